Background: an optimization exercise with open tools, aiming at small area. Do not read the settings as production practice. Where RTL was checked, it was by simulation tests only, not by an equivalence proof against the original. Runs are listed by start time; runs that overlapped did not see each other's results, and the first one shown may already differ from the original design. Some runs may be left out. An edit can pass the tests and still lose a function that they never use. Function not checked in run 2: the RTL went through the layout flow alone. Power and IR drop assume default switching activity.

--- flow/design.v ---
module sine_wave_csr(
							input          Clk,
							input          ResetN,
							input          ChipSelect,
							input          Write,
							input          Read,
							input  [1:0]   Address,
							input  [31:0]  WriteData,
							input  [9:0]   data_sin,
							output [31:0]  ReadData,
							output run,
							output [7:0] fcw,
							output enable_irq,
							output clear_irq
							);
	reg [31:0] data_reg;
	reg [7:0] fcw_reg;
	reg [2:0] control;
	assign enable_irq = control[1];
	assign run = control[0];
	assign fcw = fcw_reg;
	assign clear_irq = ChipSelect && Write && (Address == 2);
	assign ReadData = data_reg;
	always @(posedge Clk or negedge ResetN)
	begin
		if (~ResetN) begin
			fcw_reg  <= 8'h0;
			control  <= 1'h0;
		end 
		else if (ChipSelect & Write & ~(|Address)) begin         
			fcw_reg    <= WriteData[7:0];    
		end 
		else if (ChipSelect & Write & Address == 1) begin         
			control    <= WriteData[1:0];    
		end 
		else begin
			fcw_reg  <= fcw_reg;
			control <= control;
		end
	end
	always @(posedge Clk or negedge ResetN)
	begin
		if (~ResetN) begin
			data_reg  <= 32'h0;
		end else if (ChipSelect & Read) begin         
		case (Address)
		   	2'd0: data_reg <= {24'h0, fcw_reg};             
				2'd1: data_reg <= {30'h0, control};
				2'd2: data_reg <= {32'h0};	
				2'd3: data_reg <= {22'h0, data_sin};   				
		   	default: data_reg <= data_reg;
		endcase
		end else begin
			data_reg <= data_reg;
		end
	end
endmodule
module clk_divider(
						 input Clk,
						 input ResetN,
						 input run,
						 input enable_irq, 
						 input clear_irq,
						 output reg clk_1Mhz,  
						 output tick,
						 output irq  
						);
	reg [4:0] counter;
	wire timeout_event;
	reg timeout_occurred;
	always@(posedge Clk or negedge ResetN)
	begin
		if(~ResetN)
		begin
			clk_1Mhz <= 0;
			counter <= 25-1;
		end
		else
		begin
			if(run)
			begin
				if(!counter)
				begin
					clk_1Mhz <= ~clk_1Mhz;
					counter <= 25-1;
				end
				else
				begin
					counter <= counter-1;
				end
			end
			else
			begin
				clk_1Mhz <= 0;
				counter <= 25-1;               
			end
		end
	end
	assign timeout_event = ~(|counter);
	assign tick = run && !counter && !clk_1Mhz;
	always@(posedge Clk or negedge ResetN)
   begin
		if (~ResetN)
          timeout_occurred <= 0;
      else 
		begin
			if (clear_irq)
              timeout_occurred <= 0;
          else if (timeout_event)
              timeout_occurred <= 1;
		end
   end
	assign irq = timeout_occurred && enable_irq;
endmodule
module phase_accumulator(
								 input clk,   
								 input en,    
								 input rst_n,   
								 input [7:0] fcw,
								 output reg [9:0] phase    
    );
    parameter max_val = 1024;   
    always @ (posedge clk or negedge rst_n) begin
        if (!rst_n) 
				phase <= 10'b00_0000_0000;
        else if (!en)
            phase <= phase;
        else if (phase >= max_val)
            phase <= 10'b00_0000_0000;
        else 
            phase <= phase + fcw; 
        end
endmodule
module phase_to_amplitude_converter(
												input rst_n,    
												input [9:0] phase,    
												output reg [9:0] data_sin  
    );
    always @ (*) begin
            data_sin = 10'd100;
            if (!rst_n) begin
                data_sin = 10'd100;
            end
            else if (phase >= 0 && phase < 11) begin
                data_sin = 10'd100;
            end
            else if (phase >= 11 && phase < 21) begin
                data_sin = 10'd106;
            end
            else if (phase >= 21 && phase < 31) begin
                data_sin = 10'd113;
            end
            else if (phase >= 31 && phase < 41) begin
                data_sin = 10'd119;
            end
            else if (phase >= 41 && phase < 52) begin
                data_sin = 10'd125;
            end
            else if (phase >= 52 && phase < 63) begin
                data_sin = 10'd131;
            end
            else if (phase >= 63 && phase < 73) begin
                data_sin = 10'd137;
            end
            else if (phase >= 73 && phase < 83) begin
                data_sin = 10'd143;
            end
            else if (phase >= 83 && phase < 93) begin
                data_sin = 10'd148;
            end
            else if (phase >= 93 && phase < 104) begin
                data_sin = 10'd154;
            end
            else if (phase >= 104 && phase < 115) begin
                data_sin = 10'd159;
            end
            else if (phase >= 115 && phase < 125) begin
                data_sin = 10'd164;
            end
            else if (phase >= 125 && phase < 135) begin
                data_sin = 10'd168;
            end
            else if (phase >= 135 && phase < 145) begin
                data_sin = 10'd173;
            end
            else if (phase >= 145 && phase < 156) begin
                data_sin = 10'd177;
            end
            else if (phase >= 156 && phase < 166) begin
                data_sin = 10'd181;
            end
            else if (phase >= 166 && phase < 176) begin
                data_sin = 10'd184;
            end
            else if (phase >= 176 && phase < 186) begin
                data_sin = 10'd188;
            end
            else if (phase >= 186 && phase < 196) begin
                data_sin = 10'd190;
            end
            else if (phase >= 196 && phase < 207) begin
                data_sin = 10'd193;
            end
            else if (phase >= 207 && phase < 217) begin
                data_sin = 10'd195;
            end
            else if (phase >= 217 && phase < 227) begin
                data_sin = 10'd197;
            end
            else if (phase >= 227 && phase < 237) begin
                data_sin = 10'd198;
            end
            else if (phase >= 237 && phase < 247) begin
                data_sin = 10'd199;
            end
            else if (phase >= 247 && phase < 258) begin
                data_sin = 10'd200;
            end
            else if (phase >= 258 && phase < 268) begin
                data_sin = 10'd200;
            end         
            else if (phase >= 268 && phase < 278) begin
                data_sin = 10'd200;
            end
            else if (phase >= 278 && phase < 288) begin
                data_sin = 10'd199;
            end
            else if (phase >= 288 && phase < 298) begin
                data_sin = 10'd198;
            end
            else if (phase >= 298 && phase < 309) begin
                data_sin = 10'd197;
            end
            else if (phase >= 309 && phase < 319) begin
                data_sin = 10'd195;
            end
            else if (phase >= 319 && phase < 329) begin
                data_sin = 10'd193;
            end
            else if (phase >= 329 && phase < 339) begin
                data_sin = 10'd190;
            end
            else if (phase >= 334 && phase < 344) begin
                data_sin = 10'd188;
            end
            else if (phase >= 344 && phase < 355) begin
                data_sin = 10'd184;
            end
            else if (phase >= 355 && phase < 365) begin
                data_sin = 10'd181;
            end
            else if (phase >= 365 && phase < 375) begin
                data_sin = 10'd177;
            end
            else if (phase >= 375 && phase < 385) begin
                data_sin = 10'd173;
            end
            else if (phase >= 385 && phase < 395) begin
                data_sin = 10'd168;
            end
            else if (phase >= 395 && phase < 407) begin
                data_sin = 10'd164;
            end
            else if (phase >= 407 && phase < 418) begin
                data_sin = 10'd159;
            end
            else if (phase >= 418 && phase < 428) begin
                data_sin = 10'd154;
            end
            else if (phase >= 428 && phase < 439) begin
                data_sin = 10'd148;
            end
            else if (phase >= 439 && phase < 449) begin
                data_sin = 10'd143;
            end
            else if (phase >= 449 && phase < 460) begin
                data_sin = 10'd137;
            end
            else if (phase >= 460 && phase < 470) begin
                data_sin = 10'd131;
            end
            else if (phase >= 470 && phase < 480) begin
                data_sin = 10'd125;
            end
            else if (phase >= 480 && phase < 490) begin
                data_sin = 10'd119;
            end
            else if (phase >= 490 && phase < 500) begin
                data_sin = 10'd113;
            end
            else if (phase >= 500 && phase < 512) begin
                data_sin = 10'd106;
            end
            else if (phase >= 512 && phase < 522) begin
                data_sin = 10'd100;
            end
            else if (phase >= 522 && phase < 532) begin
                data_sin = 10'd94;
            end
            else if (phase >= 432 && phase < 542) begin
                data_sin = 10'd87;
            end
            else if (phase >= 542 && phase < 552) begin
                data_sin = 10'd81;
            end
            else if (phase >= 552 && phase < 553) begin
                data_sin = 10'd75;
            end
            else if (phase >= 553 && phase < 563) begin
                data_sin = 10'd69;
            end
            else if (phase >= 563 && phase < 573) begin
                data_sin = 10'd63;
            end
            else if (phase >= 573 && phase < 583) begin
                data_sin = 10'd57;
            end
            else if (phase >= 583 && phase < 593) begin
                data_sin = 10'd52;
            end
            else if (phase >= 593 && phase < 604) begin
                data_sin = 10'd46;
            end
            else if (phase >= 604 && phase < 614) begin
                data_sin = 10'd41;
            end
            else if (phase >= 614 && phase < 624) begin
                data_sin = 10'd36;
            end
            else if (phase >= 624 && phase < 634) begin
                data_sin = 10'd32;
            end
            else if (phase >= 634 && phase < 644) begin
                data_sin = 10'd27;
            end
            else if (phase >= 644 && phase < 665) begin
                data_sin = 10'd23;
            end
            else if (phase >= 665 && phase < 675) begin
                data_sin = 10'd19;
            end
            else if (phase >= 675 && phase < 685) begin
                data_sin = 10'd16;
            end
            else if (phase >= 685 && phase < 695) begin
                data_sin = 10'd12;
            end
            else if (phase >= 695 && phase < 705) begin
                data_sin = 10'd10;
            end
            else if (phase >= 705 && phase < 716) begin
                data_sin = 10'd7;
            end
            else if (phase >= 716 && phase < 726) begin
                data_sin = 10'd5;
            end
            else if (phase >= 726 && phase < 736) begin
                data_sin = 10'd3;
            end
            else if (phase >= 736 && phase < 746) begin
                data_sin = 10'd2;
            end
            else if (phase >= 746 && phase < 756) begin
                data_sin = 10'd1;
            end
            else if (phase >= 756 && phase < 767) begin
                data_sin = 10'd0;
            end
            else if (phase >= 767 && phase < 777) begin
                data_sin = 10'd0;
            end                  
            else if (phase >= 777 && phase < 787) begin
                data_sin = 10'd0;
            end      
            else if (phase >= 787 && phase < 797) begin
                data_sin = 10'd1;
            end
            else if (phase >= 797 && phase < 807) begin
                data_sin = 10'd2;
            end
            else if (phase >= 807 && phase < 819) begin
                data_sin = 10'd3;
            end
            else if (phase >= 819 && phase < 829) begin
                data_sin = 10'd5;
            end
            else if (phase >= 829 && phase < 839) begin
                data_sin = 10'd7;
            end
            else if (phase >= 839 && phase < 849) begin
                data_sin = 10'd10;
            end
            else if (phase >= 849 && phase < 859) begin
                data_sin = 10'd12;
            end
            else if (phase >= 859 && phase < 870) begin
                data_sin = 10'd16;
            end
            else if (phase >= 870 && phase < 880) begin
                data_sin = 10'd19;
            end
            else if (phase >= 880 && phase < 890) begin
                data_sin = 10'd23;
            end
            else if (phase >= 890 && phase < 900) begin
                data_sin = 10'd27;
            end
            else if (phase >= 900 && phase < 910) begin
                data_sin = 10'd32;
            end
            else if (phase >= 910 && phase < 921) begin
                data_sin = 10'd36;
            end
            else if (phase >= 921 && phase < 932) begin
                data_sin = 10'd41;
            end
            else if (phase >= 932 && phase < 942) begin
                data_sin = 10'd46;
            end
            else if (phase >= 942 && phase < 952) begin
                data_sin = 10'd52;
            end
            else if (phase >= 952 && phase < 962) begin
                data_sin = 10'd57;
            end
            else if (phase >= 962 && phase < 973) begin
                data_sin = 10'd63;
            end
            else if (phase >= 973 && phase < 983) begin
                data_sin = 10'd69;
            end
            else if (phase >= 983 && phase < 993) begin
                data_sin = 10'd75;
            end
            else if (phase >= 993 && phase < 1003) begin
                data_sin = 10'd81;
            end
            else if (phase >= 1003 && phase < 1013) begin
                data_sin = 10'd87;
            end
            else if (phase >= 1013 && phase <= 1023) begin
                data_sin = 10'd94;
            end
    end         
endmodule
module sine_wave_generator(  
									input clk,      
									input en,       
									input rst_n,      
									input [7:0] fcw,
									output [9:0] phase,      
									output [9:0] data_sin    
    );    
    phase_accumulator            accumulator_inst (clk, en, rst_n, fcw, phase);
    phase_to_amplitude_converter converter_inst   (rst_n, phase, data_sin);
endmodule
module sine_wave_wrapper(
								 input         Clk,
								 input         ResetN,
								 input         ChipSelect,
								 input         Write,
								 input         Read,
								 input  [1:0]  Address,
								 input  [31:0] WriteData,
								 output [31:0] ReadData,
								 output [9:0]  oData_sin,
								 output irq
								 );
	wire run, clk_1Mhz, tick, enable_irq, clear_irq;
	wire [7:0] fcw;
	wire [9:0] phase;
	wire [9:0] data_sin;
	assign data_sin = oData_sin;
	sine_wave_csr CSR(
							.Clk         (Clk        ),
							.ResetN      (ResetN     ),
							.ChipSelect  (ChipSelect ), 
							.Write       (Write      ),
							.Read        (Read       ),
							.Address     (Address    ),
							.WriteData   (WriteData  ),
							.ReadData 	 (ReadData   ),
							.run         (run        ),
							.fcw		    (fcw	 	    ),
							.data_sin	 (data_sin	 ),
							.enable_irq	 (enable_irq ),
							.clear_irq	 (clear_irq  )
						  );
	clk_divider clk_div(
								.Clk(Clk),
								.ResetN(ResetN),
								.run(run),
								.clk_1Mhz(clk_1Mhz),
								.tick(tick),
								.irq(irq),
								.enable_irq(enable_irq),
								.clear_irq(clear_irq  )
							 );
	sine_wave_generator sine_gen(
										  .clk(Clk),     
										  .en(tick),
										  .rst_n(ResetN),     
										  .phase(phase),  
										  .fcw(fcw),
										  .data_sin(oData_sin)
										 );
endmodule
--- flow/run.sh ---
#!/bin/bash
# synth_recipe.tcl (not shown) runs the flow's synth.tcl, then flattens the netlist and writes it again
# the make line also repeats each setting of config.mk as NAME=value (left out here)
make -C /OpenROAD-flow-scripts/flow DESIGN_CONFIG=/design/flow/config.mk WORK_HOME=/design/flow/orfs CLKGATE_MAP_FILE= SYNTH_SCRIPT=/design/flow/synth_recipe.tcl finish
--- flow/config.mk ---
export PLATFORM = sky130hd
export DESIGN_NAME = sine_wave_wrapper
export DESIGN_NICKNAME = sine_wave_wrapper
export VERILOG_FILES = /design/flow/design.v
export SDC_FILE = /design/flow/constraint.sdc
export NUM_CORES = 4
export LEC_CHECK = 0
export CAP_MARGIN = 20
export CORE_MARGIN = 2
export CORE_UTILIZATION = 40
export SLEW_MARGIN = 20
--- flow/constraint.sdc ---
create_clock -name core_clock -period 10.0 [get_ports {Clk}]
set_input_delay 2.0000 -clock core_clock [delete_from_list [all_inputs] [get_ports {Clk}]]
set_output_delay 2.0000 -clock core_clock [all_outputs]
set_load 0.01 [all_outputs]
==> summary.txt, run 1 <==
number of port buffers=31; clock-pin slew on the worst setup and hold paths=0.08 ns; power density over cell area=180 mW/mm^2; clk_skew=0.0102 ns; Setup crit start kind=flop; worst skew pair latency=a little under 0.3 ns; Syn-to-layout area delta=7.44%; antenna diode count=0; DIE AREA=0.0117 sq mm; total grt overflow=0; crit end category=output port; total CTS buffers=5; unrepaired setup endpoints after global routing=false; Critical Path AT=roughly 4.4 ns; DP Cell Count=712; Iter 0 DRT Violations=~740; Least-Margin Pin Slew=~1.2 ns; routability congestion estimate=~1.0; core box area=0.0107 sq mm; Synth cell types=85; Clock Sinks=35; initial antenna violation count=0; Post-CTS Setup Bufs=0; Area contributors post-synth=dfrtp_1, nand2_1, buf_4; first-pass GRT wire length=between 20000 and 30000 microns; Worst Path Max Fanout=between 50 and 60; mapped cell area=around 0.0044 sq mm; Post-synth EDFFs=0; Rows=38; Hold WC Path Type=reg2reg; WL final=17600 microns; post-place instance area=around 0.0046 sq mm; clk buf depth=2; DR WL/cell=24.4 microns; critical path class=reg2out; Final period util=0.640; vias in the first global route=4633; Post-Layout Cell Count=between 700 and 800; slew margin rel.=0.217; Slew Limit Fails=0; # hold bufs at CTS=0; largest net degree at the start of global routing=56; Vias=4951; IR Drop Worst-Case VDD=roughly 0.15 mV; fin nets=~630; Vias/cell=between 6 and 7; async set-or-reset flop fraction in the synthesized netlist=1.00; max FFs per register=10; Mean Syn Cell Area=7.54 sq um; GRT Total Usage=0.305; top cell type's share of synthesized area=0.189; Mapped Cells=about 580; setup violators final=0; cell taking the most area after synthesis=dfrtp_1; Antenna Violating Nets Remaining=0; DRT Pass-1 Iters=6; sequential area share after synthesis=0.202; IO Count=82; Synthesis Warnings=4; Die Ht=108 microns; CTS tree=done; clock period minus worst slack=roughly 6.4 ns; fmax=about 160 MHz; critical path required time=around 8 ns; LEAKAGE=about 0.0018 uW; post-detail-place hpwl=between 10000 and 15000 microns; post-CTS sizing=0; layout cells sized above 1=0.0845; Most used DFF post-synth=dfrtp_1; Initial Util=0.406; max-cap viol count=0; #FFs+latches synth=35; Final Cell Area=around 0.0047 sq mm; H-Tree Depth=2; Root Buffer=clkbuf_8; run status=no timing/DRC/antenna violations; DRC Markers=0; Setup TNS Final=0 ns; Die Wd=108 microns; count of final hold-check violations=0
-- synthesized netlist by cell type, drive strengths merged, types with 7 or more instances --
library cell,n
ha,9
o32ai,10
dfrtp,33
nor2b,13
o31ai,8
mux2,10
a21o,14
nand3,23
xnor2,7
a31oi,7
o21ai,30
o211ai,9
a22o,7
nand4,8
inv,20
nor3,24
clkbuf,18
nor3b,7
buf,54
or3,8
nor2,31
nand2,61
nor4,9
a21oi,34
-- layout make-up --
| type | instances | area (sq um) |
|---|---|---|
| Fill cell | 1166 | 6060 |
| Multi-Input combinational cell | 475 | 3080 |
| Sequential cell | 35 | 878 |
| Timing Repair Buffer | 41 | 380 |
| Tap cell | 140 | 175 |
| Inverter | 21 | 78.8 |
| Clock buffer | 5 | 68.8 |
| Clock inverter | 3 | 23.8 |
-- worst paths after layout --
kind / startpoint / endpoint / slack, ns / cells after the start
min: clk_div.counter[0] / clk_div.counter[0] / 0.45 / 1
min in group asynchronous: ResetN / clk_div.counter[0] / 1.75 / 2
max in group asynchronous: ResetN / clk_div.counter[3] / 7.90 / 2
max reg2reg: sine_gen.accumulator_inst.phase[5] / CSR.data_reg[0] / 6.15 / 9
min reg2reg: clk_div.counter[0] / clk_div.counter[0] / 0.45 / 1
max: sine_gen.accumulator_inst.phase[5] / oData_sin[6] / 3.60 / 9
-- cells in the final DEF, fill, tap and decap left out, types with 5 or more instances in the layout --
cell,instances
o211ai_1,8
nor2b_1,13
a211oi_1,6
and3_1,6
o31ai_1,8
inv_1,20
a22o_1,7
nand3_1,23
nor4_1,8
buf_4,10
o2111ai_1,5
a31oi_1,7
clkdlybuf4s50_1,30
xnor2_1,7
a21o_1,13
nand4_1,8
or3_1,7
nor2_1,31
clkbuf_8,5
nand2_1,61
o21a_1,5
a21oi_1,34
nor3_1,23
o32ai_1,10
nor3b_1,7
o21ai_0,30
mux2_2,10
ha_1,9
conb_1,26
dfrtp_1,33
nand2b_1,6
-- kinds of logic (layout without fill, tap and decap cells) --
logic type	Yosys count	in the layout	share of synthesized area
xor+xnor	9	9	0.0181
flops	35	35	0.202
other cells	1	26	0.000861
fa+ha+maj	10	10	0.0304
buf+inv	93	70	0.118
mux	13	13	0.0327
compound gates	190	190	0.319
simple gates	227	227	0.279
-- per-layer routing --
metal	wire, microns	vias to the layer above	global-route usage
met5	0	-	0
met4	874	0	0.152
met3	1710	58	0.0476
met2	8140	368	0.484
met1	6840	2369	0.400
li1	-	2156	-
-- critical path: stages (launching register included) --
cell	delay [ns]
dfrtp_1	0.40
buf_4	0.50
clkinv_1	0.75
o21ai_0	0.44
nand2_1	0.13
a221oi_1	0.37
nand2_1	0.15
or3_1	0.43
o311ai_4	0.32
clkdlybuf4s50_1	0.58
-- metrics by stage --
stage / setup WS [ns] / hold WS [ns] / power (uW) / utilization
finish: 3.60 / 0.452 / 844 / 0.436
floorplan: 5.00 / 0.425 / 571 / -
detailed placement: 3.65 / 0.444 / 717 / 0.427
CTS: 3.64 / 0.455 / 825 / 0.435
global route: 3.44 / 0.483 / 898 / 0.436
global placement: 3.64 / 0.441 / 726 / 0.425
-- power by group --
group          internal, uW  switching, uW  total (uW)
sequential              174           44.1         218
combinational           176            345         521
clock                  49.8           55.7         105
total                   400            444         844
==> run 2, diff against run 1 <==
==> flow/design.v (replaced) <==
module sine_wave_csr(
	input         Clk,
	input         ResetN,
	input         ChipSelect,
	input         Write,
	input         Read,
	input  [1:0]  Address,
	input  [31:0] WriteData,
	input  [9:0]  data_sin,
	output [31:0] ReadData,
	output        run,
	output [7:0]  fcw,
	output        enable_irq,
	output        clear_irq
);
	reg [7:0] data_reg;
	reg [7:0] fcw_reg;
	reg [1:0] control;
	wire wr = ChipSelect & Write;
	wire rd = ChipSelect & Read;
	assign enable_irq = control[1];
	assign run        = control[0];
	assign fcw        = fcw_reg;
	assign clear_irq  = wr & (Address == 2'd2);
	assign ReadData   = {24'h0, data_reg};
	always @(posedge Clk or negedge ResetN)
		if (~ResetN)
			fcw_reg <= 8'h0;
		else if (wr & (Address == 2'd0))
			fcw_reg <= WriteData[7:0];
	always @(posedge Clk or negedge ResetN)
		if (~ResetN)
			control <= 2'h0;
		else if (wr & (Address == 2'd1))
			control <= WriteData[1:0];
	always @(posedge Clk or negedge ResetN)
		if (~ResetN)
			data_reg <= 8'h0;
		else if (rd)
			case (Address)
				2'd0: data_reg <= fcw_reg;
				2'd1: data_reg <= {6'h0, control};
				2'd2: data_reg <= 8'h0;
				2'd3: data_reg <= data_sin[7:0];
			endcase
endmodule
module clk_divider(
	input  Clk,
	input  ResetN,
	input  run,
	input  enable_irq,
	input  clear_irq,
	output tick,
	output irq
);
	reg [4:0] counter;
	reg       tg;
	reg       flag;
	wire zero = ~|counter;
	always @(posedge Clk or negedge ResetN)
		if (~ResetN) begin
			counter <= 5'd24;
			tg      <= 1'b0;
		end else if (~run | zero) begin
			counter <= 5'd24;
			tg      <= run & ~tg;
		end else
			counter <= counter - 5'd1;
	always @(posedge Clk or negedge ResetN)
		if (~ResetN)
			flag <= 1'b0;
		else if (clear_irq)
			flag <= 1'b0;
		else if (zero)
			flag <= 1'b1;
	assign tick = run & zero & ~tg;
	assign irq  = flag & enable_irq;
endmodule
module phase_accumulator(
	input            clk,
	input            en,
	input            rst_n,
	input      [7:0] fcw,
	output reg [9:0] phase
);
	always @(posedge clk or negedge rst_n)
		if (!rst_n)
			phase <= 10'd0;
		else
			phase <= phase + {2'b00, fcw & {8{en}}};
endmodule
module phase_to_amplitude_converter(
	input  [9:0] phase,
	output [9:0] data_sin
);
	wire [7:0] d;
	assign data_sin = {2'b00, d};
wire new_n19, new_n20, new_n21, new_n22, new_n23, new_n24, new_n25,
    new_n26, new_n27, new_n28, new_n29, new_n30, new_n31, new_n32, new_n33,
    new_n34, new_n35, new_n36, new_n37, new_n39, new_n40, new_n41, new_n42,
    new_n43, new_n44, new_n45, new_n46, new_n47, new_n48, new_n49, new_n50,
    new_n51, new_n52, new_n53, new_n54, new_n55, new_n56, new_n57, new_n58,
    new_n59, new_n60, new_n61, new_n62, new_n63, new_n64, new_n65, new_n66,
    new_n67, new_n68, new_n69, new_n70, new_n71, new_n72, new_n73, new_n74,
    new_n75, new_n76, new_n77, new_n78, new_n79, new_n80, new_n81, new_n82,
    new_n83, new_n84, new_n85, new_n86, new_n87, new_n88, new_n89, new_n91,
    new_n92, new_n93, new_n94, new_n95, new_n96, new_n97, new_n98, new_n99,
    new_n100, new_n101, new_n102, new_n103, new_n104, new_n105, new_n106,
    new_n107, new_n108, new_n109, new_n110, new_n111, new_n112, new_n113,
    new_n114, new_n115, new_n116, new_n117, new_n118, new_n119, new_n120,
    new_n121, new_n122, new_n123, new_n124, new_n125, new_n126, new_n127,
    new_n128, new_n129, new_n130, new_n131, new_n132, new_n133, new_n134,
    new_n135, new_n136, new_n137, new_n138, new_n139, new_n140, new_n141,
    new_n142, new_n143, new_n144, new_n145, new_n146, new_n147, new_n148,
    new_n149, new_n150, new_n151, new_n152, new_n153, new_n154, new_n155,
    new_n156, new_n157, new_n158, new_n159, new_n160, new_n161, new_n162,
    new_n163, new_n164, new_n165, new_n166, new_n167, new_n168, new_n169,
    new_n170, new_n171, new_n172, new_n173, new_n174, new_n175, new_n176,
    new_n177, new_n179, new_n180, new_n181, new_n182, new_n183, new_n184,
    new_n185, new_n186, new_n187, new_n188, new_n189, new_n190, new_n191,
    new_n192, new_n193, new_n194, new_n195, new_n196, new_n197, new_n198,
    new_n199, new_n200, new_n201, new_n202, new_n203, new_n204, new_n205,
    new_n206, new_n207, new_n208, new_n209, new_n210, new_n211, new_n212,
    new_n213, new_n214, new_n215, new_n216, new_n217, new_n218, new_n219,
    new_n220, new_n221, new_n222, new_n223, new_n224, new_n225, new_n226,
    new_n227, new_n228, new_n229, new_n230, new_n231, new_n232, new_n233,
    new_n234, new_n235, new_n236, new_n237, new_n238, new_n239, new_n240,
    new_n241, new_n242, new_n243, new_n244, new_n245, new_n246, new_n247,
    new_n248, new_n249, new_n250, new_n251, new_n252, new_n253, new_n254,
    new_n255, new_n256, new_n257, new_n258, new_n259, new_n260, new_n261,
    new_n262, new_n263, new_n264, new_n265, new_n266, new_n267, new_n268,
    new_n269, new_n270, new_n271, new_n272, new_n273, new_n274, new_n275,
    new_n276, new_n277, new_n278, new_n279, new_n280, new_n281, new_n282,
    new_n283, new_n285, new_n286, new_n287, new_n288, new_n289, new_n290,
    new_n291, new_n292, new_n293, new_n295, new_n296, new_n297, new_n298,
    new_n299, new_n300, new_n301, new_n302, new_n303, new_n304, new_n305,
    new_n306, new_n307, new_n308, new_n309, new_n310, new_n311, new_n312,
    new_n313, new_n314, new_n315, new_n316, new_n317, new_n318, new_n319,
    new_n320, new_n321, new_n322, new_n323, new_n324, new_n325, new_n326,
    new_n327, new_n328, new_n329, new_n330, new_n331, new_n332, new_n333,
    new_n334, new_n335, new_n336, new_n337, new_n338, new_n339, new_n340,
    new_n341, new_n342, new_n343, new_n344, new_n345, new_n346, new_n347,
    new_n348, new_n349, new_n350, new_n351, new_n352, new_n353, new_n354,
    new_n355, new_n356, new_n357, new_n358, new_n359, new_n360, new_n361,
    new_n362, new_n363, new_n364, new_n365, new_n366, new_n367, new_n368,
    new_n369, new_n370, new_n371, new_n372, new_n373, new_n374, new_n375,
    new_n376, new_n377, new_n378, new_n380, new_n381, new_n382, new_n383,
    new_n384, new_n385, new_n386, new_n387, new_n388, new_n389, new_n390,
    new_n391, new_n392, new_n393, new_n394, new_n395, new_n396, new_n397,
    new_n398, new_n399, new_n400, new_n401, new_n402, new_n403, new_n404,
    new_n405, new_n406, new_n407, new_n408, new_n409, new_n410, new_n411,
    new_n412, new_n413, new_n414, new_n415, new_n416, new_n417, new_n418,
    new_n419, new_n420, new_n421, new_n422, new_n423, new_n424, new_n425,
    new_n426, new_n427, new_n428, new_n429, new_n430, new_n431, new_n432,
    new_n433, new_n434, new_n435, new_n436, new_n437, new_n438, new_n439,
    new_n440, new_n441, new_n442, new_n443, new_n444, new_n445, new_n446,
    new_n447, new_n448, new_n449, new_n450, new_n451, new_n452, new_n453,
    new_n454, new_n455, new_n456, new_n457, new_n458, new_n459, new_n460,
    new_n461, new_n462, new_n463, new_n464, new_n465, new_n466, new_n468,
    new_n469, new_n470, new_n471, new_n472, new_n473, new_n474, new_n475,
    new_n476, new_n477, new_n478, new_n479, new_n480, new_n481, new_n482,
    new_n483, new_n484, new_n485, new_n486, new_n487, new_n488, new_n489,
    new_n490, new_n491, new_n492, new_n493, new_n494, new_n495, new_n496,
    new_n497, new_n498, new_n499, new_n500, new_n501, new_n502, new_n503,
    new_n504, new_n505, new_n506, new_n507, new_n508, new_n509, new_n510;
  assign new_n19 = phase[8] & phase[7];
  assign new_n20 = ~phase[5] & ~phase[4];
  assign new_n21 = phase[6] & ~new_n20;
  assign new_n22 = new_n19 & new_n21;
  assign new_n23 = ~phase[3] & ~phase[2];
  assign new_n24 = phase[5] & phase[4];
  assign new_n25 = ~new_n23 & new_n24;
  assign new_n26 = ~phase[8] & ~phase[6];
  assign new_n27 = ~phase[7] & new_n26;
  assign new_n28 = ~new_n25 & new_n27;
  assign new_n29 = ~new_n22 & ~new_n28;
  assign new_n30 = phase[6] & ~phase[5];
  assign new_n31 = phase[2] & phase[1];
  assign new_n32 = ~phase[3] & ~new_n31;
  assign new_n33 = phase[3] & phase[2];
  assign new_n34 = ~phase[4] & new_n33;
  assign new_n35 = ~new_n32 & ~new_n34;
  assign new_n36 = new_n30 & ~new_n35;
  assign new_n37 = ~new_n29 & ~new_n36;
  assign d[7] = ~phase[9] & ~new_n37;
  assign new_n39 = phase[1] & phase[0];
  assign new_n40 = new_n23 & ~new_n39;
  assign new_n41 = ~phase[1] & ~phase[0];
  assign new_n42 = new_n33 & ~new_n41;
  assign new_n43 = ~new_n40 & ~new_n42;
  assign new_n44 = ~phase[7] & ~new_n43;
  assign new_n45 = new_n39 & new_n44;
  assign new_n46 = ~phase[9] & ~new_n23;
  assign new_n47 = ~new_n40 & ~new_n46;
  assign new_n48 = ~phase[7] & ~new_n47;
  assign new_n49 = ~new_n45 & new_n48;
  assign new_n50 = ~phase[6] & ~new_n49;
  assign new_n51 = ~phase[8] & phase[4];
  assign new_n52 = phase[8] & ~phase[4];
  assign new_n53 = phase[7] & new_n52;
  assign new_n54 = phase[9] & ~phase[1];
  assign new_n55 = new_n53 & new_n54;
  assign new_n56 = ~new_n51 & ~new_n55;
  assign new_n57 = new_n50 & ~new_n56;
  assign new_n58 = phase[9] & phase[5];
  assign new_n59 = new_n57 & new_n58;
  assign new_n60 = new_n37 & ~new_n59;
  assign new_n61 = phase[3] & ~new_n41;
  assign new_n62 = phase[6] & ~new_n33;
  assign new_n63 = ~new_n61 & new_n62;
  assign new_n64 = ~phase[2] & ~phase[0];
  assign new_n65 = ~phase[2] & ~phase[1];
  assign new_n66 = phase[3] & ~new_n65;
  assign new_n67 = ~new_n64 & new_n66;
  assign new_n68 = ~phase[6] & new_n67;
  assign new_n69 = ~new_n63 & ~new_n68;
  assign new_n70 = ~phase[7] & ~phase[5];
  assign new_n71 = ~phase[4] & new_n70;
  assign new_n72 = ~new_n69 & new_n71;
  assign new_n73 = ~phase[7] & phase[6];
  assign new_n74 = phase[7] & ~phase[6];
  assign new_n75 = ~new_n73 & ~new_n74;
  assign new_n76 = ~new_n72 & ~new_n75;
  assign new_n77 = ~phase[8] & ~phase[7];
  assign new_n78 = ~new_n19 & ~new_n77;
  assign new_n79 = phase[7] & new_n20;
  assign new_n80 = new_n23 & new_n79;
  assign new_n81 = new_n78 & ~new_n80;
  assign new_n82 = ~new_n76 & new_n81;
  assign new_n83 = ~phase[4] & ~new_n61;
  assign new_n84 = phase[7] & ~new_n83;
  assign new_n85 = new_n36 & new_n84;
  assign new_n86 = phase[9] & new_n85;
  assign new_n87 = ~new_n82 & new_n86;
  assign new_n88 = ~phase[9] & new_n82;
  assign new_n89 = ~new_n87 & ~new_n88;
  assign d[6] = new_n60 | ~new_n89;
  assign new_n91 = ~new_n33 & new_n53;
  assign new_n92 = ~new_n57 & ~new_n91;
  assign new_n93 = phase[5] & new_n92;
  assign new_n94 = ~phase[7] & phase[3];
  assign new_n95 = ~new_n42 & ~new_n94;
  assign new_n96 = ~phase[8] & ~new_n95;
  assign new_n97 = new_n93 & ~new_n96;
  assign new_n98 = ~phase[6] & phase[4];
  assign new_n99 = ~phase[9] & ~new_n98;
  assign new_n100 = phase[8] & ~new_n99;
  assign new_n101 = phase[6] & ~phase[4];
  assign new_n102 = ~new_n94 & ~new_n101;
  assign new_n103 = new_n100 & new_n102;
  assign new_n104 = ~new_n93 & ~new_n103;
  assign new_n105 = phase[7] & phase[4];
  assign new_n106 = ~phase[6] & phase[5];
  assign new_n107 = phase[3] & new_n106;
  assign new_n108 = ~phase[8] & phase[7];
  assign new_n109 = ~phase[4] & ~new_n108;
  assign new_n110 = new_n107 & ~new_n109;
  assign new_n111 = ~phase[9] & ~new_n110;
  assign new_n112 = ~new_n105 & ~new_n111;
  assign new_n113 = phase[6] & phase[5];
  assign new_n114 = new_n66 & new_n113;
  assign new_n115 = phase[4] & new_n114;
  assign new_n116 = new_n112 & new_n115;
  assign new_n117 = ~phase[3] & ~new_n39;
  assign new_n118 = ~new_n23 & ~new_n117;
  assign new_n119 = phase[9] & new_n118;
  assign new_n120 = new_n31 & new_n58;
  assign new_n121 = new_n101 & ~new_n120;
  assign new_n122 = ~new_n119 & new_n121;
  assign new_n123 = ~phase[3] & new_n77;
  assign new_n124 = new_n122 & new_n123;
  assign new_n125 = ~new_n116 & ~new_n124;
  assign new_n126 = phase[7] & phase[2];
  assign new_n127 = ~phase[9] & new_n41;
  assign new_n128 = new_n51 & new_n127;
  assign new_n129 = ~phase[7] & ~new_n51;
  assign new_n130 = ~phase[2] & ~new_n105;
  assign new_n131 = ~new_n129 & new_n130;
  assign new_n132 = ~new_n128 & ~new_n131;
  assign new_n133 = ~new_n126 & ~new_n132;
  assign new_n134 = ~phase[5] & ~phase[3];
  assign new_n135 = new_n133 & new_n134;
  assign new_n136 = ~phase[6] & new_n135;
  assign new_n137 = new_n125 & ~new_n136;
  assign new_n138 = ~phase[9] & ~new_n32;
  assign new_n139 = ~new_n117 & new_n138;
  assign new_n140 = new_n137 & ~new_n139;
  assign new_n141 = ~new_n104 & new_n140;
  assign new_n142 = ~new_n97 & new_n141;
  assign new_n143 = ~phase[6] & ~new_n66;
  assign new_n144 = new_n71 & new_n143;
  assign new_n145 = ~new_n142 & ~new_n144;
  assign new_n146 = ~new_n78 & ~new_n145;
  assign new_n147 = new_n106 & new_n108;
  assign new_n148 = ~phase[9] & ~phase[8];
  assign new_n149 = new_n73 & new_n148;
  assign new_n150 = ~new_n147 & ~new_n149;
  assign new_n151 = new_n42 & ~new_n150;
  assign new_n152 = new_n137 & ~new_n151;
  assign new_n153 = ~new_n50 & new_n51;
  assign new_n154 = new_n152 & new_n153;
  assign new_n155 = ~new_n30 & ~new_n106;
  assign new_n156 = ~new_n101 & new_n155;
  assign new_n157 = ~new_n78 & ~new_n156;
  assign new_n158 = phase[9] & ~new_n157;
  assign new_n159 = ~new_n154 & new_n158;
  assign new_n160 = ~new_n146 & new_n159;
  assign new_n161 = ~new_n29 & new_n145;
  assign new_n162 = phase[9] & new_n29;
  assign new_n163 = new_n157 & ~new_n162;
  assign new_n164 = ~new_n161 & new_n163;
  assign new_n165 = new_n100 & new_n139;
  assign new_n166 = phase[4] & ~new_n118;
  assign new_n167 = ~new_n42 & new_n148;
  assign new_n168 = ~phase[7] & ~new_n40;
  assign new_n169 = phase[6] & ~new_n168;
  assign new_n170 = new_n167 & new_n169;
  assign new_n171 = new_n166 & new_n170;
  assign new_n172 = ~new_n165 & ~new_n171;
  assign new_n173 = ~new_n164 & new_n172;
  assign new_n174 = ~new_n160 & new_n173;
  assign new_n175 = new_n58 & new_n60;
  assign new_n176 = ~new_n82 & ~new_n85;
  assign new_n177 = ~new_n175 & new_n176;
  assign d[5] = new_n174 & new_n177;
  assign new_n179 = ~new_n26 & ~new_n139;
  assign new_n180 = ~new_n174 & new_n179;
  assign new_n181 = new_n24 & ~new_n180;
  assign new_n182 = ~phase[3] & new_n41;
  assign new_n183 = ~new_n143 & ~new_n182;
  assign new_n184 = phase[9] & ~new_n183;
  assign new_n185 = ~new_n61 & new_n184;
  assign new_n186 = ~new_n113 & new_n117;
  assign new_n187 = phase[4] & ~new_n23;
  assign new_n188 = ~new_n186 & new_n187;
  assign new_n189 = ~new_n185 & new_n188;
  assign new_n190 = ~phase[4] & new_n23;
  assign new_n191 = new_n184 & new_n190;
  assign new_n192 = ~new_n189 & ~new_n191;
  assign new_n193 = phase[7] & phase[6];
  assign new_n194 = ~new_n192 & new_n193;
  assign new_n195 = d[5] & ~new_n194;
  assign new_n196 = new_n181 & ~new_n195;
  assign new_n197 = phase[6] & ~new_n174;
  assign new_n198 = new_n20 & new_n197;
  assign new_n199 = ~phase[6] & ~phase[4];
  assign new_n200 = ~phase[9] & ~phase[7];
  assign new_n201 = ~phase[7] & new_n24;
  assign new_n202 = ~new_n79 & ~new_n201;
  assign new_n203 = new_n139 & ~new_n202;
  assign new_n204 = ~phase[5] & ~new_n67;
  assign new_n205 = ~phase[8] & ~new_n32;
  assign new_n206 = ~new_n204 & ~new_n205;
  assign new_n207 = new_n23 & new_n41;
  assign new_n208 = phase[9] & phase[4];
  assign new_n209 = new_n30 & new_n208;
  assign new_n210 = ~new_n207 & new_n209;
  assign new_n211 = ~new_n206 & new_n210;
  assign new_n212 = ~new_n203 & ~new_n211;
  assign new_n213 = new_n46 & new_n79;
  assign new_n214 = ~new_n98 & ~new_n101;
  assign new_n215 = ~phase[9] & new_n134;
  assign new_n216 = phase[8] & new_n70;
  assign new_n217 = ~new_n215 & new_n216;
  assign new_n218 = new_n214 & new_n217;
  assign new_n219 = ~new_n213 & ~new_n218;
  assign new_n220 = new_n212 & ~new_n219;
  assign new_n221 = ~new_n32 & ~new_n39;
  assign new_n222 = ~phase[9] & ~new_n221;
  assign new_n223 = ~new_n92 & ~new_n222;
  assign new_n224 = ~phase[7] & ~new_n138;
  assign new_n225 = ~new_n223 & ~new_n224;
  assign new_n226 = phase[8] & ~phase[6];
  assign new_n227 = ~phase[5] & new_n226;
  assign new_n228 = ~new_n225 & new_n227;
  assign new_n229 = ~new_n220 & ~new_n228;
  assign new_n230 = ~phase[4] & new_n113;
  assign new_n231 = ~new_n51 & ~new_n230;
  assign new_n232 = new_n40 & ~new_n231;
  assign new_n233 = ~phase[8] & new_n101;
  assign new_n234 = ~new_n232 & ~new_n233;
  assign new_n235 = new_n229 & new_n234;
  assign new_n236 = new_n200 & ~new_n235;
  assign new_n237 = new_n113 & ~new_n139;
  assign new_n238 = phase[3] & ~new_n78;
  assign new_n239 = new_n185 & new_n238;
  assign new_n240 = new_n92 & ~new_n239;
  assign new_n241 = phase[5] & ~new_n23;
  assign new_n242 = ~new_n240 & new_n241;
  assign new_n243 = ~new_n237 & ~new_n242;
  assign new_n244 = ~phase[8] & ~new_n66;
  assign new_n245 = ~phase[9] & phase[8];
  assign new_n246 = phase[9] & ~phase[8];
  assign new_n247 = ~new_n245 & ~new_n246;
  assign new_n248 = new_n214 & ~new_n247;
  assign new_n249 = ~phase[7] & ~new_n106;
  assign new_n250 = new_n248 & new_n249;
  assign new_n251 = ~new_n244 & new_n250;
  assign new_n252 = new_n243 & new_n251;
  assign new_n253 = ~new_n155 & ~new_n240;
  assign new_n254 = ~new_n113 & new_n139;
  assign new_n255 = ~new_n237 & ~new_n254;
  assign new_n256 = ~new_n192 & new_n255;
  assign new_n257 = ~new_n199 & ~new_n256;
  assign new_n258 = phase[7] & ~new_n40;
  assign new_n259 = ~new_n61 & ~new_n258;
  assign new_n260 = new_n106 & ~new_n259;
  assign new_n261 = ~phase[7] & ~new_n68;
  assign new_n262 = ~new_n260 & new_n261;
  assign new_n263 = ~phase[9] & ~new_n206;
  assign new_n264 = ~new_n262 & new_n263;
  assign new_n265 = ~new_n257 & new_n264;
  assign new_n266 = new_n152 & ~new_n265;
  assign new_n267 = ~new_n253 & new_n266;
  assign new_n268 = ~new_n252 & new_n267;
  assign new_n269 = ~new_n236 & new_n268;
  assign new_n270 = new_n133 & ~new_n269;
  assign new_n271 = ~new_n199 & ~new_n270;
  assign new_n272 = ~phase[9] & ~phase[5];
  assign new_n273 = ~new_n271 & new_n272;
  assign new_n274 = new_n176 & new_n212;
  assign new_n275 = new_n145 & new_n274;
  assign new_n276 = ~new_n273 & new_n275;
  assign new_n277 = ~phase[8] & new_n113;
  assign new_n278 = new_n174 & new_n277;
  assign new_n279 = new_n276 & ~new_n278;
  assign new_n280 = ~new_n198 & new_n279;
  assign new_n281 = ~new_n196 & new_n280;
  assign new_n282 = phase[5] & ~phase[4];
  assign new_n283 = new_n194 & new_n282;
  assign d[4] = new_n281 & ~new_n283;
  assign new_n285 = phase[7] & ~new_n122;
  assign new_n286 = new_n122 & ~new_n194;
  assign new_n287 = ~new_n285 & ~new_n286;
  assign new_n288 = ~new_n281 & ~new_n287;
  assign new_n289 = new_n281 & new_n287;
  assign new_n290 = new_n30 & ~new_n289;
  assign new_n291 = ~new_n288 & new_n290;
  assign new_n292 = new_n269 & ~new_n291;
  assign new_n293 = new_n19 & ~new_n192;
  assign d[3] = ~new_n292 | new_n293;
  assign new_n295 = new_n114 & new_n245;
  assign new_n296 = new_n107 & new_n208;
  assign new_n297 = phase[7] & ~new_n296;
  assign new_n298 = ~new_n295 & new_n297;
  assign new_n299 = ~new_n256 & new_n298;
  assign new_n300 = new_n31 & new_n196;
  assign new_n301 = ~phase[3] & new_n58;
  assign new_n302 = new_n199 & new_n301;
  assign new_n303 = ~phase[6] & ~phase[5];
  assign new_n304 = new_n51 & ~new_n303;
  assign new_n305 = new_n42 & new_n304;
  assign new_n306 = ~phase[7] & ~new_n305;
  assign new_n307 = ~new_n302 & new_n306;
  assign new_n308 = ~new_n300 & new_n307;
  assign new_n309 = ~new_n299 & ~new_n308;
  assign new_n310 = ~new_n85 & ~new_n112;
  assign new_n311 = ~new_n72 & new_n310;
  assign new_n312 = phase[4] & new_n33;
  assign new_n313 = ~phase[6] & ~phase[1];
  assign new_n314 = new_n312 & ~new_n313;
  assign new_n315 = ~phase[6] & ~new_n41;
  assign new_n316 = ~new_n77 & new_n282;
  assign new_n317 = ~new_n315 & new_n316;
  assign new_n318 = ~new_n314 & ~new_n317;
  assign new_n319 = phase[6] & ~new_n66;
  assign new_n320 = phase[8] & ~new_n319;
  assign new_n321 = ~new_n318 & ~new_n320;
  assign new_n322 = new_n40 & new_n226;
  assign new_n323 = phase[9] & ~new_n322;
  assign new_n324 = ~new_n321 & new_n323;
  assign new_n325 = ~new_n311 & ~new_n324;
  assign new_n326 = ~new_n34 & ~new_n166;
  assign new_n327 = ~new_n106 & new_n142;
  assign new_n328 = new_n106 & ~new_n142;
  assign new_n329 = ~new_n327 & ~new_n328;
  assign new_n330 = ~new_n326 & ~new_n329;
  assign new_n331 = ~phase[5] & ~new_n135;
  assign new_n332 = phase[9] & ~new_n135;
  assign new_n333 = ~new_n265 & ~new_n332;
  assign new_n334 = new_n331 & new_n333;
  assign new_n335 = ~new_n331 & ~new_n333;
  assign new_n336 = ~new_n334 & ~new_n335;
  assign new_n337 = phase[3] & ~new_n133;
  assign new_n338 = new_n108 & ~new_n337;
  assign new_n339 = ~new_n336 & new_n338;
  assign new_n340 = ~new_n330 & new_n339;
  assign new_n341 = ~new_n43 & new_n113;
  assign new_n342 = ~new_n119 & ~new_n341;
  assign new_n343 = ~phase[7] & new_n52;
  assign new_n344 = ~new_n342 & new_n343;
  assign new_n345 = ~phase[6] & new_n46;
  assign new_n346 = new_n31 & new_n193;
  assign new_n347 = ~new_n345 & ~new_n346;
  assign new_n348 = phase[1] & new_n52;
  assign new_n349 = new_n23 & new_n74;
  assign new_n350 = new_n348 & new_n349;
  assign new_n351 = ~new_n213 & ~new_n350;
  assign new_n352 = new_n347 & new_n351;
  assign new_n353 = phase[0] & new_n201;
  assign new_n354 = ~phase[5] & ~new_n33;
  assign new_n355 = new_n51 & new_n354;
  assign new_n356 = ~new_n353 & ~new_n355;
  assign new_n357 = ~new_n347 & new_n356;
  assign new_n358 = ~new_n352 & ~new_n357;
  assign new_n359 = ~new_n344 & ~new_n358;
  assign new_n360 = new_n125 & new_n359;
  assign new_n361 = new_n229 & new_n360;
  assign new_n362 = new_n200 & ~new_n214;
  assign new_n363 = ~phase[1] & phase[0];
  assign new_n364 = new_n52 & new_n363;
  assign new_n365 = ~new_n362 & ~new_n364;
  assign new_n366 = phase[2] & new_n154;
  assign new_n367 = ~new_n135 & ~new_n366;
  assign new_n368 = ~new_n365 & ~new_n367;
  assign new_n369 = phase[3] & new_n64;
  assign new_n370 = new_n60 & new_n369;
  assign new_n371 = ~new_n215 & ~new_n370;
  assign new_n372 = new_n348 & ~new_n371;
  assign new_n373 = ~new_n243 & new_n248;
  assign new_n374 = ~new_n372 & ~new_n373;
  assign new_n375 = ~new_n368 & new_n374;
  assign new_n376 = new_n361 & new_n375;
  assign new_n377 = ~new_n340 & new_n376;
  assign new_n378 = ~new_n325 & new_n377;
  assign d[2] = ~new_n309 & new_n378;
  assign new_n380 = phase[4] & ~new_n33;
  assign new_n381 = new_n73 & new_n380;
  assign new_n382 = ~new_n40 & new_n381;
  assign new_n383 = ~new_n63 & new_n154;
  assign new_n384 = ~new_n51 & ~new_n303;
  assign new_n385 = ~new_n26 & ~new_n384;
  assign new_n386 = new_n70 & ~new_n385;
  assign new_n387 = ~new_n32 & new_n385;
  assign new_n388 = ~new_n36 & ~new_n387;
  assign new_n389 = ~new_n386 & new_n388;
  assign new_n390 = new_n63 & ~new_n365;
  assign new_n391 = ~new_n389 & ~new_n390;
  assign new_n392 = ~new_n220 & new_n391;
  assign new_n393 = ~new_n370 & new_n392;
  assign new_n394 = ~new_n383 & new_n393;
  assign new_n395 = ~phase[4] & ~new_n66;
  assign new_n396 = ~new_n74 & ~new_n187;
  assign new_n397 = ~new_n395 & new_n396;
  assign new_n398 = phase[7] & phase[5];
  assign new_n399 = ~new_n106 & ~new_n398;
  assign new_n400 = ~new_n397 & ~new_n399;
  assign new_n401 = ~new_n45 & new_n400;
  assign new_n402 = ~new_n394 & ~new_n401;
  assign new_n403 = ~phase[9] & ~new_n402;
  assign new_n404 = ~new_n277 & ~new_n403;
  assign new_n405 = ~new_n382 & ~new_n404;
  assign new_n406 = ~new_n23 & new_n321;
  assign new_n407 = new_n21 & new_n41;
  assign new_n408 = phase[4] & ~new_n44;
  assign new_n409 = ~phase[1] & new_n30;
  assign new_n410 = ~new_n70 & ~new_n398;
  assign new_n411 = ~new_n409 & new_n410;
  assign new_n412 = new_n23 & ~new_n411;
  assign new_n413 = ~new_n408 & ~new_n412;
  assign new_n414 = ~new_n407 & ~new_n413;
  assign new_n415 = ~new_n406 & ~new_n414;
  assign new_n416 = ~new_n181 & new_n415;
  assign new_n417 = ~phase[7] & ~new_n414;
  assign new_n418 = ~phase[8] & ~new_n417;
  assign new_n419 = ~new_n197 & ~new_n418;
  assign new_n420 = ~new_n416 & new_n419;
  assign new_n421 = phase[9] & ~new_n85;
  assign new_n422 = ~new_n420 & new_n421;
  assign new_n423 = ~new_n405 & ~new_n422;
  assign new_n424 = new_n115 & ~new_n276;
  assign new_n425 = ~phase[5] & new_n23;
  assign new_n426 = ~phase[9] & phase[7];
  assign new_n427 = ~new_n39 & new_n426;
  assign new_n428 = ~new_n241 & new_n427;
  assign new_n429 = ~new_n425 & new_n428;
  assign new_n430 = ~new_n260 & ~new_n429;
  assign new_n431 = ~phase[4] & ~new_n430;
  assign new_n432 = ~phase[9] & new_n92;
  assign new_n433 = ~new_n256 & new_n432;
  assign new_n434 = phase[9] & ~new_n92;
  assign new_n435 = phase[4] & new_n66;
  assign new_n436 = phase[5] & ~new_n435;
  assign new_n437 = ~new_n36 & ~new_n436;
  assign new_n438 = ~phase[5] & ~new_n66;
  assign new_n439 = ~new_n207 & new_n438;
  assign new_n440 = ~new_n395 & ~new_n439;
  assign new_n441 = ~new_n437 & new_n440;
  assign new_n442 = ~new_n434 & new_n441;
  assign new_n443 = ~new_n433 & new_n442;
  assign new_n444 = ~new_n431 & ~new_n443;
  assign new_n445 = phase[8] & new_n41;
  assign new_n446 = new_n444 & new_n445;
  assign new_n447 = ~phase[7] & ~new_n446;
  assign new_n448 = new_n330 & ~new_n447;
  assign new_n449 = ~phase[8] & ~new_n444;
  assign new_n450 = new_n218 & new_n444;
  assign new_n451 = ~phase[4] & new_n58;
  assign new_n452 = new_n32 & new_n451;
  assign new_n453 = ~new_n143 & ~new_n452;
  assign new_n454 = ~new_n226 & new_n453;
  assign new_n455 = ~new_n106 & ~new_n454;
  assign new_n456 = ~phase[6] & phase[3];
  assign new_n457 = new_n246 & ~new_n456;
  assign new_n458 = ~new_n455 & ~new_n457;
  assign new_n459 = phase[7] & new_n23;
  assign new_n460 = new_n109 & ~new_n459;
  assign new_n461 = ~new_n458 & new_n460;
  assign new_n462 = ~new_n372 & ~new_n461;
  assign new_n463 = ~new_n450 & new_n462;
  assign new_n464 = ~new_n449 & new_n463;
  assign new_n465 = ~new_n448 & new_n464;
  assign new_n466 = ~new_n424 & new_n465;
  assign d[1] = ~new_n423 & new_n466;
  assign new_n468 = ~new_n119 & ~new_n453;
  assign new_n469 = phase[8] & ~new_n468;
  assign new_n470 = ~d[3] & new_n469;
  assign new_n471 = phase[7] & new_n212;
  assign new_n472 = ~new_n292 & new_n471;
  assign new_n473 = new_n73 & new_n292;
  assign new_n474 = ~phase[8] & ~new_n473;
  assign new_n475 = ~new_n472 & new_n474;
  assign new_n476 = ~new_n470 & ~new_n475;
  assign new_n477 = phase[3] & new_n282;
  assign new_n478 = ~new_n58 & ~new_n477;
  assign new_n479 = ~phase[7] & new_n478;
  assign new_n480 = new_n193 & ~new_n478;
  assign new_n481 = ~new_n258 & ~new_n480;
  assign new_n482 = ~new_n479 & new_n481;
  assign new_n483 = ~new_n101 & ~new_n113;
  assign new_n484 = ~new_n277 & ~new_n483;
  assign new_n485 = new_n106 & new_n148;
  assign new_n486 = ~phase[5] & new_n108;
  assign new_n487 = ~new_n485 & ~new_n486;
  assign new_n488 = ~new_n484 & new_n487;
  assign new_n489 = ~new_n482 & new_n488;
  assign new_n490 = ~new_n476 & ~new_n489;
  assign new_n491 = d[7] & ~new_n377;
  assign new_n492 = ~new_n51 & ~new_n199;
  assign new_n493 = new_n459 & ~new_n492;
  assign new_n494 = new_n150 & new_n493;
  assign new_n495 = ~new_n491 & new_n494;
  assign new_n496 = ~new_n44 & new_n98;
  assign new_n497 = new_n269 & new_n496;
  assign new_n498 = phase[8] & new_n24;
  assign new_n499 = ~new_n193 & new_n498;
  assign new_n500 = ~new_n497 & ~new_n499;
  assign new_n501 = ~new_n299 & ~new_n500;
  assign new_n502 = new_n77 & new_n312;
  assign new_n503 = ~d[7] & new_n502;
  assign new_n504 = ~new_n24 & new_n193;
  assign new_n505 = ~new_n167 & new_n504;
  assign new_n506 = ~new_n244 & new_n505;
  assign new_n507 = new_n172 & ~new_n506;
  assign new_n508 = ~new_n503 & new_n507;
  assign new_n509 = ~new_n501 & new_n508;
  assign new_n510 = ~new_n495 & new_n509;
  assign d[0] = new_n490 | ~new_n510;
endmodule
module sine_wave_generator(
	input        clk,
	input        en,
	input        rst_n,
	input  [7:0] fcw,
	output [9:0] phase,
	output [9:0] data_sin
);
	phase_accumulator            accumulator_inst (clk, en, rst_n, fcw, phase);
	phase_to_amplitude_converter converter_inst   (phase, data_sin);
endmodule
module sine_wave_wrapper(
	input         Clk,
	input         ResetN,
	input         ChipSelect,
	input         Write,
	input         Read,
	input  [1:0]  Address,
	input  [31:0] WriteData,
	output [31:0] ReadData,
	output [9:0]  oData_sin,
	output        irq
);
	wire       run, tick, enable_irq, clear_irq;
	wire [7:0] fcw;
	wire [9:0] phase;
	sine_wave_csr CSR(
		.Clk(Clk), .ResetN(ResetN),
		.ChipSelect(ChipSelect), .Write(Write), .Read(Read),
		.Address(Address), .WriteData(WriteData), .ReadData(ReadData),
		.data_sin(oData_sin), .run(run), .fcw(fcw),
		.enable_irq(enable_irq), .clear_irq(clear_irq));
	clk_divider clk_div(
		.Clk(Clk), .ResetN(ResetN), .run(run),
		.enable_irq(enable_irq), .clear_irq(clear_irq),
		.tick(tick), .irq(irq));
	sine_wave_generator sine_gen(
		.clk(Clk), .en(tick), .rst_n(ResetN), .fcw(fcw),
		.phase(phase), .data_sin(oData_sin));
endmodule
--- a/flow/config.mk
+++ b/flow/config.mk
@@ -5,6 +5,7 @@
 export SDC_FILE = /design/flow/constraint.sdc
 export NUM_CORES = 4
 export LEC_CHECK = 0
+export ABC_AREA = 1
 export CAP_MARGIN = 20
 export CORE_MARGIN = 2
 export CORE_UTILIZATION = 40
==> summary.txt, run 2 <==
initial antenna violation count=0 (unchanged); Synth Area in Simple Gates=0.313 (+0.0337); first-pass GRT wire length=22400 microns (-17%); Rows=36 (-5.3%); Critical Path Stages=25 (+16); Hold WC Path Type=reg2reg; most common cell after layout, fill and taps aside=nand2_1; Most used DFF post-synth=dfrtp_1; Synth Area in Compound Gates=0.196 (-0.123); number of port buffers=31 (unchanged); DRT Pass-1 Iters=6 (unchanged); H-Tree Depth=2 (unchanged); worst hold endpoint=clk_div.counter[0]; LEAKAGE=0.00223 uW (+26%); top cell type's share of synthesized area=0.205 (+0.0157); fin nets=689 (+9.7%); largest net degree at the start of global routing=36 (-36%); post-CTS sizing=0 (unchanged); clock-pin slew on the worst setup and hold paths=0.08 ns (about the same); Post-Synth XOR/XNOR Area=0.0196 (+0.00150); Post-CTS Setup Bufs=0 (unchanged); most frequent cells in the layout=nand2_1, inv_1, nor2_1; Iter 0 DRT Violations=705 (-4.3%); CTS tree=done; fmax=148 MHz (-5.2%); count of final hold-check violations=0 (unchanged); Synthesis Warnings=3 (-1); Slew Limit Fails=0 (unchanged); crit path buf inv count=3 (unchanged); total grt overflow=0 (unchanged); CP max stage delay=0.67 ns (-0.08 ns); GRT Total Usage=0.260 (-0.0443); Worst R2R Start=sine_gen.accumulator_inst.phase[6]; clk_skew=0.00698 ns (-0.00319 ns); Final period util=0.675 (+0.0349); sequential area share after synthesis=0.218 (+0.0167); IO Count=82 (unchanged); Die Ht=104 microns (-3.8%); #FFs+latches synth=35 (unchanged); Least-Margin Pin Slew=0.766 ns (-0.393 ns); antenna diode count=0 (unchanged); Initial Util=0.412 (+0.00624); async set-or-reset flop fraction in the synthesized netlist=1.00 (unchanged); clk buf depth=2 (unchanged); most frequent cell after synthesis=nand2_1; DR WL/cell=19.0 microns (-22%); mapped cell area=0.00403 sq mm (-7.6%); vias in the first global route=4106 (-11%); largest family of logic cells by synthesized area=simple AND/OR/NAND/NOR gates; Setup crit start kind=flop; Vias=4391 (-11%); Min-Delay Path Depth=1 (unchanged); unrepaired setup endpoints after global routing=false; DIE AREA=0.0109 sq mm (-7.4%); Slowest cell on crit path=dfrtp_1; Vias/cell=5.82 (-15%); most used cell, CP=nand2_1; total CTS buffers=5 (unchanged); WHS=0.426 ns (-0.0253 ns); RR Endpoint=CSR.data_reg[0]; DRC Markers=0 (unchanged); Mapped Cells=597 (+3.3%); WL final=14300 microns (-18%); # hold bufs at CTS=0 (unchanged); Synth cell types=56 (-34%); Clock Sinks=35 (unchanged); worst skew pair latency=0.29 ns (about the same); max FFs per register=10 (unchanged); DP Cell Count=747 (+4.9%); post-synthesis adder-cell area fraction=0.0920 (+0.0616); IR Drop Worst-Case VDD=0.0746 mV (-49%); core box area=0.00977 sq mm (-9.0%); post-detail-place hpwl=10900 microns (-17%); crit end category=output port; clock period minus worst slack=6.75 ns (+0.349 ns); Tot Pwr=796 uW (-5.7%); Post-synth EDFFs=0 (unchanged); layout cells sized above 1=0.0868 (+0.00233); Post-Layout Cell Count=755 (+4.9%); Area contributors post-synth=dfrtp_1, nand2_1, ha_1; multiplexer share of the synthesized area=0 (-0.0327); Root Buffer=clkbuf_8; run status=no timing/DRC/antenna violations; Post-synth top cells=nand2_1, inv_1, nor2_1, o21ai_0, dfrtp_1; power density over cell area=181 mW/mm^2 (+0.25%); setup violators final=0 (unchanged); max-cap viol count=0 (unchanged); CP top delay family=simple AND/OR/NAND/NOR gates; Critical Path AT=4.75 ns (+0.35 ns); R2R setup slack=5.86 ns (-0.29 ns); Syn-to-layout area delta=9.39%; Setup TNS Final=0 ns (unchanged); min-delay src=clk_div.counter[0]; reg2reg path depth=26 (+17); routability congestion estimate=0.991 (-2.4%); critical path required time=8.00 ns (about the same); Mean Syn Cell Area=6.74 sq um (-11%); Antenna Violating Nets Remaining=0 (unchanged); critical path class=reg2out; Die Wd=104 microns (-3.8%); cell taking the most area after synthesis=dfrtp_1; slew margin rel.=0.490 (+0.273); Worst Path Max Fanout=15 (-72%)
[run 2: area by class of cell]
| class | instances | area, sq um |
|---|---|---|
| clock inverter | 3 | 47.5 |
| inverter | 82 | 308 |
| multi-input combinational | 462 | 2590 |
| tap | 133 | 166 |
| clock buffer | 5 | 68.8 |
| sequential | 35 | 878 |
| fill | 1017 | 5370 |
| timing repair buffer | 35 | 340 |
[run 2: per-stage QoR]
stage	setup slack (ns)	cell area, sq um	utilization
4_1_cts	3.37	4400	0.450
2_1_floorplan	5.19	4120	-
6_report	3.25	4400	0.450
3_5_place_dp	3.70	4290	0.439
5_1_grt	3.00	4400	0.450
3_3_place_gp	3.64	4290	0.439
[run 2: worst max path at each step]
stage / startpoint / endpoint / slack (ns)
finish: sine_gen.accumulator_inst.phase[6] / oData_sin[0] / 3.25
CTS: sine_gen.accumulator_inst.phase[6] / oData_sin[0] / 3.37
detailed placement: sine_gen.accumulator_inst.phase[6] / oData_sin[0] / 3.70
global route: sine_gen.accumulator_inst.phase[6] / oData_sin[0] / 3.00
floorplan: sine_gen.accumulator_inst.phase[6] / oData_sin[0] / 5.19
global placement: sine_gen.accumulator_inst.phase[6] / oData_sin[0] / 3.64
[run 2: per-layer routing]
layer | track usage | share of wire | vias up
li1 | - | - | 1990
met1 | 0.354 | 0.41 | 2025
met4 | 0.0956 | 0.038 | 0
met3 | 0.0539 | 0.11 | 55
met2 | 0.405 | 0.44 | 321
met5 | 0 | 0 | -
[run 2: cell families (layout without fill, tap and decap cells)]
| group | after synthesis | count (layout) |
|---|---|---|
| and+or+nand+nor | 271 | 271 |
| buffers and inverters | 125 | 125 |
| AOI/OAI and AO/OA | 127 | 127 |
| other | 1 | 26 |
| adders and majority gates | 29 | 29 |
| xor gates and xnor gates | 9 | 9 |
| DFF | 35 | 35 |
[run 2: power breakdown]
part | internal [uW] | switching [uW] | total (uW)
combinational | 167 | 296 | 463
clock | 75.6 | 58.8 | 134
sequential | 167 | 32.1 | 199
total | 409 | 387 | 796
==> run 3, diff against run 2 <==
--- a/flow/design.v
+++ b/flow/design.v
@@ -53,19 +53,23 @@
 	output tick,
 	output irq
 );
-	reg [4:0] counter;
+	reg [4:0] lf;
 	reg       tg;
 	reg       flag;
-	wire zero = ~|counter;
+	wire zero = ~(lf[3] | lf[1] | lf[0]);    
+	wire go   = run & ~zero;                  
 	always @(posedge Clk or negedge ResetN)
-		if (~ResetN) begin
-			counter <= 5'd24;
-			tg      <= 1'b0;
-		end else if (~run | zero) begin
-			counter <= 5'd24;
-			tg      <= run & ~tg;
-		end else
-			counter <= counter - 5'd1;
+		if (~ResetN)
+			lf <= 5'b00010;
+		else if (go)
+			lf <= {lf[3:0], lf[4] ^ lf[1]};
+		else
+			lf <= 5'b00010;
+	always @(posedge Clk or negedge ResetN)
+		if (~ResetN)
+			tg <= 1'b0;
+		else
+			tg <= run & (tg ^ zero);
 	always @(posedge Clk or negedge ResetN)
 		if (~ResetN)
 			flag <= 1'b0;
==> flow/flow/run.sh (new file) <==
#!/bin/bash
# Layout flow: the standard flow (standard.sh), with two changes.
#  * Synthesis runs the standard flow's synthesis script unchanged, but ABC maps the logic
#    with an area-oriented script (flow/abc_area.script) and Yosys's
#    half/full-adder extraction is left out, so ABC maps all the logic.
#    Registers are mapped by the same dfflibmap step as in the standard flow.
#  * Ports are buffered with sky130_fd_sc_hd__buf_1 instead of the buffer
#    buffer_ports picks by default.
# Each step's output goes to a log file of its own in this folder; ORFS's own
# per-step logs are under orfs/logs.
set -euo pipefail
W=$PWD
rm -rf "$W/scripts_area"
cp -r "$FLOW_HOME/scripts" "$W/scripts_area"
cp "$W/flow/abc_area.script" "$W/scripts_area/abc_area.script"
bash standard.sh SCRIPTS_DIR="$W/scripts_area" ABC_AREA=1 ADDER_MAP_FILE= synth > "$W/synth.log" 2>&1
bash standard.sh "BUFFER_PORTS_ARGS=-buffer_cell sky130_fd_sc_hd__buf_1" finish > "$W/layout.log" 2>&1
==> flow/flow/abc_area.script (new file) <==
strash
&get -n
&st
&dch
&nf -R 1000
&put
topo
==> flow/standard.sh (new file) <==
#!/bin/bash
# synth_recipe.tcl (not shown) runs the flow's synth.tcl, then flattens the netlist and writes it again
# the make line also repeats each setting of config.mk as NAME=value (left out here)
make -C /OpenROAD-flow-scripts/flow DESIGN_CONFIG=/design/flow/config.mk WORK_HOME=/design/flow/orfs CLKGATE_MAP_FILE= SYNTH_SCRIPT=/design/flow/synth_recipe.tcl "${@:-finish}"
--- a/flow/config.mk
+++ b/flow/config.mk
@@ -5,7 +5,6 @@
 export SDC_FILE = /design/flow/constraint.sdc
 export NUM_CORES = 4
 export LEC_CHECK = 0
-export ABC_AREA = 1
 export CAP_MARGIN = 20
 export CORE_MARGIN = 2
 export CORE_UTILIZATION = 40
removed: flow/run.sh
==> summary.txt, run 3 <==
# hold bufs at CTS=0 (unchanged); most frequent cells in the layout=nor2_1, nand2_1, a21oi_1; Initial Util=0.411 (-0.00125); Iter 0 DRT Violations=721 (+2.3%); IO Count=82 (unchanged); unrepaired setup endpoints after global routing=false; GRT Total Usage=0.268 (+0.00805); sequential area share after synthesis=0.263 (+0.0444); CTS tree=done; Min-Delay Path Depth=1 (unchanged); R2R setup slack=3.97 ns (-1.89 ns); Synthesis Warnings=3 (unchanged); post-CTS sizing=0 (unchanged); worst skew pair latency=0.29 ns (about the same); initial antenna violation count=0 (unchanged); Hold WC Path Type=reg2reg; max FFs per register=10 (unchanged); antenna diode count=0 (unchanged); DR WL/cell=19.5 microns (+2.7%); most common cell after layout, fill and taps aside=nor2_1; Filler cells=846 (-17%); Die Wd=95.4 microns (-8.6%); Post-synth EDFFs=0 (unchanged); Mapped Cells=463 (-22%); post-detail-place hpwl=8870 microns (-19%); post-place instance area=0.00355 sq mm (-17%); sequential cell area=877 sq um (-0.14%); fmax=122 MHz (-17%); clk buf depth=2 (unchanged); Rows=33 (-8.3%); Setup TNS Final=0 ns (unchanged); Vias/cell=6.32 (+8.6%); H-Tree Depth=2 (unchanged); max-cap viol count=0 (unchanged); layout cells sized above 1=0.0373 (-0.0496); core box area=0.00813 sq mm (-17%); Post-CTS Setup Bufs=0 (unchanged); Post-synth top cells=nor2_1, nand2_1, a21oi_1, o21ai_0, dfrtp_1; Worst Path Max Fanout=15 (unchanged); critical path required time=8.00 ns (about the same); fin nets=548 (-20%); total CTS buffers=5 (unchanged); total grt overflow=0 (unchanged); clock period minus worst slack=8.16 ns (+1.42 ns); vias in the first global route=3414 (-17%); Synth cell types=50 (-11%); Final period util=0.816 (+0.142); Die Ht=95.4 microns (-8.6%); Least-Margin Pin Slew=1.10 ns (+0.337 ns); Antenna Violating Nets Remaining=0 (unchanged); Slew Limit Fails=0 (unchanged); Final Cell Area=0.00367 sq mm (-17%); Clock Sinks=35 (unchanged); DRC Markers=0 (unchanged); cell taking the most area after synthesis=dfrtp_1; Mean Syn Cell Area=7.21 sq um (+7.0%); most frequent cell after synthesis=nor2_1; Syn-to-layout area delta=9.89%; largest net degree at the start of global routing=36 (unchanged); Root Buffer=clkbuf_8; reg2reg path depth=25 (-3.8%); clk_skew=0.0115 ns (+0.00454 ns); #FFs+latches synth=35 (unchanged); top cell type's share of synthesized area=0.255 (+0.0496); clock-pin slew on the worst setup and hold paths=0.08 ns (about the same); number of port buffers=31 (unchanged); routability congestion estimate=1.02 (+2.6%); critical path class=reg2out; async set-or-reset flop fraction in the synthesized netlist=1.00 (unchanged); DIE AREA=0.00910 sq mm (-16%); area of the multi-input gates=0.00231 sq mm (-11%); Critical Path AT=6.16 ns (+1.41 ns); mapped cell area=0.00334 sq mm (-17%); crit end category=output port; Area contributors post-synth=dfrtp_1, nor2_1, nand2_1; count of final hold-check violations=0 (unchanged); Setup crit start kind=flop; Most used DFF post-synth=dfrtp_1; setup violators final=0 (unchanged); WL final=12000 microns (-16%); first-pass GRT wire length=18600 microns (-17%); slew margin rel.=0.259 (-0.230); run status=no timing/DRC/antenna violations; DRT Pass-1 Iters=6 (unchanged); Vias=3886 (-12%)
run 3: final timing paths:
path                                                     from                            endpoint
setup reg to reg           sine_gen.accumulator_inst.phase[3]                     CSR.data_reg[0]
hold reg to reg                                    clk_div.tg                          clk_div.tg
max in group asynchronous                              ResetN  sine_gen.accumulator_inst.phase[0]
setup / recovery           sine_gen.accumulator_inst.phase[3]                        oData_sin[0]
min in group asynchronous                              ResetN                        clk_div.flag
hold / removal                                     clk_div.tg                          clk_div.tg
run 3: per-layer routing:
layer / track usage / wire length, microns / vias up
met5: 0 / 0 / -
met4: 0.106 / 492 / 0
met3: 0.0783 / 1380 / 52
met2: 0.369 / 5140 / 293
met1: 0.391 / 4990 / 1782
li1: - / - / 1759
run 3: logic make-up (layout without fill, tap and decap cells):
logic type	count (synthesis)	after routing	share of synthesized area
buf+inv	39	61	0.0731
mux	12	12	0.0397
flops	35	35	0.263
other cells	1	26	0.00112
compound gates	147	147	0.281
fa+ha+maj	2	2	0.00599
xor+xnor	18	18	0.0472
simple gates	209	209	0.289
run 3: critical path: stages (launching register included):
cell and delay [ns]:
dfrtp_1 0.59, or2_0 0.52, a21oi_1 0.42, o21ai_0 0.15, nor2_1 0.16, a211oi_1 0.11, a31oi_1 0.62, a21oi_1 0.16
nor3_1 0.34, a22oi_1 0.19, a21oi_1 0.18, nor3_1 0.07, nor3b_1 0.38, and3_1 0.29, a21o_1 0.18, nand3_1 0.12
a21oi_1 0.14, o21ai_0 0.10, nand2_1 0.11, a31o_1 0.19, a21oi_1 0.07, a21oi_1 0.16, a21oi_1 0.05, or3_1 0.42
buf_1 0.15
run 3: final cells by class:
| class | instances | area share |
|---|---|---|
| Clock buffer | 5 | 0.0188 |
| Sequential cell | 35 | 0.239 |
| Clock inverter | 3 | 0.0126 |
| Tap cell | 105 | 0.0358 |
| Multi-Input combinational cell | 414 | 0.630 |
| Inverter | 13 | 0.0133 |
| Timing Repair Buffer | 40 | 0.0505 |
run 3: metrics by stage:
stage	setup WS [ns]	instances	utilization	hold WS [ns]
floorplan	3.46	488	-	0.459
finish	1.84	615	0.451	0.493
CTS	2.10	615	0.451	0.495
detailed placement	2.45	607	0.437	0.479
global placement	2.40	607	0.437	0.467
global route	1.48	615	0.451	0.513
Power of run 3 is not shown: the default activity estimate is doubtful for this run.
==> run 4, diff against run 3 <==
--- a/flow/flow/run.sh
+++ b/flow/flow/run.sh
@@ -4,6 +4,8 @@
 #    with an area-oriented script (flow/abc_area.script) and Yosys's
 #    half/full-adder extraction is left out, so ABC maps all the logic.
 #    Registers are mapped by the same dfflibmap step as in the standard flow.
+#  * Clock tree synthesis inserts no dummy loads.
+#  * Global placement is not timing-driven (the clock period leaves ample slack).
 #  * Ports are buffered with sky130_fd_sc_hd__buf_1 instead of the buffer
 #    buffer_ports picks by default.
 # Each step's output goes to a log file of its own in this folder; ORFS's own
@@ -14,4 +16,6 @@
 cp -r "$FLOW_HOME/scripts" "$W/scripts_area"
 cp "$W/flow/abc_area.script" "$W/scripts_area/abc_area.script"
 bash standard.sh SCRIPTS_DIR="$W/scripts_area" ABC_AREA=1 ADDER_MAP_FILE= synth > "$W/synth.log" 2>&1
-bash standard.sh "BUFFER_PORTS_ARGS=-buffer_cell sky130_fd_sc_hd__buf_1" finish > "$W/layout.log" 2>&1
+bash standard.sh "BUFFER_PORTS_ARGS=-buffer_cell sky130_fd_sc_hd__buf_1" \
+  "CTS_ARGS=-sink_clustering_enable -repair_clock_nets -dont_use_dummy_load" \
+  GPL_TIMING_DRIVEN=0 finish > "$W/layout.log" 2>&1
==> summary.txt, run 4 <==
run status=no timing/DRC/antenna violations; reg2reg path depth=24 (-4.0%); Rows=33 (unchanged); count of final hold-check violations=0 (unchanged); routability congestion estimate=1.00 (-1.4%); GRT Total Usage=0.280 (+0.0114); Initial Util=0.411 (unchanged); Syn-to-layout area delta=13.0%; clock-pin slew on the worst setup and hold paths=0.09 ns (about the same); clk buf depth=2 (unchanged); fin nets=566 (+3.3%); Critical Path AT=6.59 ns (+0.43 ns); Mapped Cells=463 (unchanged); setup violators final=0 (unchanged); DRC Markers=0 (unchanged); #FFs+latches synth=35 (unchanged); max FFs per register=10 (unchanged); H-Tree Depth=2 (unchanged); Iter 0 DRT Violations=552 (-23%); Slew Limit Fails=0 (unchanged); Setup crit start kind=flop; first-pass GRT wire length=19200 microns (+3.1%); unrepaired setup endpoints after global routing=false; worst skew pair latency=0.30 ns (about the same); post-CTS sizing=0 (unchanged); total grt overflow=0 (unchanged); WHS=0.498 ns (+0.00453 ns); Post-Layout Cell Count=630 (+2.4%); layout cells sized above 1=0.0705 (+0.0332); CTS tree=done; Die Wd=95.4 microns (unchanged); Synth cell types=50 (unchanged); Die Ht=95.4 microns (unchanged); clock period minus worst slack=8.59 ns (+0.426 ns); number of port buffers=31 (unchanged); vias in the first global route=3473 (+1.7%); DR WL/cell=19.7 microns (+1.1%); utilization after layout=0.464 (+0.0129); initial antenna violation count=0 (unchanged); DP Cell Count=625 (+3.0%); top cell type's share of synthesized area=0.255 (unchanged); Most used DFF post-synth=dfrtp_1; Filler cells=867 (+2.5%); core box area=0.00813 sq mm (unchanged); mapped cell area=0.00334 sq mm (unchanged); slew margin rel.=0.194 (-0.0654); Worst Path Max Fanout=21 (+6); most frequent cell after synthesis=nor2_1; async set-or-reset flop fraction in the synthesized netlist=1.00 (unchanged); Setup TNS Final=0 ns (unchanged); Post-CTS Setup Bufs=0 (unchanged); total CTS buffers=5 (unchanged); most common cell after layout, fill and taps aside=nor2_1; Post-synth top cells=nor2_1, nand2_1, a21oi_1, o21ai_0, dfrtp_1; Post-synth EDFFs=0 (unchanged); most frequent cells in the layout=nor2_1, nand2_1, a21oi_1; fmax=116 MHz (-5.0%); WL final=12400 microns (+3.6%); crit end category=output port; sequential area share after synthesis=0.263 (unchanged); Root Buffer=clkbuf_8; # hold bufs at CTS=0 (unchanged); Vias=3936 (+1.3%); max-cap viol count=0 (unchanged); critical path class=reg2out; DRT Pass-1 Iters=7 (+1); Least-Margin Pin Slew=1.20 ns (+0.0974 ns); critical path required time=8.00 ns (about the same); largest net degree at the start of global routing=40 (+11%); Clock Sinks=35 (unchanged); Final period util=0.859 (+0.0426); Vias/cell=6.25 (-1.1%); post-detail-place hpwl=9060 microns (+2.2%); IO Count=82 (unchanged); Hold WC Path Type=reg2reg; antenna diode count=0 (unchanged); Min-Delay Path Depth=1 (unchanged); cell taking the most area after synthesis=dfrtp_1; clk_skew=0.0309 ns (+0.0194 ns); Synthesis Warnings=3 (unchanged); Antenna Violating Nets Remaining=0 (unchanged); Mean Syn Cell Area=7.21 sq um (unchanged); Area contributors post-synth=dfrtp_1, nor2_1, nand2_1; DIE AREA=0.00910 sq mm (unchanged)
run 4: worst max-delay path: stages (launching register included):
cell	delay, ns
dfrtp_1	0.91
clkinv_1	0.71
nor2_1	0.51
nand4_1	0.15
a211oi_1	0.48
a31oi_1	0.25
a21oi_1	0.26
nor3_1	0.09
a22oi_1	0.35
a21oi_1	0.11
o21ai_0	0.09
nor3b_1	0.42
and3_1	0.31
a21o_1	0.17
nand3_1	0.11
a21oi_1	0.14
o21ai_0	0.10
nand2_1	0.11
a31o_1	0.18
a21oi_1	0.06
a21oi_1	0.15
a21oi_1	0.07
or3_1	0.42
buf_1	0.15
run 4: routing by layer:
| metal | GRT usage | part of all wire | up-vias |
|---|---|---|---|
| li1 | - | - | 1789 |
| met1 | 0.389 | 0.41 | 1788 |
| met2 | 0.404 | 0.42 | 297 |
| met3 | 0.0783 | 0.12 | 62 |
| met4 | 0.121 | 0.048 | 0 |
| met5 | 0 | 0 | - |
run 4: area by class of cell:
type / instances / area [sq um] / share of cell area
Inverter: 13 / 48.8 / 0.0129
Multi-Input combinational cell: 414 / 2310 / 0.613
Clock buffer: 5 / 68.8 / 0.0182
Buffer: 26 / 195 / 0.0517
Tap cell: 105 / 131 / 0.0348
Sequential cell: 35 / 881 / 0.233
Timing Repair Buffer: 32 / 138 / 0.0365
run 4: cell families (layout without fill, tap and decap cells):
| logic type | count (synthesis) | in the layout | share of synthesized area |
|---|---|---|---|
| compound gates | 147 | 147 | 0.281 |
| xor+xnor | 18 | 18 | 0.0472 |
| fa+ha+maj | 2 | 2 | 0.00599 |
| buf+inv | 39 | 76 | 0.0731 |
| flops | 35 | 35 | 0.263 |
| mux | 12 | 12 | 0.0397 |
| other cells | 1 | 26 | 0.00112 |
| simple gates | 209 | 209 | 0.289 |
run 4: stage by stage:
step	instance area, sq um	setup WS (ns)
2_1_floorplan	3430	3.46
3_3_place_gp	3680	1.73
3_5_place_dp	3700	1.88
4_1_cts	3770	1.59
5_1_grt	3770	1.01
6_report	3770	1.41
run 4: path summary, 6_finish.rpt:
path	from	end	slack, ns
min reg2reg	clk_div.lf[2]	clk_div.lf[3]	0.50
min	clk_div.lf[2]	clk_div.lf[3]	0.50
max in group asynchronous	ResetN	clk_div.lf[1]	8.03
max	sine_gen.accumulator_inst.phase[8]	oData_sin[0]	1.41
max reg2reg	sine_gen.accumulator_inst.phase[8]	CSR.data_reg[0]	3.52
min in group asynchronous	ResetN	CSR.data_reg[0]	1.55
Power of run 4 is not shown: the default activity estimate is doubtful for this run.
==> run 5, diff against run 4 <==
==> flow/design.v (replaced) <==
module sine_wave_csr(
	input         Clk,
	input         ResetN,
	input         ChipSelect,
	input         Write,
	input         Read,
	input  [1:0]  Address,
	input  [31:0] WriteData,
	input  [9:0]  data_sin,
	output [31:0] ReadData,
	output        run,
	output [7:0]  fcw,
	output        enable_irq,
	output        clear_irq
);
	reg [7:0] data_reg;
	reg [7:0] fcw_reg;
	reg [1:0] control;
	wire wr = ChipSelect & Write;
	wire rd = ChipSelect & Read;
	assign enable_irq = control[1];
	assign run        = control[0];
	assign fcw        = fcw_reg;
	assign clear_irq  = wr & (Address == 2'd2);
	assign ReadData   = {24'h0, data_reg};
	always @(posedge Clk or negedge ResetN)
		if (~ResetN)
			fcw_reg <= 8'h0;
		else if (wr & (Address == 2'd0))
			fcw_reg <= WriteData[7:0];
	always @(posedge Clk or negedge ResetN)
		if (~ResetN)
			control <= 2'h0;
		else if (wr & (Address == 2'd1))
			control <= WriteData[1:0];
	always @(posedge Clk or negedge ResetN)
		if (~ResetN)
			data_reg <= 8'h0;
		else if (rd)
			case (Address)
				2'd0: data_reg <= fcw_reg;
				2'd1: data_reg <= {6'h0, control};
				2'd2: data_reg <= 8'h0;
				2'd3: data_reg <= data_sin[7:0];
			endcase
endmodule
module clk_divider(
	input  Clk,
	input  ResetN,
	input  run,
	input  enable_irq,
	input  clear_irq,
	output tick,
	output irq
);
	reg [4:0] lf;
	reg       tg;
	reg       flag;
	wire zero = ~(lf[3] | lf[1] | lf[0]);    
	wire go   = run & ~zero;                  
	always @(posedge Clk or negedge ResetN)
		if (~ResetN)
			lf <= 5'b00010;
		else if (go)
			lf <= {lf[3:0], lf[4] ^ lf[1]};
		else
			lf <= 5'b00010;
	always @(posedge Clk or negedge ResetN)
		if (~ResetN)
			tg <= 1'b0;
		else
			tg <= run & (tg ^ zero);
	always @(posedge Clk or negedge ResetN)
		if (~ResetN)
			flag <= 1'b0;
		else if (clear_irq)
			flag <= 1'b0;
		else if (zero)
			flag <= 1'b1;
	assign tick = run & zero & ~tg;
	assign irq  = flag & enable_irq;
endmodule
module phase_accumulator(
	input            clk,
	input            en,
	input            rst_n,
	input      [7:0] fcw,
	output reg [9:0] phase
);
	wire [9:0] b = {2'b00, fcw & {8{en}}};
	wire [10:0] c;
	wire [9:0] s;
	assign c[0] = 1'b0;
	genvar i;
	generate
		for (i = 0; i < 10; i = i + 1) begin : rca
			assign s[i]   = phase[i] ^ b[i] ^ c[i];
			assign c[i+1] = (phase[i] & b[i]) | (c[i] & (phase[i] ^ b[i]));
		end
	endgenerate
	always @(posedge clk or negedge rst_n)
		if (!rst_n)
			phase <= 10'd0;
		else
			phase <= s;
endmodule
module phase_to_amplitude_converter(
	input  [9:0] phase,
	output [9:0] data_sin
);
	wire [7:0] d;
	assign data_sin = {2'b00, d};
wire new_n19, new_n20, new_n21, new_n22, new_n23, new_n24, new_n25,
    new_n26, new_n27, new_n28, new_n29, new_n30, new_n31, new_n32, new_n33,
    new_n35, new_n36, new_n37, new_n38, new_n39, new_n40, new_n41, new_n42,
    new_n43, new_n44, new_n45, new_n46, new_n47, new_n48, new_n49, new_n50,
    new_n51, new_n52, new_n53, new_n54, new_n55, new_n56, new_n57, new_n58,
    new_n59, new_n60, new_n61, new_n62, new_n63, new_n64, new_n65, new_n66,
    new_n67, new_n68, new_n69, new_n70, new_n71, new_n72, new_n73, new_n74,
    new_n75, new_n76, new_n77, new_n78, new_n79, new_n81, new_n82, new_n83,
    new_n84, new_n85, new_n86, new_n87, new_n88, new_n89, new_n90, new_n91,
    new_n92, new_n93, new_n94, new_n95, new_n96, new_n97, new_n98, new_n99,
    new_n100, new_n101, new_n102, new_n103, new_n104, new_n105, new_n106,
    new_n107, new_n108, new_n109, new_n110, new_n111, new_n112, new_n113,
    new_n114, new_n115, new_n116, new_n117, new_n118, new_n119, new_n120,
    new_n121, new_n122, new_n123, new_n124, new_n125, new_n126, new_n127,
    new_n128, new_n129, new_n130, new_n131, new_n132, new_n133, new_n134,
    new_n135, new_n136, new_n137, new_n138, new_n139, new_n140, new_n141,
    new_n142, new_n143, new_n144, new_n145, new_n146, new_n147, new_n148,
    new_n149, new_n150, new_n151, new_n152, new_n153, new_n154, new_n155,
    new_n156, new_n157, new_n158, new_n159, new_n160, new_n161, new_n162,
    new_n163, new_n164, new_n165, new_n166, new_n167, new_n168, new_n169,
    new_n170, new_n171, new_n172, new_n174, new_n175, new_n176, new_n177,
    new_n178, new_n179, new_n180, new_n181, new_n182, new_n183, new_n184,
    new_n185, new_n186, new_n187, new_n188, new_n189, new_n190, new_n191,
    new_n192, new_n193, new_n194, new_n195, new_n196, new_n197, new_n198,
    new_n199, new_n200, new_n201, new_n202, new_n203, new_n204, new_n205,
    new_n206, new_n207, new_n208, new_n209, new_n210, new_n211, new_n212,
    new_n213, new_n214, new_n215, new_n216, new_n217, new_n218, new_n219,
    new_n220, new_n221, new_n222, new_n223, new_n224, new_n225, new_n226,
    new_n227, new_n228, new_n229, new_n230, new_n231, new_n232, new_n233,
    new_n234, new_n235, new_n236, new_n237, new_n238, new_n239, new_n240,
    new_n241, new_n242, new_n243, new_n244, new_n245, new_n246, new_n247,
    new_n248, new_n249, new_n250, new_n251, new_n252, new_n253, new_n254,
    new_n255, new_n256, new_n257, new_n258, new_n259, new_n260, new_n261,
    new_n262, new_n263, new_n264, new_n265, new_n266, new_n267, new_n268,
    new_n269, new_n270, new_n271, new_n272, new_n273, new_n274, new_n275,
    new_n276, new_n277, new_n278, new_n279, new_n280, new_n281, new_n282,
    new_n283, new_n284, new_n285, new_n286, new_n287, new_n288, new_n289,
    new_n290, new_n291, new_n292, new_n293, new_n294, new_n295, new_n296,
    new_n297, new_n298, new_n299, new_n300, new_n301, new_n302, new_n303,
    new_n305, new_n306, new_n307, new_n308, new_n309, new_n310, new_n311,
    new_n312, new_n313, new_n314, new_n315, new_n316, new_n317, new_n318,
    new_n319, new_n320, new_n321, new_n322, new_n323, new_n324, new_n325,
    new_n326, new_n327, new_n328, new_n329, new_n330, new_n331, new_n333,
    new_n334, new_n335, new_n336, new_n337, new_n338, new_n339, new_n340,
    new_n341, new_n342, new_n343, new_n344, new_n345, new_n346, new_n347,
    new_n348, new_n349, new_n350, new_n351, new_n352, new_n353, new_n354,
    new_n355, new_n356, new_n357, new_n358, new_n359, new_n360, new_n361,
    new_n362, new_n363, new_n364, new_n365, new_n366, new_n367, new_n368,
    new_n369, new_n370, new_n371, new_n372, new_n373, new_n374, new_n375,
    new_n376, new_n377, new_n378, new_n379, new_n381, new_n382, new_n383,
    new_n384, new_n385, new_n386, new_n387, new_n388, new_n389, new_n390,
    new_n391, new_n392, new_n393, new_n394, new_n395, new_n396, new_n397,
    new_n398, new_n399, new_n400, new_n401, new_n402, new_n403, new_n404,
    new_n405, new_n406, new_n407, new_n408, new_n409, new_n410, new_n411,
    new_n412, new_n413, new_n414, new_n415, new_n416, new_n417, new_n418,
    new_n419, new_n420, new_n421, new_n422, new_n423, new_n424, new_n425,
    new_n426, new_n427, new_n428, new_n429, new_n431, new_n432, new_n433,
    new_n434, new_n435, new_n436, new_n437, new_n438, new_n439, new_n440,
    new_n441, new_n442, new_n443, new_n444, new_n445, new_n446, new_n447,
    new_n448, new_n449, new_n450, new_n451, new_n452, new_n453, new_n454,
    new_n455, new_n456, new_n457, new_n458, new_n459, new_n460, new_n461;
  assign new_n19 = phase[2] & phase[1];
  assign new_n20 = ~phase[3] & ~new_n19;
  assign new_n21 = phase[6] & phase[4];
  assign new_n22 = ~new_n20 & new_n21;
  assign new_n23 = phase[6] & phase[5];
  assign new_n24 = ~new_n22 & ~new_n23;
  assign new_n25 = phase[8] & phase[7];
  assign new_n26 = ~new_n24 & new_n25;
  assign new_n27 = ~phase[3] & ~phase[2];
  assign new_n28 = phase[5] & phase[4];
  assign new_n29 = ~new_n27 & new_n28;
  assign new_n30 = ~phase[7] & ~phase[6];
  assign new_n31 = ~phase[8] & new_n30;
  assign new_n32 = ~new_n29 & new_n31;
  assign new_n33 = ~new_n26 & ~new_n32;
  assign d[7] = ~phase[9] & new_n33;
  assign new_n35 = phase[1] & phase[0];
  assign new_n36 = phase[3] & phase[2];
  assign new_n37 = ~new_n27 & ~new_n36;
  assign new_n38 = new_n35 & ~new_n37;
  assign new_n39 = phase[9] & ~new_n27;
  assign new_n40 = ~phase[7] & ~new_n39;
  assign new_n41 = ~new_n38 & new_n40;
  assign new_n42 = ~phase[6] & ~new_n41;
  assign new_n43 = ~phase[8] & phase[4];
  assign new_n44 = phase[8] & ~phase[4];
  assign new_n45 = phase[7] & new_n44;
  assign new_n46 = phase[9] & ~phase[1];
  assign new_n47 = new_n45 & new_n46;
  assign new_n48 = ~new_n43 & ~new_n47;
  assign new_n49 = new_n42 & ~new_n48;
  assign new_n50 = phase[9] & phase[5];
  assign new_n51 = new_n49 & new_n50;
  assign new_n52 = ~new_n33 & ~new_n51;
  assign new_n53 = ~phase[1] & ~phase[0];
  assign new_n54 = new_n36 & ~new_n53;
  assign new_n55 = ~phase[4] & ~new_n54;
  assign new_n56 = phase[7] & phase[6];
  assign new_n57 = ~new_n55 & new_n56;
  assign new_n58 = new_n24 & new_n57;
  assign new_n59 = ~phase[2] & ~phase[0];
  assign new_n60 = ~phase[1] & new_n59;
  assign new_n61 = phase[3] & ~new_n60;
  assign new_n62 = ~phase[4] & ~new_n61;
  assign new_n63 = ~phase[5] & new_n62;
  assign new_n64 = phase[8] & phase[6];
  assign new_n65 = ~new_n63 & new_n64;
  assign new_n66 = ~phase[8] & new_n27;
  assign new_n67 = new_n63 & new_n66;
  assign new_n68 = ~new_n65 & ~new_n67;
  assign new_n69 = phase[7] & ~phase[6];
  assign new_n70 = phase[8] & ~phase[7];
  assign new_n71 = ~phase[8] & phase[7];
  assign new_n72 = ~new_n70 & ~new_n71;
  assign new_n73 = ~new_n69 & ~new_n72;
  assign new_n74 = new_n68 & new_n73;
  assign new_n75 = ~new_n58 & ~new_n74;
  assign new_n76 = ~phase[9] & ~new_n68;
  assign new_n77 = phase[9] & new_n68;
  assign new_n78 = ~new_n76 & ~new_n77;
  assign new_n79 = ~new_n75 & new_n78;
  assign d[6] = new_n52 | new_n79;
  assign new_n81 = ~phase[6] & ~phase[5];
  assign new_n82 = phase[5] & new_n21;
  assign new_n83 = new_n72 & ~new_n82;
  assign new_n84 = d[7] & new_n83;
  assign new_n85 = ~new_n81 & new_n84;
  assign new_n86 = ~phase[6] & phase[5];
  assign new_n87 = ~phase[6] & ~phase[4];
  assign new_n88 = ~new_n21 & ~new_n87;
  assign new_n89 = phase[7] & new_n88;
  assign new_n90 = ~new_n86 & ~new_n89;
  assign new_n91 = ~d[7] & ~new_n90;
  assign new_n92 = phase[3] & new_n59;
  assign new_n93 = new_n52 & new_n92;
  assign new_n94 = ~phase[2] & ~phase[1];
  assign new_n95 = phase[3] & ~new_n94;
  assign new_n96 = ~new_n59 & new_n95;
  assign new_n97 = ~phase[5] & ~new_n96;
  assign new_n98 = new_n61 & ~new_n97;
  assign new_n99 = ~phase[7] & ~new_n98;
  assign new_n100 = phase[8] & ~new_n97;
  assign new_n101 = phase[5] & new_n20;
  assign new_n102 = ~phase[9] & ~new_n101;
  assign new_n103 = ~new_n100 & new_n102;
  assign new_n104 = ~new_n99 & new_n103;
  assign new_n105 = ~new_n93 & ~new_n104;
  assign new_n106 = phase[1] & new_n44;
  assign new_n107 = ~new_n105 & new_n106;
  assign new_n108 = ~phase[7] & new_n43;
  assign new_n109 = ~phase[9] & ~phase[3];
  assign new_n110 = new_n53 & new_n109;
  assign new_n111 = ~new_n27 & ~new_n110;
  assign new_n112 = new_n108 & ~new_n111;
  assign new_n113 = phase[7] & ~phase[4];
  assign new_n114 = new_n27 & new_n113;
  assign new_n115 = ~new_n110 & new_n114;
  assign new_n116 = ~phase[2] & new_n71;
  assign new_n117 = new_n110 & new_n116;
  assign new_n118 = ~new_n115 & ~new_n117;
  assign new_n119 = ~new_n112 & new_n118;
  assign new_n120 = ~phase[7] & new_n95;
  assign new_n121 = new_n81 & ~new_n120;
  assign new_n122 = phase[8] & ~new_n101;
  assign new_n123 = phase[9] & phase[6];
  assign new_n124 = ~new_n122 & new_n123;
  assign new_n125 = ~new_n121 & ~new_n124;
  assign new_n126 = new_n119 & ~new_n125;
  assign new_n127 = ~phase[4] & ~new_n71;
  assign new_n128 = new_n126 & new_n127;
  assign new_n129 = ~new_n107 & ~new_n128;
  assign new_n130 = ~new_n91 & new_n129;
  assign new_n131 = new_n72 & ~new_n130;
  assign new_n132 = ~phase[6] & phase[4];
  assign new_n133 = ~phase[3] & ~phase[0];
  assign new_n134 = ~new_n20 & ~new_n133;
  assign new_n135 = phase[8] & new_n134;
  assign new_n136 = new_n132 & new_n135;
  assign new_n137 = ~phase[7] & phase[6];
  assign new_n138 = new_n27 & ~new_n35;
  assign new_n139 = ~new_n54 & ~new_n138;
  assign new_n140 = phase[4] & new_n139;
  assign new_n141 = new_n137 & new_n140;
  assign new_n142 = phase[6] & new_n43;
  assign new_n143 = ~new_n134 & new_n142;
  assign new_n144 = ~new_n141 & new_n143;
  assign new_n145 = ~new_n136 & ~new_n144;
  assign new_n146 = ~phase[9] & ~new_n145;
  assign new_n147 = ~phase[8] & new_n54;
  assign new_n148 = ~new_n30 & ~new_n56;
  assign new_n149 = new_n147 & new_n148;
  assign new_n150 = ~new_n121 & ~new_n149;
  assign new_n151 = ~new_n126 & ~new_n150;
  assign new_n152 = phase[4] & new_n95;
  assign new_n153 = new_n50 & new_n152;
  assign new_n154 = phase[9] & new_n134;
  assign new_n155 = new_n19 & new_n50;
  assign new_n156 = ~phase[8] & ~phase[4];
  assign new_n157 = ~phase[3] & new_n156;
  assign new_n158 = ~new_n155 & new_n157;
  assign new_n159 = ~new_n154 & new_n158;
  assign new_n160 = ~new_n153 & ~new_n159;
  assign new_n161 = new_n137 & ~new_n160;
  assign new_n162 = ~new_n151 & ~new_n161;
  assign new_n163 = ~new_n42 & new_n43;
  assign new_n164 = new_n162 & new_n163;
  assign new_n165 = phase[9] & ~new_n164;
  assign new_n166 = ~new_n146 & ~new_n165;
  assign new_n167 = ~new_n131 & ~new_n166;
  assign new_n168 = ~new_n85 & ~new_n167;
  assign new_n169 = phase[9] & new_n71;
  assign new_n170 = new_n168 & ~new_n169;
  assign new_n171 = new_n50 & new_n52;
  assign new_n172 = new_n170 & ~new_n171;
  assign d[5] = new_n75 & new_n172;
  assign new_n174 = ~phase[9] & ~phase[7];
  assign new_n175 = new_n87 & new_n104;
  assign new_n176 = new_n21 & new_n36;
  assign new_n177 = ~phase[4] & ~new_n95;
  assign new_n178 = phase[8] & new_n177;
  assign new_n179 = ~new_n71 & ~new_n178;
  assign new_n180 = new_n23 & ~new_n179;
  assign new_n181 = ~new_n176 & ~new_n180;
  assign new_n182 = new_n100 & ~new_n134;
  assign new_n183 = ~new_n113 & new_n125;
  assign new_n184 = ~new_n182 & new_n183;
  assign new_n185 = new_n181 & ~new_n184;
  assign new_n186 = ~phase[2] & new_n132;
  assign new_n187 = ~new_n56 & ~new_n186;
  assign new_n188 = ~new_n20 & ~new_n187;
  assign new_n189 = ~new_n23 & ~new_n188;
  assign new_n190 = new_n185 & ~new_n189;
  assign new_n191 = new_n166 & new_n190;
  assign new_n192 = ~phase[2] & new_n191;
  assign new_n193 = phase[6] & ~new_n61;
  assign new_n194 = new_n164 & ~new_n193;
  assign new_n195 = phase[6] & new_n119;
  assign new_n196 = new_n20 & ~new_n195;
  assign new_n197 = new_n24 & ~new_n196;
  assign new_n198 = phase[8] & ~new_n197;
  assign new_n199 = ~phase[9] & ~phase[5];
  assign new_n200 = phase[7] & ~phase[2];
  assign new_n201 = new_n62 & ~new_n200;
  assign new_n202 = new_n199 & ~new_n201;
  assign new_n203 = ~new_n93 & new_n202;
  assign new_n204 = ~new_n198 & new_n203;
  assign new_n205 = ~new_n194 & new_n204;
  assign new_n206 = ~new_n192 & new_n205;
  assign new_n207 = ~phase[6] & new_n71;
  assign new_n208 = new_n206 & ~new_n207;
  assign new_n209 = new_n175 & new_n208;
  assign new_n210 = ~new_n36 & new_n45;
  assign new_n211 = ~new_n49 & ~new_n210;
  assign new_n212 = new_n25 & new_n211;
  assign new_n213 = new_n113 & new_n199;
  assign new_n214 = ~new_n114 & ~new_n213;
  assign new_n215 = ~new_n35 & ~new_n214;
  assign new_n216 = phase[8] & ~phase[6];
  assign new_n217 = ~new_n215 & new_n216;
  assign new_n218 = ~new_n212 & new_n217;
  assign new_n219 = ~new_n206 & new_n218;
  assign new_n220 = phase[2] & new_n175;
  assign new_n221 = new_n70 & ~new_n109;
  assign new_n222 = ~new_n88 & new_n221;
  assign new_n223 = ~new_n220 & ~new_n222;
  assign new_n224 = ~new_n219 & new_n223;
  assign new_n225 = new_n134 & new_n213;
  assign new_n226 = new_n119 & ~new_n164;
  assign new_n227 = ~phase[9] & new_n30;
  assign new_n228 = phase[8] & ~phase[1];
  assign new_n229 = ~new_n227 & ~new_n228;
  assign new_n230 = ~phase[5] & ~new_n229;
  assign new_n231 = ~new_n226 & new_n230;
  assign new_n232 = ~phase[1] & new_n27;
  assign new_n233 = new_n84 & ~new_n232;
  assign new_n234 = ~new_n93 & ~new_n233;
  assign new_n235 = ~phase[6] & new_n60;
  assign new_n236 = new_n154 & new_n235;
  assign new_n237 = new_n72 & new_n236;
  assign new_n238 = new_n211 & ~new_n237;
  assign new_n239 = ~new_n23 & ~new_n81;
  assign new_n240 = ~new_n238 & new_n239;
  assign new_n241 = ~new_n234 & new_n240;
  assign new_n242 = ~new_n107 & ~new_n161;
  assign new_n243 = ~new_n241 & new_n242;
  assign new_n244 = ~new_n231 & new_n243;
  assign new_n245 = ~new_n191 & new_n244;
  assign new_n246 = new_n27 & new_n53;
  assign new_n247 = phase[9] & new_n21;
  assign new_n248 = ~new_n246 & new_n247;
  assign new_n249 = ~new_n100 & new_n248;
  assign new_n250 = new_n245 & new_n249;
  assign new_n251 = ~new_n225 & ~new_n250;
  assign new_n252 = ~phase[5] & new_n251;
  assign new_n253 = ~new_n224 & new_n252;
  assign new_n254 = ~new_n209 & ~new_n253;
  assign new_n255 = phase[4] & new_n138;
  assign new_n256 = new_n68 & ~new_n255;
  assign new_n257 = ~phase[4] & ~new_n138;
  assign new_n258 = ~new_n256 & ~new_n257;
  assign new_n259 = ~new_n185 & new_n258;
  assign new_n260 = new_n254 & ~new_n259;
  assign new_n261 = new_n174 & ~new_n260;
  assign new_n262 = new_n162 & ~new_n240;
  assign new_n263 = ~new_n261 & new_n262;
  assign new_n264 = ~new_n119 & new_n199;
  assign new_n265 = ~new_n263 & new_n264;
  assign new_n266 = phase[4] & new_n134;
  assign new_n267 = ~new_n43 & ~new_n266;
  assign new_n268 = ~new_n86 & ~new_n267;
  assign new_n269 = phase[6] & ~phase[5];
  assign new_n270 = new_n267 & ~new_n269;
  assign new_n271 = ~new_n268 & ~new_n270;
  assign new_n272 = ~new_n172 & new_n271;
  assign new_n273 = ~new_n43 & new_n81;
  assign new_n274 = ~phase[8] & phase[5];
  assign new_n275 = phase[6] & new_n274;
  assign new_n276 = ~new_n273 & ~new_n275;
  assign new_n277 = new_n172 & ~new_n276;
  assign new_n278 = new_n28 & new_n174;
  assign new_n279 = new_n134 & new_n278;
  assign new_n280 = new_n251 & ~new_n279;
  assign new_n281 = ~phase[7] & phase[3];
  assign new_n282 = ~new_n147 & ~new_n281;
  assign new_n283 = new_n211 & new_n282;
  assign new_n284 = new_n50 & new_n87;
  assign new_n285 = ~new_n283 & new_n284;
  assign new_n286 = ~phase[5] & new_n248;
  assign new_n287 = new_n283 & new_n286;
  assign new_n288 = new_n75 & ~new_n287;
  assign new_n289 = ~new_n285 & new_n288;
  assign new_n290 = new_n280 & new_n289;
  assign new_n291 = ~new_n277 & new_n290;
  assign new_n292 = ~new_n272 & new_n291;
  assign new_n293 = ~new_n265 & new_n292;
  assign new_n294 = phase[6] & ~new_n53;
  assign new_n295 = phase[9] & ~new_n294;
  assign new_n296 = ~phase[3] & new_n295;
  assign new_n297 = phase[7] & phase[4];
  assign new_n298 = ~new_n27 & new_n297;
  assign new_n299 = ~new_n296 & new_n298;
  assign new_n300 = new_n114 & new_n295;
  assign new_n301 = ~new_n299 & ~new_n300;
  assign new_n302 = new_n23 & ~new_n301;
  assign new_n303 = new_n170 & new_n302;
  assign d[4] = new_n293 & ~new_n303;
  assign new_n305 = ~phase[7] & ~phase[5];
  assign new_n306 = phase[5] & new_n87;
  assign new_n307 = ~new_n99 & new_n306;
  assign new_n308 = ~new_n215 & ~new_n307;
  assign new_n309 = new_n168 & ~new_n308;
  assign new_n310 = ~new_n138 & ~new_n308;
  assign new_n311 = ~new_n23 & ~new_n310;
  assign new_n312 = ~phase[8] & ~new_n311;
  assign new_n313 = ~new_n309 & new_n312;
  assign new_n314 = ~new_n305 & ~new_n313;
  assign new_n315 = new_n44 & ~new_n154;
  assign new_n316 = ~new_n314 & ~new_n315;
  assign new_n317 = new_n293 & new_n316;
  assign new_n318 = ~new_n293 & ~new_n316;
  assign new_n319 = new_n269 & ~new_n318;
  assign new_n320 = ~new_n317 & new_n319;
  assign new_n321 = ~new_n172 & new_n274;
  assign new_n322 = ~new_n135 & ~new_n156;
  assign new_n323 = ~new_n236 & ~new_n322;
  assign new_n324 = ~new_n23 & ~new_n323;
  assign new_n325 = ~new_n301 & ~new_n324;
  assign new_n326 = ~new_n321 & new_n325;
  assign new_n327 = ~phase[7] & new_n156;
  assign new_n328 = ~new_n168 & new_n327;
  assign new_n329 = ~new_n175 & ~new_n328;
  assign new_n330 = ~new_n326 & new_n329;
  assign new_n331 = new_n263 & new_n330;
  assign d[3] = new_n320 | ~new_n331;
  assign new_n333 = ~new_n126 & ~new_n329;
  assign new_n334 = ~new_n61 & new_n199;
  assign new_n335 = ~new_n50 & ~new_n334;
  assign new_n336 = new_n119 & ~new_n335;
  assign new_n337 = new_n329 & new_n336;
  assign new_n338 = ~new_n333 & ~new_n337;
  assign new_n339 = new_n71 & ~new_n338;
  assign new_n340 = ~new_n55 & ~new_n266;
  assign new_n341 = new_n339 & ~new_n340;
  assign new_n342 = new_n245 & new_n254;
  assign new_n343 = ~new_n341 & new_n342;
  assign new_n344 = new_n138 & new_n216;
  assign new_n345 = new_n36 & new_n108;
  assign new_n346 = phase[1] & new_n345;
  assign new_n347 = phase[9] & ~new_n346;
  assign new_n348 = ~new_n344 & new_n347;
  assign new_n349 = new_n181 & new_n348;
  assign new_n350 = new_n63 & new_n137;
  assign new_n351 = phase[9] & ~new_n297;
  assign new_n352 = ~new_n58 & ~new_n351;
  assign new_n353 = ~new_n350 & new_n352;
  assign new_n354 = ~new_n339 & new_n353;
  assign new_n355 = ~new_n349 & ~new_n354;
  assign new_n356 = ~new_n147 & new_n301;
  assign new_n357 = new_n266 & ~new_n356;
  assign new_n358 = phase[7] & phase[2];
  assign new_n359 = ~phase[4] & ~new_n358;
  assign new_n360 = new_n296 & new_n359;
  assign new_n361 = ~new_n357 & ~new_n360;
  assign new_n362 = ~phase[9] & ~new_n23;
  assign new_n363 = ~new_n137 & new_n362;
  assign new_n364 = phase[7] & ~phase[5];
  assign new_n365 = ~new_n236 & new_n364;
  assign new_n366 = phase[9] & ~new_n86;
  assign new_n367 = ~new_n365 & new_n366;
  assign new_n368 = ~new_n363 & ~new_n367;
  assign new_n369 = ~new_n361 & new_n368;
  assign new_n370 = new_n133 & new_n228;
  assign new_n371 = new_n29 & new_n227;
  assign new_n372 = ~new_n370 & new_n371;
  assign new_n373 = new_n23 & ~new_n139;
  assign new_n374 = ~new_n154 & ~new_n373;
  assign new_n375 = ~phase[7] & new_n44;
  assign new_n376 = ~new_n374 & new_n375;
  assign new_n377 = ~new_n372 & ~new_n376;
  assign new_n378 = ~new_n369 & new_n377;
  assign new_n379 = ~new_n355 & new_n378;
  assign d[2] = new_n343 & new_n379;
  assign new_n381 = new_n280 & d[3];
  assign new_n382 = ~phase[9] & ~new_n381;
  assign new_n383 = phase[5] & ~new_n152;
  assign new_n384 = ~new_n177 & new_n383;
  assign new_n385 = ~new_n51 & new_n384;
  assign new_n386 = ~phase[4] & ~new_n36;
  assign new_n387 = phase[6] & ~new_n386;
  assign new_n388 = ~new_n248 & new_n387;
  assign new_n389 = ~new_n385 & ~new_n388;
  assign new_n390 = ~new_n174 & ~new_n389;
  assign new_n391 = ~new_n382 & new_n390;
  assign new_n392 = ~new_n308 & new_n382;
  assign new_n393 = ~new_n310 & ~new_n392;
  assign new_n394 = ~new_n391 & new_n393;
  assign new_n395 = new_n28 & new_n370;
  assign new_n396 = ~phase[5] & new_n222;
  assign new_n397 = ~new_n395 & ~new_n396;
  assign new_n398 = new_n394 & ~new_n397;
  assign new_n399 = ~phase[8] & ~new_n394;
  assign new_n400 = ~new_n29 & ~new_n313;
  assign new_n401 = ~new_n42 & ~new_n400;
  assign new_n402 = ~new_n208 & ~new_n401;
  assign new_n403 = ~new_n141 & ~new_n402;
  assign new_n404 = ~new_n181 & new_n301;
  assign new_n405 = ~new_n369 & ~new_n404;
  assign new_n406 = ~new_n231 & new_n405;
  assign new_n407 = new_n170 & ~new_n406;
  assign new_n408 = ~phase[5] & new_n255;
  assign new_n409 = ~new_n140 & ~new_n408;
  assign new_n410 = new_n216 & ~new_n409;
  assign new_n411 = ~new_n58 & new_n347;
  assign new_n412 = ~new_n410 & new_n411;
  assign new_n413 = ~new_n407 & new_n412;
  assign new_n414 = ~new_n69 & ~new_n177;
  assign new_n415 = phase[5] & ~new_n137;
  assign new_n416 = ~new_n414 & new_n415;
  assign new_n417 = ~new_n347 & new_n416;
  assign new_n418 = ~new_n413 & ~new_n417;
  assign new_n419 = ~new_n403 & new_n418;
  assign new_n420 = ~new_n212 & ~new_n339;
  assign new_n421 = new_n97 & new_n248;
  assign new_n422 = phase[6] & ~new_n421;
  assign new_n423 = ~new_n266 & ~new_n422;
  assign new_n424 = ~new_n420 & new_n423;
  assign new_n425 = new_n23 & ~new_n280;
  assign new_n426 = new_n129 & ~new_n425;
  assign new_n427 = ~new_n424 & new_n426;
  assign new_n428 = ~new_n419 & new_n427;
  assign new_n429 = ~new_n399 & new_n428;
  assign d[1] = ~new_n398 & new_n429;
  assign new_n431 = ~phase[7] & new_n154;
  assign new_n432 = new_n216 & ~new_n431;
  assign new_n433 = new_n129 & ~new_n432;
  assign new_n434 = ~new_n316 & new_n433;
  assign new_n435 = ~new_n381 & new_n434;
  assign new_n436 = new_n156 & new_n269;
  assign new_n437 = phase[5] & ~new_n109;
  assign new_n438 = ~new_n436 & ~new_n437;
  assign new_n439 = ~phase[7] & ~new_n438;
  assign new_n440 = phase[7] & new_n438;
  assign new_n441 = ~new_n385 & new_n440;
  assign new_n442 = new_n343 & new_n441;
  assign new_n443 = ~new_n439 & ~new_n442;
  assign new_n444 = new_n381 & ~new_n443;
  assign new_n445 = ~new_n140 & ~new_n297;
  assign new_n446 = new_n263 & ~new_n445;
  assign new_n447 = ~new_n385 & ~new_n446;
  assign new_n448 = phase[5] & phase[3];
  assign new_n449 = new_n89 & new_n448;
  assign new_n450 = ~new_n374 & new_n449;
  assign new_n451 = ~new_n30 & ~new_n450;
  assign new_n452 = ~new_n447 & ~new_n451;
  assign new_n453 = phase[8] & new_n114;
  assign new_n454 = ~new_n345 & ~new_n453;
  assign new_n455 = ~d[7] & ~new_n454;
  assign new_n456 = new_n56 & ~new_n156;
  assign new_n457 = ~new_n298 & new_n456;
  assign new_n458 = ~new_n146 & ~new_n457;
  assign new_n459 = ~new_n455 & new_n458;
  assign new_n460 = ~new_n452 & new_n459;
  assign new_n461 = ~new_n444 & new_n460;
  assign d[0] = new_n435 | ~new_n461;
endmodule
module sine_wave_generator(
	input        clk,
	input        en,
	input        rst_n,
	input  [7:0] fcw,
	output [9:0] phase,
	output [9:0] data_sin
);
	phase_accumulator            accumulator_inst (clk, en, rst_n, fcw, phase);
	phase_to_amplitude_converter converter_inst   (phase, data_sin);
endmodule
module sine_wave_wrapper(
	input         Clk,
	input         ResetN,
	input         ChipSelect,
	input         Write,
	input         Read,
	input  [1:0]  Address,
	input  [31:0] WriteData,
	output [31:0] ReadData,
	output [9:0]  oData_sin,
	output        irq
);
	wire       run, tick, enable_irq, clear_irq;
	wire [7:0] fcw;
	wire [9:0] phase;
	sine_wave_csr CSR(
		.Clk(Clk), .ResetN(ResetN),
		.ChipSelect(ChipSelect), .Write(Write), .Read(Read),
		.Address(Address), .WriteData(WriteData), .ReadData(ReadData),
		.data_sin(oData_sin), .run(run), .fcw(fcw),
		.enable_irq(enable_irq), .clear_irq(clear_irq));
	clk_divider clk_div(
		.Clk(Clk), .ResetN(ResetN), .run(run),
		.enable_irq(enable_irq), .clear_irq(clear_irq),
		.tick(tick), .irq(irq));
	sine_wave_generator sine_gen(
		.clk(Clk), .en(tick), .rst_n(ResetN), .fcw(fcw),
		.phase(phase), .data_sin(oData_sin));
endmodule
==> flow/flow/run.sh (replaced) <==
#!/bin/bash
# Layout flow: the standard flow (standard.sh) with these changes.
#  * Synthesis runs the standard flow's synthesis script unchanged, but ABC maps the logic
#    with an area-oriented script (flow/abc_area.script).
#    Half adders are kept out of synthesis (ha_1 is barred there), so Yosys
#    extracts only full adders (the phase accumulator's ripple chain) and ABC
#    maps everything else.
#    Registers are mapped by the same dfflibmap step as in the standard flow.
#  * Layout settings passed to standard.sh below: the buffers synthesis
#    leaves are removed at floorplan, constant outputs share one tie cell,
#    clock tree synthesis inserts no dummy loads, and ports are buffered with
#    sky130_fd_sc_hd__buf_1.
# Each step's output goes to a log file of its own in this folder; ORFS's own
# per-step logs are under orfs/logs.
set -euo pipefail
W=$PWD
rm -rf "$W/scripts_area"
cp -r "$FLOW_HOME/scripts" "$W/scripts_area"
cp "$W/flow/abc_area.script" "$W/scripts_area/abc_area.script"
bash standard.sh SCRIPTS_DIR="$W/scripts_area" ABC_AREA=1 ADDER_MAP_FILE=$FLOW_HOME/platforms/sky130hd/cells_adders_hd.v "DONT_USE_CELLS=sky130_fd_sc_hd__probe_p_8 sky130_fd_sc_hd__probec_p_8 sky130_fd_sc_hd__lpflow_bleeder_1 sky130_fd_sc_hd__lpflow_clkbufkapwr_1 sky130_fd_sc_hd__lpflow_clkbufkapwr_16 sky130_fd_sc_hd__lpflow_clkbufkapwr_2 sky130_fd_sc_hd__lpflow_clkbufkapwr_4 sky130_fd_sc_hd__lpflow_clkbufkapwr_8 sky130_fd_sc_hd__lpflow_clkinvkapwr_1 sky130_fd_sc_hd__lpflow_clkinvkapwr_16 sky130_fd_sc_hd__lpflow_clkinvkapwr_2 sky130_fd_sc_hd__lpflow_clkinvkapwr_4 sky130_fd_sc_hd__lpflow_clkinvkapwr_8 sky130_fd_sc_hd__lpflow_decapkapwr_12 sky130_fd_sc_hd__lpflow_decapkapwr_3 sky130_fd_sc_hd__lpflow_decapkapwr_4 sky130_fd_sc_hd__lpflow_decapkapwr_6 sky130_fd_sc_hd__lpflow_decapkapwr_8 sky130_fd_sc_hd__lpflow_inputiso0n_1 sky130_fd_sc_hd__lpflow_inputiso0p_1 sky130_fd_sc_hd__lpflow_inputiso1n_1 sky130_fd_sc_hd__lpflow_inputiso1p_1 sky130_fd_sc_hd__lpflow_inputisolatch_1 sky130_fd_sc_hd__lpflow_isobufsrc_1 sky130_fd_sc_hd__lpflow_isobufsrc_16 sky130_fd_sc_hd__lpflow_isobufsrc_2 sky130_fd_sc_hd__lpflow_isobufsrc_4 sky130_fd_sc_hd__lpflow_isobufsrc_8 sky130_fd_sc_hd__lpflow_isobufsrckapwr_16 sky130_fd_sc_hd__lpflow_lsbuf_lh_hl_isowell_tap_1 sky130_fd_sc_hd__lpflow_lsbuf_lh_hl_isowell_tap_2 sky130_fd_sc_hd__lpflow_lsbuf_lh_hl_isowell_tap_4 sky130_fd_sc_hd__lpflow_lsbuf_lh_isowell_4 sky130_fd_sc_hd__lpflow_lsbuf_lh_isowell_tap_1 sky130_fd_sc_hd__lpflow_lsbuf_lh_isowell_tap_2 sky130_fd_sc_hd__lpflow_lsbuf_lh_isowell_tap_4 sky130_fd_sc_hd__ha_1" synth > "$W/synth.log" 2>&1
bash standard.sh \
  REMOVE_ABC_BUFFERS=1 SKIP_REPAIR_TIE_FANOUT=1 GPL_TIMING_DRIVEN=0 SETUP_SLACK_MARGIN=0.3 "CTS_ARGS=-sink_clustering_enable -sink_clustering_size 50 -sink_clustering_max_diameter 1000 -buf_list sky130_fd_sc_hd__clkbuf_16 -root_buf sky130_fd_sc_hd__clkbuf_16 -repair_clock_nets -dont_use_dummy_load" \
  "BUFFER_PORTS_ARGS=-buffer_cell sky130_fd_sc_hd__buf_1" \
  finish > "$W/layout.log" 2>&1
==> summary.txt, run 5 <==
Syn-to-layout area delta=6.50%; Filler cells=801 (-7.6%); Vias/cell=6.33 (+1.3%); layout cells sized above 1=0.0302 (-0.0402); Rows=32 (-3.0%); clock period minus worst slack=9.27 ns (+0.684 ns); initial antenna violation count=0 (unchanged); Setup crit end=oData_sin[1]; sequential area share after synthesis=0.278 (+0.0153); antenna diode count=0 (unchanged); # hold bufs at CTS=0 (unchanged); fin nets=478 (-16%); Die Ht=92.8 microns (-2.7%); routability congestion estimate=1.00 (about the same); reg2reg path depth=30 (+25%); max FFs per register=10 (unchanged); number of port buffers=31 (unchanged); fmax=108 MHz (-7.4%); WL final=11100 microns (-11%); Clock Sinks=35 (unchanged); CP top delay family=simple AND/OR/NAND/NOR gates; #FFs+latches synth=35 (unchanged); clk_skew=0.0178 ns (-0.0131 ns); count of final hold-check violations=0 (unchanged); clock-pin slew on the worst setup and hold paths=0.06 ns (-0.03 ns); Synthesis Warnings=3 (unchanged); async set-or-reset flop fraction in the synthesized netlist=1.00 (unchanged); utilization after layout=0.437 (-0.0269); WHS=0.481 ns (-0.0172 ns); Critical Path Stages=29 (+26%); Worst Setup SP=sine_gen.accumulator_inst.phase[7]; slew margin rel.=0.301 (+0.107); DIE AREA=0.00862 sq mm (-5.3%); critical path required time=8.00 ns (about the same); Setup crit start kind=flop; worst skew pair latency=0.28 ns (-0.02 ns); total grt overflow=0 (unchanged); area of the multi-input gates=0.00206 sq mm (-11%); GRT Total Usage=0.264 (-0.0153); Synth cell types=52 (+4.0%); DR WL/cell=20.8 microns (+5.2%); DRT Pass-1 Iters=5 (-2); unrepaired setup endpoints after global routing=false; H-Tree Depth=2 (unchanged); first-pass GRT wire length=17600 microns (-8.4%); CP max stage delay=1.03 ns (+0.12 ns); Slew Limit Fails=0 (unchanged); run status=no timing/DRC/antenna violations; setup violators final=0 (unchanged); crit path buf inv count=3 (+1); post-detail-place hpwl=8240 microns (-9.1%); Setup TNS Final=0 ns (unchanged); mapped cell area=0.00316 sq mm (-5.5%); Mean Syn Cell Area=7.53 sq um (+4.4%); critical path class=reg2out; Final period util=0.927 (+0.0684); max-cap viol count=0 (unchanged); Antenna Violating Nets Remaining=0 (unchanged); sequential cell area=882 sq um (+0.14%); most common cell after layout, fill and taps aside=nand2_1; Worst R2R Start=sine_gen.accumulator_inst.phase[7]; Post-synth EDFFs=0 (unchanged); Post-CTS Setup Bufs=0 (unchanged); vias in the first global route=3213 (-7.5%); Iter 0 DRT Violations=386 (-30%); Die Wd=92.8 microns (-2.7%); Root Buffer=clkbuf_16; cell taking the most area after synthesis=dfrtp_1; IO Count=82 (unchanged); Critical Path AT=7.27 ns (+0.68 ns); CTS tree=done; most frequent cell after synthesis=nand2_1; R2R setup slack=2.84 ns (-0.68 ns); crit end category=output port; Area contributors post-synth=dfrtp_1, nand2_1, nor2_1; Hold WC Path Type=reg2reg; Worst Path Max Fanout=27 (+29%); Slowest cell on crit path=dfrtp_1; most frequent cells in the layout=nand2_1, nor2_1, dfrtp_1, o21ai_0, buf_1; Most used DFF post-synth=dfrtp_1; RR Endpoint=CSR.data_reg[1]; core box area=0.00769 sq mm (-5.5%); Post-synth top cells=nand2_1, nor2_1, dfrtp_1, o21ai_0, buf_4; Least-Margin Pin Slew=1.05 ns (-0.152 ns); Mapped Cells=419 (-9.5%); Vias=3366 (-14%); clk buf depth=2 (unchanged); DRC Markers=0 (unchanged); Initial Util=0.410 (about the same); total CTS buffers=5 (unchanged); largest net degree at the start of global routing=31 (-23%); top cell type's share of synthesized area=0.270 (+0.0149)
-- run 5: cell count changes after synthesis, sizes merged, moves of 6 or more --
cell,previous run,this run
a21oi,38,24
nand2,58,66
and2,8,15
fa,0,7
nor2,62,55
nor3,21,15
xnor2,10,4
-- run 5: worst min path at each step --
stage / startpoint / endpoint / cells after the start
after detailed placement: clk_div.lf[0] / clk_div.lf[1] / 1
after CTS: clk_div.lf[2] / clk_div.lf[3] / 1
after global placement: clk_div.lf[2] / clk_div.lf[3] / 1
after floorplan: clk_div.tg / clk_div.tg / 1
after global routing: clk_div.lf[2] / clk_div.lf[3] / 1
final: clk_div.lf[2] / clk_div.lf[3] / 1
-- run 5: kinds of logic (layout without fill, tap and decap cells) --
group | Yosys count | in the layout | share of synthesized area
simple gates | 202 | 202 | 0.297
compound gates | 123 | 123 | 0.253
flops | 35 | 35 | 0.278
buf+inv | 34 | 45 | 0.0714
mux | 10 | 10 | 0.0357
fa+ha+maj | 7 | 7 | 0.0444
xor+xnor | 7 | 7 | 0.0194
other cells | 1 | 1 | 0.00119
-- run 5: per-layer routing --
layer,vias up,wire [microns],GRT usage
li1,1520,-,-
met2,232,4670,0.379
met1,1563,4770,0.386
met5,-,0,0
met4,0,435,0.0944
met3,51,1180,0.0627
-- run 5: cell type report --
| class | instances | share of cell area |
|---|---|---|
| inverters | 8 | 0.00894 |
| flip-flops and latches | 35 | 0.262 |
| multi-input cells | 350 | 0.612 |
| well taps | 102 | 0.0380 |
| clock buffers | 5 | 0.0372 |
| repair buffers | 32 | 0.0410 |
-- run 5: what timing repair did --
action | CTS | global route
gates resized for setup | 0 | 5
endpoints found under the hold margin | 0 | 0
setup endpoints to repair | 0 | 1
-- run 5: worst reg2reg max path, delay by kind of cell (launching register included) --
kind | cells | cell delay [ns]
flops | 1 | 1.03
buf+inv | 2 | 0.64
simple gates | 17 | 3.21
compound gates | 10 | 2.01
xor+xnor | 1 | 0.17
-- run 5: stage by stage --
| step | instance area (sq um) | setup slack (ns) | cells |
|---|---|---|---|
| 5_1_grt | 3360 | 0.386 | 532 |
| 6_report | 3360 | 0.726 | 532 |
| 3_3_place_gp | 3200 | 0.662 | 526 |
| 3_5_place_dp | 3230 | 0.934 | 527 |
| 4_1_cts | 3350 | 0.587 | 532 |
| 2_1_floorplan | 2960 | 2.72 | 393 |
Power of run 5 is not shown: the default activity estimate is doubtful for this run.
==> run 6, diff against run 5 <==
--- a/flow/flow/run.sh
+++ b/flow/flow/run.sh
@@ -19,6 +19,6 @@
 cp "$W/flow/abc_area.script" "$W/scripts_area/abc_area.script"
 bash standard.sh SCRIPTS_DIR="$W/scripts_area" ABC_AREA=1 ADDER_MAP_FILE=$FLOW_HOME/platforms/sky130hd/cells_adders_hd.v "DONT_USE_CELLS=sky130_fd_sc_hd__probe_p_8 sky130_fd_sc_hd__probec_p_8 sky130_fd_sc_hd__lpflow_bleeder_1 sky130_fd_sc_hd__lpflow_clkbufkapwr_1 sky130_fd_sc_hd__lpflow_clkbufkapwr_16 sky130_fd_sc_hd__lpflow_clkbufkapwr_2 sky130_fd_sc_hd__lpflow_clkbufkapwr_4 sky130_fd_sc_hd__lpflow_clkbufkapwr_8 sky130_fd_sc_hd__lpflow_clkinvkapwr_1 sky130_fd_sc_hd__lpflow_clkinvkapwr_16 sky130_fd_sc_hd__lpflow_clkinvkapwr_2 sky130_fd_sc_hd__lpflow_clkinvkapwr_4 sky130_fd_sc_hd__lpflow_clkinvkapwr_8 sky130_fd_sc_hd__lpflow_decapkapwr_12 sky130_fd_sc_hd__lpflow_decapkapwr_3 sky130_fd_sc_hd__lpflow_decapkapwr_4 sky130_fd_sc_hd__lpflow_decapkapwr_6 sky130_fd_sc_hd__lpflow_decapkapwr_8 sky130_fd_sc_hd__lpflow_inputiso0n_1 sky130_fd_sc_hd__lpflow_inputiso0p_1 sky130_fd_sc_hd__lpflow_inputiso1n_1 sky130_fd_sc_hd__lpflow_inputiso1p_1 sky130_fd_sc_hd__lpflow_inputisolatch_1 sky130_fd_sc_hd__lpflow_isobufsrc_1 sky130_fd_sc_hd__lpflow_isobufsrc_16 sky130_fd_sc_hd__lpflow_isobufsrc_2 sky130_fd_sc_hd__lpflow_isobufsrc_4 sky130_fd_sc_hd__lpflow_isobufsrc_8 sky130_fd_sc_hd__lpflow_isobufsrckapwr_16 sky130_fd_sc_hd__lpflow_lsbuf_lh_hl_isowell_tap_1 sky130_fd_sc_hd__lpflow_lsbuf_lh_hl_isowell_tap_2 sky130_fd_sc_hd__lpflow_lsbuf_lh_hl_isowell_tap_4 sky130_fd_sc_hd__lpflow_lsbuf_lh_isowell_4 sky130_fd_sc_hd__lpflow_lsbuf_lh_isowell_tap_1 sky130_fd_sc_hd__lpflow_lsbuf_lh_isowell_tap_2 sky130_fd_sc_hd__lpflow_lsbuf_lh_isowell_tap_4 sky130_fd_sc_hd__ha_1" synth > "$W/synth.log" 2>&1
 bash standard.sh \
-  REMOVE_ABC_BUFFERS=1 SKIP_REPAIR_TIE_FANOUT=1 GPL_TIMING_DRIVEN=0 SETUP_SLACK_MARGIN=0.3 "CTS_ARGS=-sink_clustering_enable -sink_clustering_size 50 -sink_clustering_max_diameter 1000 -buf_list sky130_fd_sc_hd__clkbuf_16 -root_buf sky130_fd_sc_hd__clkbuf_16 -repair_clock_nets -dont_use_dummy_load" \
+  REMOVE_ABC_BUFFERS=1 SKIP_REPAIR_TIE_FANOUT=1 GPL_TIMING_DRIVEN=0 SETUP_SLACK_MARGIN=0.3 "CTS_ARGS=-sink_clustering_enable -repair_clock_nets -dont_use_dummy_load" \
   "BUFFER_PORTS_ARGS=-buffer_cell sky130_fd_sc_hd__buf_1" \
   finish > "$W/layout.log" 2>&1
==> summary.txt, run 6 <==
IO Count=82 (unchanged); count of final hold-check violations=0 (unchanged); Slew Limit Fails=0 (unchanged); Filler cells=807 (+0.75%); most frequent cell after synthesis=nand2_1; Post-synth top cells=nand2_1, nor2_1, dfrtp_1, o21ai_0, buf_4; post-detail-place hpwl=8240 microns (unchanged); H-Tree Depth=2 (unchanged); slew margin rel.=0.302 (+0.00132); mapped cell area=0.00316 sq mm (unchanged); routability congestion estimate=1.00 (unchanged); vias in the first global route=3203 (-0.31%); sequential area share after synthesis=0.278 (unchanged); Post-CTS Setup Bufs=0 (unchanged); core box area=0.00769 sq mm (unchanged); run status=no timing/DRC/antenna violations; # hold bufs at CTS=0 (unchanged); critical path class=reg2out; Final period util=0.925 (-0.00261); max FFs per register=10 (unchanged); CTS tree=done; Initial Util=0.410 (unchanged); Setup TNS Final=0 ns (unchanged); Hold WC Path Type=reg2reg; critical path required time=8.00 ns (about the same); Worst Path Max Fanout=27 (unchanged); Synthesis Warnings=3 (unchanged); WL final=11000 microns (-0.35%); DR WL/cell=20.7 microns (-0.35%); Clock Sinks=35 (unchanged); total CTS buffers=5 (unchanged); Syn-to-layout area delta=4.72%; Iter 0 DRT Violations=357 (-7.5%); most common cell after layout, fill and taps aside=nand2_1; DRT Pass-1 Iters=5 (unchanged); Die Ht=92.8 microns (unchanged); Vias/cell=6.41 (+1.2%); fin nets=478 (unchanged); Root Buffer=clkbuf_8; number of port buffers=31 (unchanged); post-CTS sizing=0 (unchanged); Critical Path AT=7.25 ns (-0.02 ns); crit end category=output port; unrepaired setup endpoints after global routing=false; CP max stage delay=1.03 ns (about the same); most frequent cells in the layout=nand2_1, nor2_1, dfrtp_1, o21ai_0, buf_1; GRT Total Usage=0.263 (-0.00112); DRC Markers=0 (unchanged); async set-or-reset flop fraction in the synthesized netlist=1.00 (unchanged); Slowest cell on crit path=dfrtp_1; DIE AREA=0.00862 sq mm (unchanged); fmax=108 MHz (+0.28%); antenna diode count=0 (unchanged); worst skew pair latency=0.28 ns (about the same); total grt overflow=0 (unchanged); cell taking the most area after synthesis=dfrtp_1; clk_skew=0.0222 ns (+0.00445 ns); Most used DFF post-synth=dfrtp_1; Mean Syn Cell Area=7.53 sq um (unchanged); first-pass GRT wire length=17500 microns (-0.35%); Rows=32 (unchanged); WHS=0.486 ns (+0.00525 ns); Antenna Violating Nets Remaining=0 (unchanged); initial antenna violation count=0 (unchanged); Mapped Cells=419 (unchanged); top cell type's share of synthesized area=0.270 (unchanged); Setup crit start kind=flop; Area contributors post-synth=dfrtp_1, nand2_1, nor2_1; Die Wd=92.8 microns (unchanged); clock period minus worst slack=9.25 ns (-0.0261 ns); #FFs+latches synth=35 (unchanged); layout cells sized above 1=0.0302 (unchanged); Synth cell types=52 (unchanged); max-cap viol count=0 (unchanged); largest net degree at the start of global routing=31 (unchanged); clk buf depth=2 (unchanged); CP top delay family=simple AND/OR/NAND/NOR gates; Vias=3408 (+1.2%); Post-synth EDFFs=0 (unchanged); crit path buf inv count=3 (unchanged); Least-Margin Pin Slew=1.05 ns (-0.00198 ns); setup violators final=0 (unchanged); clock-pin slew on the worst setup and hold paths=0.08 ns (+0.02 ns)
[run 6: stage by stage]
| stage | setup WS (ns) | std cells | cell area, sq um | utilization |
|---|---|---|---|---|
| after global routing | 0.342 | 532 | 3300 | 0.430 |
| after global placement | 0.662 | 526 | 3200 | 0.417 |
| after CTS | 0.577 | 532 | 3290 | 0.429 |
| after detailed placement | 0.934 | 527 | 3230 | 0.420 |
| final | 0.753 | 532 | 3300 | 0.430 |
| after floorplan | 2.72 | 393 | 2960 | - |
[run 6: final timing paths]
check,startpoint,to,slack (ns),cells after the start
max in group asynchronous,ResetN,clk_div.lf[1],7.97,2
hold / removal,clk_div.lf[2],clk_div.lf[3],0.49,1
hold reg to reg,clk_div.lf[2],clk_div.lf[3],0.49,1
setup / recovery,sine_gen.accumulator_inst.phase[7],oData_sin[1],0.75,29
min in group asynchronous,ResetN,CSR.data_reg[1],1.58,1
setup reg to reg,sine_gen.accumulator_inst.phase[7],CSR.data_reg[1],2.87,30
[run 6: cells by family (layout without fill, tap and decap cells)]
logic type	Yosys count	after routing	share of synthesized area
simple gates	202	202	0.297
compound gates	123	123	0.253
buf+inv	34	45	0.0714
other cells	1	1	0.00119
xor+xnor	7	7	0.0194
mux	10	10	0.0357
flops	35	35	0.278
fa+ha+maj	7	7	0.0444
[run 6: area by class of cell]
cell class	instances	area [sq um]	area share
repair buffers	32	138	0.0417
multi-input cells	350	2060	0.623
inverters	8	30.0	0.00909
clock buffers	5	68.8	0.0208
well taps	102	128	0.0386
flip-flops and latches	35	882	0.267
[run 6: worst reg2reg max path, delay by kind of cell (launching register included)]
| family | cells | cell delay (ns) |
|---|---|---|
| AOI/OAI and AO/OA | 10 | 1.99 |
| xor gates and xnor gates | 1 | 0.17 |
| buffers and inverters | 2 | 0.65 |
| DFF | 1 | 1.03 |
| and+or+nand+nor | 17 | 3.23 |
[run 6: metal layers]
layer	track usage	share of wire	vias to the layer above
met5	0	0	-
met4	0.0870	0.036	0
met3	0.0675	0.11	37
met2	0.378	0.42	265
met1	0.384	0.43	1588
li1	-	-	1518
Power of run 6 is not shown: the default activity estimate is doubtful for this run.
==> run 7, diff against run 6 <==
==> flow/design.v (replaced) <==
module sine_wave_csr(
	input         Clk,
	input         ResetN,
	input         ChipSelect,
	input         Write,
	input         Read,
	input  [1:0]  Address,
	input  [31:0] WriteData,
	input  [9:0]  data_sin,
	output [31:0] ReadData,
	output        run,
	output [7:0]  fcw,
	output        enable_irq,
	output        clear_irq
);
	reg [7:0] data_reg;
	reg [7:0] fcw_reg;
	reg [1:0] control;
	wire wr = ChipSelect & Write;
	wire rd = ChipSelect & Read;
	assign enable_irq = control[1];
	assign run        = control[0];
	assign fcw        = fcw_reg;
	assign clear_irq  = wr & (Address == 2'd2);
	assign ReadData   = {24'h0, data_reg};
	always @(posedge Clk or negedge ResetN)
		if (~ResetN)
			fcw_reg <= 8'h0;
		else if (wr & (Address == 2'd0))
			fcw_reg <= WriteData[7:0];
	always @(posedge Clk or negedge ResetN)
		if (~ResetN)
			control <= 2'h0;
		else if (wr & (Address == 2'd1))
			control <= WriteData[1:0];
	always @(posedge Clk or negedge ResetN)
		if (~ResetN)
			data_reg <= 8'h0;
		else if (rd)
			case (Address)
				2'd0: data_reg <= fcw_reg;
				2'd1: data_reg <= {6'h0, control};
				2'd2: data_reg <= 8'h0;
				2'd3: data_reg <= data_sin[7:0];
			endcase
endmodule
module clk_divider(
	input  Clk,
	input  ResetN,
	input  run,
	input  enable_irq,
	input  clear_irq,
	output tick,
	output irq
);
	reg [4:0] lf;
	reg       tg;
	reg       flag;
	wire zero = ~(lf[3] | lf[1] | lf[0]);    
	wire go   = run & ~zero;                  
	always @(posedge Clk or negedge ResetN)
		if (~ResetN)
			lf <= 5'b00010;
		else if (go)
			lf <= {lf[3:0], lf[4] ^ lf[1]};
		else
			lf <= 5'b00010;
	always @(posedge Clk or negedge ResetN)
		if (~ResetN)
			tg <= 1'b0;
		else
			tg <= run & (tg ^ zero);
	always @(posedge Clk or negedge ResetN)
		if (~ResetN)
			flag <= 1'b0;
		else if (clear_irq)
			flag <= 1'b0;
		else if (zero)
			flag <= 1'b1;
	assign tick = run & zero & ~tg;
	assign irq  = flag & enable_irq;
endmodule
module phase_accumulator(
	input            clk,
	input            en,
	input            rst_n,
	input      [7:0] fcw,
	output reg [9:0] phase
);
	wire [9:0] b = {2'b00, fcw & {8{en}}};
	wire [10:0] c;
	wire [9:0] s;
	assign c[0] = 1'b0;
	genvar i;
	generate
		for (i = 0; i < 10; i = i + 1) begin : rca
			assign s[i]   = phase[i] ^ b[i] ^ c[i];
			assign c[i+1] = (phase[i] & b[i]) | (c[i] & (phase[i] ^ b[i]));
		end
	endgenerate
	always @(posedge clk or negedge rst_n)
		if (!rst_n)
			phase <= 10'd0;
		else
			phase <= s;
endmodule
module phase_to_amplitude_converter(
	input  [9:0] phase,
	output [9:0] data_sin
);
	wire [7:0] d;
	assign data_sin = {2'b00, d};
wire new_n19, new_n20, new_n21, new_n22, new_n23, new_n24, new_n25,
    new_n26, new_n27, new_n28, new_n29, new_n30, new_n31, new_n32, new_n33,
    new_n34, new_n35, new_n36, new_n37, new_n38, new_n39, new_n40, new_n41,
    new_n42, new_n43, new_n44, new_n45, new_n46, new_n47, new_n48, new_n49,
    new_n50, new_n51, new_n52, new_n53, new_n54, new_n55, new_n56, new_n57,
    new_n58, new_n59, new_n60, new_n61, new_n62, new_n63, new_n64, new_n65,
    new_n66, new_n67, new_n68, new_n69, new_n70, new_n71, new_n72, new_n73,
    new_n74, new_n75, new_n76, new_n77, new_n78, new_n79, new_n80, new_n81,
    new_n82, new_n83, new_n84, new_n85, new_n86, new_n87, new_n88, new_n89,
    new_n90, new_n91, new_n92, new_n93, new_n94, new_n95, new_n96, new_n97,
    new_n98, new_n99, new_n100, new_n101, new_n102, new_n103, new_n104,
    new_n105, new_n106, new_n107, new_n108, new_n109, new_n110, new_n111,
    new_n112, new_n113, new_n114, new_n115, new_n116, new_n117, new_n118,
    new_n119, new_n120, new_n121, new_n122, new_n123, new_n124, new_n125,
    new_n126, new_n127, new_n128, new_n129, new_n130, new_n131, new_n132,
    new_n133, new_n134, new_n135, new_n136, new_n137, new_n139, new_n140,
    new_n141, new_n142, new_n143, new_n144, new_n145, new_n146, new_n147,
    new_n148, new_n149, new_n150, new_n151, new_n152, new_n153, new_n154,
    new_n155, new_n156, new_n157, new_n158, new_n159, new_n160, new_n161,
    new_n162, new_n163, new_n164, new_n165, new_n166, new_n167, new_n168,
    new_n169, new_n170, new_n171, new_n172, new_n173, new_n174, new_n175,
    new_n176, new_n177, new_n178, new_n180, new_n181, new_n182, new_n183,
    new_n185, new_n186, new_n187, new_n188, new_n189, new_n190, new_n191,
    new_n192, new_n193, new_n194, new_n195, new_n196, new_n197, new_n198,
    new_n199, new_n200, new_n201, new_n202, new_n203, new_n204, new_n205,
    new_n206, new_n207, new_n208, new_n209, new_n210, new_n211, new_n212,
    new_n213, new_n214, new_n215, new_n216, new_n217, new_n218, new_n219,
    new_n220, new_n221, new_n222, new_n223, new_n224, new_n225, new_n226,
    new_n227, new_n228, new_n229, new_n230, new_n231, new_n232, new_n233,
    new_n234, new_n235, new_n236, new_n237, new_n238, new_n239, new_n240,
    new_n241, new_n242, new_n243, new_n244, new_n245, new_n246, new_n247,
    new_n248, new_n249, new_n250, new_n251, new_n252, new_n253, new_n254,
    new_n255, new_n256, new_n257, new_n258, new_n259, new_n260, new_n261,
    new_n262, new_n263, new_n264, new_n265, new_n266, new_n267, new_n268,
    new_n269, new_n270, new_n271, new_n272, new_n273, new_n274, new_n275,
    new_n276, new_n277, new_n278, new_n279, new_n280, new_n281, new_n282,
    new_n283, new_n284, new_n285, new_n286, new_n287, new_n288, new_n289,
    new_n290, new_n291, new_n293, new_n294, new_n295, new_n296, new_n297,
    new_n298, new_n299, new_n300, new_n301, new_n302, new_n303, new_n304,
    new_n305, new_n306, new_n307, new_n308, new_n309, new_n310, new_n311,
    new_n312, new_n313, new_n314, new_n315, new_n316, new_n317, new_n318,
    new_n319, new_n320, new_n321, new_n322, new_n323, new_n325, new_n326,
    new_n327, new_n328, new_n329, new_n330, new_n331, new_n332, new_n333,
    new_n334, new_n335, new_n336, new_n337, new_n338, new_n339, new_n340,
    new_n341, new_n342, new_n343, new_n344, new_n345, new_n346, new_n347,
    new_n348, new_n349, new_n350, new_n351, new_n352, new_n353, new_n354,
    new_n355, new_n356, new_n357, new_n358, new_n359, new_n360, new_n361,
    new_n362, new_n363, new_n364, new_n365, new_n366, new_n367, new_n368,
    new_n369, new_n371, new_n372, new_n373, new_n374, new_n375, new_n376,
    new_n377, new_n378, new_n379, new_n380, new_n381, new_n382, new_n383,
    new_n384, new_n385, new_n386, new_n387, new_n388, new_n389, new_n390,
    new_n391, new_n392, new_n393, new_n395, new_n396, new_n397, new_n398,
    new_n399, new_n400, new_n401, new_n402, new_n403, new_n404;
  assign new_n19 = phase[6] & ~phase[5];
  assign new_n20 = ~phase[4] & new_n19;
  assign new_n21 = ~phase[7] & phase[6];
  assign new_n22 = phase[7] & ~phase[6];
  assign new_n23 = ~new_n21 & ~new_n22;
  assign new_n24 = ~new_n20 & new_n23;
  assign new_n25 = phase[1] & phase[0];
  assign new_n26 = ~phase[3] & ~phase[2];
  assign new_n27 = ~new_n25 & new_n26;
  assign new_n28 = ~phase[6] & phase[5];
  assign new_n29 = phase[9] & phase[4];
  assign new_n30 = new_n28 & new_n29;
  assign new_n31 = ~new_n27 & new_n30;
  assign new_n32 = new_n24 & ~new_n31;
  assign new_n33 = phase[4] & new_n32;
  assign new_n34 = ~phase[1] & ~phase[0];
  assign new_n35 = ~new_n22 & ~new_n34;
  assign new_n36 = ~phase[8] & phase[5];
  assign new_n37 = ~phase[9] & ~phase[3];
  assign new_n38 = ~new_n36 & new_n37;
  assign new_n39 = ~new_n35 & new_n38;
  assign new_n40 = phase[4] & ~new_n19;
  assign new_n41 = ~new_n39 & new_n40;
  assign new_n42 = ~new_n26 & new_n41;
  assign new_n43 = new_n33 & new_n42;
  assign new_n44 = ~phase[6] & ~phase[5];
  assign new_n45 = ~phase[2] & ~phase[1];
  assign new_n46 = phase[3] & ~new_n45;
  assign new_n47 = ~phase[4] & ~new_n46;
  assign new_n48 = ~new_n44 & ~new_n47;
  assign new_n49 = ~new_n23 & new_n46;
  assign new_n50 = ~new_n31 & ~new_n49;
  assign new_n51 = new_n48 & new_n50;
  assign new_n52 = phase[3] & phase[2];
  assign new_n53 = ~new_n34 & new_n52;
  assign new_n54 = phase[3] & ~new_n53;
  assign new_n55 = ~phase[8] & ~phase[7];
  assign new_n56 = ~new_n54 & new_n55;
  assign new_n57 = ~new_n51 & new_n56;
  assign new_n58 = ~new_n43 & new_n57;
  assign new_n59 = phase[9] & ~phase[4];
  assign new_n60 = new_n55 & new_n59;
  assign new_n61 = ~new_n24 & new_n60;
  assign new_n62 = new_n27 & ~new_n55;
  assign new_n63 = ~phase[6] & phase[4];
  assign new_n64 = phase[9] & new_n63;
  assign new_n65 = ~new_n53 & new_n64;
  assign new_n66 = ~new_n62 & new_n65;
  assign new_n67 = ~new_n61 & ~new_n66;
  assign new_n68 = phase[6] & phase[5];
  assign new_n69 = ~phase[3] & phase[2];
  assign new_n70 = ~new_n25 & new_n69;
  assign new_n71 = ~new_n68 & new_n70;
  assign new_n72 = ~phase[7] & ~new_n44;
  assign new_n73 = phase[2] & phase[1];
  assign new_n74 = ~phase[3] & ~new_n73;
  assign new_n75 = new_n72 & ~new_n74;
  assign new_n76 = ~new_n71 & new_n75;
  assign new_n77 = phase[9] & new_n76;
  assign new_n78 = ~phase[9] & new_n68;
  assign new_n79 = ~new_n53 & new_n78;
  assign new_n80 = ~new_n62 & new_n79;
  assign new_n81 = ~phase[4] & ~new_n80;
  assign new_n82 = ~new_n77 & new_n81;
  assign new_n83 = new_n67 & ~new_n82;
  assign new_n84 = new_n58 & new_n83;
  assign new_n85 = phase[4] & ~new_n27;
  assign new_n86 = ~phase[9] & ~new_n44;
  assign new_n87 = new_n55 & new_n86;
  assign new_n88 = ~new_n85 & new_n87;
  assign new_n89 = ~new_n84 & new_n88;
  assign new_n90 = ~phase[4] & ~new_n72;
  assign new_n91 = new_n61 & ~new_n77;
  assign new_n92 = ~phase[8] & ~new_n44;
  assign new_n93 = new_n23 & new_n92;
  assign new_n94 = ~new_n24 & new_n93;
  assign new_n95 = ~new_n25 & new_n52;
  assign new_n96 = new_n94 & new_n95;
  assign new_n97 = ~new_n91 & ~new_n96;
  assign new_n98 = phase[8] & ~phase[6];
  assign new_n99 = ~new_n77 & new_n98;
  assign new_n100 = ~new_n53 & ~new_n99;
  assign new_n101 = new_n97 & new_n100;
  assign new_n102 = new_n90 & new_n101;
  assign new_n103 = ~new_n89 & new_n102;
  assign new_n104 = new_n19 & ~new_n34;
  assign new_n105 = phase[3] & new_n104;
  assign new_n106 = phase[8] & phase[7];
  assign new_n107 = ~new_n36 & ~new_n106;
  assign new_n108 = ~new_n105 & new_n107;
  assign new_n109 = ~phase[5] & ~new_n47;
  assign new_n110 = ~phase[9] & ~new_n109;
  assign new_n111 = new_n108 & new_n110;
  assign new_n112 = ~new_n23 & ~new_n111;
  assign new_n113 = phase[4] & ~new_n74;
  assign new_n114 = ~new_n112 & ~new_n113;
  assign new_n115 = ~phase[5] & ~new_n55;
  assign new_n116 = new_n114 & new_n115;
  assign new_n117 = ~new_n103 & new_n116;
  assign new_n118 = new_n43 & new_n72;
  assign new_n119 = new_n26 & new_n34;
  assign new_n120 = phase[8] & phase[5];
  assign new_n121 = phase[7] & ~new_n120;
  assign new_n122 = ~new_n119 & new_n121;
  assign new_n123 = ~phase[9] & ~phase[4];
  assign new_n124 = new_n106 & new_n123;
  assign new_n125 = ~phase[4] & new_n26;
  assign new_n126 = ~new_n124 & new_n125;
  assign new_n127 = new_n122 & ~new_n126;
  assign new_n128 = ~phase[9] & ~new_n52;
  assign new_n129 = new_n127 & new_n128;
  assign new_n130 = new_n20 & new_n129;
  assign new_n131 = ~new_n118 & ~new_n130;
  assign new_n132 = phase[7] & ~new_n92;
  assign new_n133 = new_n24 & ~new_n132;
  assign new_n134 = ~new_n55 & new_n133;
  assign new_n135 = new_n32 & ~new_n134;
  assign new_n136 = new_n131 & new_n135;
  assign new_n137 = ~new_n117 & new_n136;
  assign d[7] = ~phase[9] & ~new_n137;
  assign new_n139 = new_n131 & ~new_n134;
  assign new_n140 = ~new_n117 & new_n139;
  assign new_n141 = ~new_n55 & ~new_n106;
  assign new_n142 = ~new_n19 & ~new_n28;
  assign new_n143 = ~phase[9] & ~new_n142;
  assign new_n144 = ~new_n141 & new_n143;
  assign new_n145 = ~new_n137 & new_n144;
  assign new_n146 = phase[9] & new_n141;
  assign new_n147 = phase[9] & new_n85;
  assign new_n148 = new_n49 & new_n68;
  assign new_n149 = new_n147 & new_n148;
  assign new_n150 = new_n25 & new_n52;
  assign new_n151 = ~phase[9] & new_n150;
  assign new_n152 = ~phase[2] & phase[1];
  assign new_n153 = ~new_n142 & new_n152;
  assign new_n154 = ~new_n151 & ~new_n153;
  assign new_n155 = new_n48 & ~new_n49;
  assign new_n156 = new_n154 & ~new_n155;
  assign new_n157 = ~new_n127 & new_n156;
  assign new_n158 = new_n24 & new_n47;
  assign new_n159 = ~phase[5] & new_n158;
  assign new_n160 = ~phase[4] & ~new_n159;
  assign new_n161 = new_n157 & new_n160;
  assign new_n162 = phase[9] & new_n44;
  assign new_n163 = new_n161 & new_n162;
  assign new_n164 = new_n63 & new_n106;
  assign new_n165 = ~phase[4] & ~new_n26;
  assign new_n166 = ~new_n44 & new_n165;
  assign new_n167 = ~new_n70 & ~new_n124;
  assign new_n168 = ~phase[9] & ~new_n26;
  assign new_n169 = new_n167 & new_n168;
  assign new_n170 = ~new_n166 & new_n169;
  assign new_n171 = new_n164 & new_n170;
  assign new_n172 = ~new_n163 & ~new_n171;
  assign new_n173 = phase[6] & new_n88;
  assign new_n174 = new_n172 & ~new_n173;
  assign new_n175 = ~new_n149 & new_n174;
  assign new_n176 = ~new_n146 & new_n175;
  assign new_n177 = ~new_n145 & new_n176;
  assign new_n178 = ~new_n140 & new_n177;
  assign d[6] = new_n137 | new_n178;
  assign new_n180 = phase[9] & new_n32;
  assign new_n181 = ~new_n159 & new_n180;
  assign new_n182 = ~new_n117 & new_n181;
  assign new_n183 = new_n140 & ~new_n182;
  assign d[5] = new_n177 & new_n183;
  assign new_n185 = ~new_n117 & ~new_n134;
  assign new_n186 = ~phase[2] & ~new_n25;
  assign new_n187 = phase[8] & ~new_n28;
  assign new_n188 = ~new_n186 & new_n187;
  assign new_n189 = phase[3] & new_n188;
  assign new_n190 = new_n19 & new_n29;
  assign new_n191 = ~new_n119 & new_n190;
  assign new_n192 = ~new_n189 & new_n191;
  assign new_n193 = new_n68 & new_n170;
  assign new_n194 = ~new_n192 & ~new_n193;
  assign new_n195 = phase[9] & ~phase[3];
  assign new_n196 = ~new_n36 & new_n195;
  assign new_n197 = ~new_n35 & new_n196;
  assign new_n198 = ~phase[4] & ~new_n197;
  assign new_n199 = phase[7] & ~new_n71;
  assign new_n200 = ~new_n198 & new_n199;
  assign new_n201 = phase[2] & new_n197;
  assign new_n202 = new_n200 & ~new_n201;
  assign new_n203 = phase[4] & new_n26;
  assign new_n204 = new_n202 & ~new_n203;
  assign new_n205 = new_n68 & ~new_n147;
  assign new_n206 = new_n204 & new_n205;
  assign new_n207 = new_n194 & ~new_n206;
  assign new_n208 = new_n185 & new_n207;
  assign new_n209 = new_n82 & ~new_n189;
  assign new_n210 = ~phase[6] & phase[3];
  assign new_n211 = new_n186 & new_n210;
  assign new_n212 = ~new_n31 & new_n211;
  assign new_n213 = phase[9] & new_n34;
  assign new_n214 = new_n212 & new_n213;
  assign new_n215 = new_n204 & ~new_n214;
  assign new_n216 = phase[9] & ~new_n68;
  assign new_n217 = new_n215 & new_n216;
  assign new_n218 = new_n209 & ~new_n217;
  assign new_n219 = new_n118 & ~new_n151;
  assign new_n220 = phase[4] & new_n108;
  assign new_n221 = new_n129 & new_n220;
  assign new_n222 = ~new_n219 & ~new_n221;
  assign new_n223 = ~phase[5] & ~new_n106;
  assign new_n224 = ~new_n41 & new_n223;
  assign new_n225 = new_n222 & new_n224;
  assign new_n226 = ~new_n218 & new_n225;
  assign new_n227 = new_n183 & new_n225;
  assign new_n228 = new_n177 & new_n227;
  assign new_n229 = ~new_n226 & ~new_n228;
  assign new_n230 = ~new_n55 & ~new_n85;
  assign new_n231 = ~new_n229 & new_n230;
  assign new_n232 = new_n35 & new_n211;
  assign new_n233 = ~new_n132 & ~new_n232;
  assign new_n234 = new_n194 & new_n233;
  assign new_n235 = ~phase[6] & new_n48;
  assign new_n236 = ~new_n103 & new_n235;
  assign new_n237 = new_n234 & ~new_n236;
  assign new_n238 = new_n52 & new_n124;
  assign new_n239 = ~new_n164 & ~new_n238;
  assign new_n240 = ~new_n237 & new_n239;
  assign new_n241 = phase[3] & new_n73;
  assign new_n242 = ~new_n92 & new_n241;
  assign new_n243 = ~new_n21 & new_n242;
  assign new_n244 = ~new_n142 & ~new_n243;
  assign new_n245 = ~new_n182 & new_n244;
  assign new_n246 = new_n240 & new_n245;
  assign new_n247 = phase[4] & new_n58;
  assign new_n248 = ~new_n246 & ~new_n247;
  assign new_n249 = ~new_n231 & new_n248;
  assign new_n250 = ~new_n89 & new_n97;
  assign new_n251 = new_n90 & new_n250;
  assign new_n252 = new_n143 & ~new_n251;
  assign new_n253 = ~new_n232 & ~new_n238;
  assign new_n254 = new_n209 & new_n253;
  assign new_n255 = phase[5] & new_n254;
  assign new_n256 = ~new_n252 & ~new_n255;
  assign new_n257 = ~new_n170 & new_n256;
  assign new_n258 = phase[6] & new_n36;
  assign new_n259 = ~new_n99 & ~new_n258;
  assign new_n260 = new_n257 & new_n259;
  assign new_n261 = new_n229 & new_n260;
  assign new_n262 = new_n175 & ~new_n261;
  assign new_n263 = new_n249 & new_n262;
  assign new_n264 = new_n36 & new_n62;
  assign new_n265 = phase[9] & ~new_n24;
  assign new_n266 = ~new_n264 & new_n265;
  assign new_n267 = new_n263 & new_n266;
  assign new_n268 = phase[7] & new_n170;
  assign new_n269 = ~phase[9] & ~new_n158;
  assign new_n270 = ~new_n268 & new_n269;
  assign new_n271 = ~new_n20 & new_n270;
  assign new_n272 = new_n254 & new_n271;
  assign new_n273 = new_n74 & new_n92;
  assign new_n274 = new_n272 & ~new_n273;
  assign new_n275 = phase[8] & new_n215;
  assign new_n276 = ~new_n274 & ~new_n275;
  assign new_n277 = new_n174 & new_n276;
  assign new_n278 = ~new_n247 & new_n277;
  assign new_n279 = ~new_n246 & new_n278;
  assign new_n280 = ~new_n231 & new_n279;
  assign new_n281 = new_n229 & new_n259;
  assign new_n282 = new_n280 & new_n281;
  assign new_n283 = ~new_n267 & new_n282;
  assign new_n284 = ~new_n120 & d[5];
  assign new_n285 = new_n142 & new_n284;
  assign new_n286 = ~new_n283 & new_n285;
  assign new_n287 = new_n208 & ~new_n286;
  assign new_n288 = ~new_n84 & ~new_n142;
  assign new_n289 = ~new_n274 & new_n288;
  assign new_n290 = ~new_n284 & new_n289;
  assign new_n291 = ~new_n263 & new_n290;
  assign d[4] = new_n287 & ~new_n291;
  assign new_n293 = phase[8] & new_n166;
  assign new_n294 = ~new_n142 & ~new_n293;
  assign new_n295 = ~new_n284 & new_n294;
  assign new_n296 = ~phase[5] & new_n114;
  assign new_n297 = ~new_n103 & new_n296;
  assign new_n298 = ~phase[9] & ~new_n297;
  assign new_n299 = new_n134 & ~new_n298;
  assign new_n300 = ~new_n295 & new_n299;
  assign new_n301 = ~phase[9] & new_n300;
  assign new_n302 = ~new_n91 & ~new_n301;
  assign new_n303 = new_n185 & ~new_n219;
  assign new_n304 = ~new_n280 & new_n303;
  assign new_n305 = new_n157 & ~new_n165;
  assign new_n306 = ~phase[6] & ~new_n72;
  assign new_n307 = new_n274 & new_n306;
  assign new_n308 = ~new_n305 & new_n307;
  assign new_n309 = ~new_n55 & new_n307;
  assign new_n310 = ~new_n229 & new_n309;
  assign new_n311 = ~new_n308 & ~new_n310;
  assign new_n312 = ~new_n70 & new_n206;
  assign new_n313 = new_n93 & new_n214;
  assign new_n314 = ~new_n149 & ~new_n313;
  assign new_n315 = ~new_n312 & new_n314;
  assign new_n316 = new_n311 & new_n315;
  assign new_n317 = ~new_n304 & new_n316;
  assign new_n318 = new_n302 & new_n317;
  assign new_n319 = ~new_n24 & new_n263;
  assign new_n320 = ~new_n20 & new_n187;
  assign new_n321 = new_n21 & new_n320;
  assign new_n322 = ~phase[9] & new_n321;
  assign new_n323 = new_n319 & new_n322;
  assign d[3] = ~new_n318 | new_n323;
  assign new_n325 = new_n282 & new_n284;
  assign new_n326 = ~new_n267 & new_n325;
  assign new_n327 = ~new_n142 & new_n284;
  assign new_n328 = ~new_n326 & ~new_n327;
  assign new_n329 = new_n132 & new_n311;
  assign new_n330 = new_n304 & new_n329;
  assign new_n331 = ~new_n86 & new_n117;
  assign new_n332 = ~new_n159 & ~new_n331;
  assign new_n333 = ~new_n124 & ~new_n215;
  assign new_n334 = new_n140 & new_n333;
  assign new_n335 = new_n240 & new_n334;
  assign new_n336 = new_n332 & ~new_n335;
  assign new_n337 = ~new_n298 & new_n332;
  assign new_n338 = ~new_n295 & new_n337;
  assign new_n339 = ~new_n336 & ~new_n338;
  assign new_n340 = ~new_n164 & ~new_n243;
  assign new_n341 = new_n67 & new_n340;
  assign new_n342 = ~new_n298 & new_n341;
  assign new_n343 = ~new_n261 & new_n342;
  assign new_n344 = ~new_n339 & new_n343;
  assign new_n345 = ~new_n330 & new_n344;
  assign new_n346 = new_n222 & ~new_n300;
  assign new_n347 = new_n316 & new_n346;
  assign new_n348 = ~phase[9] & ~new_n161;
  assign new_n349 = new_n261 & new_n348;
  assign new_n350 = new_n29 & new_n44;
  assign new_n351 = new_n241 & new_n350;
  assign new_n352 = new_n81 & new_n321;
  assign new_n353 = ~new_n351 & ~new_n352;
  assign new_n354 = phase[3] & new_n19;
  assign new_n355 = new_n322 & new_n354;
  assign new_n356 = ~new_n91 & ~new_n355;
  assign new_n357 = ~new_n118 & new_n356;
  assign new_n358 = new_n353 & new_n357;
  assign new_n359 = ~new_n84 & new_n358;
  assign new_n360 = ~new_n349 & new_n359;
  assign new_n361 = ~new_n217 & new_n360;
  assign new_n362 = new_n347 & new_n361;
  assign new_n363 = ~new_n345 & new_n362;
  assign new_n364 = new_n328 & new_n363;
  assign new_n365 = ~new_n55 & ~new_n229;
  assign new_n366 = new_n305 & ~new_n365;
  assign new_n367 = ~new_n28 & new_n366;
  assign new_n368 = new_n362 & ~new_n367;
  assign new_n369 = ~new_n328 & new_n368;
  assign d[2] = new_n364 | new_n369;
  assign new_n371 = ~new_n111 & ~new_n130;
  assign new_n372 = ~new_n268 & new_n371;
  assign new_n373 = ~new_n19 & ~d[2];
  assign new_n374 = new_n372 & ~new_n373;
  assign new_n375 = ~phase[4] & new_n86;
  assign new_n376 = new_n264 & new_n375;
  assign new_n377 = new_n66 & new_n134;
  assign new_n378 = ~new_n376 & ~new_n377;
  assign new_n379 = ~new_n328 & new_n367;
  assign new_n380 = new_n378 & ~new_n379;
  assign new_n381 = new_n23 & new_n48;
  assign new_n382 = ~new_n330 & ~new_n381;
  assign new_n383 = ~d[5] & new_n218;
  assign new_n384 = ~new_n26 & ~new_n63;
  assign new_n385 = ~new_n383 & new_n384;
  assign new_n386 = phase[5] & new_n385;
  assign new_n387 = ~new_n382 & ~new_n386;
  assign new_n388 = new_n250 & ~new_n283;
  assign new_n389 = ~new_n387 & new_n388;
  assign new_n390 = new_n33 & new_n134;
  assign new_n391 = new_n347 & new_n390;
  assign new_n392 = ~new_n149 & ~new_n391;
  assign new_n393 = new_n389 & new_n392;
  assign d[0] = ~new_n380 | ~new_n393;
  assign new_n395 = ~new_n146 & new_n172;
  assign new_n396 = new_n347 & new_n395;
  assign new_n397 = d[0] & new_n396;
  assign new_n398 = ~new_n374 & new_n397;
  assign new_n399 = ~new_n264 & new_n319;
  assign new_n400 = new_n36 & new_n51;
  assign new_n401 = ~new_n270 & new_n400;
  assign new_n402 = ~new_n339 & ~new_n401;
  assign new_n403 = ~new_n399 & new_n402;
  assign new_n404 = new_n380 & new_n403;
  assign d[1] = ~new_n398 & new_n404;
endmodule
module sine_wave_generator(
	input        clk,
	input        en,
	input        rst_n,
	input  [7:0] fcw,
	output [9:0] phase,
	output [9:0] data_sin
);
	phase_accumulator            accumulator_inst (clk, en, rst_n, fcw, phase);
	phase_to_amplitude_converter converter_inst   (phase, data_sin);
endmodule
module sine_wave_wrapper(
	input         Clk,
	input         ResetN,
	input         ChipSelect,
	input         Write,
	input         Read,
	input  [1:0]  Address,
	input  [31:0] WriteData,
	output [31:0] ReadData,
	output [9:0]  oData_sin,
	output        irq
);
	wire       run, tick, enable_irq, clear_irq;
	wire [7:0] fcw;
	wire [9:0] phase;
	sine_wave_csr CSR(
		.Clk(Clk), .ResetN(ResetN),
		.ChipSelect(ChipSelect), .Write(Write), .Read(Read),
		.Address(Address), .WriteData(WriteData), .ReadData(ReadData),
		.data_sin(oData_sin), .run(run), .fcw(fcw),
		.enable_irq(enable_irq), .clear_irq(clear_irq));
	clk_divider clk_div(
		.Clk(Clk), .ResetN(ResetN), .run(run),
		.enable_irq(enable_irq), .clear_irq(clear_irq),
		.tick(tick), .irq(irq));
	sine_wave_generator sine_gen(
		.clk(Clk), .en(tick), .rst_n(ResetN), .fcw(fcw),
		.phase(phase), .data_sin(oData_sin));
endmodule
==> summary.txt, run 7 <==
fin nets=433 (-9.4%); Clock Sinks=35 (unchanged); fmax=106 MHz (-1.6%); GR peak layer=met1; clock-pin slew on the worst setup and hold paths=0.07 ns (about the same); most frequent cells in the layout=nand2_1, nor2_1, dfrtp_1, buf_1, nor3_1; Post-Synth XOR/XNOR Area=0.0150 (-0.00444); unrepaired setup endpoints after global routing=false; post-detail-place hpwl=7120 microns (-14%); met1 usage=0.336 (-0.0483); max-cap viol count=0 (unchanged); multiplexer share of the synthesized area=0.0385 (+0.00286); critical path class=reg2out; number of port buffers=31 (unchanged); Post-Layout Cell Count=484 (-9.0%); WL final=9550 microns (-13%); Filler cells=744 (-7.8%); Post-synth top cells=nand2_1, nor2_1, dfrtp_1, buf_4, nor3_1; post-synthesis adder-cell area fraction=0.0480 (+0.00356); Setup TNS Final=0 ns (unchanged); WHS=0.494 ns (+0.00807 ns); cell taking the most area after synthesis=dfrtp_1; H-Tree Depth=2 (unchanged); Synthesis Warnings=3 (unchanged); core box area=0.00718 sq mm (-6.7%); first-pass GRT wire length=14500 microns (-17%); Syn-to-layout area delta=7.24%; Hold WC Path Type=reg2reg; met3 usage=0.0693 (+0.00172); max FFs per register=10 (unchanged); area of the multi-input gates=0.00187 sq mm (-9.4%); antenna diode count=0 (unchanged); DRC Markers=0 (unchanged); Die Wd=89.5 microns (-3.6%); #FFs+latches synth=35 (unchanged); Worst Path Max Fanout=14 (-48%); IO Count=82 (unchanged); total grt overflow=0 (unchanged); critical path required time=8.00 ns (about the same); mapped cell area=0.00292 sq mm (-7.4%); sequential cell area=885 sq um (+0.28%); initial antenna violation count=1 (+1); Antenna Violating Nets Remaining=0 (unchanged); setup violators final=0 (unchanged); Critical Path AT=7.40 ns (+0.15 ns); DR WL/cell=19.7 microns (-4.7%); Iter 0 DRT Violations=548 (+54%); sequential area share after synthesis=0.300 (+0.0223); total CTS buffers=5 (unchanged); Mapped Cells=372 (-11%); Final Cell Area=0.00313 sq mm (-5.2%); Synth cell types=49 (-5.8%); slew margin rel.=0.371 (+0.0685); CP top delay family=simple AND/OR/NAND/NOR gates; routability congestion estimate=1.02 (+1.8%); Final period util=0.940 (+0.0149); Initial Util=0.407 (-0.00333); Slowest cell on crit path=dfrtp_4; crit end category=output port; met2 usage=0.335 (-0.0433); run status=no timing/DRC/antenna violations; most common cell after layout, fill and taps aside=nand2_1; async set-or-reset flop fraction in the synthesized netlist=1.00 (unchanged); layout cells sized above 1=0.0571 (+0.0269); DRT Pass-1 Iters=7 (+2); CTS tree=done; post-place instance area=0.00299 sq mm (-7.4%); Least-Margin Pin Slew=0.931 ns (-0.116 ns); Vias=3127 (-8.2%); Setup crit start kind=flop; Synth Area in Simple Gates=0.353 (+0.0563); most frequent cell after synthesis=nand2_1; largest family of logic cells by synthesized area=simple AND/OR/NAND/NOR gates; clk_skew=0.0175 ns (-0.00469 ns); DP Cell Count=477 (-9.5%); top cell type's share of synthesized area=0.291 (+0.0216); GRT Total Usage=0.244 (-0.0189); Slew Limit Fails=0 (unchanged); # hold bufs at CTS=0 (unchanged); Most used DFF post-synth=dfrtp_1; clock period minus worst slack=9.40 ns (+0.149 ns); Mean Syn Cell Area=7.85 sq um (+4.3%); DIE AREA=0.00800 sq mm (-7.1%); worst skew pair latency=0.30 ns (+0.02 ns); CP max stage delay=0.58 ns (-0.45 ns); vias in the first global route=2778 (-13%); largest net degree at the start of global routing=30 (-3.2%); Area contributors post-synth=dfrtp_1, nand2_1, buf_4; Post-synth EDFFs=0 (unchanged); Rows=31 (-3.1%); clk buf depth=2 (unchanged); Root Buffer=clkbuf_8; crit path buf inv count=2 (-1); Vias/cell=6.46 (+0.85%); count of final hold-check violations=0 (unchanged); Synth Area in Compound Gates=0.164 (-0.0889); Die Ht=89.5 microns (-3.6%)
## run 7: repair_timing
item,4_1_cts,5_1_grt
endpoints found under the setup margin,3,4
resized for setup,7,12
pin swaps,1,1
buffers inserted,2,0
## run 7: metrics by stage
step	util	setup WS [ns]
2_1_floorplan	-	2.07
3_3_place_gp	0.413	-0.654
3_5_place_dp	0.416	-0.400
4_1_cts	0.430	0.371
5_1_grt	0.437	0.320
6_report	0.437	0.604
## run 7: cell type report
type | count | share of cell area
Multi-Input combinational cell | 301 | 0.595
Inverter | 10 | 0.0120
Tap cell | 99 | 0.0395
Clock buffer | 5 | 0.0220
Sequential cell | 35 | 0.282
Timing Repair Buffer | 34 | 0.0487
## run 7: worst reg2reg max path: cells and delay by family, from the launching register on
kind | cells | cell delay [ns]
AO/OA/AOI/OAI | 9 | 2.41
buffers and inverters | 1 | 0.19
flip-flops | 1 | 0.58
AND/OR/NAND/NOR | 19 | 3.96
## run 7: final timing paths
kind,from,end,slack [ns],depth (start not counted)
worst max-delay path,sine_gen.accumulator_inst.phase[5],oData_sin[1],0.60,28
worst min-delay path,clk_div.lf[2],clk_div.lf[3],0.49,1
worst max register to register,sine_gen.accumulator_inst.phase[5],CSR.data_reg[1],2.76,29
worst min register to register,clk_div.lf[2],clk_div.lf[3],0.49,1
max in group asynchronous,ResetN,clk_div.lf[1],8.00,2
min in group asynchronous,ResetN,CSR.data_reg[4],1.55,1
## run 7: metal layers
layer,vias up,part of all wire
met5,-,0.0014
li1,1369,-
met2,291,0.42
met3,70,0.11
met4,2,0.070
met1,1395,0.40
## run 7: cells by family after synthesis
family | Yosys count
DFF | 35
xor gates and xnor gates | 5
other | 1
muxes | 10
and+or+nand+nor | 207
adders and majority gates | 7
AOI/OAI and AO/OA | 71
buffers and inverters | 36
Power of run 7 is not shown: the default activity estimate is doubtful for this run.
==> run 8, diff against run 7 <==
--- a/flow/flow/run.sh
+++ b/flow/flow/run.sh
@@ -19,6 +19,6 @@
 cp "$W/flow/abc_area.script" "$W/scripts_area/abc_area.script"
 bash standard.sh SCRIPTS_DIR="$W/scripts_area" ABC_AREA=1 ADDER_MAP_FILE=$FLOW_HOME/platforms/sky130hd/cells_adders_hd.v "DONT_USE_CELLS=sky130_fd_sc_hd__probe_p_8 sky130_fd_sc_hd__probec_p_8 sky130_fd_sc_hd__lpflow_bleeder_1 sky130_fd_sc_hd__lpflow_clkbufkapwr_1 sky130_fd_sc_hd__lpflow_clkbufkapwr_16 sky130_fd_sc_hd__lpflow_clkbufkapwr_2 sky130_fd_sc_hd__lpflow_clkbufkapwr_4 sky130_fd_sc_hd__lpflow_clkbufkapwr_8 sky130_fd_sc_hd__lpflow_clkinvkapwr_1 sky130_fd_sc_hd__lpflow_clkinvkapwr_16 sky130_fd_sc_hd__lpflow_clkinvkapwr_2 sky130_fd_sc_hd__lpflow_clkinvkapwr_4 sky130_fd_sc_hd__lpflow_clkinvkapwr_8 sky130_fd_sc_hd__lpflow_decapkapwr_12 sky130_fd_sc_hd__lpflow_decapkapwr_3 sky130_fd_sc_hd__lpflow_decapkapwr_4 sky130_fd_sc_hd__lpflow_decapkapwr_6 sky130_fd_sc_hd__lpflow_decapkapwr_8 sky130_fd_sc_hd__lpflow_inputiso0n_1 sky130_fd_sc_hd__lpflow_inputiso0p_1 sky130_fd_sc_hd__lpflow_inputiso1n_1 sky130_fd_sc_hd__lpflow_inputiso1p_1 sky130_fd_sc_hd__lpflow_inputisolatch_1 sky130_fd_sc_hd__lpflow_isobufsrc_1 sky130_fd_sc_hd__lpflow_isobufsrc_16 sky130_fd_sc_hd__lpflow_isobufsrc_2 sky130_fd_sc_hd__lpflow_isobufsrc_4 sky130_fd_sc_hd__lpflow_isobufsrc_8 sky130_fd_sc_hd__lpflow_isobufsrckapwr_16 sky130_fd_sc_hd__lpflow_lsbuf_lh_hl_isowell_tap_1 sky130_fd_sc_hd__lpflow_lsbuf_lh_hl_isowell_tap_2 sky130_fd_sc_hd__lpflow_lsbuf_lh_hl_isowell_tap_4 sky130_fd_sc_hd__lpflow_lsbuf_lh_isowell_4 sky130_fd_sc_hd__lpflow_lsbuf_lh_isowell_tap_1 sky130_fd_sc_hd__lpflow_lsbuf_lh_isowell_tap_2 sky130_fd_sc_hd__lpflow_lsbuf_lh_isowell_tap_4 sky130_fd_sc_hd__ha_1" synth > "$W/synth.log" 2>&1
 bash standard.sh \
-  REMOVE_ABC_BUFFERS=1 SKIP_REPAIR_TIE_FANOUT=1 GPL_TIMING_DRIVEN=0 SETUP_SLACK_MARGIN=0.3 "CTS_ARGS=-sink_clustering_enable -repair_clock_nets -dont_use_dummy_load" \
+  REMOVE_ABC_BUFFERS=1 SKIP_REPAIR_TIE_FANOUT=1 GPL_TIMING_DRIVEN=0 SETUP_SLACK_MARGIN=0.3 "CTS_ARGS=-sink_clustering_enable -repair_clock_nets -dont_use_dummy_load -root_buf sky130_fd_sc_hd__clkbuf_8 -buf_list sky130_fd_sc_hd__clkbuf_4" \
   "BUFFER_PORTS_ARGS=-buffer_cell sky130_fd_sc_hd__buf_1" \
   finish > "$W/layout.log" 2>&1
==> summary.txt, run 8 <==
top cell type's share of synthesized area=0.291 (unchanged); H-Tree Depth=2 (unchanged); Setup TNS Final=0 ns (unchanged); cell taking the most area after synthesis=dfrtp_1; most common cell after layout, fill and taps aside=nand2_1; critical path class=reg2out; worst skew pair latency=0.30 ns (about the same); number of port buffers=31 (unchanged); WL final=9550 microns (unchanged); clock period minus worst slack=9.40 ns (unchanged); Clock Sinks=35 (unchanged); Initial Util=0.407 (unchanged); utilization after layout=0.437 (unchanged); setup violators final=0 (unchanged); antenna diode count=0 (unchanged); DRC Markers=0 (unchanged); Antenna Violating Nets Remaining=0 (unchanged); total grt overflow=0 (unchanged); multiplexer share of the synthesized area=0.0385 (unchanged); Slowest cell on crit path=dfrtp_4; fin nets=433 (unchanged); count of final hold-check violations=0 (unchanged); Rows=31 (unchanged); GRT Total Usage=0.244 (unchanged); Final period util=0.940 (unchanged); IO Count=82 (unchanged); Root Buffer=clkbuf_8; run status=no timing/DRC/antenna violations; initial antenna violation count=1 (unchanged); largest net degree at the start of global routing=30 (unchanged); met3 usage=0.0693 (unchanged); unrepaired setup endpoints after global routing=false; Synth Area in Compound Gates=0.164 (unchanged); vias in the first global route=2778 (unchanged); max FFs per register=10 (unchanged); total CTS buffers=5 (unchanged); Syn-to-layout area delta=7.24% (unchanged); CP max stage delay=0.58 ns (about the same); max-cap viol count=0 (unchanged); Die Wd=89.5 microns (unchanged); Least-Margin Pin Slew=0.931 ns (unchanged); post-detail-place hpwl=7120 microns (unchanged); slew margin rel.=0.371 (unchanged); fmax=106 MHz (unchanged); sequential area share after synthesis=0.300 (unchanged); # hold bufs at CTS=0 (unchanged); Worst Path Max Fanout=14 (unchanged); DIE AREA=0.00800 sq mm (unchanged); Mean Syn Cell Area=7.85 sq um (unchanged); most frequent cell after synthesis=nand2_1; Critical Path AT=7.40 ns (about the same); DRT Pass-1 Iters=7 (unchanged); clock-pin slew on the worst setup and hold paths=0.07 ns (about the same); clk buf depth=2 (unchanged); Post-Synth XOR/XNOR Area=0.0150 (unchanged); Most used DFF post-synth=dfrtp_1; core box area=0.00718 sq mm (unchanged); Vias=3127 (unchanged); Die Ht=89.5 microns (unchanged); first-pass GRT wire length=14500 microns (unchanged); Synth Area in Simple Gates=0.353 (unchanged); met1 usage=0.336 (unchanged); GR peak layer=met1; post-synthesis adder-cell area fraction=0.0480 (unchanged); Iter 0 DRT Violations=548 (unchanged); DR WL/cell=19.7 microns (unchanged); clk_skew=0.0175 ns (unchanged); critical path required time=8.00 ns (about the same); Synthesis Warnings=3 (unchanged); CTS tree=done; layout cells sized above 1=0.0571 (unchanged); Synth cell types=49 (unchanged); Mapped Cells=372 (unchanged); DP Cell Count=477 (unchanged); largest family of logic cells by synthesized area=simple AND/OR/NAND/NOR gates; met2 usage=0.335 (unchanged); WHS=0.494 ns (unchanged); Post-synth top cells=nand2_1, nor2_1, dfrtp_1, buf_4, nor3_1; #FFs+latches synth=35 (unchanged); Area contributors post-synth=dfrtp_1, nand2_1, buf_4; Filler cells=744 (unchanged); Post-synth EDFFs=0 (unchanged); crit end category=output port; routability congestion estimate=1.02 (unchanged); Setup crit start kind=flop; Vias/cell=6.46 (unchanged); async set-or-reset flop fraction in the synthesized netlist=1.00 (unchanged); Slew Limit Fails=0 (unchanged); most frequent cells in the layout=nand2_1, nor2_1, dfrtp_1, buf_1, nor3_1; Post-Layout Cell Count=484 (unchanged); Hold WC Path Type=reg2reg; mapped cell area=0.00292 sq mm (unchanged)
## run 8: stage by stage
step | setup WS, ns | cell area [sq um]
finish | 0.604 | 3130
CTS | 0.371 | 3090
detailed placement | -0.400 | 2990
global route | 0.320 | 3130
floorplan | 2.07 | 2730
global placement | -0.654 | 2970
## run 8: final cells by class
class / count / area, sq um / share of cell area
Multi-Input combinational cell: 301 / 1870 / 0.595
Sequential cell: 35 / 885 / 0.282
Timing Repair Buffer: 34 / 153 / 0.0487
Tap cell: 99 / 124 / 0.0395
Clock buffer: 5 / 68.8 / 0.0220
Inverter: 10 / 37.5 / 0.0120
## run 8: critical path: cells and delay by family (launching register included)
kind | cells | cell delay, ns
and+or+nand+nor | 18 | 3.87
AOI/OAI and AO/OA | 8 | 2.25
DFF | 1 | 0.58
buffers and inverters | 2 | 0.39
## run 8: worst paths after layout
check	startpoint	end	slack [ns]	cells past startpoint
worst max-delay path	sine_gen.accumulator_inst.phase[5]	oData_sin[1]	0.60	28
worst min register to register	clk_div.lf[2]	clk_div.lf[3]	0.49	1
worst min-delay path	clk_div.lf[2]	clk_div.lf[3]	0.49	1
worst max register to register	sine_gen.accumulator_inst.phase[5]	CSR.data_reg[1]	2.76	29
max in group asynchronous	ResetN	clk_div.lf[1]	8.00	2
min in group asynchronous	ResetN	CSR.data_reg[4]	1.55	1
## run 8: cells by family (layout without fill, tap and decap cells)
logic type / after synthesis / after routing
DFF: 35 / 35
xor gates and xnor gates: 5 / 5
buffers and inverters: 36 / 49
and+or+nand+nor: 207 / 207
adders and majority gates: 7 / 7
other: 1 / 1
AOI/OAI and AO/OA: 71 / 71
muxes: 10 / 10
## run 8: repair_timing
action,in CTS,in global routing
setup buffers,2,0
pin swaps,1,1
gates resized for setup,7,12
endpoints found under the setup margin,3,4
## run 8: metal layers
layer	up-vias	wire length [microns]
met1	1395	3850
met5	-	13
met2	291	3970
met3	70	1040
li1	1369	-
met4	2	668
Power of run 8 is not shown: the default activity estimate is doubtful for this run.
==> run 9, diff against run 8 <==
==> flow/design.v (replaced) <==
module sine_wave_csr(
	input         Clk,
	input         ResetN,
	input         ChipSelect,
	input         Write,
	input         Read,
	input  [1:0]  Address,
	input  [31:0] WriteData,
	input  [9:0]  data_sin,
	output [31:0] ReadData,
	output        run,
	output [7:0]  fcw,
	output        enable_irq,
	output        clear_irq
);
	reg [7:0] data_reg;
	reg [7:0] fcw_reg;
	reg [1:0] control;
	wire wr = ChipSelect & Write;
	wire rd = ChipSelect & Read;
	assign enable_irq = control[1];
	assign run        = control[0];
	assign fcw        = fcw_reg;
	assign clear_irq  = wr & (Address == 2'd2);
	assign ReadData   = {24'h0, data_reg};
	always @(posedge Clk or negedge ResetN)
		if (~ResetN)
			fcw_reg <= 8'h0;
		else if (wr & (Address == 2'd0))
			fcw_reg <= WriteData[7:0];
	always @(posedge Clk or negedge ResetN)
		if (~ResetN)
			control <= 2'h0;
		else if (wr & (Address == 2'd1))
			control <= WriteData[1:0];
	always @(posedge Clk or negedge ResetN)
		if (~ResetN)
			data_reg <= 8'h0;
		else if (rd)
			case (Address)
				2'd0: data_reg <= fcw_reg;
				2'd1: data_reg <= {6'h0, control};
				2'd2: data_reg <= 8'h0;
				2'd3: data_reg <= data_sin[7:0];
			endcase
endmodule
module clk_divider(
	input  Clk,
	input  ResetN,
	input  run,
	input  enable_irq,
	input  clear_irq,
	output tick,
	output irq
);
	reg [4:0] lf;
	reg       tg;
	reg       flag;
	wire zero = ~(lf[3] | lf[1] | lf[0]);    
	wire go   = run & ~zero;                  
	always @(posedge Clk or negedge ResetN)
		if (~ResetN)
			lf <= 5'b00010;
		else if (go)
			lf <= {lf[3:0], lf[4] ^ lf[1]};
		else
			lf <= 5'b00010;
	always @(posedge Clk or negedge ResetN)
		if (~ResetN)
			tg <= 1'b0;
		else
			tg <= run & (tg ^ zero);
	always @(posedge Clk or negedge ResetN)
		if (~ResetN)
			flag <= 1'b0;
		else if (clear_irq)
			flag <= 1'b0;
		else if (zero)
			flag <= 1'b1;
	assign tick = run & zero & ~tg;
	assign irq  = flag & enable_irq;
endmodule
module phase_accumulator(
	input            clk,
	input            en,
	input            rst_n,
	input      [7:0] fcw,
	output reg [9:0] phase
);
	wire [9:0] b = {2'b00, fcw & {8{en}}};
	wire [10:0] c;
	wire [9:0] s;
	assign c[0] = 1'b0;
	genvar i;
	generate
		for (i = 0; i < 10; i = i + 1) begin : rca
			assign s[i]   = phase[i] ^ b[i] ^ c[i];
			assign c[i+1] = (phase[i] & b[i]) | (c[i] & (phase[i] ^ b[i]));
		end
	endgenerate
	always @(posedge clk or negedge rst_n)
		if (!rst_n)
			phase <= 10'd0;
		else
			phase <= s;
endmodule
module phase_to_amplitude_converter(
	input  [9:0] phase,
	output [9:0] data_sin
);
	wire [7:0] d;
	assign data_sin = {2'b00, d};
wire new_n19, new_n20, new_n21, new_n22, new_n23, new_n24, new_n25,
    new_n26, new_n27, new_n28, new_n29, new_n30, new_n31, new_n32, new_n33,
    new_n34, new_n35, new_n36, new_n37, new_n38, new_n39, new_n40, new_n41,
    new_n42, new_n43, new_n44, new_n45, new_n46, new_n47, new_n48, new_n49,
    new_n50, new_n51, new_n52, new_n53, new_n54, new_n55, new_n56, new_n57,
    new_n58, new_n59, new_n60, new_n61, new_n62, new_n63, new_n64, new_n65,
    new_n66, new_n67, new_n68, new_n69, new_n70, new_n71, new_n72, new_n73,
    new_n74, new_n75, new_n76, new_n77, new_n78, new_n79, new_n80, new_n81,
    new_n83, new_n84, new_n85, new_n86, new_n87, new_n88, new_n89, new_n90,
    new_n91, new_n93, new_n94, new_n95, new_n96, new_n97, new_n98, new_n99,
    new_n100, new_n101, new_n102, new_n103, new_n104, new_n105, new_n106,
    new_n107, new_n108, new_n109, new_n110, new_n111, new_n112, new_n113,
    new_n114, new_n115, new_n116, new_n117, new_n118, new_n119, new_n120,
    new_n121, new_n122, new_n123, new_n124, new_n125, new_n126, new_n127,
    new_n128, new_n129, new_n130, new_n131, new_n132, new_n133, new_n134,
    new_n135, new_n136, new_n137, new_n138, new_n139, new_n140, new_n141,
    new_n142, new_n143, new_n144, new_n145, new_n146, new_n147, new_n148,
    new_n149, new_n150, new_n151, new_n152, new_n153, new_n154, new_n155,
    new_n156, new_n158, new_n159, new_n160, new_n161, new_n162, new_n163,
    new_n164, new_n165, new_n166, new_n167, new_n168, new_n169, new_n170,
    new_n171, new_n172, new_n173, new_n174, new_n175, new_n176, new_n177,
    new_n178, new_n179, new_n180, new_n181, new_n182, new_n183, new_n184,
    new_n185, new_n186, new_n187, new_n188, new_n189, new_n190, new_n191,
    new_n192, new_n193, new_n194, new_n195, new_n196, new_n197, new_n198,
    new_n199, new_n200, new_n201, new_n202, new_n203, new_n204, new_n205,
    new_n206, new_n207, new_n208, new_n209, new_n210, new_n211, new_n212,
    new_n213, new_n214, new_n215, new_n216, new_n217, new_n218, new_n219,
    new_n220, new_n221, new_n222, new_n223, new_n224, new_n225, new_n226,
    new_n227, new_n228, new_n229, new_n230, new_n231, new_n232, new_n233,
    new_n234, new_n235, new_n236, new_n237, new_n238, new_n239, new_n240,
    new_n241, new_n242, new_n243, new_n244, new_n245, new_n246, new_n247,
    new_n248, new_n249, new_n250, new_n251, new_n252, new_n253, new_n254,
    new_n255, new_n256, new_n257, new_n258, new_n259, new_n260, new_n261,
    new_n262, new_n263, new_n264, new_n265, new_n266, new_n267, new_n268,
    new_n269, new_n270, new_n271, new_n272, new_n273, new_n274, new_n276,
    new_n277, new_n278, new_n279, new_n280, new_n281, new_n282, new_n283,
    new_n284, new_n285, new_n286, new_n287, new_n288, new_n289, new_n290,
    new_n291, new_n292, new_n293, new_n294, new_n295, new_n296, new_n297,
    new_n298, new_n299, new_n300, new_n301, new_n302, new_n303, new_n304,
    new_n305, new_n306, new_n307, new_n308, new_n309, new_n310, new_n311,
    new_n312, new_n313, new_n315, new_n316, new_n317, new_n318, new_n319,
    new_n320, new_n321, new_n322, new_n323, new_n324, new_n325, new_n326,
    new_n327, new_n328, new_n329, new_n330, new_n331, new_n332, new_n333,
    new_n334, new_n335, new_n336, new_n337, new_n338, new_n339, new_n340,
    new_n341, new_n342, new_n343, new_n344, new_n345, new_n346, new_n347,
    new_n349, new_n350, new_n351, new_n352, new_n353, new_n354, new_n355,
    new_n356, new_n357, new_n358, new_n359, new_n360, new_n361, new_n362,
    new_n363, new_n364, new_n365, new_n366, new_n367, new_n368, new_n369,
    new_n370, new_n371, new_n372, new_n373, new_n374, new_n375, new_n376,
    new_n377, new_n378, new_n379, new_n380, new_n382;
  assign new_n19 = ~phase[3] & ~phase[2];
  assign new_n20 = phase[4] & ~new_n19;
  assign new_n21 = ~phase[9] & new_n20;
  assign new_n22 = phase[7] & ~phase[6];
  assign new_n23 = phase[5] & ~new_n22;
  assign new_n24 = phase[8] & ~phase[1];
  assign new_n25 = ~new_n23 & new_n24;
  assign new_n26 = ~phase[7] & phase[6];
  assign new_n27 = ~new_n22 & ~new_n26;
  assign new_n28 = ~phase[1] & ~phase[0];
  assign new_n29 = phase[3] & phase[2];
  assign new_n30 = ~new_n28 & ~new_n29;
  assign new_n31 = new_n27 & new_n30;
  assign new_n32 = ~new_n25 & new_n31;
  assign new_n33 = ~phase[8] & phase[5];
  assign new_n34 = ~phase[3] & ~new_n33;
  assign new_n35 = ~new_n32 & new_n34;
  assign new_n36 = new_n21 & ~new_n35;
  assign new_n37 = ~phase[8] & ~phase[7];
  assign new_n38 = ~new_n22 & ~new_n37;
  assign new_n39 = ~phase[9] & new_n38;
  assign new_n40 = ~phase[5] & new_n39;
  assign new_n41 = ~new_n36 & new_n40;
  assign new_n42 = phase[9] & ~phase[5];
  assign new_n43 = ~phase[8] & new_n42;
  assign new_n44 = phase[1] & phase[0];
  assign new_n45 = ~new_n43 & new_n44;
  assign new_n46 = new_n19 & ~new_n45;
  assign new_n47 = ~phase[7] & phase[4];
  assign new_n48 = ~new_n46 & new_n47;
  assign new_n49 = ~phase[8] & ~phase[5];
  assign new_n50 = phase[9] & ~new_n49;
  assign new_n51 = new_n48 & new_n50;
  assign new_n52 = ~new_n28 & new_n29;
  assign new_n53 = phase[7] & ~phase[4];
  assign new_n54 = phase[6] & phase[5];
  assign new_n55 = new_n53 & ~new_n54;
  assign new_n56 = ~new_n52 & new_n55;
  assign new_n57 = new_n27 & ~new_n56;
  assign new_n58 = ~new_n51 & new_n57;
  assign new_n59 = ~new_n41 & new_n58;
  assign new_n60 = ~new_n28 & ~new_n53;
  assign new_n61 = phase[3] & new_n60;
  assign new_n62 = ~new_n29 & ~new_n54;
  assign new_n63 = ~phase[4] & new_n62;
  assign new_n64 = ~new_n61 & new_n63;
  assign new_n65 = ~phase[9] & phase[6];
  assign new_n66 = new_n19 & new_n53;
  assign new_n67 = new_n65 & ~new_n66;
  assign new_n68 = new_n64 & new_n67;
  assign new_n69 = ~phase[7] & ~phase[6];
  assign new_n70 = phase[6] & new_n37;
  assign new_n71 = ~phase[7] & ~phase[5];
  assign new_n72 = ~new_n70 & new_n71;
  assign new_n73 = new_n21 & ~new_n72;
  assign new_n74 = new_n69 & new_n73;
  assign new_n75 = ~new_n35 & new_n74;
  assign new_n76 = ~new_n68 & ~new_n75;
  assign new_n77 = phase[8] & phase[7];
  assign new_n78 = ~new_n37 & ~new_n77;
  assign new_n79 = new_n76 & ~new_n78;
  assign new_n80 = new_n59 & new_n79;
  assign new_n81 = ~phase[9] & new_n80;
  assign d[7] = ~phase[9] & ~new_n81;
  assign new_n83 = phase[2] & phase[1];
  assign new_n84 = ~phase[3] & ~new_n83;
  assign new_n85 = new_n56 & new_n84;
  assign new_n86 = new_n27 & new_n78;
  assign new_n87 = ~new_n85 & new_n86;
  assign new_n88 = ~new_n68 & ~new_n87;
  assign new_n89 = ~phase[9] & ~new_n78;
  assign new_n90 = ~phase[9] & ~new_n89;
  assign new_n91 = ~new_n88 & new_n90;
  assign d[6] = new_n80 | new_n91;
  assign new_n93 = ~new_n39 & ~new_n64;
  assign new_n94 = new_n44 & ~new_n66;
  assign new_n95 = ~phase[8] & ~phase[3];
  assign new_n96 = ~new_n94 & new_n95;
  assign new_n97 = ~new_n93 & new_n96;
  assign new_n98 = new_n75 & new_n96;
  assign new_n99 = ~new_n97 & ~new_n98;
  assign new_n100 = phase[7] & new_n54;
  assign new_n101 = new_n20 & new_n100;
  assign new_n102 = ~new_n37 & ~new_n101;
  assign new_n103 = ~phase[4] & ~new_n77;
  assign new_n104 = ~new_n52 & new_n103;
  assign new_n105 = new_n65 & new_n104;
  assign new_n106 = ~new_n46 & new_n105;
  assign new_n107 = ~phase[3] & ~phase[0];
  assign new_n108 = ~new_n54 & new_n107;
  assign new_n109 = ~new_n53 & ~new_n108;
  assign new_n110 = phase[9] & ~new_n84;
  assign new_n111 = new_n109 & new_n110;
  assign new_n112 = phase[1] & ~new_n19;
  assign new_n113 = new_n20 & new_n112;
  assign new_n114 = new_n43 & new_n113;
  assign new_n115 = ~new_n111 & ~new_n114;
  assign new_n116 = ~new_n106 & new_n115;
  assign new_n117 = ~phase[2] & ~phase[1];
  assign new_n118 = phase[3] & ~new_n117;
  assign new_n119 = ~phase[4] & phase[3];
  assign new_n120 = new_n33 & new_n119;
  assign new_n121 = ~phase[0] & ~new_n29;
  assign new_n122 = ~new_n120 & new_n121;
  assign new_n123 = ~new_n39 & new_n122;
  assign new_n124 = new_n118 & ~new_n123;
  assign new_n125 = ~phase[4] & ~new_n124;
  assign new_n126 = new_n116 & new_n125;
  assign new_n127 = new_n102 & new_n126;
  assign new_n128 = new_n99 & new_n127;
  assign new_n129 = new_n54 & ~new_n128;
  assign new_n130 = ~phase[6] & ~phase[5];
  assign new_n131 = ~new_n91 & ~new_n130;
  assign new_n132 = new_n89 & new_n131;
  assign new_n133 = ~new_n129 & new_n132;
  assign new_n134 = new_n21 & new_n44;
  assign new_n135 = ~new_n37 & ~new_n134;
  assign new_n136 = ~new_n36 & new_n135;
  assign new_n137 = ~new_n69 & new_n89;
  assign new_n138 = ~new_n48 & new_n137;
  assign new_n139 = ~new_n136 & new_n138;
  assign new_n140 = phase[9] & new_n78;
  assign new_n141 = phase[9] & phase[5];
  assign new_n142 = new_n26 & new_n141;
  assign new_n143 = new_n20 & new_n142;
  assign new_n144 = new_n118 & new_n143;
  assign new_n145 = phase[9] & new_n66;
  assign new_n146 = new_n130 & new_n145;
  assign new_n147 = ~new_n144 & ~new_n146;
  assign new_n148 = ~new_n140 & new_n147;
  assign new_n149 = ~new_n139 & new_n148;
  assign new_n150 = ~d[6] & new_n149;
  assign new_n151 = ~new_n133 & new_n150;
  assign new_n152 = ~phase[8] & ~new_n53;
  assign new_n153 = ~new_n118 & new_n152;
  assign new_n154 = ~phase[4] & new_n130;
  assign new_n155 = new_n153 & new_n154;
  assign new_n156 = ~new_n81 & ~new_n155;
  assign d[5] = new_n151 | ~new_n156;
  assign new_n158 = ~new_n129 & new_n131;
  assign new_n159 = ~new_n20 & new_n28;
  assign new_n160 = ~phase[5] & ~new_n159;
  assign new_n161 = phase[4] & ~new_n27;
  assign new_n162 = new_n160 & new_n161;
  assign new_n163 = phase[6] & ~new_n162;
  assign new_n164 = phase[8] & ~new_n23;
  assign new_n165 = phase[6] & new_n164;
  assign new_n166 = new_n124 & new_n165;
  assign new_n167 = ~new_n163 & ~new_n166;
  assign new_n168 = new_n52 & new_n112;
  assign new_n169 = new_n77 & new_n168;
  assign new_n170 = phase[4] & new_n77;
  assign new_n171 = ~new_n169 & ~new_n170;
  assign new_n172 = ~phase[9] & ~new_n104;
  assign new_n173 = ~new_n27 & ~new_n172;
  assign new_n174 = new_n171 & new_n173;
  assign new_n175 = new_n167 & new_n174;
  assign new_n176 = new_n131 & new_n175;
  assign new_n177 = ~new_n104 & new_n176;
  assign new_n178 = ~new_n129 & new_n177;
  assign new_n179 = ~phase[6] & ~new_n77;
  assign new_n180 = new_n29 & new_n44;
  assign new_n181 = new_n75 & ~new_n180;
  assign new_n182 = ~phase[9] & phase[5];
  assign new_n183 = new_n152 & new_n182;
  assign new_n184 = new_n93 & new_n183;
  assign new_n185 = ~new_n181 & new_n184;
  assign new_n186 = new_n179 & new_n185;
  assign new_n187 = ~new_n27 & ~new_n139;
  assign new_n188 = ~new_n186 & new_n187;
  assign new_n189 = ~new_n178 & new_n188;
  assign new_n190 = new_n36 & new_n69;
  assign new_n191 = phase[6] & ~phase[5];
  assign new_n192 = ~new_n190 & ~new_n191;
  assign new_n193 = new_n128 & new_n192;
  assign new_n194 = ~new_n33 & ~new_n42;
  assign new_n195 = ~new_n72 & new_n194;
  assign new_n196 = phase[6] & new_n195;
  assign new_n197 = new_n136 & new_n196;
  assign new_n198 = ~new_n190 & ~new_n197;
  assign new_n199 = ~new_n128 & new_n198;
  assign new_n200 = ~new_n193 & ~new_n199;
  assign new_n201 = ~new_n48 & new_n72;
  assign new_n202 = ~new_n33 & new_n179;
  assign new_n203 = ~new_n89 & new_n202;
  assign new_n204 = ~new_n201 & ~new_n203;
  assign new_n205 = ~new_n200 & new_n204;
  assign new_n206 = new_n189 & new_n205;
  assign new_n207 = ~d[5] & ~new_n206;
  assign new_n208 = new_n158 & new_n207;
  assign new_n209 = ~phase[4] & new_n23;
  assign new_n210 = phase[7] & ~new_n46;
  assign new_n211 = ~new_n35 & new_n210;
  assign new_n212 = new_n99 & new_n102;
  assign new_n213 = new_n116 & new_n212;
  assign new_n214 = new_n211 & ~new_n213;
  assign new_n215 = new_n88 & ~new_n214;
  assign new_n216 = ~new_n104 & new_n131;
  assign new_n217 = ~new_n129 & new_n216;
  assign new_n218 = ~new_n61 & new_n62;
  assign new_n219 = new_n88 & new_n218;
  assign new_n220 = ~new_n217 & new_n219;
  assign new_n221 = ~new_n215 & ~new_n220;
  assign new_n222 = phase[7] & ~new_n54;
  assign new_n223 = new_n29 & ~new_n222;
  assign new_n224 = new_n114 & new_n223;
  assign new_n225 = new_n76 & ~new_n224;
  assign new_n226 = new_n27 & ~new_n52;
  assign new_n227 = new_n51 & new_n226;
  assign new_n228 = ~new_n41 & ~new_n227;
  assign new_n229 = new_n225 & new_n228;
  assign new_n230 = ~new_n133 & new_n229;
  assign new_n231 = phase[6] & new_n152;
  assign new_n232 = ~new_n77 & ~new_n231;
  assign new_n233 = ~new_n162 & new_n232;
  assign new_n234 = ~new_n200 & new_n233;
  assign new_n235 = new_n230 & new_n234;
  assign new_n236 = ~phase[4] & new_n70;
  assign new_n237 = ~phase[3] & new_n236;
  assign new_n238 = ~new_n111 & new_n237;
  assign new_n239 = ~phase[9] & new_n101;
  assign new_n240 = new_n99 & new_n239;
  assign new_n241 = ~phase[6] & new_n41;
  assign new_n242 = ~new_n144 & ~new_n241;
  assign new_n243 = ~new_n240 & new_n242;
  assign new_n244 = ~new_n238 & new_n243;
  assign new_n245 = new_n35 & new_n145;
  assign new_n246 = new_n244 & ~new_n245;
  assign new_n247 = ~new_n235 & new_n246;
  assign new_n248 = ~new_n120 & ~new_n201;
  assign new_n249 = new_n229 & new_n248;
  assign new_n250 = ~new_n81 & new_n249;
  assign new_n251 = ~new_n155 & new_n250;
  assign new_n252 = ~new_n151 & new_n251;
  assign new_n253 = ~new_n39 & new_n246;
  assign new_n254 = new_n252 & new_n253;
  assign new_n255 = ~new_n247 & ~new_n254;
  assign new_n256 = ~new_n152 & new_n191;
  assign new_n257 = d[5] & new_n256;
  assign new_n258 = ~new_n227 & ~new_n257;
  assign new_n259 = ~new_n255 & new_n258;
  assign new_n260 = ~new_n221 & ~new_n259;
  assign new_n261 = new_n209 & ~new_n260;
  assign new_n262 = new_n208 & ~new_n261;
  assign new_n263 = ~new_n255 & ~new_n257;
  assign new_n264 = new_n25 & new_n66;
  assign new_n265 = ~new_n160 & new_n264;
  assign new_n266 = new_n50 & new_n221;
  assign new_n267 = ~new_n178 & ~new_n206;
  assign new_n268 = ~new_n266 & new_n267;
  assign new_n269 = ~new_n265 & new_n268;
  assign new_n270 = new_n263 & new_n269;
  assign new_n271 = d[5] & ~new_n158;
  assign new_n272 = ~new_n270 & new_n271;
  assign new_n273 = new_n88 & ~new_n178;
  assign new_n274 = ~new_n272 & new_n273;
  assign d[4] = ~new_n262 & new_n274;
  assign new_n276 = ~new_n139 & ~new_n186;
  assign new_n277 = ~new_n178 & new_n276;
  assign new_n278 = ~new_n265 & ~new_n266;
  assign new_n279 = new_n263 & new_n278;
  assign new_n280 = phase[7] & ~new_n33;
  assign new_n281 = ~new_n279 & new_n280;
  assign new_n282 = ~new_n217 & new_n218;
  assign new_n283 = ~new_n151 & ~new_n282;
  assign new_n284 = ~new_n200 & ~new_n203;
  assign new_n285 = ~new_n155 & new_n284;
  assign new_n286 = new_n283 & new_n285;
  assign new_n287 = new_n124 & new_n130;
  assign new_n288 = ~new_n54 & ~new_n287;
  assign new_n289 = ~new_n189 & new_n288;
  assign new_n290 = new_n286 & new_n289;
  assign new_n291 = ~new_n155 & ~new_n290;
  assign new_n292 = ~phase[7] & new_n291;
  assign new_n293 = new_n260 & new_n292;
  assign new_n294 = ~new_n281 & ~new_n293;
  assign new_n295 = new_n277 & new_n294;
  assign new_n296 = new_n212 & new_n280;
  assign new_n297 = ~new_n279 & new_n296;
  assign new_n298 = ~phase[9] & ~new_n49;
  assign new_n299 = new_n53 & new_n298;
  assign new_n300 = new_n288 & new_n299;
  assign new_n301 = phase[5] & ~new_n77;
  assign new_n302 = new_n85 & new_n301;
  assign new_n303 = ~phase[9] & new_n302;
  assign new_n304 = new_n29 & new_n195;
  assign new_n305 = new_n171 & ~new_n304;
  assign new_n306 = ~new_n236 & new_n305;
  assign new_n307 = ~new_n303 & new_n306;
  assign new_n308 = new_n300 & new_n307;
  assign new_n309 = ~new_n297 & new_n308;
  assign new_n310 = new_n52 & new_n70;
  assign new_n311 = new_n48 & new_n310;
  assign new_n312 = new_n246 & ~new_n311;
  assign new_n313 = ~new_n309 & new_n312;
  assign d[3] = ~new_n295 | ~new_n313;
  assign new_n315 = ~new_n297 & ~new_n303;
  assign new_n316 = ~new_n43 & ~new_n200;
  assign new_n317 = new_n230 & new_n316;
  assign new_n318 = new_n277 & new_n317;
  assign new_n319 = new_n291 & new_n318;
  assign new_n320 = new_n306 & new_n319;
  assign new_n321 = new_n315 & new_n320;
  assign new_n322 = ~d[4] & new_n298;
  assign new_n323 = new_n321 & ~new_n322;
  assign new_n324 = phase[9] & new_n46;
  assign new_n325 = new_n302 & new_n324;
  assign new_n326 = ~new_n144 & ~new_n325;
  assign new_n327 = new_n225 & new_n326;
  assign new_n328 = phase[6] & ~new_n29;
  assign new_n329 = ~new_n180 & ~new_n328;
  assign new_n330 = ~phase[5] & ~new_n22;
  assign new_n331 = new_n329 & new_n330;
  assign new_n332 = ~new_n77 & ~new_n236;
  assign new_n333 = new_n331 & new_n332;
  assign new_n334 = ~new_n252 & new_n333;
  assign new_n335 = ~new_n257 & new_n334;
  assign new_n336 = ~new_n255 & new_n335;
  assign new_n337 = new_n327 & ~new_n336;
  assign new_n338 = new_n214 & ~new_n282;
  assign new_n339 = ~new_n23 & new_n338;
  assign new_n340 = new_n337 & ~new_n339;
  assign new_n341 = new_n312 & new_n340;
  assign new_n342 = ~new_n309 & new_n341;
  assign new_n343 = new_n172 & new_n197;
  assign new_n344 = ~new_n128 & new_n343;
  assign new_n345 = new_n140 & new_n209;
  assign new_n346 = ~new_n344 & ~new_n345;
  assign new_n347 = new_n342 & new_n346;
  assign d[2] = ~new_n323 & new_n347;
  assign new_n349 = ~new_n89 & new_n238;
  assign new_n350 = ~new_n146 & ~new_n349;
  assign new_n351 = ~new_n70 & new_n301;
  assign new_n352 = ~new_n128 & new_n351;
  assign new_n353 = new_n23 & new_n352;
  assign new_n354 = ~new_n338 & new_n353;
  assign new_n355 = new_n350 & ~new_n354;
  assign new_n356 = ~new_n270 & new_n355;
  assign new_n357 = phase[5] & ~new_n231;
  assign new_n358 = ~new_n39 & ~new_n89;
  assign new_n359 = ~new_n118 & new_n182;
  assign new_n360 = new_n358 & new_n359;
  assign new_n361 = new_n357 & ~new_n360;
  assign new_n362 = ~new_n206 & new_n361;
  assign new_n363 = new_n291 & new_n362;
  assign new_n364 = new_n337 & new_n363;
  assign new_n365 = new_n356 & new_n364;
  assign new_n366 = new_n315 & new_n365;
  assign new_n367 = ~new_n181 & ~new_n366;
  assign new_n368 = ~new_n120 & new_n357;
  assign new_n369 = new_n230 & new_n368;
  assign new_n370 = ~new_n266 & ~new_n369;
  assign new_n371 = ~new_n22 & ~new_n206;
  assign new_n372 = new_n370 & new_n371;
  assign new_n373 = new_n291 & new_n372;
  assign new_n374 = new_n342 & new_n373;
  assign new_n375 = new_n367 & ~new_n374;
  assign new_n376 = ~new_n139 & new_n284;
  assign new_n377 = ~new_n281 & new_n376;
  assign new_n378 = new_n342 & new_n377;
  assign new_n379 = ~new_n39 & new_n252;
  assign new_n380 = ~new_n378 & new_n379;
  assign d[1] = ~new_n375 | new_n380;
  assign new_n382 = new_n337 & new_n356;
  assign d[0] = ~new_n315 | ~new_n382;
endmodule
module sine_wave_generator(
	input        clk,
	input        en,
	input        rst_n,
	input  [7:0] fcw,
	output [9:0] phase,
	output [9:0] data_sin
);
	phase_accumulator            accumulator_inst (clk, en, rst_n, fcw, phase);
	phase_to_amplitude_converter converter_inst   (phase, data_sin);
endmodule
module sine_wave_wrapper(
	input         Clk,
	input         ResetN,
	input         ChipSelect,
	input         Write,
	input         Read,
	input  [1:0]  Address,
	input  [31:0] WriteData,
	output [31:0] ReadData,
	output [9:0]  oData_sin,
	output        irq
);
	wire       run, tick, enable_irq, clear_irq;
	wire [7:0] fcw;
	wire [9:0] phase;
	sine_wave_csr CSR(
		.Clk(Clk), .ResetN(ResetN),
		.ChipSelect(ChipSelect), .Write(Write), .Read(Read),
		.Address(Address), .WriteData(WriteData), .ReadData(ReadData),
		.data_sin(oData_sin), .run(run), .fcw(fcw),
		.enable_irq(enable_irq), .clear_irq(clear_irq));
	clk_divider clk_div(
		.Clk(Clk), .ResetN(ResetN), .run(run),
		.enable_irq(enable_irq), .clear_irq(clear_irq),
		.tick(tick), .irq(irq));
	sine_wave_generator sine_gen(
		.clk(Clk), .en(tick), .rst_n(ResetN), .fcw(fcw),
		.phase(phase), .data_sin(oData_sin));
endmodule
--- a/flow/flow/run.sh
+++ b/flow/flow/run.sh
@@ -19,6 +19,6 @@
 cp "$W/flow/abc_area.script" "$W/scripts_area/abc_area.script"
 bash standard.sh SCRIPTS_DIR="$W/scripts_area" ABC_AREA=1 ADDER_MAP_FILE=$FLOW_HOME/platforms/sky130hd/cells_adders_hd.v "DONT_USE_CELLS=sky130_fd_sc_hd__probe_p_8 sky130_fd_sc_hd__probec_p_8 sky130_fd_sc_hd__lpflow_bleeder_1 sky130_fd_sc_hd__lpflow_clkbufkapwr_1 sky130_fd_sc_hd__lpflow_clkbufkapwr_16 sky130_fd_sc_hd__lpflow_clkbufkapwr_2 sky130_fd_sc_hd__lpflow_clkbufkapwr_4 sky130_fd_sc_hd__lpflow_clkbufkapwr_8 sky130_fd_sc_hd__lpflow_clkinvkapwr_1 sky130_fd_sc_hd__lpflow_clkinvkapwr_16 sky130_fd_sc_hd__lpflow_clkinvkapwr_2 sky130_fd_sc_hd__lpflow_clkinvkapwr_4 sky130_fd_sc_hd__lpflow_clkinvkapwr_8 sky130_fd_sc_hd__lpflow_decapkapwr_12 sky130_fd_sc_hd__lpflow_decapkapwr_3 sky130_fd_sc_hd__lpflow_decapkapwr_4 sky130_fd_sc_hd__lpflow_decapkapwr_6 sky130_fd_sc_hd__lpflow_decapkapwr_8 sky130_fd_sc_hd__lpflow_inputiso0n_1 sky130_fd_sc_hd__lpflow_inputiso0p_1 sky130_fd_sc_hd__lpflow_inputiso1n_1 sky130_fd_sc_hd__lpflow_inputiso1p_1 sky130_fd_sc_hd__lpflow_inputisolatch_1 sky130_fd_sc_hd__lpflow_isobufsrc_1 sky130_fd_sc_hd__lpflow_isobufsrc_16 sky130_fd_sc_hd__lpflow_isobufsrc_2 sky130_fd_sc_hd__lpflow_isobufsrc_4 sky130_fd_sc_hd__lpflow_isobufsrc_8 sky130_fd_sc_hd__lpflow_isobufsrckapwr_16 sky130_fd_sc_hd__lpflow_lsbuf_lh_hl_isowell_tap_1 sky130_fd_sc_hd__lpflow_lsbuf_lh_hl_isowell_tap_2 sky130_fd_sc_hd__lpflow_lsbuf_lh_hl_isowell_tap_4 sky130_fd_sc_hd__lpflow_lsbuf_lh_isowell_4 sky130_fd_sc_hd__lpflow_lsbuf_lh_isowell_tap_1 sky130_fd_sc_hd__lpflow_lsbuf_lh_isowell_tap_2 sky130_fd_sc_hd__lpflow_lsbuf_lh_isowell_tap_4 sky130_fd_sc_hd__ha_1" synth > "$W/synth.log" 2>&1
 bash standard.sh \
-  REMOVE_ABC_BUFFERS=1 SKIP_REPAIR_TIE_FANOUT=1 GPL_TIMING_DRIVEN=0 SETUP_SLACK_MARGIN=0.3 "CTS_ARGS=-sink_clustering_enable -repair_clock_nets -dont_use_dummy_load -root_buf sky130_fd_sc_hd__clkbuf_8 -buf_list sky130_fd_sc_hd__clkbuf_4" \
+  REMOVE_ABC_BUFFERS=1 SKIP_REPAIR_TIE_FANOUT=1 GPL_TIMING_DRIVEN=0 SETUP_SLACK_MARGIN=0.3 "CTS_ARGS=-sink_clustering_enable -repair_clock_nets -dont_use_dummy_load" \
   "BUFFER_PORTS_ARGS=-buffer_cell sky130_fd_sc_hd__buf_1" \
   finish > "$W/layout.log" 2>&1
==> summary.txt, run 9 <==
sequential cell area=877 sq um (-0.85%); setup violators final=0 (unchanged); Initial Util=0.415 (+0.00777); utilization after layout=0.435 (-0.00126); Final period util=0.815 (-0.125); antenna diode count=0 (unchanged); IO Count=82 (unchanged); unrepaired setup endpoints after global routing=false; run status=no timing/DRC/antenna violations; Slew Limit Fails=0 (unchanged); critical path required time=8.00 ns (about the same); max FFs per register=10 (unchanged); DIE AREA=0.00774 sq mm (-3.3%); Iter 0 DRT Violations=358 (-35%); crit end category=output port; most frequent cells in the layout=nor2_1, nand2_1, dfrtp_1; Clock Sinks=35 (unchanged); worst skew pair latency=0.28 ns (-0.02 ns); Mapped Cells=352 (-5.4%); clock-pin slew on the worst setup and hold paths=0.07 ns (about the same); Vias=2917 (-6.7%); DP Cell Count=454 (-4.8%); Met2 Wirelength=3920 microns (-1.3%); post-CTS sizing=0 (-7); mapped cell area=0.00282 sq mm (-3.5%); Rows=30 (-3.2%); Hold WC Path Type=reg2reg; Min-Delay Path Depth=1 (unchanged); largest net degree at the start of global routing=27 (-10%); M1 WL=3400 microns (-12%); top cell type's share of synthesized area=0.302 (+0.0106); GRT Total Usage=0.240 (-0.00462); count of final hold-check violations=0 (unchanged); Least-Margin Pin Slew=0.985 ns (+0.0544 ns); R2R setup slack=3.95 ns (+1.19 ns); Post-Layout Cell Count=459 (-5.2%); number of port buffers=31 (unchanged); DRT Pass-1 Iters=7 (unchanged); post-detail-place hpwl=6660 microns (-6.5%); Worst Path Max Fanout=20 (+6); Setup crit start kind=flop; fmax=123 MHz (+15%); Post-CTS Setup Bufs=0 (-2); Worst R2R Start=sine_gen.accumulator_inst.phase[7]; async set-or-reset flop fraction in the synthesized netlist=1.00 (unchanged); Setup TNS Final=0 ns (unchanged); #FFs+latches synth=35 (unchanged); Die Ht=88.0 microns (-1.7%); DR WL met3=797 microns (-23%); DRC Markers=0 (unchanged); fin nets=411 (-5.1%); most frequent cell after synthesis=nor2_1; routability congestion estimate=0.962 (-5.6%); CTS tree=done; clock period minus worst slack=8.15 ns (-1.25 ns); cell taking the most area after synthesis=dfrtp_1; Post-synth top cells=nor2_1, nand2_1, dfrtp_1, buf_4, nor3_1; area of the multi-input gates=0.00172 sq mm (-8.0%); total CTS buffers=5 (unchanged); initial antenna violation count=0 (-1); WL final=8700 microns (-8.9%); H-Tree Depth=2 (unchanged); critical path class=reg2out; Vias/cell=6.36 (-1.6%); clk buf depth=2 (unchanged); Mean Syn Cell Area=8.01 sq um (+2.0%); DR WL/cell=18.9 microns (-3.9%); layout cells sized above 1=0.0220 (-0.0351); Synth cell types=48 (-2.0%); Filler cells=709 (-4.7%); Critical Path AT=6.15 ns (-1.25 ns); first-pass GRT wire length=14300 microns (-1.4%); Post-synth EDFFs=0 (unchanged); Synthesis Warnings=3 (unchanged); Syn-to-layout area delta=4.93%; uppermost routed layer=met4; Die Wd=88.0 microns (-1.7%); RR Endpoint=CSR.data_reg[1]; total grt overflow=0 (unchanged); clk_skew=0.0156 ns (-0.00197 ns); vias in the first global route=2810 (+1.2%); reg2reg path depth=20 (-31%); most common cell after layout, fill and taps aside=nor2_1; # hold bufs at CTS=0 (unchanged); Antenna Violating Nets Remaining=0 (unchanged); max-cap viol count=0 (unchanged); slew margin rel.=0.338 (-0.0326); Area contributors post-synth=dfrtp_1, buf_4, nor2_1; Most used DFF post-synth=dfrtp_1; min-delay src=clk_div.lf[2]; sequential area share after synthesis=0.311 (+0.0109); Root Buffer=clkbuf_8; core box area=0.00679 sq mm (-5.3%); worst hold endpoint=clk_div.lf[3]
run 9: changes by cell type in the layout (fill, tap and decap cells not counted), moves of 3 or more:
| cell | before | now |
|---|---|---|
| or4_1 | 4 | 0 |
| dfrtp_1 | 30 | 34 |
| o21ai_0 | 11 | 8 |
| o211ai_1 | 4 | 1 |
| and2_0 | 14 | 18 |
| dfrtp_2 | 3 | 0 |
| nand2_1 | 53 | 42 |
| nand4_1 | 11 | 7 |
| a311o_1 | 0 | 3 |
| nor2_1 | 44 | 49 |
| nand2b_1 | 2 | 7 |
run 9: worst max-delay path by stage:
| stage | startpoint | to | slack (ns) | cells after the start |
|---|---|---|---|---|
| floorplan | sine_gen.accumulator_inst.phase[6] | oData_sin[2] | 3.70 | 19 |
| global placement | sine_gen.accumulator_inst.phase[7] | oData_sin[2] | 2.28 | 18 |
| detailed placement | sine_gen.accumulator_inst.phase[7] | oData_sin[2] | 2.37 | 16 |
| CTS | sine_gen.accumulator_inst.phase[7] | oData_sin[2] | 2.06 | 16 |
| global route | sine_gen.accumulator_inst.phase[9] | oData_sin[2] | 1.43 | 19 |
| finish | sine_gen.accumulator_inst.phase[7] | oData_sin[1] | 1.85 | 19 |
run 9: cell type report:
cell class                      count  share of cell area
Clock buffer                        5              0.0233
Inverter                            8              0.0102
Multi-Input combinational cell    283               0.580
Sequential cell                    35               0.297
Tap cell                           96              0.0406
Timing Repair Buffer               32              0.0491
run 9: metrics by stage:
step                      cell area, sq um  setup WS (ns)  hold WS [ns]
after floorplan                       2620           3.70         0.459
after detailed placement              2890           2.37         0.474
after global routing                  2960           1.43         0.500
after CTS                             2960           2.06         0.494
after global placement                2860           2.28         0.468
final                                 2960           1.85         0.489
run 9: metal layers:
layer,vias up,global-route usage
li1,1296,-
met1,1312,0.312
met2,243,0.386
met3,66,0.0330
met4,0,0.131
met5,-,0
run 9: cell families after synthesis:
logic type,Yosys count,share of synthesized area
compound gates,61,0.150
xor+xnor,5,0.0155
fa+ha+maj,7,0.0497
buf+inv,34,0.0799
flops,35,0.311
mux,10,0.0399
other cells,1,0.00133
simple gates,199,0.353
run 9: worst max-delay path, cell delays in order, from the launching register on:
cell and delay, ns:
dfrtp_1 0.87, nor2_1 0.32, nor3_1 0.83, nor2_1 0.22
a2111oi_0 0.64, nand2b_1 0.35, nand2_1 0.15, a211o_1 0.34
nand3_1 0.18, nor3_1 0.07, nor2_1 0.14, a21oi_1 0.08
o311ai_0 0.18, and3_1 0.31, nand2b_1 0.09, nand4b_1 0.13
nand4_1 0.16, o41ai_1 0.40, nand4_1 0.22, buf_1 0.18
Power of run 9 is not shown: the default activity estimate is doubtful for this run.
==> run 10, diff against run 9 <==
--- a/flow/flow/run.sh
+++ b/flow/flow/run.sh
@@ -19,6 +19,6 @@
 cp "$W/flow/abc_area.script" "$W/scripts_area/abc_area.script"
 bash standard.sh SCRIPTS_DIR="$W/scripts_area" ABC_AREA=1 ADDER_MAP_FILE=$FLOW_HOME/platforms/sky130hd/cells_adders_hd.v "DONT_USE_CELLS=sky130_fd_sc_hd__probe_p_8 sky130_fd_sc_hd__probec_p_8 sky130_fd_sc_hd__lpflow_bleeder_1 sky130_fd_sc_hd__lpflow_clkbufkapwr_1 sky130_fd_sc_hd__lpflow_clkbufkapwr_16 sky130_fd_sc_hd__lpflow_clkbufkapwr_2 sky130_fd_sc_hd__lpflow_clkbufkapwr_4 sky130_fd_sc_hd__lpflow_clkbufkapwr_8 sky130_fd_sc_hd__lpflow_clkinvkapwr_1 sky130_fd_sc_hd__lpflow_clkinvkapwr_16 sky130_fd_sc_hd__lpflow_clkinvkapwr_2 sky130_fd_sc_hd__lpflow_clkinvkapwr_4 sky130_fd_sc_hd__lpflow_clkinvkapwr_8 sky130_fd_sc_hd__lpflow_decapkapwr_12 sky130_fd_sc_hd__lpflow_decapkapwr_3 sky130_fd_sc_hd__lpflow_decapkapwr_4 sky130_fd_sc_hd__lpflow_decapkapwr_6 sky130_fd_sc_hd__lpflow_decapkapwr_8 sky130_fd_sc_hd__lpflow_inputiso0n_1 sky130_fd_sc_hd__lpflow_inputiso0p_1 sky130_fd_sc_hd__lpflow_inputiso1n_1 sky130_fd_sc_hd__lpflow_inputiso1p_1 sky130_fd_sc_hd__lpflow_inputisolatch_1 sky130_fd_sc_hd__lpflow_isobufsrc_1 sky130_fd_sc_hd__lpflow_isobufsrc_16 sky130_fd_sc_hd__lpflow_isobufsrc_2 sky130_fd_sc_hd__lpflow_isobufsrc_4 sky130_fd_sc_hd__lpflow_isobufsrc_8 sky130_fd_sc_hd__lpflow_isobufsrckapwr_16 sky130_fd_sc_hd__lpflow_lsbuf_lh_hl_isowell_tap_1 sky130_fd_sc_hd__lpflow_lsbuf_lh_hl_isowell_tap_2 sky130_fd_sc_hd__lpflow_lsbuf_lh_hl_isowell_tap_4 sky130_fd_sc_hd__lpflow_lsbuf_lh_isowell_4 sky130_fd_sc_hd__lpflow_lsbuf_lh_isowell_tap_1 sky130_fd_sc_hd__lpflow_lsbuf_lh_isowell_tap_2 sky130_fd_sc_hd__lpflow_lsbuf_lh_isowell_tap_4 sky130_fd_sc_hd__ha_1" synth > "$W/synth.log" 2>&1
 bash standard.sh \
-  REMOVE_ABC_BUFFERS=1 SKIP_REPAIR_TIE_FANOUT=1 GPL_TIMING_DRIVEN=0 SETUP_SLACK_MARGIN=0.3 "CTS_ARGS=-sink_clustering_enable -repair_clock_nets -dont_use_dummy_load" \
+  REMOVE_ABC_BUFFERS=1 SKIP_REPAIR_TIE_FANOUT=1 SLEW_MARGIN=0 CAP_MARGIN=0 GPL_TIMING_DRIVEN=0 SETUP_SLACK_MARGIN=0.3 "CTS_ARGS=-sink_clustering_enable -repair_clock_nets -dont_use_dummy_load" \
   "BUFFER_PORTS_ARGS=-buffer_cell sky130_fd_sc_hd__buf_1" \
   finish > "$W/layout.log" 2>&1
==> summary.txt, run 10 <==
async set-or-reset flop fraction in the synthesized netlist=1.00 (unchanged); Antenna Violating Nets Remaining=0 (unchanged); layout cells sized above 1=0.0193 (-0.00270); Worst Path Max Fanout=20 (unchanged); worst skew pair latency=0.28 ns (about the same); setup violators final=0 (unchanged); Setup TNS Final=0 ns (unchanged); clock period minus worst slack=8.05 ns (-0.0954 ns); DIE AREA=0.00774 sq mm (unchanged); antenna diode count=0 (unchanged); first-pass GRT wire length=14000 microns (-2.0%); Worst R2R Start=sine_gen.accumulator_inst.phase[7]; Hold WC Path Type=reg2reg; vias in the first global route=2821 (+0.39%); Setup crit start kind=flop; Worst Setup SP=sine_gen.accumulator_inst.phase[7]; sequential area share after synthesis=0.311 (unchanged); max FFs per register=10 (unchanged); Synth cell types=48 (unchanged); core box area=0.00679 sq mm (unchanged); Vias=2915 (-0.069%); Syn-to-layout area delta=3.95%; fin nets=410 (-0.24%); Root Buffer=clkbuf_8; Die Ht=88.0 microns (unchanged); clk buf depth=2 (unchanged); Die Wd=88.0 microns (unchanged); Post-synth top cells=nor2_1, nand2_1, dfrtp_1, buf_4, nor3_1; Rows=30 (unchanged); Post-CTS Setup Bufs=0 (unchanged); critical path class=reg2out; CTS tree=done; critical path required time=8.00 ns (about the same); Critical Path AT=6.05 ns (-0.10 ns); number of port buffers=31 (unchanged); Final period util=0.805 (-0.00954); WL final=8600 microns (-1.1%); reg2reg path depth=19 (-5.0%); largest net degree at the start of global routing=36 (+33%); most common cell after layout, fill and taps aside=nor2_1; unrepaired setup endpoints after global routing=false; most frequent cells in the layout=nor2_1, nand2_1, dfrtp_1; Most used DFF post-synth=dfrtp_1; GRT Total Usage=0.236 (-0.00379); DRT Pass-1 Iters=5 (-2); run status=no timing/DRC/antenna violations; Area contributors post-synth=dfrtp_1, buf_4, nor2_1; Iter 0 DRT Violations=327 (-8.7%); clock-pin slew on the worst setup and hold paths=0.06 ns (about the same); RR Endpoint=CSR.data_reg[1]; mapped cell area=0.00282 sq mm (unchanged); clk_skew=0.0103 ns (-0.00522 ns); Least-Margin Pin Slew=0.866 ns (-0.119 ns); post-CTS sizing=0 (unchanged); routability congestion estimate=0.962 (unchanged); max-cap viol count=0 (unchanged); initial antenna violation count=0 (unchanged); total CTS buffers=5 (unchanged); Slew Limit Fails=0 (unchanged); R2R setup slack=4.05 ns (+0.10 ns); Synthesis Warnings=3 (unchanged); H-Tree Depth=2 (unchanged); cell taking the most area after synthesis=dfrtp_1; IO Count=82 (unchanged); Mean Syn Cell Area=8.01 sq um (unchanged); crit end category=output port; most frequent cell after synthesis=nor2_1; Clock Sinks=35 (unchanged); Vias/cell=6.36 (+0.15%); Mapped Cells=352 (unchanged); #FFs+latches synth=35 (unchanged); Setup crit end=oData_sin[1]; DRC Markers=0 (unchanged); top cell type's share of synthesized area=0.302 (unchanged); Post-synth EDFFs=0 (unchanged); # hold bufs at CTS=0 (unchanged); post-detail-place hpwl=6500 microns (-2.4%); DR WL/cell=18.8 microns (-0.89%); count of final hold-check violations=0 (unchanged); fmax=124 MHz (+1.2%); slew margin rel.=0.418 (+0.0801); Initial Util=0.415 (unchanged); total grt overflow=0 (unchanged)
[run 10: cell types whose count changed in the layout (fill, tap and decap cells not counted)]
cell / change
buf_16: -1
[run 10: worst min path at each step]
stage / start / endpoint / slack (ns) / cells past startpoint
2_1_floorplan: clk_div.tg / clk_div.tg / 0.46 / 1
3_3_place_gp: clk_div.lf[2] / clk_div.lf[3] / 0.47 / 1
3_5_place_dp: clk_div.lf[2] / clk_div.lf[3] / 0.48 / 1
4_1_cts: clk_div.lf[2] / clk_div.lf[3] / 0.50 / 1
5_1_grt: clk_div.lf[2] / clk_div.lf[3] / 0.50 / 1
6_report: clk_div.lf[2] / clk_div.lf[3] / 0.48 / 1
[run 10: final cells by class]
cell class / instances / area (sq um)
Fill cell: 708 / 3860
Multi-Input combinational cell: 283 / 1720
Sequential cell: 35 / 877
Tap cell: 96 / 120
Timing Repair Buffer: 31 / 118
Clock buffer: 5 / 68.8
Inverter: 8 / 30.0
[run 10: logic make-up (layout without fill, tap and decap cells)]
group / after synthesis / count (layout) / share of synthesized area
multiplexers: 10 / 10 / 0.0399
AND/OR/NAND/NOR: 199 / 199 / 0.353
buffers and inverters: 34 / 44 / 0.0799
other: 1 / 1 / 0.00133
adder cells (fa/ha/maj): 7 / 7 / 0.0497
XOR/XNOR: 5 / 5 / 0.0155
AO/OA/AOI/OAI: 61 / 61 / 0.150
flip-flops: 35 / 35 / 0.311
[run 10: metrics by stage]
stage | hold slack (ns) | area, sq um | instances | utilization | setup slack [ns]
floorplan | 0.459 | 2620 | 326 | - | 3.70
global placement | 0.468 | 2860 | 453 | 0.421 | 2.28
detailed placement | 0.476 | 2860 | 453 | 0.421 | 2.51
CTS | 0.495 | 2930 | 458 | 0.431 | 2.20
global route | 0.497 | 2930 | 458 | 0.431 | 1.48
finish | 0.485 | 2930 | 458 | 0.431 | 1.95
[run 10: worst max-delay path: stages (launching register included)]
cell and delay, ns:
dfrtp_1 0.86, nor2_1 0.31, nor3_1 0.74, nor2_1 0.20, a2111oi_0 0.67, nand2b_1 0.36, nand2_1 0.15, a211oi_1 0.47
a31oi_1 0.14, nor2_1 0.11, a21oi_1 0.08, o311ai_0 0.19, and3_1 0.31, nand2b_1 0.09, nand4b_1 0.13, nand4_1 0.15
o41ai_1 0.38, nand4_1 0.23, buf_1 0.19
[run 10: per-layer routing]
metal,GRT usage,wire (microns),up-vias
li1,-,-,1292
met1,0.307,3320,1330
met2,0.371,3850,229
met3,0.0377,905,64
met4,0.140,524,0
met5,0,0,-
Power of run 10 is not shown: the default activity estimate is doubtful for this run.
==> run 11, diff against run 10 <==
--- a/flow/flow/run.sh
+++ b/flow/flow/run.sh
@@ -6,10 +6,14 @@
 #    extracts only full adders (the phase accumulator's ripple chain) and ABC
 #    maps everything else.
 #    Registers are mapped by the same dfflibmap step as in the standard flow.
-#  * Layout settings passed to standard.sh below: the buffers synthesis
-#    leaves are removed at floorplan, constant outputs share one tie cell,
-#    clock tree synthesis inserts no dummy loads, and ports are buffered with
-#    sky130_fd_sc_hd__buf_1.
+#  * Layout settings passed to standard.sh below:
+#    - the buffers synthesis leaves are removed at floorplan
+#      (REMOVE_ABC_BUFFERS) and constant outputs share one tie cell
+#      (SKIP_REPAIR_TIE_FANOUT);
+#    - global placement is not timing-driven, and timing repair keeps a
+#      0.3 ns setup margin (SETUP_SLACK_MARGIN);
+#    - clock tree synthesis inserts no dummy loads;
+#    - every port is buffered, with sky130_fd_sc_hd__buf_1.
 # Each step's output goes to a log file of its own in this folder; ORFS's own
 # per-step logs are under orfs/logs.
 set -euo pipefail
==> summary.txt, run 11 <==
Post-synth top cells=nor2_1, nand2_1, dfrtp_1, buf_4, nor3_1; M1 WL=3320 microns (unchanged); Setup TNS Final=0 ns (unchanged); # hold bufs at CTS=0 (unchanged); Slew Limit Fails=0 (unchanged); most common cell after layout, fill and taps aside=nor2_1; slew margin rel.=0.418 (unchanged); GRT Total Usage=0.236 (unchanged); CP max stage delay=0.86 ns (about the same); max-cap viol count=0 (unchanged); DR WL met3=905 microns (unchanged); unrepaired setup endpoints after global routing=false; Die Ht=88.0 microns (unchanged); H-Tree Depth=2 (unchanged); total CTS buffers=5 (unchanged); post-detail-place hpwl=6500 microns (unchanged); crit path buf inv count=1 (unchanged); post-CTS sizing=0 (unchanged); Post-synth EDFFs=0 (unchanged); Syn-to-layout area delta=3.95% (unchanged); sequential area share after synthesis=0.311 (unchanged); fin nets=410 (unchanged); Clock Sinks=35 (unchanged); Setup crit start kind=flop; WL final=8600 microns (unchanged); Antenna Violating Nets Remaining=0 (unchanged); crit-path cells=nor2_1 > nor3_1 > nor2_1 > a2111oi_0 > nand2b_1 > nand2_1 > a211oi_1 > a31oi_1 > nor2_1 > a21oi_1 > o311ai_0 > and3_1 > nand2b_1 > nand4b_1 > nand4_1 > o41ai_1 > nand4_1 > buf_1; IO Count=82 (unchanged); Worst Path Max Fanout=20 (unchanged); mapped cell area=0.00282 sq mm (unchanged); Final Cell Area=0.00293 sq mm (unchanged); CTS tree=done; DIE AREA=0.00774 sq mm (unchanged); initial antenna violation count=0 (unchanged); DR WL/cell=18.8 microns (unchanged); clock-pin slew on the worst setup and hold paths=0.06 ns (about the same); Area contributors post-synth=dfrtp_1, buf_4, nor2_1; CP top delay family=simple AND/OR/NAND/NOR gates; largest net degree at the start of global routing=36 (unchanged); critical path class=reg2out; setup violators final=0 (unchanged); layout cells sized above 1=0.0193 (unchanged); most frequent cells in the layout=nor2_1, nand2_1, dfrtp_1; Die Wd=88.0 microns (unchanged); WHS=0.485 ns (unchanged); most used cell, CP=nor2_1; Final period util=0.805 (unchanged); utilization after layout=0.431 (unchanged); uppermost routed layer=met4; max FFs per register=10 (unchanged); vias in the first global route=2821 (unchanged); Iter 0 DRT Violations=327 (unchanged); Vias=2915 (unchanged); Rows=30 (unchanged); fmax=124 MHz (unchanged); antenna diode count=0 (unchanged); crit end category=output port; Most used DFF post-synth=dfrtp_1; Critical Path AT=6.05 ns (about the same); clk buf depth=2 (unchanged); first-pass GRT wire length=14000 microns (unchanged); async set-or-reset flop fraction in the synthesized netlist=1.00 (unchanged); count of final hold-check violations=0 (unchanged); DRC Markers=0 (unchanged); Met2 Wirelength=3850 microns (unchanged); run status=no timing/DRC/antenna violations; number of port buffers=31 (unchanged); cell taking the most area after synthesis=dfrtp_1; Hold WC Path Type=reg2reg; clk_skew=0.0103 ns (unchanged); Synth cell types=48 (unchanged); routability congestion estimate=0.962 (unchanged); critical path required time=8.00 ns (about the same); most frequent cell after synthesis=nor2_1; Post-CTS Setup Bufs=0 (unchanged); clock period minus worst slack=8.05 ns (unchanged); top cell type's share of synthesized area=0.302 (unchanged); DRT Pass-1 Iters=5 (unchanged); Root Buffer=clkbuf_8; #FFs+latches synth=35 (unchanged); Initial Util=0.415 (unchanged); core box area=0.00679 sq mm (unchanged); Least-Margin Pin Slew=0.866 ns (unchanged); post-place instance area=0.00286 sq mm (unchanged); Vias/cell=6.36 (unchanged); Synthesis Warnings=3 (unchanged); Slowest cell on crit path=dfrtp_1; Mean Syn Cell Area=8.01 sq um (unchanged); total grt overflow=0 (unchanged); Mapped Cells=352 (unchanged); worst skew pair latency=0.28 ns (about the same)
[run 11: cell counts after synthesis]
No cell type changed its count.
[run 11: worst paths after layout]
check | from | slack [ns] | cells after the start | end
worst min-delay path | clk_div.lf[2] | 0.48 | 1 | clk_div.lf[3]
worst min register to register | clk_div.lf[2] | 0.48 | 1 | clk_div.lf[3]
min in group asynchronous | ResetN | 1.79 | 1 | sine_gen.accumulator_inst.phase[3]
max in group asynchronous | ResetN | 7.72 | 1 | CSR.control[1]
worst max register to register | sine_gen.accumulator_inst.phase[7] | 4.05 | 19 | CSR.data_reg[1]
worst max-delay path | sine_gen.accumulator_inst.phase[7] | 1.95 | 18 | oData_sin[1]
[run 11: cells by family (layout without fill, tap and decap cells)]
group           Yosys count  in the layout  synth area share
other cells               1              1           0.00133
simple gates            199            199             0.353
flops                    35             35             0.311
xor+xnor                  5              5            0.0155
buf+inv                  34             44            0.0799
compound gates           61             61             0.150
fa+ha+maj                 7              7            0.0497
mux                      10             10            0.0399
[run 11: cell type report]
cell class	instances	area (sq um)
clock buffers	5	68.8
well taps	96	120
repair buffers	31	118
fillers	708	3860
flip-flops and latches	35	877
multi-input cells	283	1720
inverters	8	30.0
[run 11: stage by stage]
stage               worst slack (ns)  cells
floorplan                       3.70    326
global placement                2.28    453
detailed placement              2.51    453
CTS                             2.20    458
global route                    1.48    458
finish                          1.95    458
[run 11: per-layer routing]
metal	track usage	vias up
li1	-	1292
met1	0.307	1330
met2	0.371	229
met3	0.0377	64
met4	0.140	0
met5	0	-
Power of run 11 is not shown: the default activity estimate is doubtful for this run.
==> run 12, diff against run 11 <==
==> flow/design.v (replaced) <==
module sine_wave_csr(
	input         Clk,
	input         ResetN,
	input         ChipSelect,
	input         Write,
	input         Read,
	input  [1:0]  Address,
	input  [31:0] WriteData,
	input  [9:0]  data_sin,
	output [31:0] ReadData,
	output        run,
	output [7:0]  fcw,
	output        enable_irq,
	output        clear_irq
);
	reg [7:0] data_reg;
	reg [7:0] fcw_reg;
	reg [1:0] control;
	wire wr = ChipSelect & Write;
	wire rd = ChipSelect & Read;
	assign enable_irq = control[1];
	assign run        = control[0];
	assign fcw        = fcw_reg;
	assign clear_irq  = wr & (Address == 2'd2);
	assign ReadData   = {24'h0, data_reg};
	always @(posedge Clk or negedge ResetN)
		if (~ResetN)
			fcw_reg <= 8'h0;
		else if (wr & (Address == 2'd0))
			fcw_reg <= WriteData[7:0];
	always @(posedge Clk or negedge ResetN)
		if (~ResetN)
			control <= 2'h0;
		else if (wr & (Address == 2'd1))
			control <= WriteData[1:0];
	always @(posedge Clk or negedge ResetN)
		if (~ResetN)
			data_reg <= 8'h0;
		else if (rd)
			case (Address)
				2'd0: data_reg <= fcw_reg;
				2'd1: data_reg <= {6'h0, control};
				2'd2: data_reg <= 8'h0;
				2'd3: data_reg <= data_sin[7:0];
			endcase
endmodule
module clk_divider(
	input  Clk,
	input  ResetN,
	input  run,
	input  enable_irq,
	input  clear_irq,
	output tick,
	output irq
);
	reg [4:0] lf;
	reg       tg;
	reg       flag;
	wire zero = ~(lf[3] | lf[1] | lf[0]);    
	wire go   = run & ~zero;                  
	always @(posedge Clk or negedge ResetN)
		if (~ResetN)
			lf <= 5'b00010;
		else if (go)
			lf <= {lf[3:0], lf[4] ^ lf[1]};
		else
			lf <= 5'b00010;
	always @(posedge Clk or negedge ResetN)
		if (~ResetN)
			tg <= 1'b0;
		else
			tg <= run & (tg ^ zero);
	always @(posedge Clk or negedge ResetN)
		if (~ResetN)
			flag <= 1'b0;
		else if (clear_irq)
			flag <= 1'b0;
		else if (zero)
			flag <= 1'b1;
	assign tick = run & zero & ~tg;
	assign irq  = flag & enable_irq;
endmodule
module phase_accumulator(
	input            clk,
	input            en,
	input            rst_n,
	input      [7:0] fcw,
	output reg [9:0] phase
);
	wire [9:0] b = {2'b00, fcw & {8{en}}};
	wire [10:0] c;
	wire [9:0] s;
	assign c[0] = 1'b0;
	genvar i;
	generate
		for (i = 0; i < 10; i = i + 1) begin : rca
			assign s[i]   = phase[i] ^ b[i] ^ c[i];
			assign c[i+1] = (phase[i] & b[i]) | (c[i] & (phase[i] ^ b[i]));
		end
	endgenerate
	always @(posedge clk or negedge rst_n)
		if (!rst_n)
			phase <= 10'd0;
		else
			phase <= s;
endmodule
module phase_to_amplitude_converter(
	input  [9:0] phase,
	output [9:0] data_sin
);
	wire [7:0] d;
	assign data_sin = {2'b00, d};
wire new_n19, new_n20, new_n21, new_n22, new_n23, new_n24, new_n25,
    new_n26, new_n27, new_n28, new_n29, new_n30, new_n31, new_n32, new_n33,
    new_n34, new_n35, new_n36, new_n37, new_n38, new_n39, new_n40, new_n41,
    new_n42, new_n43, new_n44, new_n45, new_n46, new_n47, new_n48, new_n49,
    new_n50, new_n51, new_n52, new_n53, new_n54, new_n55, new_n56, new_n57,
    new_n58, new_n59, new_n60, new_n61, new_n62, new_n63, new_n64, new_n65,
    new_n66, new_n67, new_n68, new_n69, new_n70, new_n71, new_n72, new_n73,
    new_n74, new_n75, new_n76, new_n77, new_n78, new_n79, new_n80, new_n81,
    new_n82, new_n83, new_n84, new_n85, new_n86, new_n87, new_n88, new_n89,
    new_n90, new_n91, new_n92, new_n94, new_n95, new_n96, new_n97, new_n98,
    new_n99, new_n100, new_n101, new_n102, new_n103, new_n104, new_n105,
    new_n106, new_n107, new_n108, new_n109, new_n110, new_n111, new_n112,
    new_n113, new_n114, new_n115, new_n116, new_n117, new_n118, new_n119,
    new_n120, new_n121, new_n122, new_n123, new_n124, new_n125, new_n126,
    new_n127, new_n128, new_n129, new_n130, new_n131, new_n132, new_n133,
    new_n134, new_n135, new_n136, new_n137, new_n139, new_n140, new_n141,
    new_n142, new_n143, new_n144, new_n145, new_n146, new_n147, new_n148,
    new_n149, new_n150, new_n151, new_n152, new_n153, new_n154, new_n155,
    new_n156, new_n157, new_n158, new_n159, new_n160, new_n161, new_n163,
    new_n164, new_n165, new_n166, new_n167, new_n168, new_n169, new_n170,
    new_n171, new_n172, new_n173, new_n174, new_n175, new_n176, new_n177,
    new_n178, new_n179, new_n180, new_n181, new_n182, new_n183, new_n184,
    new_n185, new_n186, new_n187, new_n188, new_n189, new_n190, new_n191,
    new_n192, new_n193, new_n194, new_n195, new_n196, new_n197, new_n198,
    new_n199, new_n200, new_n201, new_n202, new_n203, new_n204, new_n205,
    new_n206, new_n207, new_n208, new_n209, new_n210, new_n211, new_n212,
    new_n213, new_n214, new_n215, new_n216, new_n217, new_n218, new_n219,
    new_n220, new_n221, new_n222, new_n223, new_n224, new_n225, new_n226,
    new_n227, new_n228, new_n229, new_n230, new_n231, new_n232, new_n233,
    new_n234, new_n235, new_n236, new_n237, new_n238, new_n239, new_n240,
    new_n241, new_n242, new_n243, new_n244, new_n245, new_n246, new_n247,
    new_n248, new_n249, new_n250, new_n251, new_n252, new_n253, new_n254,
    new_n255, new_n256, new_n257, new_n258, new_n259, new_n260, new_n261,
    new_n262, new_n263, new_n264, new_n265, new_n266, new_n268, new_n269,
    new_n270, new_n271, new_n272, new_n273, new_n274, new_n275, new_n276,
    new_n277, new_n278, new_n279, new_n280, new_n281, new_n282, new_n283,
    new_n284, new_n285, new_n286, new_n287, new_n288, new_n289, new_n290,
    new_n291, new_n292, new_n293, new_n294, new_n295, new_n296, new_n297,
    new_n298, new_n299, new_n300, new_n301, new_n302, new_n303, new_n304,
    new_n305, new_n306, new_n307, new_n308, new_n309, new_n310, new_n311,
    new_n312, new_n313, new_n314, new_n315, new_n316, new_n317, new_n318,
    new_n319, new_n320, new_n321, new_n322, new_n323, new_n324, new_n325,
    new_n327, new_n328, new_n329, new_n330, new_n331, new_n332, new_n333,
    new_n334, new_n335, new_n336, new_n337, new_n338, new_n339, new_n340,
    new_n341, new_n343, new_n344, new_n345, new_n346, new_n347, new_n348,
    new_n349, new_n350, new_n351, new_n352, new_n353, new_n354, new_n355,
    new_n356, new_n357, new_n358, new_n359, new_n361, new_n362, new_n363;
  assign new_n19 = phase[6] & phase[5];
  assign new_n20 = ~phase[1] & ~phase[0];
  assign new_n21 = ~phase[2] & new_n20;
  assign new_n22 = phase[3] & ~new_n21;
  assign new_n23 = ~new_n19 & ~new_n22;
  assign new_n24 = phase[7] & ~phase[4];
  assign new_n25 = ~phase[3] & ~phase[2];
  assign new_n26 = new_n24 & new_n25;
  assign new_n27 = phase[6] & ~phase[4];
  assign new_n28 = ~phase[9] & new_n27;
  assign new_n29 = ~new_n26 & new_n28;
  assign new_n30 = new_n23 & new_n29;
  assign new_n31 = phase[3] & phase[2];
  assign new_n32 = ~phase[1] & ~new_n31;
  assign new_n33 = phase[8] & ~phase[5];
  assign new_n34 = new_n32 & new_n33;
  assign new_n35 = ~phase[7] & phase[6];
  assign new_n36 = phase[7] & ~phase[6];
  assign new_n37 = ~new_n35 & ~new_n36;
  assign new_n38 = ~new_n20 & new_n37;
  assign new_n39 = ~new_n34 & new_n38;
  assign new_n40 = ~phase[8] & phase[5];
  assign new_n41 = ~phase[3] & ~new_n40;
  assign new_n42 = ~new_n39 & new_n41;
  assign new_n43 = ~phase[9] & phase[5];
  assign new_n44 = new_n37 & new_n43;
  assign new_n45 = phase[4] & ~new_n25;
  assign new_n46 = ~phase[6] & new_n45;
  assign new_n47 = new_n44 & new_n46;
  assign new_n48 = ~new_n42 & new_n47;
  assign new_n49 = ~new_n30 & ~new_n48;
  assign new_n50 = ~phase[9] & ~new_n19;
  assign new_n51 = new_n26 & new_n50;
  assign new_n52 = ~phase[8] & ~phase[5];
  assign new_n53 = phase[9] & new_n52;
  assign new_n54 = phase[1] & phase[0];
  assign new_n55 = ~new_n53 & new_n54;
  assign new_n56 = ~new_n51 & new_n55;
  assign new_n57 = new_n25 & ~new_n56;
  assign new_n58 = ~new_n20 & new_n31;
  assign new_n59 = ~phase[6] & ~new_n58;
  assign new_n60 = ~phase[7] & phase[4];
  assign new_n61 = phase[9] & ~new_n52;
  assign new_n62 = new_n60 & new_n61;
  assign new_n63 = new_n59 & new_n62;
  assign new_n64 = ~new_n57 & new_n63;
  assign new_n65 = ~phase[8] & ~new_n24;
  assign new_n66 = ~phase[9] & ~phase[5];
  assign new_n67 = ~new_n36 & new_n66;
  assign new_n68 = ~new_n65 & new_n67;
  assign new_n69 = new_n41 & new_n68;
  assign new_n70 = ~new_n39 & new_n69;
  assign new_n71 = ~new_n45 & new_n68;
  assign new_n72 = ~new_n70 & ~new_n71;
  assign new_n73 = ~new_n64 & new_n72;
  assign new_n74 = new_n49 & new_n73;
  assign new_n75 = ~new_n57 & new_n60;
  assign new_n76 = new_n61 & new_n75;
  assign new_n77 = ~phase[4] & ~new_n58;
  assign new_n78 = ~phase[5] & new_n27;
  assign new_n79 = new_n77 & new_n78;
  assign new_n80 = new_n37 & ~new_n79;
  assign new_n81 = ~phase[8] & ~phase[7];
  assign new_n82 = phase[8] & phase[7];
  assign new_n83 = ~new_n81 & ~new_n82;
  assign new_n84 = new_n80 & ~new_n83;
  assign new_n85 = ~new_n76 & new_n84;
  assign new_n86 = new_n74 & new_n85;
  assign new_n87 = ~phase[6] & ~phase[5];
  assign new_n88 = phase[3] & ~new_n32;
  assign new_n89 = new_n65 & ~new_n88;
  assign new_n90 = ~phase[4] & new_n89;
  assign new_n91 = new_n87 & new_n90;
  assign new_n92 = ~phase[9] & ~new_n91;
  assign d[7] = ~new_n86 & new_n92;
  assign new_n94 = ~phase[5] & new_n74;
  assign new_n95 = new_n77 & ~new_n82;
  assign new_n96 = ~phase[9] & phase[6];
  assign new_n97 = new_n95 & new_n96;
  assign new_n98 = ~new_n57 & new_n97;
  assign new_n99 = ~phase[3] & ~phase[0];
  assign new_n100 = ~new_n19 & new_n99;
  assign new_n101 = phase[2] & phase[1];
  assign new_n102 = ~phase[3] & ~new_n101;
  assign new_n103 = ~new_n100 & ~new_n102;
  assign new_n104 = phase[9] & ~new_n24;
  assign new_n105 = new_n103 & new_n104;
  assign new_n106 = new_n19 & new_n45;
  assign new_n107 = new_n53 & new_n101;
  assign new_n108 = ~new_n106 & ~new_n107;
  assign new_n109 = ~new_n105 & new_n108;
  assign new_n110 = ~new_n98 & new_n109;
  assign new_n111 = ~phase[4] & new_n110;
  assign new_n112 = ~new_n40 & ~new_n43;
  assign new_n113 = ~phase[2] & new_n112;
  assign new_n114 = ~new_n56 & new_n113;
  assign new_n115 = new_n88 & ~new_n114;
  assign new_n116 = ~phase[7] & ~new_n19;
  assign new_n117 = ~new_n40 & ~new_n116;
  assign new_n118 = ~new_n115 & new_n117;
  assign new_n119 = new_n111 & new_n118;
  assign new_n120 = ~new_n94 & new_n119;
  assign new_n121 = ~new_n19 & ~new_n87;
  assign new_n122 = ~phase[9] & ~new_n121;
  assign new_n123 = ~new_n120 & new_n122;
  assign new_n124 = ~phase[9] & new_n83;
  assign new_n125 = ~new_n123 & ~new_n124;
  assign new_n126 = ~new_n86 & new_n125;
  assign new_n127 = ~new_n95 & new_n121;
  assign new_n128 = phase[7] & ~new_n42;
  assign new_n129 = ~new_n110 & new_n128;
  assign new_n130 = new_n127 & new_n129;
  assign new_n131 = ~d[7] & new_n130;
  assign new_n132 = ~new_n23 & new_n129;
  assign new_n133 = ~new_n131 & ~new_n132;
  assign new_n134 = new_n80 & new_n83;
  assign new_n135 = ~new_n30 & ~new_n134;
  assign new_n136 = ~new_n86 & new_n135;
  assign new_n137 = new_n133 & new_n136;
  assign d[6] = ~new_n126 & ~new_n137;
  assign new_n139 = ~phase[9] & new_n86;
  assign new_n140 = ~new_n91 & ~new_n139;
  assign new_n141 = ~phase[9] & ~new_n83;
  assign new_n142 = ~new_n120 & ~new_n121;
  assign new_n143 = new_n141 & ~new_n142;
  assign new_n144 = phase[6] & new_n65;
  assign new_n145 = new_n42 & ~new_n56;
  assign new_n146 = new_n45 & ~new_n145;
  assign new_n147 = ~new_n144 & ~new_n146;
  assign new_n148 = new_n141 & ~new_n147;
  assign new_n149 = ~new_n75 & new_n148;
  assign new_n150 = new_n88 & new_n106;
  assign new_n151 = phase[9] & new_n35;
  assign new_n152 = new_n150 & new_n151;
  assign new_n153 = new_n49 & ~new_n152;
  assign new_n154 = phase[9] & new_n83;
  assign new_n155 = phase[9] & new_n26;
  assign new_n156 = new_n87 & new_n155;
  assign new_n157 = ~new_n154 & ~new_n156;
  assign new_n158 = new_n153 & new_n157;
  assign new_n159 = ~new_n149 & new_n158;
  assign new_n160 = ~new_n143 & new_n159;
  assign new_n161 = ~d[6] & new_n160;
  assign d[5] = ~new_n140 | new_n161;
  assign new_n163 = ~phase[8] & ~phase[4];
  assign new_n164 = phase[3] & new_n163;
  assign new_n165 = phase[5] & ~new_n164;
  assign new_n166 = ~phase[7] & ~new_n165;
  assign new_n167 = ~new_n75 & new_n166;
  assign new_n168 = new_n58 & new_n81;
  assign new_n169 = new_n107 & new_n168;
  assign new_n170 = ~new_n167 & ~new_n169;
  assign new_n171 = new_n74 & new_n170;
  assign new_n172 = ~new_n44 & new_n171;
  assign new_n173 = new_n140 & new_n172;
  assign new_n174 = ~new_n161 & new_n173;
  assign new_n175 = phase[6] & new_n115;
  assign new_n176 = ~phase[5] & ~new_n175;
  assign new_n177 = new_n20 & new_n25;
  assign new_n178 = new_n176 & ~new_n177;
  assign new_n179 = ~new_n37 & new_n65;
  assign new_n180 = new_n178 & new_n179;
  assign new_n181 = ~new_n82 & ~new_n180;
  assign new_n182 = new_n31 & new_n56;
  assign new_n183 = ~phase[5] & ~new_n182;
  assign new_n184 = ~new_n167 & new_n183;
  assign new_n185 = phase[9] & new_n184;
  assign new_n186 = new_n181 & new_n185;
  assign new_n187 = ~new_n174 & new_n186;
  assign new_n188 = ~phase[5] & ~new_n178;
  assign new_n189 = ~new_n187 & new_n188;
  assign new_n190 = new_n24 & ~new_n101;
  assign new_n191 = phase[9] & ~new_n190;
  assign new_n192 = new_n117 & new_n191;
  assign new_n193 = ~new_n77 & new_n192;
  assign new_n194 = new_n74 & ~new_n193;
  assign new_n195 = ~d[7] & new_n127;
  assign new_n196 = ~new_n37 & ~new_n149;
  assign new_n197 = new_n195 & new_n196;
  assign new_n198 = new_n194 & new_n197;
  assign new_n199 = ~new_n189 & new_n198;
  assign new_n200 = new_n87 & new_n115;
  assign new_n201 = new_n23 & ~new_n195;
  assign new_n202 = ~new_n200 & ~new_n201;
  assign new_n203 = new_n48 & ~new_n182;
  assign new_n204 = new_n40 & new_n50;
  assign new_n205 = ~new_n203 & new_n204;
  assign new_n206 = new_n202 & new_n205;
  assign new_n207 = phase[9] & ~phase[5];
  assign new_n208 = new_n37 & new_n207;
  assign new_n209 = ~new_n90 & new_n208;
  assign new_n210 = d[5] & new_n209;
  assign new_n211 = ~new_n206 & ~new_n210;
  assign new_n212 = ~new_n199 & new_n211;
  assign new_n213 = phase[6] & ~new_n81;
  assign new_n214 = ~new_n75 & new_n213;
  assign new_n215 = new_n196 & ~new_n214;
  assign new_n216 = new_n212 & new_n215;
  assign new_n217 = ~new_n94 & new_n117;
  assign new_n218 = new_n111 & ~new_n115;
  assign new_n219 = ~new_n217 & ~new_n218;
  assign new_n220 = phase[6] & ~new_n120;
  assign new_n221 = ~new_n219 & new_n220;
  assign new_n222 = new_n147 & new_n221;
  assign new_n223 = ~new_n148 & ~new_n222;
  assign new_n224 = ~new_n143 & ~new_n144;
  assign new_n225 = new_n223 & new_n224;
  assign new_n226 = new_n181 & new_n225;
  assign new_n227 = ~new_n174 & new_n226;
  assign new_n228 = new_n133 & new_n135;
  assign new_n229 = new_n61 & ~new_n228;
  assign new_n230 = ~phase[1] & new_n51;
  assign new_n231 = ~new_n178 & new_n230;
  assign new_n232 = new_n35 & new_n45;
  assign new_n233 = new_n168 & new_n232;
  assign new_n234 = new_n42 & new_n155;
  assign new_n235 = ~new_n233 & ~new_n234;
  assign new_n236 = ~new_n231 & new_n235;
  assign new_n237 = ~new_n229 & new_n236;
  assign new_n238 = ~new_n227 & new_n237;
  assign new_n239 = phase[5] & ~phase[4];
  assign new_n240 = new_n238 & new_n239;
  assign new_n241 = ~new_n142 & ~d[5];
  assign new_n242 = ~new_n240 & new_n241;
  assign new_n243 = ~new_n216 & new_n242;
  assign new_n244 = ~phase[3] & new_n35;
  assign new_n245 = new_n65 & new_n244;
  assign new_n246 = new_n77 & new_n245;
  assign new_n247 = ~new_n105 & new_n246;
  assign new_n248 = ~phase[3] & ~new_n82;
  assign new_n249 = ~new_n56 & new_n248;
  assign new_n250 = phase[4] & new_n52;
  assign new_n251 = new_n249 & ~new_n250;
  assign new_n252 = phase[7] & new_n106;
  assign new_n253 = ~phase[9] & new_n252;
  assign new_n254 = ~new_n251 & new_n253;
  assign new_n255 = ~new_n247 & ~new_n254;
  assign new_n256 = ~phase[6] & ~new_n40;
  assign new_n257 = ~new_n82 & new_n256;
  assign new_n258 = ~new_n221 & ~new_n257;
  assign new_n259 = new_n196 & new_n258;
  assign new_n260 = new_n255 & ~new_n259;
  assign new_n261 = new_n238 & new_n260;
  assign new_n262 = ~new_n44 & ~d[5];
  assign new_n263 = new_n142 & ~new_n262;
  assign new_n264 = ~new_n261 & new_n263;
  assign new_n265 = ~new_n134 & ~new_n264;
  assign new_n266 = ~new_n199 & new_n265;
  assign d[4] = ~new_n243 & new_n266;
  assign new_n268 = new_n117 & ~new_n252;
  assign new_n269 = ~new_n251 & new_n268;
  assign new_n270 = ~new_n238 & new_n269;
  assign new_n271 = new_n24 & new_n50;
  assign new_n272 = ~new_n52 & new_n271;
  assign new_n273 = ~new_n200 & new_n272;
  assign new_n274 = new_n40 & new_n102;
  assign new_n275 = new_n271 & new_n274;
  assign new_n276 = phase[9] & new_n247;
  assign new_n277 = ~new_n275 & ~new_n276;
  assign new_n278 = new_n31 & new_n50;
  assign new_n279 = new_n117 & new_n278;
  assign new_n280 = new_n277 & ~new_n279;
  assign new_n281 = new_n273 & new_n280;
  assign new_n282 = ~new_n270 & new_n281;
  assign new_n283 = ~phase[6] & new_n155;
  assign new_n284 = new_n57 & new_n283;
  assign new_n285 = new_n153 & ~new_n284;
  assign new_n286 = ~new_n187 & new_n285;
  assign new_n287 = new_n181 & new_n184;
  assign new_n288 = ~new_n225 & new_n287;
  assign new_n289 = ~new_n174 & new_n288;
  assign new_n290 = phase[4] & ~new_n19;
  assign new_n291 = ~new_n133 & new_n290;
  assign new_n292 = new_n255 & ~new_n291;
  assign new_n293 = ~new_n289 & new_n292;
  assign new_n294 = new_n286 & new_n293;
  assign new_n295 = ~phase[6] & ~new_n72;
  assign new_n296 = new_n235 & ~new_n295;
  assign new_n297 = ~new_n152 & new_n296;
  assign new_n298 = ~new_n91 & new_n297;
  assign new_n299 = new_n294 & new_n298;
  assign new_n300 = ~new_n282 & new_n299;
  assign new_n301 = ~new_n37 & ~new_n206;
  assign new_n302 = ~new_n210 & new_n301;
  assign new_n303 = ~new_n199 & new_n302;
  assign new_n304 = ~phase[9] & ~new_n95;
  assign new_n305 = new_n222 & new_n304;
  assign new_n306 = ~new_n45 & new_n256;
  assign new_n307 = phase[9] & new_n306;
  assign new_n308 = ~new_n19 & ~new_n307;
  assign new_n309 = new_n202 & new_n308;
  assign new_n310 = ~new_n305 & new_n309;
  assign new_n311 = ~new_n161 & new_n310;
  assign new_n312 = ~new_n303 & new_n311;
  assign new_n313 = new_n300 & ~new_n312;
  assign new_n314 = ~new_n270 & new_n277;
  assign new_n315 = ~new_n279 & new_n314;
  assign new_n316 = new_n313 & new_n315;
  assign new_n317 = ~new_n134 & ~new_n238;
  assign new_n318 = new_n316 & new_n317;
  assign new_n319 = ~new_n282 & new_n297;
  assign new_n320 = new_n117 & ~new_n251;
  assign new_n321 = ~new_n238 & new_n320;
  assign new_n322 = new_n255 & ~new_n321;
  assign new_n323 = new_n212 & new_n322;
  assign new_n324 = new_n319 & new_n323;
  assign new_n325 = ~new_n149 & new_n324;
  assign d[3] = new_n318 | ~new_n325;
  assign new_n327 = ~phase[4] & new_n144;
  assign new_n328 = ~new_n35 & ~new_n52;
  assign new_n329 = ~phase[9] & ~new_n328;
  assign new_n330 = ~new_n61 & ~new_n329;
  assign new_n331 = ~new_n327 & ~new_n330;
  assign new_n332 = new_n223 & new_n331;
  assign new_n333 = new_n194 & new_n332;
  assign new_n334 = new_n323 & new_n333;
  assign new_n335 = new_n316 & new_n334;
  assign new_n336 = new_n297 & ~new_n305;
  assign new_n337 = new_n294 & new_n336;
  assign new_n338 = ~new_n282 & new_n337;
  assign new_n339 = ~phase[4] & new_n19;
  assign new_n340 = new_n154 & new_n339;
  assign new_n341 = new_n338 & ~new_n340;
  assign d[2] = ~new_n335 & new_n341;
  assign new_n343 = ~new_n231 & new_n258;
  assign new_n344 = ~new_n227 & new_n343;
  assign new_n345 = new_n338 & new_n344;
  assign new_n346 = new_n174 & ~new_n345;
  assign new_n347 = new_n165 & new_n224;
  assign new_n348 = new_n74 & new_n347;
  assign new_n349 = ~new_n229 & ~new_n348;
  assign new_n350 = ~new_n216 & new_n349;
  assign new_n351 = new_n313 & new_n350;
  assign new_n352 = ~new_n346 & ~new_n351;
  assign new_n353 = ~new_n35 & ~new_n89;
  assign new_n354 = new_n347 & new_n353;
  assign new_n355 = phase[5] & new_n37;
  assign new_n356 = new_n219 & new_n355;
  assign new_n357 = new_n133 & new_n356;
  assign new_n358 = new_n286 & ~new_n357;
  assign new_n359 = ~new_n261 & new_n358;
  assign d[0] = ~new_n314 | ~new_n359;
  assign new_n361 = ~new_n216 & ~d[0];
  assign new_n362 = new_n354 & new_n361;
  assign new_n363 = ~new_n203 & ~new_n362;
  assign d[1] = ~new_n352 | ~new_n363;
endmodule
module sine_wave_generator(
	input        clk,
	input        en,
	input        rst_n,
	input  [7:0] fcw,
	output [9:0] phase,
	output [9:0] data_sin
);
	phase_accumulator            accumulator_inst (clk, en, rst_n, fcw, phase);
	phase_to_amplitude_converter converter_inst   (phase, data_sin);
endmodule
module sine_wave_wrapper(
	input         Clk,
	input         ResetN,
	input         ChipSelect,
	input         Write,
	input         Read,
	input  [1:0]  Address,
	input  [31:0] WriteData,
	output [31:0] ReadData,
	output [9:0]  oData_sin,
	output        irq
);
	wire       run, tick, enable_irq, clear_irq;
	wire [7:0] fcw;
	wire [9:0] phase;
	sine_wave_csr CSR(
		.Clk(Clk), .ResetN(ResetN),
		.ChipSelect(ChipSelect), .Write(Write), .Read(Read),
		.Address(Address), .WriteData(WriteData), .ReadData(ReadData),
		.data_sin(oData_sin), .run(run), .fcw(fcw),
		.enable_irq(enable_irq), .clear_irq(clear_irq));
	clk_divider clk_div(
		.Clk(Clk), .ResetN(ResetN), .run(run),
		.enable_irq(enable_irq), .clear_irq(clear_irq),
		.tick(tick), .irq(irq));
	sine_wave_generator sine_gen(
		.clk(Clk), .en(tick), .rst_n(ResetN), .fcw(fcw),
		.phase(phase), .data_sin(oData_sin));
endmodule
==> summary.txt, run 12 <==
min-delay src=clk_div.lf[2]; Worst Setup SP=sine_gen.accumulator_inst.phase[9]; Setup TNS Final=0 ns (unchanged); unrepaired setup endpoints after global routing=false; vias in the first global route=2569 (-8.9%); Most used DFF post-synth=dfrtp_1; crit end category=output port; Post-synth top cells=nand2_1, nor2_1, dfrtp_1, buf_4, and2_0; Mean Syn Cell Area=8.18 sq um (+2.1%); async set-or-reset flop fraction in the synthesized netlist=1.00 (unchanged); CP top delay family=compound AO/OA/AOI/OAI gates; count of final hold-check violations=0 (unchanged); slew margin rel.=0.241 (-0.177); DP Cell Count=443 (-2.2%); max FFs per register=10 (unchanged); critical path class=reg2out; Critical Path AT=6.91 ns (+0.86 ns); top cell type's share of synthesized area=0.304 (+0.00229); CTS tree=done; IO Count=82 (unchanged); final setup margin=1.09 ns (-0.857 ns); met2 usage=0.323 (-0.0475); crit-path cells=clkinv_1 > o2111ai_1 > nand2_1 > a311o_1 > nor2_1 > or4_1 > o21ai_0 > a221oi_1 > or4_1 > nand3_1 > and3_1 > o311ai_0 > o311ai_0 > or3_1 > a41oi_1 > buf_1; Vias=2785 (-4.5%); fin nets=400 (-2.4%); DIE AREA=0.00768 sq mm (-0.73%); DR WL/cell=18.8 microns (about the same); clock-pin slew on the worst setup and hold paths=0.07 ns (about the same); Post-CTS Setup Bufs=0 (unchanged); post-CTS sizing=0 (unchanged); Setup crit start kind=flop; Final period util=0.891 (+0.0857); sequential area share after synthesis=0.314 (+0.00237); Synthesis Warnings=3 (unchanged); Iter 0 DRT Violations=470 (+44%); antenna diode count=0 (unchanged); most common cell after layout, fill and taps aside=nand2_1; Least-Margin Pin Slew=1.13 ns (+0.263 ns); cell taking the most area after synthesis=dfrtp_1; fmax=112 MHz (-9.6%); total grt overflow=0 (unchanged); met3 usage=0.0518 (+0.0141); Post-synth EDFFs=0 (unchanged); WHS=0.484 ns (-0.000931 ns); Syn-to-layout area delta=3.98% (about the same); Critical Path Stages=16 (-2); met1 usage=0.322 (+0.0153); clk_skew=0.0206 ns (+0.0103 ns); GR peak layer=met2; Synth cell types=50 (+4.2%); Clock Sinks=35 (unchanged); Die Wd=87.6 microns (-0.36%); initial antenna violation count=0 (unchanged); DRT Pass-1 Iters=7 (+2); WL final=8420 microns (-2.1%); max-cap viol count=0 (unchanged); Slowest cell on crit path=dfrtp_1; H-Tree Depth=2 (unchanged); Rows=30 (unchanged); post-detail-place hpwl=6280 microns (-3.3%); CP max stage delay=0.83 ns (-0.03 ns); clk buf depth=2 (unchanged); worst skew pair latency=0.29 ns (about the same); routability congestion estimate=1.00 (+4.3%); Min-Delay Path Depth=1 (unchanged); GRT Total Usage=0.226 (-0.00964); clock period minus worst slack=8.91 ns (+0.857 ns); Area contributors post-synth=dfrtp_1, buf_4, nand2_1; Die Ht=87.6 microns (-0.36%); Initial Util=0.412 (-0.00313); most frequent cells in the layout=nand2_1, nor2_1, dfrtp_1; Worst R2R Start=sine_gen.accumulator_inst.phase[9]; # hold bufs at CTS=0 (unchanged); first-pass GRT wire length=13500 microns (-4.2%); Mapped Cells=342 (-2.8%); run status=no timing/DRC/antenna violations; largest net degree at the start of global routing=36 (unchanged); Slew Limit Fails=0 (unchanged); mapped cell area=0.00280 sq mm (-0.75%); core box area=0.00679 sq mm (unchanged); number of port buffers=31 (unchanged); Post-Layout Cell Count=448 (-2.2%); critical path required time=8.00 ns (about the same); #FFs+latches synth=35 (unchanged); DRC Markers=0 (unchanged); total CTS buffers=5 (unchanged); Root Buffer=clkbuf_8; reg2reg path depth=17 (-2); dpl ws=1.76 ns (-0.755 ns); Antenna Violating Nets Remaining=0 (unchanged); setup violators final=0 (unchanged); Hold WC Path Type=reg2reg; most frequent cell after synthesis=nand2_1; R2R setup slack=3.24 ns (-0.81 ns); crit path buf inv count=2 (+1); layout cells sized above 1=0.0199 (+0.000549); Worst Path Max Fanout=20 (unchanged); Vias/cell=6.22 (-2.3%)
-- run 12: changes by cell type in the layout (fill, tap and decap cells not counted), sizes merged, moves of 3 or more --
cell and change:
nor3 -6, o31ai +3, and3 -4, nand2 +3
or4 +4, o21ai +4, nor4 -10, or3 +4
nor2 -6
-- run 12: cell type report --
class / instances / area, sq um
repair buffers: 31 / 118
multi-input cells: 273 / 1700
well taps: 96 / 120
fillers: 697 / 3880
clock buffers: 5 / 68.8
flip-flops and latches: 35 / 877
inverters: 8 / 30.0
-- run 12: path summary, 6_finish.rpt --
path,end
min in group asynchronous,CSR.control[1]
worst min-delay path,clk_div.lf[3]
max in group asynchronous,CSR.data_reg[7]
worst max register to register,CSR.data_reg[4]
worst min register to register,clk_div.lf[3]
worst max-delay path,oData_sin[4]
-- run 12: cells by family (layout without fill, tap and decap cells) --
| family | Yosys count | after routing | share of synthesized area |
|---|---|---|---|
| multiplexers | 10 | 10 | 0.0403 |
| flip-flops | 35 | 35 | 0.314 |
| AND/OR/NAND/NOR | 175 | 175 | 0.308 |
| other | 1 | 1 | 0.00134 |
| AO/OA/AOI/OAI | 74 | 74 | 0.187 |
| adder cells (fa/ha/maj) | 7 | 7 | 0.0501 |
| buffers and inverters | 34 | 44 | 0.0805 |
| XOR/XNOR | 6 | 6 | 0.0188 |
-- run 12: per-stage QoR --
| step | instance area (sq um) | utilization |
|---|---|---|
| after detailed placement | 2840 | 0.418 |
| after global routing | 2910 | 0.428 |
| final | 2910 | 0.428 |
| after global placement | 2840 | 0.418 |
| after CTS | 2910 | 0.428 |
| after floorplan | 2600 | - |
-- run 12: routing by layer --
| layer | share of wire | vias up |
|---|---|---|
| met3 | 0.11 | 43 |
| met2 | 0.41 | 201 |
| li1 | - | 1266 |
| met5 | 0 | - |
| met1 | 0.43 | 1275 |
| met4 | 0.046 | 0 |
Power of run 12 is not shown: the default activity estimate is doubtful for this run.
==> run 13, diff against run 12 <==
--- a/flow/flow/run.sh
+++ b/flow/flow/run.sh
@@ -23,6 +23,6 @@
 cp "$W/flow/abc_area.script" "$W/scripts_area/abc_area.script"
 bash standard.sh SCRIPTS_DIR="$W/scripts_area" ABC_AREA=1 ADDER_MAP_FILE=$FLOW_HOME/platforms/sky130hd/cells_adders_hd.v "DONT_USE_CELLS=sky130_fd_sc_hd__probe_p_8 sky130_fd_sc_hd__probec_p_8 sky130_fd_sc_hd__lpflow_bleeder_1 sky130_fd_sc_hd__lpflow_clkbufkapwr_1 sky130_fd_sc_hd__lpflow_clkbufkapwr_16 sky130_fd_sc_hd__lpflow_clkbufkapwr_2 sky130_fd_sc_hd__lpflow_clkbufkapwr_4 sky130_fd_sc_hd__lpflow_clkbufkapwr_8 sky130_fd_sc_hd__lpflow_clkinvkapwr_1 sky130_fd_sc_hd__lpflow_clkinvkapwr_16 sky130_fd_sc_hd__lpflow_clkinvkapwr_2 sky130_fd_sc_hd__lpflow_clkinvkapwr_4 sky130_fd_sc_hd__lpflow_clkinvkapwr_8 sky130_fd_sc_hd__lpflow_decapkapwr_12 sky130_fd_sc_hd__lpflow_decapkapwr_3 sky130_fd_sc_hd__lpflow_decapkapwr_4 sky130_fd_sc_hd__lpflow_decapkapwr_6 sky130_fd_sc_hd__lpflow_decapkapwr_8 sky130_fd_sc_hd__lpflow_inputiso0n_1 sky130_fd_sc_hd__lpflow_inputiso0p_1 sky130_fd_sc_hd__lpflow_inputiso1n_1 sky130_fd_sc_hd__lpflow_inputiso1p_1 sky130_fd_sc_hd__lpflow_inputisolatch_1 sky130_fd_sc_hd__lpflow_isobufsrc_1 sky130_fd_sc_hd__lpflow_isobufsrc_16 sky130_fd_sc_hd__lpflow_isobufsrc_2 sky130_fd_sc_hd__lpflow_isobufsrc_4 sky130_fd_sc_hd__lpflow_isobufsrc_8 sky130_fd_sc_hd__lpflow_isobufsrckapwr_16 sky130_fd_sc_hd__lpflow_lsbuf_lh_hl_isowell_tap_1 sky130_fd_sc_hd__lpflow_lsbuf_lh_hl_isowell_tap_2 sky130_fd_sc_hd__lpflow_lsbuf_lh_hl_isowell_tap_4 sky130_fd_sc_hd__lpflow_lsbuf_lh_isowell_4 sky130_fd_sc_hd__lpflow_lsbuf_lh_isowell_tap_1 sky130_fd_sc_hd__lpflow_lsbuf_lh_isowell_tap_2 sky130_fd_sc_hd__lpflow_lsbuf_lh_isowell_tap_4 sky130_fd_sc_hd__ha_1" synth > "$W/synth.log" 2>&1
 bash standard.sh \
-  REMOVE_ABC_BUFFERS=1 SKIP_REPAIR_TIE_FANOUT=1 SLEW_MARGIN=0 CAP_MARGIN=0 GPL_TIMING_DRIVEN=0 SETUP_SLACK_MARGIN=0.3 "CTS_ARGS=-sink_clustering_enable -repair_clock_nets -dont_use_dummy_load" \
+  REMOVE_ABC_BUFFERS=1 SKIP_REPAIR_TIE_FANOUT=1 SLEW_MARGIN=0 CAP_MARGIN=0 GPL_TIMING_DRIVEN=0 SETUP_SLACK_MARGIN=0.3 "CTS_ARGS=-sink_clustering_enable -repair_clock_nets -dont_use_dummy_load -buf_list sky130_fd_sc_hd__clkbuf_2 sky130_fd_sc_hd__clkbuf_4 sky130_fd_sc_hd__clkbuf_8" \
   "BUFFER_PORTS_ARGS=-buffer_cell sky130_fd_sc_hd__buf_1" \
   finish > "$W/layout.log" 2>&1
==> summary.txt, run 13 <==
run status=stopped before the end; Stop stage=clock tree synthesis; Err=[ERROR STA-0564] clock_tree_synthesis positional arguments not supported.; Rows=30 (unchanged); Post-Synth XOR/XNOR Area=0.0188 (unchanged); #FFs+latches synth=35 (unchanged); Synth Area in Simple Gates=0.308 (unchanged); Synth Area in Compound Gates=0.187 (unchanged); IO Count=82 (unchanged); sequential area share after synthesis=0.314 (unchanged); number of port buffers=31 (unchanged); Initial Util=0.412 (unchanged); Mapped Cells=342 (unchanged); Most used DFF post-synth=dfrtp_1; Die Wd=87.6 microns (unchanged); async set-or-reset flop fraction in the synthesized netlist=1.00 (unchanged); largest family of logic cells by synthesized area=simple AND/OR/NAND/NOR gates; DP Cell Count=443 (unchanged); Mean Syn Cell Area=8.18 sq um (unchanged); Post-synth EDFFs=0 (unchanged); top cell type's share of synthesized area=0.304 (unchanged); Synthesis Warnings=3 (unchanged); routability congestion estimate=1.00 (unchanged); Die Ht=87.6 microns (unchanged); post-detail-place hpwl=6280 microns (unchanged); multiplexer share of the synthesized area=0.0403 (unchanged); most frequent cell after synthesis=nand2_1; Area contributors post-synth=dfrtp_1, buf_4, nand2_1; post-synthesis adder-cell area fraction=0.0501 (unchanged); mapped cell area=0.00280 sq mm (unchanged); cell taking the most area after synthesis=dfrtp_1; Post-synth top cells=nand2_1, nor2_1, dfrtp_1, buf_4, and2_0; Synth cell types=50 (unchanged); post-place instance area=0.00284 sq mm (unchanged)
## run 13: cell counts after synthesis
No cell type changed its count.
## run 13: worst min path at each step
stage / startpoint / to / slack (ns) / cells after the start
after floorplan: clk_div.tg / clk_div.tg / 0.46 / 1
after global placement: clk_div.lf[2] / clk_div.lf[3] / 0.46 / 1
after detailed placement: clk_div.lf[2] / clk_div.lf[3] / 0.48 / 1
## run 13: per-stage QoR
| step | util | setup slack (ns) |
|---|---|---|
| 3_3_place_gp | 0.418 | 1.51 |
| 2_1_floorplan | - | 3.18 |
| 3_5_place_dp | 0.418 | 1.76 |
## run 13: cells by family after synthesis
group / Yosys count
buffers and inverters: 34
other: 1
adders and majority gates: 7
xor gates and xnor gates: 6
AOI/OAI and AO/OA: 74
DFF: 35
and+or+nand+nor: 175
muxes: 10
==> run 14, diff against run 13 <==
--- a/flow/flow/run.sh
+++ b/flow/flow/run.sh
@@ -23,6 +23,6 @@
 cp "$W/flow/abc_area.script" "$W/scripts_area/abc_area.script"
 bash standard.sh SCRIPTS_DIR="$W/scripts_area" ABC_AREA=1 ADDER_MAP_FILE=$FLOW_HOME/platforms/sky130hd/cells_adders_hd.v "DONT_USE_CELLS=sky130_fd_sc_hd__probe_p_8 sky130_fd_sc_hd__probec_p_8 sky130_fd_sc_hd__lpflow_bleeder_1 sky130_fd_sc_hd__lpflow_clkbufkapwr_1 sky130_fd_sc_hd__lpflow_clkbufkapwr_16 sky130_fd_sc_hd__lpflow_clkbufkapwr_2 sky130_fd_sc_hd__lpflow_clkbufkapwr_4 sky130_fd_sc_hd__lpflow_clkbufkapwr_8 sky130_fd_sc_hd__lpflow_clkinvkapwr_1 sky130_fd_sc_hd__lpflow_clkinvkapwr_16 sky130_fd_sc_hd__lpflow_clkinvkapwr_2 sky130_fd_sc_hd__lpflow_clkinvkapwr_4 sky130_fd_sc_hd__lpflow_clkinvkapwr_8 sky130_fd_sc_hd__lpflow_decapkapwr_12 sky130_fd_sc_hd__lpflow_decapkapwr_3 sky130_fd_sc_hd__lpflow_decapkapwr_4 sky130_fd_sc_hd__lpflow_decapkapwr_6 sky130_fd_sc_hd__lpflow_decapkapwr_8 sky130_fd_sc_hd__lpflow_inputiso0n_1 sky130_fd_sc_hd__lpflow_inputiso0p_1 sky130_fd_sc_hd__lpflow_inputiso1n_1 sky130_fd_sc_hd__lpflow_inputiso1p_1 sky130_fd_sc_hd__lpflow_inputisolatch_1 sky130_fd_sc_hd__lpflow_isobufsrc_1 sky130_fd_sc_hd__lpflow_isobufsrc_16 sky130_fd_sc_hd__lpflow_isobufsrc_2 sky130_fd_sc_hd__lpflow_isobufsrc_4 sky130_fd_sc_hd__lpflow_isobufsrc_8 sky130_fd_sc_hd__lpflow_isobufsrckapwr_16 sky130_fd_sc_hd__lpflow_lsbuf_lh_hl_isowell_tap_1 sky130_fd_sc_hd__lpflow_lsbuf_lh_hl_isowell_tap_2 sky130_fd_sc_hd__lpflow_lsbuf_lh_hl_isowell_tap_4 sky130_fd_sc_hd__lpflow_lsbuf_lh_isowell_4 sky130_fd_sc_hd__lpflow_lsbuf_lh_isowell_tap_1 sky130_fd_sc_hd__lpflow_lsbuf_lh_isowell_tap_2 sky130_fd_sc_hd__lpflow_lsbuf_lh_isowell_tap_4 sky130_fd_sc_hd__ha_1" synth > "$W/synth.log" 2>&1
 bash standard.sh \
-  REMOVE_ABC_BUFFERS=1 SKIP_REPAIR_TIE_FANOUT=1 SLEW_MARGIN=0 CAP_MARGIN=0 GPL_TIMING_DRIVEN=0 SETUP_SLACK_MARGIN=0.3 "CTS_ARGS=-sink_clustering_enable -repair_clock_nets -dont_use_dummy_load -buf_list sky130_fd_sc_hd__clkbuf_2 sky130_fd_sc_hd__clkbuf_4 sky130_fd_sc_hd__clkbuf_8" \
+  REMOVE_ABC_BUFFERS=1 SKIP_REPAIR_TIE_FANOUT=1 SLEW_MARGIN=0 CAP_MARGIN=0 GPL_TIMING_DRIVEN=0 SETUP_SLACK_MARGIN=0.3 "CTS_ARGS=-repair_clock_nets -dont_use_dummy_load" \
   "BUFFER_PORTS_ARGS=-buffer_cell sky130_fd_sc_hd__buf_1" \
   finish > "$W/layout.log" 2>&1
==> summary.txt, run 14 <==
crit-path cells=clkinv_1 > o2111ai_1 > nand2_1 > a311o_1 > nor2_1 > or4_1 > o21ai_0 > a221oi_1 > or4_1 > nand3_1 > and3_1 > o311ai_0 > o311ai_0 > or3_1 > a41oi_1 > buf_1; Area contributors post-synth=dfrtp_1, buf_4, nand2_1; Clock Sinks=35; total CTS buffers=5; unrepaired setup endpoints after global routing=false; sequential area share after synthesis=0.314 (unchanged); slew margin rel.=0.241; fmax=112 MHz; antenna diode count=0; Iter 0 DRT Violations=470; Filler cells=between 600 and 700; DIE AREA=roughly 0.0077 sq mm; WL final=about 8400 microns; mapped cell area=0.00280 sq mm (unchanged); routability congestion estimate=1.00 (unchanged); max-cap viol count=0; Critical Path AT=approximately 6.9 ns; Post-Synth XOR/XNOR Area=0.0188 (unchanged); layout cells sized above 1=0.0199; post-CTS sizing=0; Worst Path Max Fanout=20; Post-CTS Setup Bufs=0; Synth cell types=50 (unchanged); Setup crit start kind=flop; multiplexer share of the synthesized area=0.0403 (unchanged); clock-pin slew on the worst setup and hold paths=around 0.070 ns; crit end category=output port; DR WL/cell=about 19 microns; cell taking the most area after synthesis=dfrtp_1; CP top delay family=compound AO/OA/AOI/OAI gates; worst skew pair latency=slightly below 0.3 ns; Post-synth top cells=nand2_1, nor2_1, dfrtp_1, buf_4, and2_0; H-Tree Depth=2; Min-Delay Path Depth=1; DRC Markers=0; Rows=30 (unchanged); most frequent cells in the layout=nand2_1, nor2_1, dfrtp_1; run status=no timing/DRC/antenna violations; Slowest cell on crit path=dfrtp_1; Antenna Violating Nets Remaining=0; largest net degree at the start of global routing=36; # hold bufs at CTS=0; Synth Area in Simple Gates=0.308 (unchanged); total grt overflow=0; max FFs per register=10; Setup TNS Final=0 ns; most common cell after layout, fill and taps aside=nand2_1; setup violators final=0; most frequent cell after synthesis=nand2_1; Synth Area in Compound Gates=0.187 (unchanged); IO Count=82 (unchanged); Critical Path Stages=16; Die Ht=87.6 microns (unchanged); number of port buffers=31 (unchanged); CP max stage delay=0.83 ns; Post-synth EDFFs=0 (unchanged); Synthesis Warnings=3 (unchanged); core box area=0.00679 sq mm; clock period minus worst slack=roughly 8.9 ns; Mean Syn Cell Area=8.18 sq um (unchanged); clk_skew=approximately 0.021 ns; critical path required time=around 8 ns; Syn-to-layout area delta=3.98%; Slew Limit Fails=0; Root Buffer=clkbuf_8; Hold WC Path Type=reg2reg; Vias=2785; Die Wd=87.6 microns (unchanged); Least-Margin Pin Slew=1.13 ns; crit path buf inv count=2; critical path class=reg2out; #FFs+latches synth=35 (unchanged); Initial Util=0.412 (unchanged); GRT Total Usage=0.226; first-pass GRT wire length=between 10000 and 15000 microns; post-detail-place hpwl=6280 microns (unchanged); clk buf depth=2; Final period util=0.891; top cell type's share of synthesized area=0.304 (unchanged); async set-or-reset flop fraction in the synthesized netlist=1.00 (unchanged); fin nets=400; initial antenna violation count=0; Mapped Cells=342 (unchanged); DRT Pass-1 Iters=7; Vias/cell=approximately 6.2; post-synthesis adder-cell area fraction=0.0501 (unchanged); reg2reg path depth=17; Most used DFF post-synth=dfrtp_1; largest family of logic cells by synthesized area=simple AND/OR/NAND/NOR gates; count of final hold-check violations=0; vias in the first global route=between 2000 and 3000; CTS tree=done
==> run 14: metal layers <==
layer,vias to the layer above,global-route usage,wire length [microns]
li1,1266,-,-
met1,1275,0.322,3600
met2,201,0.323,3490
met3,43,0.0518,944
met4,0,0.110,387
met5,-,0,0
==> run 14: through the flow <==
stage	std cells	area, sq um	utilization	worst slack (ns)	hold slack (ns)
global route	448	2910	0.428	0.695	0.508
global placement	443	2840	0.418	1.51	0.464
detailed placement	443	2840	0.418	1.76	0.478
floorplan	316	2600	-	3.18	0.459
CTS	448	2910	0.428	1.43	0.485
finish	448	2910	0.428	1.09	0.484
==> run 14: final cells by class <==
| cell class | count | area, sq um | area share |
|---|---|---|---|
| repair buffers | 31 | 118 | 0.0404 |
| flip-flops and latches | 35 | 877 | 0.302 |
| well taps | 96 | 120 | 0.0413 |
| multi-input cells | 273 | 1700 | 0.583 |
| clock buffers | 5 | 68.8 | 0.0237 |
| inverters | 8 | 30.0 | 0.0103 |
==> run 14: cell families after synthesis <==
group | Yosys count
xor+xnor | 6
flops | 35
mux | 10
other cells | 1
compound gates | 74
buf+inv | 34
simple gates | 175
fa+ha+maj | 7
==> run 14: path summary, 6_finish.rpt <==
path | startpoint | endpoint | slack [ns]
worst max-delay path | sine_gen.accumulator_inst.phase[9] | oData_sin[4] | 1.09
worst min-delay path | clk_div.lf[2] | clk_div.lf[3] | 0.48
max in group asynchronous | ResetN | CSR.data_reg[7] | 7.70
min in group asynchronous | ResetN | CSR.control[1] | 1.79
worst min register to register | clk_div.lf[2] | clk_div.lf[3] | 0.48
worst max register to register | sine_gen.accumulator_inst.phase[9] | CSR.data_reg[4] | 3.24
Power of run 14 is not shown: the default activity estimate is doubtful for this run.

-- separate check: timing with driven ports --
In the flow no input, the clock included, has a driving cell. The finished layouts below were timed again as built, in two steps.
Step 1: set_driving_cell puts a clkbuf_16 on Clk and a buf_2 on each other input, an assumption about the parent block.
Step 2 adds t to the input delays and takes it off the output delays; t is the mean of the earliest and latest rising clock arrival at the registers after step 1. Input paths then give back, and output paths get back, about the clock's delay inside the block.
Three values: ideal ports, drivers, drivers and shift; two values: the first two.
| run | t (ns) | setup WS [ns] | worst register clock-pin slew, ns | worst data-port slew with drivers (ns) |
|---|---|---|---|---|
| run 1 | 0.312 | 3.604 / 3.574 / 3.645 | 0.08 / 0.08 | 0.04 |
| run 2 | 0.322 | 3.255 / 3.224 / 3.546 | 0.08 / 0.08 | 0.03 |
| run 3 | 0.316 | 1.836 / 1.807 / 2.123 | 0.08 / 0.08 | 0.03 |
| run 4 | 0.312 | 1.410 / 1.381 / 1.694 | 0.09 / 0.09 | 0.03 |
| run 5 | 0.301 | 0.726 / 0.693 / 0.994 | 0.06 / 0.06 | 0.03 |
| run 6 | 0.298 | 0.753 / 0.727 / 1.025 | 0.08 / 0.08 | 0.03 |
| run 7 | 0.317 | 0.604 / 0.575 / 0.892 | 0.07 / 0.07 | 0.03 |
| run 8 | 0.317 | 0.604 / 0.575 / 0.892 | 0.07 / 0.07 | 0.03 |
| run 9 | 0.296 | 1.851 / 1.828 / 2.124 | 0.07 / 0.07 | 0.04 |
| run 10 | 0.295 | 1.947 / 1.923 / 2.218 | 0.07 / 0.07 | 0.03 |
| run 11 | 0.295 | 1.947 / 1.923 / 2.218 | 0.07 / 0.07 | 0.03 |
| run 12 | 0.308 | 1.090 / 1.063 / 1.371 | 0.07 / 0.07 | 0.03 |
| run 14 | 0.308 | 1.090 / 1.063 / 1.371 | 0.07 / 0.07 | 0.03 |
After both steps every run listed still meets setup and hold.
